Context: an optimization exercise on an open-source flow, tuned for small area. The choices shown serve that exercise and are no tape-out recipe. RTL that was checked went through simulation tests only; none was proved equivalent to the original. Runs are listed by start time; runs that overlapped did not see each other's results, and the first one shown may already differ from the original design. Not every run is shown, and edits may drop behaviour that the tests do not exercise. The RTL of runs 3 and 16 to 19 was laid out without a check of its function. Power and IR drop assume default switching activity.

### config.mk
export PLATFORM = sky130hd
export DESIGN_NAME = diwall_top
export DESIGN_NICKNAME = diwall_top
export VERILOG_FILES = /design/flow/design.v
export SDC_FILE = /design/flow/constraint.sdc
export NUM_CORES = 4
export LEC_CHECK = 0
export CAP_MARGIN = 20
export CORE_MARGIN = 2
export CORE_UTILIZATION = 40
export SLEW_MARGIN = 20
### constraint.sdc
create_clock -name core_clock -period 5.0 [get_ports {clk}]
set_input_delay 1.0000 -clock core_clock [delete_from_list [all_inputs] [get_ports {clk}]]
set_output_delay 1.0000 -clock core_clock [all_outputs]
set_load 0.01 [all_outputs]
### design.v
module HPMtracer_synth(
    input logic                rst_h,
    input logic                clk_h,
    input logic [11:0]         csr_add,
    input logic [31:0]         csr_data,
    input logic [2:0][63:0]    HPM,
    output logic [2:0][63:0]   HPMout,
    input logic                EndDetect,
    output logic               EnableDetect,
    input logic          [1:0] target
    );
    bit         enableS1;
    bit         disableS1;
    assign enableS1  = (csr_add == 12'h320 )&&(csr_data ==32'h0000);
    assign disableS1 = (csr_add == 12'h320 )&&(csr_data ==32'hFFFFFFFF);
   typedef enum logic [1:0] {M=2'b11, R=2'b01, W=2'b10} state;
   state next_state;
always_ff @(posedge clk_h, negedge rst_h)
begin
  if(rst_h == 1'b0) begin
    EnableDetect <= 0;
    HPMout <= 0;
    next_state <= W;
  end
  else begin
            case(next_state)
             W: begin
                EnableDetect <= 0;
                HPMout <= 0;
                if(enableS1)
                   next_state <= M;
                else
                   next_state <= W;
                end
            M: begin
                if(disableS1) begin
                    next_state <= R;
                    EnableDetect <= 1;
                    HPMout <= HPM;
                end
                else begin
                 next_state <= M;
                 EnableDetect <= 0;
                 HPMout <= 0;
                end
                end
            R: begin
                if(EndDetect) begin
                     EnableDetect <= 0;
                     HPMout <= 0;
                     next_state <= W;
                end
                else begin
                        EnableDetect <= 0;
                        HPMout <= HPM;
                        next_state <= R;
                end
            end
            default: next_state <= W;
            endcase
  end
end
endmodule : HPMtracer_synth
module Detector(
    output logic [1:0]      alert,
    input logic             rst_h,
    input logic             clk_h,
    input  [1:0][63:0]      HPM,
    output logic            endD,
    input logic             enableD
    );
    localparam K1 = 55;
    localparam K2 = 595;
   typedef enum logic [1:0] {Analyze=2'b00, Monitor=2'b10} state;
   state next_state;
    logic  [1:0] alert_test;
    assign alert = alert_test;
  always_ff @(posedge clk_h, negedge rst_h) begin
        if(rst_h == 1'b0)  begin
                 endD <= 0;
                 alert_test <= 2'b00;
                 next_state <= Monitor;
        end
        else begin
          case(next_state)
            Analyze : begin
              endD <= 1;
              next_state <= Monitor;
              if(HPM[0] <= K1)
                alert_test <= 2'b00;       
              else if(HPM[1] <= K2)
                alert_test <= 2'b10;       
              else
                alert_test <= 2'b11;       
            end
            Monitor : begin
              endD <= 0;
              alert_test <= 2'b00;
              if(enableD)
                next_state <= Analyze;
              else
                next_state <= Monitor;
            end
            default : next_state <= Monitor;
          endcase
        end
  end
endmodule
module Ewma_rssi
    (
    input logic                rst_h,
    input logic                clk_h,
    input logic                EnableEwma,
    input logic   [31:0]       rssi,
    output  logic    [31:0]    ewma_rssi,
    output logic               endEwma,
    output logic               EnableDecision
    );
typedef enum logic [1:0] {Monitor =2'b00, Ewma = 2'b01, Init = 2'b10} state;
 state next_state;
  logic   [31:0] state_rssi, state_rssi25, real_rssi, ewmaRSSI, ewma_sum;
  assign ewma_rssi = ewmaRSSI;
  always_comb begin
    ewma_sum = real_rssi + state_rssi + state_rssi25;
    ewma_sum[31] = real_rssi[31];
  end
  always_ff @(posedge clk_h, negedge rst_h) begin
    if(rst_h == 1'b0)  begin
      endEwma <= 0;
      ewmaRSSI <= 0;
      state_rssi <= 0;
      real_rssi <= 0;
      state_rssi25 <= 0;
      EnableDecision <= 0;
      next_state <= Init;
    end
    else begin
      case(next_state)
        Init : begin
          if(EnableEwma) begin
            state_rssi <= {rssi[31], 1'b0, rssi[30:1]};
            state_rssi25 <= {rssi[31], 2'b00, rssi[30:2]};
            endEwma <= 1;
            next_state <= Monitor;
          end
        end
        Ewma: begin
          ewmaRSSI <= ewma_sum;
          state_rssi <= {ewma_sum[31], 1'b0, ewma_sum[30:1]};
          state_rssi25 <= {ewma_sum[31], 2'b00, ewma_sum[30:2]};
          endEwma <= 1;
          EnableDecision <= 1;
          next_state <= Monitor;
        end
        Monitor : begin
          endEwma <= 0;
          EnableDecision <= 0;
          if(EnableEwma) begin
            real_rssi <= {rssi[31], 2'b00, rssi[30:2]};
            next_state <= Ewma;
          end
          else next_state <= Monitor;
        end
        default : next_state <= Init;
      endcase
    end
  end
endmodule
module Ewma_Decision
    (
    input logic                rst_h,
    input logic                clk_h,
    input logic                EnableDecision,
    input logic [31:0]         ewma_rssi,
    output logic               Alert_Jamming
    );
    localparam logic [31:0] UCL = 32'd4294967231;  
    localparam logic [31:0] LCL = 32'd4294967190;  
    logic  [31:0]  ewma_sig;
    logic alert;
    assign Alert_Jamming = alert;
    assign ewma_sig  = ewma_rssi;
always_ff @(posedge clk_h, negedge rst_h) begin
    if(rst_h == 1'b0)  begin
        alert <= 0;
    end
    else begin
        if(EnableDecision) begin
            if(ewma_sig>UCL)
                alert <= 1'b1;
            else if(ewma_sig<LCL)
                alert <= 1'b1;
            else
                alert <= 1'b0;
        end
    end
end
endmodule
module diwall_top (
    input  logic        clk,
    input  logic        rst_n,
    input  logic [11:0] csr_addr,
    input  logic [31:0] csr_wdata,
    input  logic [63:0] hpm0,
    input  logic [63:0] hpm1,
    input  logic [63:0] hpm2,
    output logic [1:0]  alert,
    output logic        alert_jamming,
    output logic        detect_done,
    output logic        ewma_done,
    output logic        enable_detect,
    output logic [31:0] ewma_rssi
);
  logic [2:0][63:0] HPMsig;
  logic [2:0][63:0] HPMio;
  logic enabling;
  logic donee;
  logic donee1;
  logic doneall;
  logic [1:0] alerta;
  logic alert_jamm;
  logic [31:0] ewma_rssi_sig;
  logic EnableEwmaDecision;
  assign HPMsig[0] = hpm0;
  assign HPMsig[1] = hpm1;
  assign HPMsig[2] = hpm2;
  assign doneall = donee | donee1;
  HPMtracer_synth HPMtracer_i (
      .clk_h        (clk),
      .rst_h        (rst_n),
      .csr_add      (csr_addr),
      .csr_data     (csr_wdata),
      .HPM          (HPMsig),
      .HPMout       (HPMio),
      .EndDetect    (doneall),
      .EnableDetect (enabling),
      .target       (alerta + {1'b0, alert_jamm})
  );
  Detector Detector_i (
      .clk_h   (clk),
      .rst_h   (rst_n),
      .HPM     (HPMio[1:0]),
      .endD    (donee),
      .enableD (enabling),
      .alert   (alerta)
  );
  Ewma_rssi Ewma_i (
      .clk_h          (clk),
      .rst_h          (rst_n),
      .EnableEwma     (enabling),
      .rssi           (HPMio[2][31:0]),
      .ewma_rssi      (ewma_rssi_sig),
      .endEwma        (donee1),
      .EnableDecision (EnableEwmaDecision)
  );
  Ewma_Decision Ewma_i_Decision (
      .clk_h          (clk),
      .rst_h          (rst_n),
      .ewma_rssi      (ewma_rssi_sig),
      .EnableDecision (EnableEwmaDecision),
      .Alert_Jamming  (alert_jamm)
  );
  assign alert         = alerta;
  assign alert_jamming = alert_jamm;
  assign detect_done   = donee;
  assign ewma_done     = donee1;
  assign enable_detect = enabling;
  assign ewma_rssi     = ewma_rssi_sig;
endmodule
### run.sh
#!/bin/bash
# synth_recipe.tcl (not shown) runs the flow's synth.tcl, then flattens the netlist and writes it again
# the make line also repeats each setting of config.mk as NAME=value (left out here)
make -C /OpenROAD-flow-scripts/flow DESIGN_CONFIG=/design/flow/config.mk WORK_HOME=/design/flow/orfs CLKGATE_MAP_FILE= SYNTH_SCRIPT=/design/flow/synth_recipe.tcl finish
==> results.toml, run 1 <==
[timing]
worst_pin_slew_ns = 1.06
clock_skew_ns = 0.0334
drv_slew = 0
rsz0062_at_grt = "no"
fin_crit_ns = 3.29
setup-violations-final = 0
final_hold_viol_count = 0
fin_crit_sh = 0.657
slew_headroom = 0.291
max_freq_ghz = 0.304
tns_ns = 0
whs_ns = 0.452

[synthesis]
synthArstFlopShare = 1.00
syn_inst = 1105
yosys.area_share.simple = 0.120
synth_top_family_by_area = "compound AO/OA/AOI/OAI gates"
yosys-top-cells-area = "dfrtp_1 51%, a22o_1 11%, fa_1 4.8%"
synth_top_area_cell = "dfrtp_1"
synth_adder_area_share = 0.0820
synth_top_area_frac = 0.510
avgSynthCellArea_um2 = 11.3
synth_edf_count = 0
synth_nets = 1407
synthMuxAreaShare = 0.0354
ys_types = 63
synth_area_um2 = 12500
seq_area_frac_synth = 0.516
synth-seq-cells = 258
synth_compound_area_frac = 0.207
synth_xor_xnor_area_share = 0.0126
yosysWarningCount = 4
synth_ff_type = "dfrtp_1"

[run]
maxCapViolations = 0

[clock_network]
cts_tree = "done"
insertion_delay_ns = 0.57
cts_resized = 0
htree_num_levels = 1
clock_path_buffers = 3
numCtsBuffers = 28
clk_pin_slew_worst_paths_ns = 0.06
ctsHoldBuffers = 0
cts_setup_buffers = 0
clock-sinks = 258
clockRootBuffer = "clkbuf_16"

[floorplan]
die_w_um = 181
dieArea_um2 = 32700
core_area_um2 = 30700
io_pins = 276
die_h_um = 181
rows = 64
start_util = 0.408

[cells_and_area]
nets = 1624
areaGrowthSynthToFinish_pct = 30.1
final_layout_size_suffix_gt1_frac = 0.0856
fin_area_um2 = 16300

[setup_path]
cp.required_ns = 5.48
critPathKind = "reg -> reg"
cp-start-kind = "flop"
crit_path_max_fanout = 5
cp-end-kind = "flop"
arrival_ns = 3.77

[global_route]
grt_pass1_vias = 9924
grt_max_degree = 100
antenna_found_initial = 5
grt_usage = 0.198
grt_overflow = 0
grt_pass1_wl_um = 53000

[route]
avgViaCountPerCell = 5.56
drc = 0
final_antenna_net_count = 0
wire_per_inst_um = 18.8
drt-total-wl_um = 32800
routed-via-count = 9682
firstDrtPassIters = 5
drt-initial-drc-count = 547

[pwr]
p_leak_nw = 7.66
p_per_area_nw_per_um2 = 275
ir_worst_vdd_mv = 0.392

[placement]
port_buffers = 237
place.gp.congestion = 0.869
hpwl_um = 23600
place_area_um2 = 15300

[run_status]
status = "timing/DRC/antenna clean"

[min_path]
hold_class = "reg -> reg"
[per-stage QoR]
step	setup slack, ns	power (mW)	std cells	utilization
2_1_floorplan	2.17	2.13	1105	-
3_3_place_gp	1.46	2.34	1688	0.498
3_5_place_dp	1.44	2.34	1688	0.498
4_1_cts	1.74	4.52	1740	0.530
5_1_grt	1.52	4.62	1740	0.530
6_report	1.71	4.47	1741	0.531
[worst paths after layout]
kind                                          start                 endpoint  slack (ns)  cells past startpoint
setup / recovery             Ewma_i.state_rssi25[0]      Ewma_i.ewmaRSSI[21]        1.71                     11
hold / removal             Detector_i.next_state[1]          Detector_i.endD        0.45                      1
setup reg to reg             Ewma_i.state_rssi25[0]      Ewma_i.ewmaRSSI[21]        1.71                     11
hold reg to reg            Detector_i.next_state[1]          Detector_i.endD        0.45                      1
max in group asynchronous                     rst_n   HPMtracer_i.HPMout[33]        3.50                      2
min in group asynchronous                     rst_n  HPMtracer_i.HPMout[136]        0.48                      1
[cell families after synthesis]
kind of cell,count (synthesis)
mux,40
simple gates,301
flops,258
xor+xnor,18
fa+ha+maj,64
compound gates,342
buf+inv,82
[critical path: stages (launching register included)]
cell and delay (ns):
dfrtp_1 0.40, fa_1 0.52, ha_1 0.17, inv_1 0.06, fa_1 0.44, nor2b_4 0.15, o211ai_2 0.11, a31oi_2 0.36
nand3_1 0.19, nand3_1 0.19, xor2_1 0.39, mux2_2 0.23
[flip-flops by register name (all words and copies together) (netlist names)]
signal	cells
Ewma_i.real_rssi	30
Ewma_i_Decision.alert	1
Ewma_i.state_rssi	1
Detector_i.alert_test	2
Detector_i.next_state	1
Ewma_i.EnableDecision	1
HPMtracer_i.EnableDetect	1
Ewma_i.ewmaRSSI	32
Ewma_i.state_rssi25	29
HPMtracer_i.HPMout	154
HPMtracer_i.next_state	2
Ewma_i.next_state	2
Ewma_i.endEwma	1
Detector_i.endD	1
[placed cells by master, fill, tap and decap left out, drive strengths merged, types with 8 or more instances in the layout]
master and instances:
fa 30, a21oi 56, nand4 28, nor2 31
nor2b 19, nor4 39, ha 34, nand3 26
a31oi 9, xor2 9, clkbuf 42, inv 18
nand2 123, buf 15, mux2 34, a21o 17
o21ai 38, a22o 154, clkdlybuf4s50 236, xnor2 9
a211oi 8, dfrtp 255
[where the power goes]
part,total (mW),switching [mW],internal [mW]
sequential,2.09,0.00000000936,2.09
combinational,0.208,0.0679,0.140
clock,2.17,0.862,1.31
total,4.47,0.930,3.54
[Yosys cell counts, drive strengths merged (28+ instances only)]
cell,number
dfrtp,255
a22o,154
nand2,123
a21oi,56
clkbuf,39
nor4,39
o21ai,38
ha,34
mux2,34
nor2,31
fa,30
nand4,28
[per-layer routing]
layer / global-route usage / vias up / part of all wire
li1: - / 4594 / -
met1: 0.268 / 4778 / 0.45
met2: 0.310 / 249 / 0.45
met3: 0.0669 / 53 / 0.081
met4: 0.0426 / 8 / 0.020
met5: 0 / - / 0.0016
[cell type report]
cell class                 instances  area (um^2)
fill                            2747        14400
sequential                       258         6460
multi-input combinational        765         5750
timing repair buffer             251         2510
clock buffer                      42          833
tap                              396          495
clock inverter                    10          156
inverter                          18         67.6
antenna                            1         2.50
==> run 2, diff against run 1 <==
==> design.v (replaced) <==
module diwall_top (
    input  logic        clk,
    input  logic        rst_n,
    input  logic [11:0] csr_addr,
    input  logic [31:0] csr_wdata,
    input  logic [63:0] hpm0,
    input  logic [63:0] hpm1,
    input  logic [63:0] hpm2,
    output logic [1:0]  alert,
    output logic        alert_jamming,
    output logic        detect_done,
    output logic        ewma_done,
    output logic        enable_detect,
    output logic [31:0] ewma_rssi
);
  logic armed;    
  logic en;       
  logic an;       
  logic dd;       
  logic init;     
  logic valid;    
  logic jam;      
  logic        v0, v1;      
  logic [30:2] rx;          
  logic        rs;          
  logic [30:0] q;           
  logic        qs;          
  logic        cy;          
  localparam int CUT = 16;
  wire csr_hit  = (csr_addr == 12'h320);
  wire arm_wr   = csr_hit & ~|csr_wdata;
  wire disarm_wr= csr_hit & &csr_wdata;
  wire busy     = en | an | (dd & init);    
  wire start    = armed & disarm_wr;
  wire ld_init  = start & ~init;
  wire ld_sum   = an & init;
  wire gt0 = (|hpm0[63:6]) | (&hpm0[5:3]);
  wire gt1 = (|hpm1[63:10]) | (hpm1[9] & (hpm1[8] | hpm1[7] |
             (hpm1[6] & (hpm1[5] | (hpm1[4] & (hpm1[3] | hpm1[2]))))));
  logic [30:0] op_r, op_a, op_b, cs_s, cs_c, sum;
  logic [31:0] k;
  always_comb begin
    op_r = {2'b00, rx[30:2]};
    op_a = {1'b0, q[30:1]};
    op_b = {2'b00, q[30:2]};
    cs_s = op_r ^ op_a ^ op_b;
    cs_c = {(op_r[29:0] & op_a[29:0]) | (op_r[29:0] & op_b[29:0]) | (op_a[29:0] & op_b[29:0]), 1'b0};
    k = '0;
    for (int i = 0; i < 31; i++) begin
      logic ci;
      ci = (i == CUT) ? cy : k[i];
      sum[i]  = cs_s[i] ^ cs_c[i] ^ ci;
      k[i+1]  = (cs_s[i] & cs_c[i]) | (cs_s[i] & ci) | (cs_c[i] & ci);
    end
  end
  wire all_hi = &{qs, q[30:8]};
  wire above  = all_hi & q[7] & q[6];
  wire ge_lcl = all_hi & q[7] & (q[6] | q[5] | (q[4] & (q[3] | (q[2] & q[1]))));
  wire jam_nx = above | ~ge_lcl;
  always_ff @(posedge clk, negedge rst_n) begin
    if (!rst_n) begin
      armed <= 1'b0;
      en    <= 1'b0;
      an    <= 1'b0;
      dd    <= 1'b0;
      init  <= 1'b0;
      valid <= 1'b0;
      jam   <= 1'b0;
      qs    <= 1'b0;
      q[0]  <= 1'b0;
    end else begin
      armed <= ~busy & (armed ? ~disarm_wr : arm_wr);
      en    <= start;
      an    <= en;
      dd    <= an;
      init  <= init | dd;
      valid <= valid | ld_sum;
      if (dd & init) jam <= jam_nx;
      if (ld_sum) begin
        qs   <= rs;
        q[0] <= sum[0];
      end
    end
  end
  always_ff @(posedge clk) begin
    cy <= k[CUT];
    if (en) begin
      v0 <= gt0;
      v1 <= gt1;
    end
    if (start) begin
      rs <= hpm2[31];
      rx <= hpm2[30:2];
    end
    if (ld_sum) q[30:1] <= sum[30:1];
    else if (ld_init) q[30:1] <= hpm2[30:1];
  end
  assign enable_detect = en;
  assign detect_done   = dd;
  assign ewma_done     = init ? dd : an;
  assign alert         = {dd & v0, dd & v0 & v1};
  assign alert_jamming = jam;
  assign ewma_rssi     = {qs, q[30:1] & {30{valid}}, q[0]};
endmodule
==> run 2 against run 1 <==
Against the previous run: now fails the layout checks on negative setup slack; synthesized area decreased by 64%; critical path depth is 8 higher; count of clock-buffer cells in the layout fell by 33; flip-flop and latch count fell by 186; utilization up 16 points; hold slack worse by 0.013 ns; combinational power decreased by 8%; first-iteration DRC count decreased by 74%; sequential power decreased by 69%; final area shrank 53%; critical path type unchanged; largest cell class is now non-clock buffers; highest routed layer unchanged.
==> results.toml, run 2 <==
[cells_and_area]
layout_common_cells = "237 x clkdlybuf4s50_1, 62 x edfxtp_1, 34 x nor4_1"
num_antenna_cells = 0
nets = 885
final_common_cell = "clkdlybuf4s50_1"
fin_area_um2 = 7610
reg.largest.list = "q x31, rx x29"
regMostFlops = "q"
n_fill_cell = 805
areaGrowthSynthToFinish_pct = 67.4
largest_reg_flops = 31
final_layout_size_suffix_gt1_frac = 0.192
final_util = 0.693

[global_route]
grt_usage = 0.234
grt_max_degree = 37
grt-busiest-layer = "met2"
use_met1 = 0.295
grt_pass1_wl_um = 22000
grtUsageMet3 = 0.0785
antenna_found_initial = 2
grt_pass1_vias = 4081
use_met2 = 0.396
grt_overflow = 0

[pwr]
p_leak_nw = 2.72
p_per_area_nw_per_um2 = 187
ir_worst_vdd_mv = 0.214

[run_status]
check-failures = "negative setup slack"
status = "complete, but fails checks"

[synthesis]
ys_top_cells_by_count = "62 x edfxtp_1, 57 x fa_1, 34 x nor4_1"
synthArstFlopShare = 0.125
ys_types = 33
synth_nets = 618
avgSynthCellArea_um2 = 14.1
seq_area_frac_synth = 0.463
syn_inst = 322
yosys-top-cells-area = "edfxtp_1 41%, fa_1 25%, mux2_2 7.4%"
synth_adder_area_share = 0.254
synth_edf_count = 62
synthMuxAreaShare = 0.0743
synth_xor_xnor_area_share = 0
yosys.area_share.simple = 0.162
synth_area_um2 = 4550
yosysWarningCount = 1
synth_top_family_by_area = "adder cells"
synth_top_area_frac = 0.409
synth_top_area_cell = "edfxtp_1"
synth_compound_area_frac = 0.0171
synth-seq-cells = 72
synth.most_common_cell = "edfxtp_1"
synth_ff_type = "edfxtp_1"

[route]
drt-initial-drc-count = 143
avgViaCountPerCell = 5.05
final_antenna_net_count = 0
routed-via-count = 3710
wire_per_inst_um = 19.2
drt-total-wl_um = 14100
drc = 0
firstDrtPassIters = 4

[timing]
slew_headroom = 0.353
setup-violations-final = 11
fin_crit_sh = 1.32
fin_ws_ns = -1.58
worst_pin_slew_ns = 0.967
fin_crit_ns = 6.58
clock_skew_ns = 0.00527
max_freq_ghz = 0.152
drv_slew = 0
rsz0062_at_grt = "yes"
final_hold_viol_count = 0

[placement]
place_area_um2 = 7290
port_buffers = 237
place.gp.congestion = 0.927
hpwl_um = 11800

[setup_path]
crit_start = "q[2]"
arrival_ns = 6.65
cp-start-kind = "flop"
cp-end-kind = "flop"
path_cells = "inv_2 > fa_1 > inv_1 > ha_2 > fa_2 > fa_2 > fa_2 > fa_2 > fa_2 > fa_2 > fa_2 > fa_2 > fa_2 > fa_2 > fa_2 > fa_2 > fa_2 > fa_2 > mux2_4"
regToRegStartpoint = "q[2]"
cp.required_ns = 5.07
critPathBufInv = 2
path_depth = 19
crit_path_max_fanout = 2
cp_top_family = "adder cells"
crit_top_cell = "fa_2"
cp_slowest_cell = "fa_1"
critPathMaxStageDelay_ns = 0.50
r2r_cells = 19
critPathKind = "reg -> reg"

[floorplan]
core_area_um2 = 11000
dieArea_um2 = 12200
die_w_um = 111
die_h_um = 111
io_pins = 276
rows = 38
start_util = 0.414

[clock_network]
clockRootBuffer = "clkbuf_16"
clk_pin_slew_worst_paths_ns = 0.06
clock-sinks = 72
numCtsBuffers = 9
clock_path_buffers = 2
cts_tree = "done"
htree_num_levels = 3
insertion_delay_ns = 0.33

[min_path]
hold_class = "reg -> reg"
hp-start = "an"
hold_depth = 0

[run]
maxCapViolations = 0
==> run 2: cells by family (layout without fill, tap and decap cells) <==
family                   Yosys count  in the layout
AO/OA/AOI/OAI                     12             12
adder cells (fa/ha/maj)           58             58
buffers and inverters             34            306
flip-flops                        72             72
multiplexers                      30             30
AND/OR/NAND/NOR                  116            116
==> run 2: final cells by class <==
| class | count | area, um^2 | area share |
|---|---|---|---|
| inverter | 27 | 101 | 0.0133 |
| clock inverter | 7 | 48.8 | 0.00641 |
| timing repair buffer | 263 | 2570 | 0.337 |
| multi-input combinational | 216 | 2390 | 0.314 |
| tap | 140 | 175 | 0.0230 |
| sequential | 72 | 2110 | 0.277 |
| clock buffer | 9 | 225 | 0.0296 |
==> run 2: metrics by stage <==
stage | cells | total power [mW] | setup WS [ns] | setup TNS, ns | hold WS [ns]
after floorplan | 322 | 0.684 | -1.40 | -8.08 | 0.412
after global placement | 712 | 0.852 | -1.45 | -8.84 | 0.421
after detailed placement | 712 | 0.855 | -1.60 | -10.18 | 0.424
after CTS | 731 | 1.44 | -1.56 | -9.62 | 0.438
after global routing | 734 | 1.47 | -1.72 | -11.17 | 0.474
final | 734 | 1.42 | -1.58 | -9.55 | 0.439
==> run 2: final timing paths <==
check | to | slack (ns)
setup / recovery | q[15] | -1.58
hold / removal | dd | 0.44
setup reg to reg | q[15] | -1.58
hold reg to reg | dd | 0.44
max in group asynchronous | valid | 3.71
min in group asynchronous | jam | 0.98
==> run 2: worst register-to-register path, stage by stage (launching register included) <==
cell and delay, ns:
edfxtp_1 0.37, inv_2 0.06, fa_1 0.50, inv_1 0.04
ha_2 0.17, fa_2 0.34, fa_2 0.35, fa_2 0.35
fa_2 0.35, fa_2 0.35, fa_2 0.34, fa_2 0.35
fa_2 0.35, fa_2 0.35, fa_2 0.34, fa_2 0.35
fa_2 0.35, fa_2 0.34, fa_2 0.40, mux2_4 0.27
==> run 2: repair_timing <==
item                                    4_1_cts  5_1_grt
pin swaps                                     1        0
gates resized for setup                       4        2
setup buffers                                 3        3
hold buffers                                  0        0
endpoints found under the setup margin       11       12
==> run 2: metal layers <==
layer  routed length, um  up-vias
li1                    -     1726
met1                5790     1826
met2                7160      134
met3                 958       20
met4                 164        4
met5                  30        -
==> run 2: power by group <==
group,switching (mW),leakage (nW),internal [mW],total (mW)
clock network,0.243,0.123,0.334,0.577
registers,0,0.697,0.652,0.652
logic,0.0415,1.90,0.150,0.192
==> run 3, diff against run 2 <==
--- a/design.v
+++ b/design.v
@@ -37,21 +37,19 @@
   wire gt0 = (|hpm0[63:6]) | (&hpm0[5:3]);
   wire gt1 = (|hpm1[63:10]) | (hpm1[9] & (hpm1[8] | hpm1[7] |
              (hpm1[6] & (hpm1[5] | (hpm1[4] & (hpm1[3] | hpm1[2]))))));
-  logic [30:0] op_r, op_a, op_b, cs_s, cs_c, sum;
+  logic [30:0] op_r, op_a, op_b, s, c, sum;
   logic [31:0] k;
+  logic        k_cut;
   always_comb begin
     op_r = {2'b00, rx[30:2]};
     op_a = {1'b0, q[30:1]};
     op_b = {2'b00, q[30:2]};
-    cs_s = op_r ^ op_a ^ op_b;
-    cs_c = {(op_r[29:0] & op_a[29:0]) | (op_r[29:0] & op_b[29:0]) | (op_a[29:0] & op_b[29:0]), 1'b0};
+    s = op_r ^ op_a ^ op_b;
+    c = {(op_r[29:0] & op_a[29:0]) | (op_r[29:0] & op_b[29:0]) | (op_a[29:0] & op_b[29:0]), 1'b0};
+    {k_cut, sum[CUT-1:0]} = {1'b0, s[CUT-1:0]} + {1'b0, c[CUT-1:0]};
+    sum[30:CUT] = s[30:CUT] + c[30:CUT] + {{(30-CUT){1'b0}}, cy};
     k = '0;
-    for (int i = 0; i < 31; i++) begin
-      logic ci;
-      ci = (i == CUT) ? cy : k[i];
-      sum[i]  = cs_s[i] ^ cs_c[i] ^ ci;
-      k[i+1]  = (cs_s[i] & cs_c[i]) | (cs_s[i] & ci) | (cs_c[i] & ci);
-    end
+    k[CUT] = k_cut;
   end
   wire all_hi = &{qs, q[30:8]};
   wire above  = all_hi & q[7] & q[6];
==> run 3 against run 2 <==
Against the previous run: the run now finishes clean; critical path type is now in -> reg; largest cell class is now multi-input gates; via count grew 29%; critical endpoint is now rx[4]; first-iteration DRC count grew to 3.0 times the previous value; register-to-register slack gained 3.2 ns; non-clock buffer count shrank 23; combinational power is essentially flat; highest routed layer is now met4; hold slack gained 0.028 ns; clock skew grew 0.0047 ns.
==> results.toml, run 3 <==
[cells_and_area]
final_layout_size_suffix_gt1_frac = 0.0490
layout_common_cells = "237 x clkdlybuf4s50_1, 62 x edfxtp_1, 40 x nor4_1"
num_antenna_cells = 0
n_fill_cell = 1005
regMostFlops = "q"
fin_cells = 887
areaGrowthSynthToFinish_pct = 54.0
largest_reg_flops = 31
nets = 1008
reg.largest.list = "q x31, rx x29"
final_common_cell = "clkdlybuf4s50_1"

[pwr]
p_sw_mw = 0.290
power_frac_clock = 0.431
finalPower_mw = 1.49
p_leak_nw = 2.96
internal-power_mw = 1.20
seq_power_share = 0.439
ir_worst_vdd_mv = 0.152
p_per_area_nw_per_um2 = 184
power_frac_comb = 0.130
swShare = 0.195

[setup_path]
rrSetupSlack_ns = 1.58
cp-start-kind = "input pin"
critPathMaxStageDelay_ns = 0.60
crit_top_cell = "nand3_1"
cp.required_ns = 5.02
arrival_ns = 3.45
regToRegStartpoint = "q[3]"
critPathKind = "in -> reg"
crit_path_max_fanout = 16
crit_start = "csr_addr[1]"
cp-end-kind = "flop"
path_cells = "clkdlybuf4s50_1 > nor4b_1 > nand3_1 > nor4_1 > nand3_1 > inv_1 > buf_4"
cp_slowest_cell = "inv_1"

[synthesis]
syn_inst = 473
yosys-top-cells-area = "edfxtp_1 36%, fa_1 12%, ha_1 6.7%"
synth.most_common_cell = "edfxtp_1"
yosysWarningCount = 1
synth_area_um2 = 5230
synth_ff_type = "edfxtp_1"
synth-seq-cells = 72
seq_area_frac_synth = 0.403
synth_top_area_frac = 0.356
ys_types = 64
ys_top_cells_by_count = "62 x edfxtp_1, 40 x nor4_1, 35 x nand2_1"
avgSynthCellArea_um2 = 11.1
synthArstFlopShare = 0.125
synth_top_area_cell = "edfxtp_1"
synth_nets = 771
synth_edf_count = 62

[global_route]
grtUsageMet3 = 0.0454
grt-busiest-layer = "met2"
use_met2 = 0.461
use_met1 = 0.332
grt_overflow = 0
grt_max_degree = 67
grt_pass1_vias = 5133
grt_pass1_wl_um = 27700
grt_usage = 0.259
antenna_found_initial = 0

[clock_network]
clockRootBuffer = "clkbuf_16"
ctsHoldBuffers = 0
cts_tree = "done"
insertion_delay_ns = 0.34
clock_path_buffers = 2
clock-sinks = 72
numCtsBuffers = 9
htree_num_levels = 3
cts_resized = 0
cts_setup_buffers = 0
clk_pin_slew_worst_paths_ns = 0.05

[placement]
place.gp.congestion = 1.01
port_buffers = 237
hpwl_um = 14700
place_inst = 871

[timing]
max_freq_ghz = 0.291
clock_skew_ns = 0.0100
final_hold_viol_count = 0
setup-violations-final = 0
whs_ns = 0.468
worst_pin_slew_ns = 0.910
slew_headroom = 0.393
rsz0062_at_grt = "no"
fin_crit_sh = 0.687
tns_ns = 0
fin_crit_ns = 3.44
drv_slew = 0

[floorplan]
die_w_um = 118
start_util = 0.413
dieArea_um2 = 14000
io_pins = 276
core_area_um2 = 12700
die_h_um = 118
rows = 41

[run]
maxCapViolations = 0

[min_path]
hp-start = "an"
hold_class = "reg -> reg"

[route]
drt-total-wl_um = 17700
drc = 0
wire_per_inst_um = 20.0
routed-via-count = 4792
avgViaCountPerCell = 5.40
final_antenna_net_count = 0
firstDrtPassIters = 4
drt-initial-drc-count = 429

[run_status]
status = "timing/DRC/antenna clean"
-- run 3: cell count changes in the layout (fill, tap and decap cells not counted), sizes merged, moves of 11 or more --
cell,previous run,this run
mux2,30,4
ha,1,28
nand2,5,35
xnor2,0,11
o21ai,4,32
fa,57,32
buf,26,3
a21oi,2,18
a21o,0,11
-- run 3: cell type report --
class / instances / area (um^2) / area share
timing repair buffer: 240 / 2410 / 0.299
multi-input combinational: 369 / 2970 / 0.368
inverter: 18 / 67.6 / 0.00839
tap: 172 / 215 / 0.0267
clock buffer: 12 / 246 / 0.0306
clock inverter: 4 / 45.0 / 0.00559
sequential: 72 / 2110 / 0.262
-- run 3: kinds of logic after synthesis --
kind of cell,Yosys count,share of synthesized area
simple gates,182,0.197
compound gates,102,0.135
flops,72,0.403
fa+ha+maj,60,0.190
buf+inv,32,0.0311
xor+xnor,20,0.0335
mux,5,0.0105
-- run 3: power groups by stage --
| stage | registers (mW) | clock network, mW | logic, mW |
|---|---|---|---|
| global route | 0.652 | 0.670 | 0.206 |
| finish | 0.652 | 0.640 | 0.193 |
| floorplan | 0.665 | 0 | 0.0177 |
| global placement | 0.664 | 0 | 0.190 |
| CTS | 0.652 | 0.648 | 0.193 |
| detailed placement | 0.664 | 0 | 0.192 |
-- run 3: worst paths after layout --
| check | to | cells after the start |
|---|---|---|
| setup / recovery | rx[4] | 7 |
| hold / removal | dd | 0 |
| setup reg to reg | q[11] | 9 |
| hold reg to reg | dd | 0 |
| max in group asynchronous | dd | 1 |
| min in group asynchronous | en | 1 |
-- run 3: layer usage --
metal | part of all wire | vias up
li1 | - | 2297
met1 | 0.41 | 2338
met2 | 0.52 | 142
met3 | 0.053 | 15
met4 | 0.011 | 0
met5 | 0 | -
-- run 3: critical path: cells and delay by family --
kind,cells,cell delay [ns]
buf+inv,3,1.41
simple gates,4,1.03
-- run 3: metrics by stage --
stage	area, um^2	setup WS (ns)	util
finish	8050	1.56	0.636
global route	8050	1.39	0.636
CTS	8050	1.53	0.636
detailed placement	7760	1.17	0.613
global placement	7760	1.26	0.613
floorplan	5230	0.584	-
==> run 4, diff against run 3 <==
--- a/design.v
+++ b/design.v
@@ -26,7 +26,7 @@
   logic [30:0] q;           
   logic        qs;          
   logic        cy;          
-  localparam int CUT = 16;
+  localparam int CUT = 17;
   wire csr_hit  = (csr_addr == 12'h320);
   wire arm_wr   = csr_hit & ~|csr_wdata;
   wire disarm_wr= csr_hit & &csr_wdata;
@@ -37,19 +37,28 @@
   wire gt0 = (|hpm0[63:6]) | (&hpm0[5:3]);
   wire gt1 = (|hpm1[63:10]) | (hpm1[9] & (hpm1[8] | hpm1[7] |
              (hpm1[6] & (hpm1[5] | (hpm1[4] & (hpm1[3] | hpm1[2]))))));
-  logic [30:0] op_r, op_a, op_b, s, c, sum;
+  logic [30:0] op_r, op_a, op_b, s, c, h, g, sum;
   logic [31:0] k;
-  logic        k_cut;
   always_comb begin
     op_r = {2'b00, rx[30:2]};
     op_a = {1'b0, q[30:1]};
     op_b = {2'b00, q[30:2]};
     s = op_r ^ op_a ^ op_b;
     c = {(op_r[29:0] & op_a[29:0]) | (op_r[29:0] & op_b[29:0]) | (op_a[29:0] & op_b[29:0]), 1'b0};
-    {k_cut, sum[CUT-1:0]} = {1'b0, s[CUT-1:0]} + {1'b0, c[CUT-1:0]};
-    sum[30:CUT] = s[30:CUT] + c[30:CUT] + {{(30-CUT){1'b0}}, cy};
+    h = s ^ c;
+    g = s & c;
     k = '0;
-    k[CUT] = k_cut;
+    sum[0] = s[0];
+    for (int i = 1; i < 31; i += 2) begin
+      logic ci;
+      ci = (i == CUT) ? cy : k[i];
+      k[i+1] = g[i] | (h[i] & ci);
+      sum[i] = h[i] ^ ci;
+      if (i < 30) begin
+        k[i+2]   = g[i+1] | (h[i+1] & g[i]) | (h[i+1] & h[i] & ci);
+        sum[i+1] = h[i+1] ^ k[i+1];
+      end
+    end
   end
   wire all_hi = &{qs, q[30:8]};
   wire above  = all_hi & q[7] & q[6];
==> run 4 against run 3 <==
Against the previous run: power up 0.45%; hold slack lost 0.032 ns; setup slack worse by 0.38 ns; largest power group unchanged; synthesized cell count shrank 14%; critical path type is now reg -> reg; sequential power is essentially flat; register-to-register slack worse by 0.39 ns; synthesized area down 5.3%.
==> results.toml, run 4 <==
[run_status]
status = "timing/DRC/antenna clean"

[synthesis]
yosysWarningCount = 1
synthArstFlopShare = 0.125
ys_types = 43
synth_ff_type = "edfxtp_1"
syn_inst = 408
yosys-top-cells-area = "edfxtp_1 38%, fa_1 18%, ha_1 6.8%"
synth_edf_count = 62
synth-seq-cells = 72
ys_top_cells_by_count = "62 x edfxtp_1, 44 x fa_1, 38 x nor4_1"
synth.most_common_cell = "edfxtp_1"
synth_area_um2 = 4950
synth_top_area_frac = 0.376
avgSynthCellArea_um2 = 12.1
synth_top_area_cell = "edfxtp_1"
seq_area_frac_synth = 0.425
synth_nets = 717

[clock_network]
clk_pin_slew_worst_paths_ns = 0.06
ctsHoldBuffers = 0
htree_num_levels = 3
clock_path_buffers = 2
cts_tree = "done"
numCtsBuffers = 9
insertion_delay_ns = 0.33
cts_resized = 0
clockRootBuffer = "clkbuf_16"
cts_setup_buffers = 0
clock-sinks = 72

[route]
avgViaCountPerCell = 5.11
wire_per_inst_um = 18.7
drt-initial-drc-count = 226
drc = 0
routed-via-count = 4209
final_antenna_net_count = 0
drt-total-wl_um = 15400
firstDrtPassIters = 5

[floorplan]
dieArea_um2 = 13300
die_w_um = 115
die_h_um = 115
start_util = 0.411
core_area_um2 = 12100
io_pins = 276
rows = 40

[cells_and_area]
nets = 958
final_common_cell = "clkdlybuf4s50_1"
layout_common_cells = "237 x clkdlybuf4s50_1, 62 x edfxtp_1, 44 x fa_1"
regMostFlops = "q"
areaGrowthSynthToFinish_pct = 58.2
fin_area_um2 = 7840
reg.largest.list = "q x31, rx x29"
largest_reg_flops = 31
final_layout_size_suffix_gt1_frac = 0.0566

[placement]
hpwl_um = 13000
place.gp.congestion = 0.933
port_buffers = 237
place_area_um2 = 7530

[setup_path]
crit_path_max_fanout = 4
cp-start-kind = "flop"
critPathKind = "reg -> reg"
rrSetupSlack_ns = 1.19
arrival_ns = 3.89
cp-end-kind = "flop"
cp.required_ns = 5.08

[timing]
worst_pin_slew_ns = 0.814
final_hold_viol_count = 0
drv_slew = 0
fin_crit_sh = 0.763
clock_skew_ns = 0.00696
setup-violations-final = 0
rsz0062_at_grt = "no"
max_freq_ghz = 0.262
tns_ns = 0
fin_crit_ns = 3.81
slew_headroom = 0.457

[global_route]
antenna_found_initial = 1
grt_pass1_vias = 4778
grt_usage = 0.246
grt_max_degree = 52
grt_pass1_wl_um = 24400
grt_overflow = 0

[pwr]
p_per_area_nw_per_um2 = 190
p_leak_nw = 2.91
ir_worst_vdd_mv = 0.150

[run]
maxCapViolations = 0

[min_path]
hold_class = "reg -> reg"
## run 4: cell families (layout without fill, tap and decap cells)
logic type	count (synthesis)	after routing	synth area share
buffers and inverters	28	274	0.0222
other	0	1	0
XOR/XNOR	13	13	0.0230
AO/OA/AOI/OAI	58	58	0.0738
adder cells (fa/ha/maj)	71	71	0.246
AND/OR/NAND/NOR	150	150	0.173
flip-flops	72	72	0.425
multiplexers	16	16	0.0364
## run 4: critical path, cell delays in order, from the launching register on
cell	delay, ns
edfxtp_1	0.46
fa_1	0.49
ha_1	0.22
fa_1	0.46
a211oi_1	0.26
o21ai_1	0.20
o21a_1	0.26
o311ai_0	0.34
nand2_1	0.14
fa_1	0.47
mux2_2	0.27
## run 4: where the power goes
group	internal [mW]	switching (mW)	leakage [nW]	total, mW
Sequential	0.652	0	0.697	0.652
Clock	0.414	0.234	0.143	0.648
Combinational	0.147	0.0447	2.07	0.192
Total	1.21	0.278	2.91	1.49
## run 4: layout make-up
class	instances	area (um^2)
Antenna cell	1	2.50
Clock buffer	14	264
Clock inverter	2	37.5
Fill cell	977	4230
Inverter	18	67.6
Multi-Input combinational cell	308	2740
Sequential cell	72	2110
Tap cell	168	210
Timing Repair Buffer	240	2410
## run 4: through the flow
| step | cells | hold slack, ns | worst slack [ns] | util | power (mW) |
|---|---|---|---|---|---|
| 2_1_floorplan | 408 | 0.392 | 0.801 | - | 0.682 |
| 6_report | 823 | 0.436 | 1.19 | 0.650 | 1.49 |
| 3_5_place_dp | 806 | 0.418 | 1.16 | 0.624 | 0.856 |
| 3_3_place_gp | 806 | 0.406 | 1.21 | 0.624 | 0.853 |
| 5_1_grt | 823 | 0.460 | 0.874 | 0.650 | 1.54 |
| 4_1_cts | 822 | 0.432 | 1.14 | 0.649 | 1.50 |
## run 4: layer usage
| metal | vias to the layer above | routed length, um | track usage |
|---|---|---|---|
| li1 | 2021 | - | - |
| met1 | 2007 | 6410 | 0.306 |
| met2 | 155 | 7700 | 0.422 |
| met3 | 26 | 951 | 0.0517 |
| met4 | 0 | 352 | 0.0916 |
| met5 | - | 0 | 0 |
## run 4: path summary, 6_finish.rpt
path | from | end | cells after the start
hold reg to reg | an | dd | 0
min in group asynchronous | rst_n | qs | 1
setup / recovery | q[2] | q[15] | 10
setup reg to reg | q[2] | q[15] | 10
hold / removal | an | dd | 0
max in group asynchronous | rst_n | armed | 1
==> run 5, diff against run 4 <==
==> flow/run.sh (new file) <==
#!/bin/bash
# The standard layout, with the smallest buffer (buf_1) on every input and
# output port instead of the one buffer_ports picks by default.
set -euo pipefail
bash standard.sh BUFFER_PORTS_ARGS="-buffer_cell sky130_fd_sc_hd__buf_1" finish > orfs_make.log 2>&1
==> standard.sh (new file) <==
#!/bin/bash
# synth_recipe.tcl (not shown) runs the flow's synth.tcl, then flattens the netlist and writes it again
# the make line also repeats each setting of config.mk as NAME=value (left out here)
make -C /OpenROAD-flow-scripts/flow DESIGN_CONFIG=/design/flow/config.mk WORK_HOME=/design/flow/orfs CLKGATE_MAP_FILE= SYNTH_SCRIPT=/design/flow/synth_recipe.tcl "${@:-finish}"
removed: run.sh
==> run 5 against run 4 <==
Against the previous run: sequential power barely moved; still clean; power shrank 8.4%; highest routed layer unchanged; clock power fell by 4.0%; global-route usage decreased by 1.4 points; clock skew decreased by 0.00076 ns; synthesized cell count unchanged; critical path type unchanged; routed wire length is 4.1% lower; final area down 19%.
==> results.toml, run 5 <==
[min_path]
hp-start = "an"
whs_endpoint = "dd"
hold_depth = 0
hold_class = "reg -> reg"

[synthesis]
yosys.area_share.simple = 0.173
synth_edf_count = 62
synth.most_common_cell = "edfxtp_1"
synth_top_area_frac = 0.376
synth_adder_area_share = 0.246
ys_types = 43
yosysWarningCount = 1
ys_top_cells_by_count = "62 x edfxtp_1, 44 x fa_1, 38 x nor4_1"
synth_top_area_cell = "edfxtp_1"
seq_area_frac_synth = 0.425
synth_top_family_by_area = "adder cells"
synthArstFlopShare = 0.125
synth_area_um2 = 4950
syn_inst = 408
yosys-top-cells-area = "edfxtp_1 38%, fa_1 18%, ha_1 6.8%"
synth_compound_area_frac = 0.0738
synthMuxAreaShare = 0.0364
avgSynthCellArea_um2 = 12.1
synth_nets = 717
synth-seq-cells = 72
synth_ff_type = "edfxtp_1"
synth_xor_xnor_area_share = 0.0230

[clock_network]
clock_path_buffers = 2
htree_num_levels = 3
cts_tree = "done"
insertion_delay_ns = 0.33
ctsHoldBuffers = 0
clk_pin_slew_worst_paths_ns = 0.06
clock-sinks = 72
cts_resized = 0
clockRootBuffer = "clkbuf_16"
cts_setup_buffers = 0
numCtsBuffers = 9

[global_route]
grt_pass1_vias = 4426
grt_usage = 0.231
grt_max_degree = 32
antenna_found_initial = 1
grt_overflow = 0
grt_pass1_wl_um = 22700

[run]
maxCapViolations = 0

[setup_path]
critPathKind = "reg -> reg"
reg2reg_to = "q[15]"
rrSetupSlack_ns = 1.15
r2r_cells = 10
arrival_ns = 3.93
regToRegStartpoint = "q[2]"
crit_path_max_fanout = 4
cp.required_ns = 5.08
cp-end-kind = "flop"
cp-start-kind = "flop"

[pwr]
p_leak_nw = 2.28
p_per_area_nw_per_um2 = 216
ir_worst_vdd_mv = 0.159

[route]
drt-total-wl_um = 14800
firstDrtPassIters = 4
drc = 0
avgViaCountPerCell = 5.18
routed-via-count = 4263
final_antenna_net_count = 0
drt-initial-drc-count = 218
wire_per_inst_um = 18.0

[cells_and_area]
largest_reg_flops = 31
regMostFlops = "q"
final_layout_size_suffix_gt1_frac = 0.0566
layout_common_cells = "237 x buf_1, 62 x edfxtp_1, 44 x fa_1"
n_fill_cell = 1124
fin_cells = 823
final_util = 0.524
final_common_cell = "buf_1"
nets = 958
areaGrowthSynthToFinish_pct = 27.6
reg.largest.list = "q x31, rx x29"

[timing]
slew_headroom = 0.423
final_hold_viol_count = 0
fin_ws_ns = 1.15
max_freq_ghz = 0.259
fin_crit_ns = 3.85
worst_pin_slew_ns = 0.865
drv_slew = 0
tns_ns = 0
setup-violations-final = 0
whs_ns = 0.425
clock_skew_ns = 0.00621
rsz0062_at_grt = "no"
fin_crit_sh = 0.771

[placement]
place.gp.congestion = 0.889
place_ws_ns = 1.16
place_inst = 806
port_buffers = 237
hpwl_um = 11900

[floorplan]
core_area_um2 = 12100
dieArea_um2 = 13300
die_h_um = 115
rows = 40
io_pins = 276
start_util = 0.411
die_w_um = 115

[run_status]
status = "timing/DRC/antenna clean"
-- run 5: changes by cell type in the layout (fill, tap and decap cells not counted) --
| cell | delta |
|---|---|
| clkinv_1 | -1 |
| clkbuf_8 | -2 |
| buf_12 | -1 |
| clkdlybuf4s50_1 | -237 |
| buf_1 | +237 |
| inv_1 | +1 |
| buf_4 | +1 |
| clkinv_2 | +3 |
| clkinvlp_4 | -1 |
-- run 5: kinds of logic after synthesis --
group                      Yosys count
DFF                                 72
and+or+nand+nor                    150
AOI/OAI and AO/OA                   58
muxes                               16
adders and majority gates           71
buffers and inverters               28
xor gates and xnor gates            13
-- run 5: where the power goes --
| group | internal, mW | total [mW] | leakage [nW] | switching (mW) |
|---|---|---|---|---|
| Sequential | 0.652 | 0.652 | 0.697 | 0 |
| Combinational | 0.0465 | 0.0924 | 1.45 | 0.0460 |
| Clock | 0.384 | 0.622 | 0.140 | 0.238 |
-- run 5: final cells by class --
class                   count  area (um^2)  area share
flip-flops and latches     72         2110       0.333
inverters                  18         67.6      0.0107
well taps                 168          210      0.0333
diodes                      1         2.50    0.000396
clock buffers              12          236      0.0374
multi-input cells         308         2740       0.433
repair buffers            240          912       0.144
clock inverters             4         45.0     0.00713
-- run 5: layer usage --
metal	routed length (um)	up-vias	GRT usage
li1	-	2024	-
met1	6180	2058	0.299
met2	7240	164	0.388
met3	1040	17	0.0485
met4	314	0	0.0803
met5	0	-	0
-- run 5: worst max path at each step --
| stage | startpoint | end | slack (ns) | depth (start not counted) |
|---|---|---|---|---|
| finish | q[2] | q[15] | 1.15 | 10 |
| global route | q[2] | q[16] | 0.85 | 11 |
| CTS | q[2] | q[15] | 1.15 | 10 |
| detailed placement | q[2] | q[15] | 1.16 | 10 |
| global placement | q[2] | q[15] | 1.23 | 10 |
| floorplan | csr_addr[1] | q[10] | 0.80 | 4 |
-- run 5: critical path: stages, from the launching register on --
cell and delay [ns]:
edfxtp_1 0.45, fa_1 0.49, ha_1 0.22, fa_1 0.47, a211oi_1 0.29, o21ai_1 0.20, o21a_1 0.26, o311ai_0 0.34
nand2_1 0.14, fa_1 0.47, mux2_2 0.26
-- run 5: stage by stage --
stage               area, um^2  total power [mW]
CTS                       6320              1.38
floorplan                 4950             0.682
detailed placement        6040             0.756
global route              6320              1.42
finish                    6320              1.37
global placement          6040             0.753
==> run 6, diff against run 5 <==
--- a/config.mk
+++ b/config.mk
@@ -5,7 +5,9 @@
 export SDC_FILE = /design/flow/constraint.sdc
 export NUM_CORES = 4
 export LEC_CHECK = 0
+export ABC_AREA = 1
 export CAP_MARGIN = 20
 export CORE_MARGIN = 2
 export CORE_UTILIZATION = 40
+export CTS_BUF_LIST = sky130_fd_sc_hd__clkbuf_4
 export SLEW_MARGIN = 20
==> run 6 against run 5 <==
Against the previous run: global-route usage shrank 0.65 points; count of clock-buffer cells in the layout rose by 2; critical path depth rose by 7; combinational power rose by 1%; final cell count rose by 7.7%; via count is 2.4% higher; flip-flop and latch count unchanged; sequential power is essentially flat; fmax is 9.1% higher; clock power down 47%; highest routed layer unchanged.
==> results.toml, run 6 <==
[timing]
rsz0062_at_grt = "no"
fin_crit_sh = 0.706
clock_skew_ns = 0.00840
tns_ns = 0
max_freq_ghz = 0.283
setup-violations-final = 0
fin_crit_ns = 3.53
fin_ws_ns = 1.47
final_hold_viol_count = 0
slew_headroom = 0.495
drv_slew = 0
worst_pin_slew_ns = 0.751

[global_route]
grt_usage = 0.225
antenna_found_initial = 0
grt_pass1_vias = 4558
grt_max_degree = 52
grt_overflow = 0
grt_pass1_wl_um = 22400

[placement]
place_ws_ns = 1.43
port_buffers = 237
place.gp.congestion = 0.944
hpwl_um = 11300
place_area_um2 = 6100

[floorplan]
dieArea_um2 = 13500
core_area_um2 = 12100
start_util = 0.414
io_pins = 276
die_h_um = 116
die_w_um = 116
rows = 40

[cells_and_area]
largest_reg_flops = 31
regMostFlops = "q"
final_common_cell = "buf_1"
fin_area_um2 = 6240
areaGrowthSynthToFinish_pct = 24.4
final_layout_size_suffix_gt1_frac = 0.0711
layout_common_cells = "237 x buf_1, 79 x nand2_1, 70 x inv_1"
nets = 1021
reg.largest.list = "q x31, rx x29"

[setup_path]
arrival_ns = 3.72
reg2reg_to = "q[15]"
cp_top_family = "adder cells"
cp-start-kind = "flop"
rrSetupSlack_ns = 1.47
cp_slowest_cell = "edfxtp_1"
critPathKind = "reg -> reg"
crit_path_max_fanout = 4
crit_top_cell = "nand2_2"
r2r_cells = 17
path_cells = "fa_1 > ha_1 > fa_1 > nand3_1 > nand3_1 > nand2_1 > nand2_2 > nand2_2 > nand2_2 > nand2_1 > nand2_2 > nand2_1 > nand2_2 > nand2_2 > nand2_2 > fa_1 > mux2_2"
cp.required_ns = 5.19
critPathMaxStageDelay_ns = 0.50
critPathBufInv = 0
regToRegStartpoint = "q[3]"
cp-end-kind = "flop"

[run]
maxCapViolations = 0

[route]
firstDrtPassIters = 4
routed-wl-met3_um = 836
wire_per_inst_um = 15.9
avgViaCountPerCell = 4.93
dr_wl_met2_um = 7100
drc = 0
wl_met1_um = 5750
drt-total-wl_um = 14100
drt-initial-drc-count = 165
final_antenna_net_count = 0
routed.top_layer = "met4"
routed-via-count = 4367

[run_status]
status = "timing/DRC/antenna clean"

[clock_network]
insertion_delay_ns = 0.43
clk_pin_slew_worst_paths_ns = 0.11
cts_setup_buffers = 0
htree_num_levels = 3
clock-sinks = 72
ctsHoldBuffers = 0
numCtsBuffers = 9
cts_tree = "done"
clock_path_buffers = 2
cts_resized = 0
clockRootBuffer = "clkbuf_4"

[synthesis]
ys_types = 31
syn_inst = 470
avgSynthCellArea_um2 = 10.7
ys_top_cells_by_count = "80 x nand2_1, 70 x inv_1, 62 x edfxtp_1"
synthArstFlopShare = 0.125
synth.most_common_cell = "nand2_1"
seq_area_frac_synth = 0.420
synth_top_area_cell = "edfxtp_1"
synth_top_area_frac = 0.371
synth_ff_type = "edfxtp_1"
synth_area_um2 = 5020
synth_edf_count = 62
synth-seq-cells = 72
synth_nets = 779
yosysWarningCount = 1
yosys-top-cells-area = "edfxtp_1 37%, fa_1 18%, ha_1 6.7%"

[pwr]
p_per_area_nw_per_um2 = 172
p_leak_nw = 2.55
ir_worst_vdd_mv = 0.145
finalPower_mw = 1.07

[min_path]
hold_class = "reg -> reg"
hp-start = "an"
hold_depth = 0
whs_endpoint = "dd"
## run 6: changes by cell type in the layout (fill, tap and decap cells not counted), sizes merged, moves of 5 or more
cell,change
nand4,-5
nand3,+7
nand2,+65
inv,+52
a21o,-7
and2,-31
nor2,+9
## run 6: kinds of logic after synthesis
group | Yosys count | share of synthesized area
simple gates | 182 | 0.178
buf+inv | 79 | 0.0601
flops | 72 | 0.420
fa+ha+maj | 71 | 0.243
compound gates | 38 | 0.0429
mux | 15 | 0.0337
xor+xnor | 13 | 0.0227
## run 6: through the flow
stage | utilization | cells | hold WS (ns)
final | 0.515 | 886 | 0.437
after detailed placement | 0.504 | 868 | 0.424
after floorplan | - | 470 | 0.395
after global routing | 0.515 | 885 | 0.447
after CTS | 0.513 | 884 | 0.430
after global placement | 0.504 | 868 | 0.422
## run 6: worst max path at each step
stage                      from     to  slack [ns]  depth (start not counted)
floorplan           csr_addr[1]  q[10]        0.74                          5
global placement           q[3]  q[15]        1.51                         17
detailed placement         q[3]  q[15]        1.43                         17
CTS                        q[3]  q[15]        1.42                         17
global route               q[2]  q[15]        1.23                         17
finish                     q[3]  q[15]        1.47                         17
## run 6: power by group
part                switching, mW  internal [mW]  leakage [nW]
Sequential     0.0000000000000358          0.651         0.695
Clock                       0.199          0.128        0.0676
Combinational              0.0462         0.0471          1.78
## run 6: per-layer routing
metal | global-route usage | vias to the layer above
li1 | - | 2104
met1 | 0.269 | 2085
met2 | 0.395 | 158
met3 | 0.0601 | 20
met4 | 0.0746 | 0
met5 | 0 | -
## run 6: worst reg2reg max path: stages (launching register included)
cell	delay (ns)
edfxtp_1	0.50
fa_1	0.48
ha_1	0.22
fa_1	0.45
nand3_1	0.10
nand3_1	0.09
nand2_1	0.09
nand2_2	0.07
nand2_2	0.07
nand2_2	0.06
nand2_1	0.08
nand2_2	0.07
nand2_1	0.07
nand2_2	0.08
nand2_2	0.07
nand2_2	0.06
fa_1	0.48
mux2_2	0.27
## run 6: final cells by class
cell class	instances	area, um^2
antenna	1	2.50
clock buffer	14	105
clock inverter	2	7.51
fill	1185	5870
inverter	70	263
multi-input combinational	319	2620
sequential	72	2110
tap	168	210
timing repair buffer	240	932
==> run 7, diff against run 6 <==
==> flow/run.sh (replaced) <==
#!/bin/bash
# The standard layout, with the smallest buffer (buf_1) on every input and
# output port, and a clock tree of small buffers without dummy loads.
set -euo pipefail
bash standard.sh BUFFER_PORTS_ARGS="-buffer_cell sky130_fd_sc_hd__buf_1" \
  CTS_ARGS="-sink_clustering_enable -repair_clock_nets -dont_use_dummy_load -buf_list sky130_fd_sc_hd__clkbuf_8 -sink_clustering_size 24 -sink_clustering_max_diameter 60" \
  finish > orfs_make.log 2>&1
--- a/config.mk
+++ b/config.mk
@@ -5,9 +5,7 @@
 export SDC_FILE = /design/flow/constraint.sdc
 export NUM_CORES = 4
 export LEC_CHECK = 0
-export ABC_AREA = 1
 export CAP_MARGIN = 20
 export CORE_MARGIN = 2
 export CORE_UTILIZATION = 40
-export CTS_BUF_LIST = sky130_fd_sc_hd__clkbuf_4
 export SLEW_MARGIN = 20
==> run 7 against run 6 <==
Against the previous run: still clean; sequential share of layout area rose by 0.43 points; synthesized cell count is 13% lower; count of clock-buffer cells in the layout is 5 lower; routed wire length rose by 4.6%; flip-flop and latch count unchanged; utilization is 0.46 points lower; fmax shrank 8.1%; global-route usage increased by 0.59 points; synthesized area is 1.3% lower; via count down 2.3%; first-iteration DRC count rose by 30%; setup slack worse by 0.31 ns; critical endpoint unchanged.
==> results.toml, run 7 <==
[setup_path]
cp.required_ns = 5.11
rrSetupSlack_ns = 1.16
cp_slowest_cell = "fa_1"
cp-end-kind = "flop"
arrival_ns = 3.95
critPathMaxStageDelay_ns = 0.49
reg2reg_to = "q[15]"
critPathBufInv = 0
crit_top_cell = "fa_1"
cp_top_family = "adder cells"
regToRegStartpoint = "q[2]"
path_cells = "fa_1 > ha_1 > fa_1 > a211oi_1 > o21ai_1 > o21a_1 > o311ai_0 > nand2_1 > fa_1 > mux2_2"
crit_path_max_fanout = 4
r2r_cells = 10
cp-start-kind = "flop"
critPathKind = "reg -> reg"

[route]
drt-total-wl_um = 14700
avgViaCountPerCell = 5.23
drt-initial-drc-count = 215
final_antenna_net_count = 0
drc = 0
routed-via-count = 4267
wire_per_inst_um = 18.0
firstDrtPassIters = 4

[synthesis]
seq_area_frac_synth = 0.425
syn_inst = 408
yosys-top-cells-area = "edfxtp_1 38%, fa_1 18%, ha_1 6.8%"
synth_ff_type = "edfxtp_1"
synth_edf_count = 62
synth_area_um2 = 4950
synth_compound_area_frac = 0.0738
synth_top_area_cell = "edfxtp_1"
synth_top_area_frac = 0.376
ys_types = 43
yosysWarningCount = 1
ys_top_cells_by_count = "62 x edfxtp_1, 44 x fa_1, 38 x nor4_1"
synthArstFlopShare = 0.125
synth_nets = 717
synth-seq-cells = 72
avgSynthCellArea_um2 = 12.1
synth_adder_area_share = 0.246
synthMuxAreaShare = 0.0364
synth_xor_xnor_area_share = 0.0230
synth_top_family_by_area = "adder cells"
yosys.area_share.simple = 0.173
synth.most_common_cell = "edfxtp_1"

[timing]
worst_pin_slew_ns = 0.873
drv_slew = 0
setup-violations-final = 0
final_hold_viol_count = 0
slew_headroom = 0.418
fin_crit_sh = 0.768
tns_ns = 0
clock_skew_ns = 0.0160
rsz0062_at_grt = "no"
max_freq_ghz = 0.260
fin_crit_ns = 3.84

[placement]
place.gp.congestion = 0.889
port_buffers = 237
hpwl_um = 11900
place_inst = 806
place_area_um2 = 6040

[cells_and_area]
regMostFlops = "q"
nets = 958
reg.largest.list = "q x31, rx x29"
layout_common_cells = "237 x buf_1, 62 x edfxtp_1, 44 x fa_1"
final_common_cell = "buf_1"
fin_cells = 816
n_fill_cell = 1140
largest_reg_flops = 31
fin_area_um2 = 6160
areaGrowthSynthToFinish_pct = 24.4
final_layout_size_suffix_gt1_frac = 0.0510

[clock_network]
cts_tree = "done"
clock_path_buffers = 2
insertion_delay_ns = 0.36
clk_pin_slew_worst_paths_ns = 0.07
cts_resized = 0
numCtsBuffers = 9
clock-sinks = 72
ctsHoldBuffers = 0
cts_setup_buffers = 0
clockRootBuffer = "clkbuf_8"
htree_num_levels = 3

[min_path]
whs_endpoint = "dd"
hp-start = "an"
hold_depth = 0
hold_class = "reg -> reg"

[floorplan]
die_h_um = 115
die_w_um = 115
core_area_um2 = 12100
start_util = 0.411
io_pins = 276
rows = 40
dieArea_um2 = 13300

[pwr]
p_per_area_nw_per_um2 = 180
ir_worst_vdd_mv = 0.108
p_leak_nw = 2.21

[global_route]
grt_pass1_vias = 4396
antenna_found_initial = 1
grt_usage = 0.231
grt_max_degree = 32
grt_overflow = 0
grt_pass1_wl_um = 22600

[run]
maxCapViolations = 0

[run_status]
status = "timing/DRC/antenna clean"
==> run 7: cell count changes after synthesis, sizes merged, moves of 4 or more <==
cell   delta
a21o      +7
nor3      +4
inv      -52
nand4     +5
nand2    -65
nor2      -9
and2     +31
nand3     -7
==> run 7: per-stage QoR <==
stage / hold WS (ns) / utilization / power [mW] / setup WS, ns
6_report: 0.429 / 0.511 / 1.11 / 1.16
2_1_floorplan: 0.392 / - / 0.682 / 0.801
4_1_cts: 0.427 / 0.511 / 1.12 / 1.14
5_1_grt: 0.439 / 0.511 / 1.15 / 0.833
3_3_place_gp: 0.409 / 0.500 / 0.753 / 1.23
3_5_place_dp: 0.410 / 0.500 / 0.756 / 1.16
==> run 7: layout make-up <==
cell class	count	area, um^2	area share
Tap cell	168	210	0.0341
Antenna cell	1	2.50	0.000406
Timing Repair Buffer	240	912	0.148
Inverter	18	67.6	0.0110
Multi-Input combinational cell	308	2740	0.444
Clock buffer	9	124	0.0201
Sequential cell	72	2110	0.342
==> run 7: how the worst max path moves through the flow <==
stage                      startpoint  endpoint  slack (ns)  depth (start not counted)
after global routing             q[2]     q[16]        0.83                         11
after detailed placement         q[2]     q[15]        1.16                         10
after global placement           q[2]     q[15]        1.23                         10
after CTS                        q[2]     q[15]        1.14                         10
final                            q[2]     q[15]        1.16                         10
after floorplan           csr_addr[1]     q[10]        0.80                          4
==> run 7: cells by family after synthesis <==
group,count (synthesis)
compound gates,58
mux,16
fa+ha+maj,71
simple gates,150
xor+xnor,13
buf+inv,28
flops,72
==> run 7: routing by layer <==
| layer | share of wire | up-vias | global-route usage |
|---|---|---|---|
| met4 | 0.024 | 0 | 0.0900 |
| met5 | 0 | - | 0 |
| met3 | 0.062 | 21 | 0.0469 |
| li1 | - | 2014 | - |
| met1 | 0.43 | 2059 | 0.297 |
| met2 | 0.49 | 173 | 0.384 |
==> run 7: power by group <==
part	switching [mW]	leakage, nW	internal, mW	total, mW
registers	0	0.697	0.651	0.651
clock network	0.203	0.0647	0.161	0.363
logic	0.0460	1.45	0.0465	0.0925
total	0.249	2.21	0.859	1.11
==> run 8, diff against run 7 <==
==> flow/run.sh (replaced) <==
#!/bin/bash
# The standard layout, with the smallest buffer (buf_1) on every input and
# output port, and a clock tree of small buffers without dummy loads.
set -euo pipefail
bash standard.sh BUFFER_PORTS_ARGS="-buffer_cell sky130_fd_sc_hd__buf_1" \
  CTS_ARGS="-sink_clustering_enable -repair_clock_nets -dont_use_dummy_load -buf_list sky130_fd_sc_hd__clkbuf_4" \
  finish > orfs_make.log 2>&1
--- a/config.mk
+++ b/config.mk
@@ -7,5 +7,5 @@
 export LEC_CHECK = 0
 export CAP_MARGIN = 20
 export CORE_MARGIN = 2
-export CORE_UTILIZATION = 40
+export CORE_UTILIZATION = 65
 export SLEW_MARGIN = 20
==> run 8 against run 7 <==
Against the previous run: combinational power decreased by 4.6%; non-clock buffer count stayed put; flip-flop and latch count unchanged; critical path type unchanged.
==> results.toml, run 8 <==
[run_status]
status = "timing/DRC/antenna clean"

[timing]
drv_slew = 0
max_freq_ghz = 0.259
clock_skew_ns = 0.0315
worst_pin_slew_ns = 0.855
setup-violations-final = 0
fin_crit_ns = 3.86
tns_ns = 0
rsz0062_at_grt = "no"
final_hold_viol_count = 0
slew_headroom = 0.430
fin_crit_sh = 0.772

[synthesis]
yosys-top-cells-area = "edfxtp_1 38%, fa_1 18%, ha_1 6.8%"
synthArstFlopShare = 0.125
yosysWarningCount = 1
synthMuxAreaShare = 0.0364
synth_edf_count = 62
synth_adder_area_share = 0.246
ys_top_cells_by_count = "62 x edfxtp_1, 44 x fa_1, 38 x nor4_1"
ys_types = 43
synth_top_area_cell = "edfxtp_1"
synth_area_um2 = 4950
synth_compound_area_frac = 0.0738
avgSynthCellArea_um2 = 12.1
synth_nets = 717
synth.most_common_cell = "edfxtp_1"
synth_top_family_by_area = "adder cells"
yosys.area_share.simple = 0.173
synth-seq-cells = 72
synth_ff_type = "edfxtp_1"
syn_inst = 408
synth_xor_xnor_area_share = 0.0230
synth_top_area_frac = 0.376
seq_area_frac_synth = 0.425

[cells_and_area]
largest_reg_flops = 31
regMostFlops = "q"
multi_input_area_um2 = 2740
final_common_cell = "buf_1"
final_layout_size_suffix_gt1_frac = 0.0510
seq_area_um2 = 2110
areaGrowthSynthToFinish_pct = 21.5
n_fill_cell = 441
final_util = 0.821
nets = 958
layout_common_cells = "237 x buf_1, 62 x edfxtp_1, 44 x fa_1"
reg.largest.list = "q x31, rx x29"
fin_cells = 746
num_antenna_cells = 0
fin_area_um2 = 6020

[placement]
hpwl_um = 10800
place_area_um2 = 5950
place_inst = 737
port_buffers = 237
place.gp.congestion = 0.900

[route]
wire_per_inst_um = 17.9
drt-initial-drc-count = 307
firstDrtPassIters = 5
final_antenna_net_count = 0
avgViaCountPerCell = 5.83
routed-via-count = 4347
drt-total-wl_um = 13400
drc = 0

[setup_path]
rrSetupSlack_ns = 1.14
crit_path_max_fanout = 4
critPathKind = "reg -> reg"
regToRegStartpoint = "q[3]"
cp-end-kind = "flop"
arrival_ns = 4.02
cp.required_ns = 5.16
reg2reg_to = "q[16]"
cp-start-kind = "flop"
r2r_cells = 11

[min_path]
hold_class = "reg -> reg"
hold_depth = 0
whs_endpoint = "dd"
hp-start = "an"

[floorplan]
io_pins = 276
die_w_um = 91.3
start_util = 0.676
core_area_um2 = 7330
dieArea_um2 = 8330
rows = 31
die_h_um = 91.3

[clock_network]
cts_resized = 0
htree_num_levels = 3
cts_tree = "done"
clk_pin_slew_worst_paths_ns = 0.12
clock_path_buffers = 2
clock-sinks = 72
insertion_delay_ns = 0.42
ctsHoldBuffers = 0
cts_setup_buffers = 0
clockRootBuffer = "clkbuf_4"
numCtsBuffers = 9

[global_route]
grt-busiest-layer = "met2"
grt_pass1_vias = 4271
grt_overflow = 0
use_met1 = 0.461
grt_max_degree = 52
grt_pass1_wl_um = 20700
use_met2 = 0.523
grt_usage = 0.322
grtUsageMet3 = 0.0456
antenna_found_initial = 0

[pwr]
finalPower_mw = 1.00
p_leak_nw = 2.19
p_per_area_nw_per_um2 = 167
ir_worst_vdd_mv = 0.123

[run]
maxCapViolations = 0
run 8: final cells by class:
cell class / count / share of cell area
Clock buffer: 9 / 0.0112
Sequential cell: 72 / 0.350
Timing Repair Buffer: 240 / 0.152
Multi-Input combinational cell: 308 / 0.455
Tap cell: 99 / 0.0206
Inverter: 18 / 0.0112
run 8: worst max path at each step:
stage | start | end | slack [ns] | cells past startpoint
5_1_grt | q[3] | q[16] | 0.93 | 11
3_3_place_gp | q[2] | q[15] | 1.28 | 10
6_report | q[3] | q[16] | 1.14 | 11
2_1_floorplan | csr_addr[1] | q[10] | 0.80 | 4
3_5_place_dp | q[3] | q[15] | 1.12 | 10
4_1_cts | q[3] | q[16] | 1.12 | 11
run 8: logic make-up after synthesis:
kind of cell / after synthesis
fa+ha+maj: 71
flops: 72
buf+inv: 28
simple gates: 150
compound gates: 58
mux: 16
xor+xnor: 13
run 8: worst max-delay path: stages (launching register included):
cell      delay, ns
edfxtp_1       0.49
fa_1           0.48
ha_1           0.22
fa_1           0.47
a211oi_1       0.29
o21ai_1        0.21
o21a_1         0.25
o311ai_0       0.35
nand2_1        0.13
fa_1           0.45
xnor2_1        0.19
o21ai_0        0.09
run 8: per-layer routing:
layer,wire length [um],up-vias
met1,5430,2103
met3,1020,18
met2,6690,215
li1,-,2011
met5,0,-
met4,223,0
run 8: where the power goes:
part           switching (mW)  total [mW]  leakage [nW]  internal (mW)
clock                   0.182       0.265        0.0414         0.0838
combinational          0.0417      0.0882          1.45         0.0465
sequential                  0       0.651         0.697          0.651
total                   0.223        1.00          2.19          0.781
run 8: metrics by stage:
| step | hold slack (ns) | worst slack (ns) |
|---|---|---|
| after global routing | 0.474 | 0.934 |
| final | 0.437 | 1.14 |
| after global placement | 0.400 | 1.28 |
| after CTS | 0.437 | 1.12 |
| after detailed placement | 0.412 | 1.12 |
| after floorplan | 0.392 | 0.801 |
==> run 9, diff against run 8 <==
==> flow/run.sh (replaced) <==
#!/bin/bash
# The standard layout, with the smallest buffer (buf_1) on every input and
# output port, and a clock tree of small buffers without dummy loads.
set -euo pipefail
bash standard.sh RECOVER_POWER=100 BUFFER_PORTS_ARGS="-buffer_cell sky130_fd_sc_hd__buf_1" \
  CTS_ARGS="-sink_clustering_enable -repair_clock_nets -dont_use_dummy_load -buf_list sky130_fd_sc_hd__clkbuf_4" \
  finish > orfs_make.log 2>&1
--- a/config.mk
+++ b/config.mk
@@ -7,5 +7,5 @@
 export LEC_CHECK = 0
 export CAP_MARGIN = 20
 export CORE_MARGIN = 2
-export CORE_UTILIZATION = 65
+export CORE_UTILIZATION = 40
 export SLEW_MARGIN = 20
==> run 9 against run 8 <==
Against the previous run: now fails the layout checks on max-capacitance violations, max-slew violations; via count decreased by 1.8%; non-clock buffer count unchanged; clock skew fell by 0.0039 ns; largest power group unchanged; sequential power about the same.
==> results.toml, run 9 <==
[run_status]
status = "complete, but fails checks"
check-failures = "max-capacitance violations, max-slew violations"

[synthesis]
synth_top_area_frac = 0.376
synth.most_common_cell = "edfxtp_1"
ys_top_cells_by_count = "62 x edfxtp_1, 44 x fa_1, 38 x nor4_1"
yosys-top-cells-area = "edfxtp_1 38%, fa_1 18%, ha_1 6.8%"
synth_top_area_cell = "edfxtp_1"
synth_nets = 717
ys_types = 43
synth_ff_type = "edfxtp_1"
yosysWarningCount = 1
synthArstFlopShare = 0.125
synth_area_um2 = 4950
syn_inst = 408
seq_area_frac_synth = 0.425
synth_edf_count = 62
synth-seq-cells = 72
avgSynthCellArea_um2 = 12.1

[cells_and_area]
regMostFlops = "q"
largest_reg_flops = 31
nets = 958
final_layout_size_suffix_gt1_frac = 0.0417
reg.largest.list = "q x31, rx x29"
layout_common_cells = "236 x buf_1, 62 x edfxtp_1, 44 x fa_1"
final_common_cell = "buf_1"
n_fill_cell = 1155
final_util = 0.504
areaGrowthSynthToFinish_pct = 22.8

[pwr]
p_per_area_nw_per_um2 = 168
p_leak_nw = 2.16
ir_worst_vdd_mv = 0.0703

[timing]
setup-violations-final = 0
clock_skew_ns = 0.0276
final_hold_viol_count = 0
slew_headroom = -0.350
fin_crit_sh = 0.788
max_freq_ghz = 0.254
fin_crit_ns = 3.94
worst_pin_slew_ns = 2.02
rsz0062_at_grt = "no"
fin_ws_ns = 1.06
drv_slew = 62
tns_ns = 0

[setup_path]
arrival_ns = 4.06
critPathMaxStageDelay_ns = 0.49
critPathBufInv = 0
path_cells = "fa_1 > ha_1 > fa_1 > a211oi_1 > o21ai_0 > o21a_1 > o311ai_0 > nand2_1 > fa_1 > xnor2_1 > o21ai_0"
cp-start-kind = "flop"
crit_top_cell = "fa_1"
cp_slowest_cell = "fa_1"
cp_top_family = "adder cells"
critPathKind = "reg -> reg"
cp.required_ns = 5.12
cp-end-kind = "flop"
crit_path_max_fanout = 4

[global_route]
grt_usage = 0.231
grt_overflow = 0
grt_max_degree = 32
grt_pass1_wl_um = 22600
antenna_found_initial = 1
grt_pass1_vias = 4397

[run]
maxCapViolations = 2

[floorplan]
dieArea_um2 = 13300
core_area_um2 = 12100
die_w_um = 115
rows = 40
start_util = 0.411
die_h_um = 115
io_pins = 276

[clock_network]
clock_path_buffers = 2
ctsHoldBuffers = 0
clockRootBuffer = "clkbuf_4"
insertion_delay_ns = 0.44
cts_tree = "done"
clk_pin_slew_worst_paths_ns = 0.11
numCtsBuffers = 9
cts_setup_buffers = 0
cts_resized = 0
htree_num_levels = 3
clock-sinks = 72

[route]
wire_per_inst_um = 18.0
drc = 0
firstDrtPassIters = 4
drt-total-wl_um = 14700
final_antenna_net_count = 0
drt-initial-drc-count = 180
avgViaCountPerCell = 5.23
routed-via-count = 4267

[placement]
hpwl_um = 11900
port_buffers = 237
place.gp.congestion = 0.889
place_ws_ns = 1.16

[min_path]
hold_class = "reg -> reg"
## run 9: cell counts after synthesis
No cell type changed its count.
## run 9: kinds of logic after synthesis
logic type | count (synthesis) | share of synthesized area
fa+ha+maj | 71 | 0.246
xor+xnor | 13 | 0.0230
mux | 16 | 0.0364
flops | 72 | 0.425
compound gates | 58 | 0.0738
simple gates | 150 | 0.173
buf+inv | 28 | 0.0222
## run 9: worst paths after layout
check                      start  endpoint  slack (ns)  cells after the start
hold / removal                an        dd        0.44                      0
max in group asynchronous  rst_n        en        4.01                      1
hold reg to reg               an        dd        0.44                      0
setup / recovery            q[2]     q[16]        1.06                     11
min in group asynchronous  rst_n        dd        0.55                      1
setup reg to reg            q[2]     q[16]        1.06                     11
## run 9: cell type report
cell class                 count  area (um^2)  share of cell area
sequential                    72         2110               0.346
tap                          168          210              0.0346
antenna                        1         2.50            0.000411
multi-input combinational    308         2730               0.448
timing repair buffer         240          901               0.148
inverter                      18         67.6              0.0111
clock buffer                   9         67.6              0.0111
## run 9: worst register-to-register path, cell delays in order, from the launching register on
cell,delay (ns)
edfxtp_1,0.47
fa_1,0.49
ha_1,0.22
fa_1,0.47
a211oi_1,0.27
o21ai_0,0.27
o21a_1,0.29
o311ai_0,0.33
nand2_1,0.14
fa_1,0.44
xnor2_1,0.16
o21ai_0,0.09
## run 9: report_power, final
group	leakage [nW]	switching (mW)	internal [mW]
Sequential	0.697	0	0.651
Clock	0.0414	0.192	0.0837
Combinational	1.42	0.0460	0.0464
## run 9: through the flow
step	hold slack [ns]	cell area (um^2)	total power, mW	instances
6_report	0.436	6080	1.02	816
5_1_grt	0.450	6080	1.06	816
2_1_floorplan	0.392	4950	0.682	408
4_1_cts	0.436	6100	1.03	815
3_3_place_gp	0.409	6040	0.753	806
3_5_place_dp	0.410	6040	0.756	806
## run 9: layer usage
| metal | GRT usage | part of all wire | vias up | wire, um |
|---|---|---|---|---|
| li1 | - | - | 2018 | - |
| met1 | 0.297 | 0.43 | 2053 | 6270 |
| met2 | 0.384 | 0.49 | 174 | 7140 |
| met3 | 0.0469 | 0.062 | 22 | 904 |
| met4 | 0.0900 | 0.024 | 0 | 358 |
| met5 | 0 | 0 | - | 0 |
==> run 10, diff against run 9 <==
==> flow/run.sh (replaced) <==
#!/bin/bash
# The standard layout, with the smallest buffer (buf_1) on every input and
# output port, and a clock tree of small buffers without dummy loads.
set -euo pipefail
bash standard.sh BUFFER_PORTS_ARGS="-buffer_cell sky130_fd_sc_hd__buf_1" \
  CTS_ARGS="-sink_clustering_enable -repair_clock_nets -dont_use_dummy_load -buf_list sky130_fd_sc_hd__clkbuf_4" \
  finish > orfs_make.log 2>&1
==> run 10 against run 9 <==
Against the previous run: the run now finishes clean; fmax is 2.4% higher; synthesized cell count did not move; largest cell class unchanged; routed wire length decreased by 0.16%; hold slack better by 0.0017 ns; via count decreased by 0.19%.
==> results.toml, run 10 <==
[run_status]
status = "timing/DRC/antenna clean"

[floorplan]
start_util = 0.411
die_w_um = 115
die_h_um = 115
io_pins = 276
core_area_um2 = 12100
dieArea_um2 = 13300
rows = 40

[cells_and_area]
final_common_cell = "buf_1"
areaGrowthSynthToFinish_pct = 23.3
n_fill_cell = 1148
nets = 958
reg.largest.list = "q x31, rx x29"
largest_reg_flops = 31
regMostFlops = "q"
layout_common_cells = "237 x buf_1, 62 x edfxtp_1, 44 x fa_1"
final_layout_size_suffix_gt1_frac = 0.0510
final_util = 0.506

[timing]
final_hold_viol_count = 0
clock_skew_ns = 0.0239
tns_ns = 0
fin_crit_ns = 3.85
slew_headroom = 0.428
rsz0062_at_grt = "no"
max_freq_ghz = 0.260
drv_slew = 0
fin_crit_sh = 0.769
setup-violations-final = 0
worst_pin_slew_ns = 0.858

[synthesis]
syn_inst = 408
yosys-top-cells-area = "edfxtp_1 38%, fa_1 18%, ha_1 6.8%"
synthArstFlopShare = 0.125
synth_nets = 717
synth.most_common_cell = "edfxtp_1"
synth_edf_count = 62
synth-seq-cells = 72
synth_ff_type = "edfxtp_1"
ys_top_cells_by_count = "62 x edfxtp_1, 44 x fa_1, 38 x nor4_1"
synth_top_area_cell = "edfxtp_1"
synth_area_um2 = 4950
synth_top_area_frac = 0.376
ys_types = 43
seq_area_frac_synth = 0.425
avgSynthCellArea_um2 = 12.1
yosysWarningCount = 1

[setup_path]
rrSetupSlack_ns = 1.15
critPathKind = "reg -> reg"
path_cells = "fa_1 > ha_1 > fa_1 > a211oi_1 > o21ai_1 > o21a_1 > o311ai_0 > nand2_1 > fa_1 > mux2_2"
cp_slowest_cell = "fa_1"
regToRegStartpoint = "q[2]"
cp-start-kind = "flop"
crit_path_max_fanout = 4
arrival_ns = 4.02
critPathMaxStageDelay_ns = 0.49
crit_start = "q[2]"
cp.required_ns = 5.17
crit_top_cell = "fa_1"
cp_top_family = "adder cells"
cp-end-kind = "flop"
path_depth = 10
worstSetupEndpoint = "q[15]"
critPathBufInv = 0
r2r_cells = 10
reg2reg_to = "q[15]"

[clock_network]
ctsHoldBuffers = 0
cts_setup_buffers = 0
cts_resized = 0
clockRootBuffer = "clkbuf_4"
htree_num_levels = 3
numCtsBuffers = 9
insertion_delay_ns = 0.43
clock_path_buffers = 2
cts_tree = "done"
clk_pin_slew_worst_paths_ns = 0.11
clock-sinks = 72

[global_route]
grt_max_degree = 32
grt_overflow = 0
grt_pass1_wl_um = 22600
grt_usage = 0.231
grt_pass1_vias = 4397
antenna_found_initial = 1

[min_path]
hold_depth = 0
hold_class = "reg -> reg"
hp-start = "an"

[route]
drt-total-wl_um = 14600
drc = 0
routed-via-count = 4259
wire_per_inst_um = 18.0
drt-initial-drc-count = 216
final_antenna_net_count = 0
avgViaCountPerCell = 5.22
firstDrtPassIters = 4

[placement]
port_buffers = 237
place.gp.congestion = 0.889
hpwl_um = 11900

[run]
maxCapViolations = 0

[pwr]
p_leak_nw = 2.19
ir_worst_vdd_mv = 0.0701
p_per_area_nw_per_um2 = 166
[run 10: worst min path at each step]
stage / to / slack [ns]
final: dd / 0.44
after floorplan: dd / 0.39
after global routing: dd / 0.45
after CTS: dd / 0.44
after detailed placement: dd / 0.41
after global placement: dd / 0.41
[run 10: final cells by class]
class | instances | area (um^2) | share of cell area
clock buffer | 9 | 67.6 | 0.0111
multi-input combinational | 308 | 2740 | 0.449
antenna | 1 | 2.50 | 0.000410
inverter | 18 | 67.6 | 0.0111
tap | 168 | 210 | 0.0344
sequential | 72 | 2110 | 0.345
timing repair buffer | 240 | 912 | 0.149
[run 10: report_power, final]
group | switching, mW | internal (mW) | total [mW] | leakage, nW
clock | 0.189 | 0.0837 | 0.273 | 0.0414
combinational | 0.0460 | 0.0465 | 0.0925 | 1.45
sequential | 0 | 0.651 | 0.651 | 0.697
total | 0.235 | 0.781 | 1.02 | 2.19
[run 10: through the flow]
step	total power, mW	cells	worst slack [ns]	cell area [um^2]	hold slack (ns)
after CTS	1.03	815	1.13	6100	0.436
after floorplan	0.682	408	0.801	4950	0.392
after global routing	1.06	816	0.821	6110	0.450
after detailed placement	0.756	806	1.16	6040	0.410
final	1.02	816	1.15	6110	0.438
after global placement	0.753	806	1.23	6040	0.409
[run 10: routing by layer]
layer / GRT usage / share of wire / vias to the layer above
met2: 0.384 / 0.49 / 175
met4: 0.0900 / 0.024 / 0
li1: - / - / 2017
met5: 0 / 0 / -
met1: 0.297 / 0.42 / 2045
met3: 0.0469 / 0.065 / 22
[run 10: cell families (layout without fill, tap and decap cells)]
kind of cell | after synthesis | after routing | synth area share
AND/OR/NAND/NOR | 150 | 150 | 0.173
flip-flops | 72 | 72 | 0.425
adder cells (fa/ha/maj) | 71 | 71 | 0.246
AO/OA/AOI/OAI | 58 | 58 | 0.0738
buffers and inverters | 28 | 267 | 0.0222
multiplexers | 16 | 16 | 0.0364
XOR/XNOR | 13 | 13 | 0.0230
other | 0 | 1 | 0
[run 10: worst reg2reg max path, delay by kind of cell, from the launching register on]
family / cells / cell delay, ns
and+or+nand+nor: 1 / 0.14
muxes: 1 / 0.26
DFF: 1 / 0.47
adders and majority gates: 4 / 1.65
AOI/OAI and AO/OA: 4 / 1.07
==> run 11, diff against run 10 <==
==> flow/run.sh (replaced) <==
#!/bin/bash
# The standard layout, with the smallest buffer (buf_1) on every input and
# output port, and a clock tree of small buffers without dummy loads.
set -euo pipefail
bash standard.sh BUFFER_PORTS_ARGS="-buffer_cell sky130_fd_sc_hd__buf_1" \
  CTS_ARGS="-sink_clustering_enable -repair_clock_nets -dont_use_dummy_load -buf_list sky130_fd_sc_hd__clkbuf_4 -root_buf sky130_fd_sc_hd__clkbuf_8 -sink_clustering_size 20" \
  finish > orfs_make.log 2>&1
==> run 11 against run 10 <==
Against the previous run: first-iteration DRC count is 0.46% lower; register-to-register slack hardly changed; sequential power hardly changed; routed wire length is 0.45% higher; critical endpoint unchanged; highest routed layer unchanged.
==> results.toml, run 11 <==
[timing]
tns_ns = 0
rsz0062_at_grt = "no"
fin_ws_ns = 1.16
clock_skew_ns = 0.0160
fin_crit_ns = 3.84
fin_crit_sh = 0.768
drv_slew = 0
slew_headroom = 0.418
worst_pin_slew_ns = 0.873
max_freq_ghz = 0.260
setup-violations-final = 0
whs_ns = 0.429
final_hold_viol_count = 0

[global_route]
grt_usage = 0.231
grt_pass1_vias = 4396
grt_max_degree = 32
antenna_found_initial = 1
grt_overflow = 0
grt_pass1_wl_um = 22600

[synthesis]
synth_ff_type = "edfxtp_1"
avgSynthCellArea_um2 = 12.1
ys_types = 43
synth_top_area_frac = 0.376
ys_top_cells_by_count = "62 x edfxtp_1, 44 x fa_1, 38 x nor4_1"
syn_inst = 408
yosys-top-cells-area = "edfxtp_1 38%, fa_1 18%, ha_1 6.8%"
synth_top_area_cell = "edfxtp_1"
synth_edf_count = 62
synth_area_um2 = 4950
seq_area_frac_synth = 0.425
synth-seq-cells = 72
yosysWarningCount = 1
synthArstFlopShare = 0.125
synth.most_common_cell = "edfxtp_1"
synth_nets = 717

[pwr]
power_frac_clock = 0.328
power_frac_comb = 0.084
p_per_area_nw_per_um2 = 180
seq_power_share = 0.588
p_leak_nw = 2.21
ir_worst_vdd_mv = 0.108
internal-power_mw = 0.859
p_sw_mw = 0.249
swShare = 0.225
finalPower_mw = 1.11

[clock_network]
insertion_delay_ns = 0.36
ctsHoldBuffers = 0
cts_tree = "done"
cts_resized = 0
numCtsBuffers = 9
clockRootBuffer = "clkbuf_8"
clock-sinks = 72
cts_setup_buffers = 0
clock_path_buffers = 2
htree_num_levels = 3
clk_pin_slew_worst_paths_ns = 0.07

[setup_path]
path_cells = "fa_1 > ha_1 > fa_1 > a211oi_1 > o21ai_1 > o21a_1 > o311ai_0 > nand2_1 > fa_1 > mux2_2"
critPathBufInv = 0
reg2reg_to = "q[15]"
arrival_ns = 3.95
rrSetupSlack_ns = 1.16
critPathMaxStageDelay_ns = 0.49
cp.required_ns = 5.11
cp-start-kind = "flop"
crit_path_max_fanout = 4
cp-end-kind = "flop"
critPathKind = "reg -> reg"
regToRegStartpoint = "q[2]"
cp_slowest_cell = "fa_1"
cp_top_family = "adder cells"
r2r_cells = 10
crit_top_cell = "fa_1"
path_depth = 10

[route]
drt-total-wl_um = 14700
routed-via-count = 4267
drt-initial-drc-count = 215
avgViaCountPerCell = 5.23
firstDrtPassIters = 4
drc = 0
wire_per_inst_um = 18.0
final_antenna_net_count = 0

[placement]
place_inst = 806
hpwl_um = 11900
port_buffers = 237
place.gp.congestion = 0.889
place_ws_ns = 1.16

[floorplan]
rows = 40
io_pins = 276
die_h_um = 115
dieArea_um2 = 13300
core_area_um2 = 12100
start_util = 0.411
die_w_um = 115

[min_path]
hp-start = "an"
whs_endpoint = "dd"
hold_depth = 0
hold_class = "reg -> reg"

[cells_and_area]
largest_reg_flops = 31
reg.largest.list = "q x31, rx x29"
nets = 958
final_common_cell = "buf_1"
fin_cells = 816
areaGrowthSynthToFinish_pct = 24.4
regMostFlops = "q"
layout_common_cells = "237 x buf_1, 62 x edfxtp_1, 44 x fa_1"
final_layout_size_suffix_gt1_frac = 0.0510

[run_status]
status = "timing/DRC/antenna clean"

[run]
maxCapViolations = 0
## run 11: routing by layer
layer,wire (um),GRT usage,vias up
met3,912,0.0469,21
met2,7180,0.384,173
met4,360,0.0900,0
li1,-,-,2014
met5,0,0,-
met1,6260,0.297,2059
## run 11: kinds of logic (layout without fill, tap and decap cells)
group / count (synthesis) / count (layout) / share of synthesized area
simple gates: 150 / 150 / 0.173
flops: 72 / 72 / 0.425
fa+ha+maj: 71 / 71 / 0.246
compound gates: 58 / 58 / 0.0738
buf+inv: 28 / 267 / 0.0222
mux: 16 / 16 / 0.0364
xor+xnor: 13 / 13 / 0.0230
other cells: 0 / 1 / 0
## run 11: worst reg2reg max path, cell delays in order (launching register included)
cell and delay, ns:
edfxtp_1 0.46, fa_1 0.49, ha_1 0.22, fa_1 0.47, a211oi_1 0.29, o21ai_1 0.20
o21a_1 0.26, o311ai_0 0.33, nand2_1 0.14, fa_1 0.47, mux2_2 0.26
## run 11: power by group through the flow
stage / Sequential [mW] / Clock [mW] / Combinational [mW]
5_1_grt: 0.651 / 0.396 / 0.102
3_5_place_dp: 0.664 / 0 / 0.0910
6_report: 0.651 / 0.363 / 0.0925
3_3_place_gp: 0.664 / 0 / 0.0883
2_1_floorplan: 0.665 / 0 / 0.0178
4_1_cts: 0.651 / 0.375 / 0.0916
## run 11: layout make-up
type                    instances  area [um^2]
multi-input cells             308         2740
repair buffers                240          912
fillers                      1140         5900
inverters                      18         67.6
well taps                     168          210
diodes                          1         2.50
flip-flops and latches         72         2110
clock buffers                   9          124
## run 11: worst max-delay path by stage
stage,to,slack [ns],from
floorplan,q[10],0.80,csr_addr[1]
global placement,q[15],1.23,q[2]
detailed placement,q[15],1.16,q[2]
CTS,q[15],1.14,q[2]
global route,q[16],0.83,q[2]
finish,q[15],1.16,q[2]
## run 11: stage by stage
stage | util | cell area [um^2]
finish | 0.511 | 6160
global route | 0.511 | 6160
detailed placement | 0.500 | 6040
CTS | 0.511 | 6160
global placement | 0.500 | 6040
floorplan | - | 4950
==> run 12, diff against run 11 <==
==> flow/run.sh (replaced) <==
#!/bin/bash
# The standard layout, with the smallest buffer (buf_1) on every input and
# output port, and a clock tree of small buffers without dummy loads.
set -euo pipefail
bash standard.sh BUFFER_PORTS_ARGS="-buffer_cell sky130_fd_sc_hd__buf_1" \
  CTS_ARGS="-sink_clustering_enable -repair_clock_nets -dont_use_dummy_load -buf_list sky130_fd_sc_hd__clkbuf_2 -root_buf sky130_fd_sc_hd__clkbuf_8 -sink_clustering_size 10" \
  finish > orfs_make.log 2>&1
==> run 12 against run 11 <==
Against the previous run: register-to-register slack about the same; sequential power about the same; power unchanged; combinational power about the same; synthesized cell count unchanged; hold slack unchanged; final area unchanged; utilization unchanged; count of clock-buffer cells in the layout unchanged; clock skew unchanged; clock power about the same; setup slack unchanged.
==> results.toml, run 12 <==
[route]
wire_per_inst_um = 18.0
routed-via-count = 4267
drt-total-wl_um = 14700
avgViaCountPerCell = 5.23
drt-initial-drc-count = 215
final_antenna_net_count = 0
drc = 0
firstDrtPassIters = 4

[cells_and_area]
final_layout_size_suffix_gt1_frac = 0.0510
final_common_cell = "buf_1"
reg.largest.list = "q x31, rx x29"
n_fill_cell = 1140
regMostFlops = "q"
layout_common_cells = "237 x buf_1, 62 x edfxtp_1, 44 x fa_1"
fin_area_um2 = 6160
areaGrowthSynthToFinish_pct = 24.4
final_util = 0.511
nets = 958
largest_reg_flops = 31

[global_route]
grt_usage = 0.231
antenna_found_initial = 1
grt_pass1_vias = 4396
grt_pass1_wl_um = 22600
grt_overflow = 0
grt_max_degree = 32

[synthesis]
synth_area_um2 = 4950
avgSynthCellArea_um2 = 12.1
synth_edf_count = 62
ys_top_cells_by_count = "62 x edfxtp_1, 44 x fa_1, 38 x nor4_1"
yosys-top-cells-area = "edfxtp_1 38%, fa_1 18%, ha_1 6.8%"
yosysWarningCount = 1
synth_nets = 717
seq_area_frac_synth = 0.425
synth.most_common_cell = "edfxtp_1"
syn_inst = 408
synth_top_area_cell = "edfxtp_1"
synthArstFlopShare = 0.125
synth-seq-cells = 72
synth_ff_type = "edfxtp_1"
synth_top_area_frac = 0.376
ys_types = 43

[floorplan]
rows = 40
die_w_um = 115
io_pins = 276
core_area_um2 = 12100
start_util = 0.411
dieArea_um2 = 13300
die_h_um = 115

[setup_path]
regToRegStartpoint = "q[2]"
cp-start-kind = "flop"
cp_slowest_cell = "fa_1"
cp_top_family = "adder cells"
path_depth = 10
reg2reg_to = "q[15]"
critPathKind = "reg -> reg"
cp.required_ns = 5.11
cp-end-kind = "flop"
worstSetupEndpoint = "q[15]"
path_cells = "fa_1 > ha_1 > fa_1 > a211oi_1 > o21ai_1 > o21a_1 > o311ai_0 > nand2_1 > fa_1 > mux2_2"
rrSetupSlack_ns = 1.16
crit_start = "q[2]"
critPathMaxStageDelay_ns = 0.49
arrival_ns = 3.95
critPathBufInv = 0
crit_top_cell = "fa_1"
r2r_cells = 10
crit_path_max_fanout = 4

[timing]
max_freq_ghz = 0.260
fin_crit_sh = 0.768
tns_ns = 0
whs_ns = 0.429
setup-violations-final = 0
final_hold_viol_count = 0
clock_skew_ns = 0.0160
worst_pin_slew_ns = 0.873
drv_slew = 0
rsz0062_at_grt = "no"
fin_crit_ns = 3.84
slew_headroom = 0.418

[clock_network]
numCtsBuffers = 9
clockRootBuffer = "clkbuf_8"
clock-sinks = 72
clk_pin_slew_worst_paths_ns = 0.07
cts_setup_buffers = 0
cts_resized = 0
ctsHoldBuffers = 0
htree_num_levels = 3
insertion_delay_ns = 0.36
cts_tree = "done"
clock_path_buffers = 2

[run]
maxCapViolations = 0

[min_path]
hold_class = "reg -> reg"

[run_status]
status = "timing/DRC/antenna clean"

[placement]
hpwl_um = 11900
place.gp.congestion = 0.889
port_buffers = 237
place_area_um2 = 6040

[pwr]
p_per_area_nw_per_um2 = 180
ir_worst_vdd_mv = 0.108
p_leak_nw = 2.21
run 12: power by group:
part           total, mW  internal (mW)  switching, mW
Combinational     0.0925         0.0465         0.0460
Clock              0.363          0.161          0.203
Sequential         0.651          0.651              0
Total               1.11          0.859          0.249
run 12: kinds of logic after synthesis:
group	after synthesis	synth area share
xor+xnor	13	0.0230
compound gates	58	0.0738
fa+ha+maj	71	0.246
buf+inv	28	0.0222
simple gates	150	0.173
flops	72	0.425
mux	16	0.0364
run 12: final cells by class:
class	instances	area [um^2]	share of cell area
multi-input combinational	308	2740	0.444
clock buffer	9	124	0.0201
antenna	1	2.50	0.000406
sequential	72	2110	0.342
timing repair buffer	240	912	0.148
inverter	18	67.6	0.0110
tap	168	210	0.0341
run 12: metal layers:
metal / wire [um] / vias to the layer above / global-route usage
met3: 912 / 21 / 0.0469
met2: 7180 / 173 / 0.384
li1: - / 2014 / -
met4: 360 / 0 / 0.0900
met1: 6260 / 2059 / 0.297
met5: 0 / - / 0
run 12: metrics by stage:
| stage | instances | setup slack [ns] | power, mW |
|---|---|---|---|
| CTS | 815 | 1.14 | 1.12 |
| finish | 816 | 1.16 | 1.11 |
| detailed placement | 806 | 1.16 | 0.756 |
| floorplan | 408 | 0.801 | 0.682 |
| global placement | 806 | 1.23 | 0.753 |
| global route | 816 | 0.833 | 1.15 |
run 12: worst register-to-register path: cells and delay by family, from the launching register on:
kind,cells,cell delay (ns)
adder cells (fa/ha/maj),4,1.65
AO/OA/AOI/OAI,4,1.08
flip-flops,1,0.46
multiplexers,1,0.26
AND/OR/NAND/NOR,1,0.14
run 12: how the worst min path moves through the flow:
stage | start | end | slack (ns) | cells after the start
6_report | an | dd | 0.43 | 0
5_1_grt | an | dd | 0.44 | 0
4_1_cts | an | dd | 0.43 | 0
3_5_place_dp | an | dd | 0.41 | 0
3_3_place_gp | an | dd | 0.41 | 0
2_1_floorplan | an | dd | 0.39 | 0
==> run 13, diff against run 12 <==
==> flow/run.sh (replaced) <==
#!/bin/bash
# The standard layout, with the smallest buffer (buf_1) on every input and
# output port, and a clock tree of small buffers without dummy loads.
set -euo pipefail
bash standard.sh BUFFER_PORTS_ARGS="-buffer_cell sky130_fd_sc_hd__buf_1" \
  CTS_ARGS="-sink_clustering_enable -repair_clock_nets -dont_use_dummy_load -buf_list sky130_fd_sc_hd__clkbuf_4 -sink_clustering_size 30 -sink_clustering_max_diameter 200" \
  finish > orfs_make.log 2>&1
==> run 13 against run 12 <==
Against the previous run: final area is 0.91% lower; utilization down 0.47 points; sequential power about the same; hold slack improved by 0.0092 ns; flip-flop and latch count unchanged; critical path depth stayed put; count of clock-buffer cells in the layout unchanged; global-route usage is essentially flat; clock power decreased by 25%; critical path type unchanged; critical endpoint unchanged; highest routed layer unchanged.
==> results.toml, run 13 <==
[floorplan]
rows = 40
start_util = 0.411
die_h_um = 115
die_w_um = 115
dieArea_um2 = 13300
core_area_um2 = 12100
io_pins = 276

[run]
maxCapViolations = 0

[timing]
fin_crit_ns = 3.85
fin_ws_ns = 1.15
drv_slew = 0
clock_skew_ns = 0.0239
rsz0062_at_grt = "no"
worst_pin_slew_ns = 0.858
final_hold_viol_count = 0
setup-violations-final = 0
max_freq_ghz = 0.260
fin_crit_sh = 0.769
tns_ns = 0
slew_headroom = 0.428

[route]
avgViaCountPerCell = 5.22
drt-initial-drc-count = 216
routed-via-count = 4259
firstDrtPassIters = 4
final_antenna_net_count = 0
wire_per_inst_um = 18.0
drt-total-wl_um = 14600
drc = 0

[setup_path]
arrival_ns = 4.02
cp.required_ns = 5.17
cp-start-kind = "flop"
cp-end-kind = "flop"
critPathKind = "reg -> reg"
crit_path_max_fanout = 4

[clock_network]
cts_setup_buffers = 0
clock_path_buffers = 2
clockRootBuffer = "clkbuf_4"
clk_pin_slew_worst_paths_ns = 0.11
insertion_delay_ns = 0.43
ctsHoldBuffers = 0
cts_tree = "done"
numCtsBuffers = 9
clock-sinks = 72
cts_resized = 0
htree_num_levels = 3

[cells_and_area]
final_layout_size_suffix_gt1_frac = 0.0510
nets = 958
n_fill_cell = 1148
areaGrowthSynthToFinish_pct = 23.3
seq_area_um2 = 2110
reg.largest.list = "q x31, rx x29"
regMostFlops = "q"
largest_reg_flops = 31
final_common_cell = "buf_1"
layout_common_cells = "237 x buf_1, 62 x edfxtp_1, 44 x fa_1"
multi_input_area_um2 = 2740

[synthesis]
ys_types = 43
yosys-top-cells-area = "edfxtp_1 38%, fa_1 18%, ha_1 6.8%"
synthArstFlopShare = 0.125
synth_nets = 717
synth_edf_count = 62
synth_top_area_frac = 0.376
synth-seq-cells = 72
ys_top_cells_by_count = "62 x edfxtp_1, 44 x fa_1, 38 x nor4_1"
synth_area_um2 = 4950
seq_area_frac_synth = 0.425
yosysWarningCount = 1
synth_top_area_cell = "edfxtp_1"
syn_inst = 408
synth.most_common_cell = "edfxtp_1"
synth_ff_type = "edfxtp_1"
avgSynthCellArea_um2 = 12.1

[pwr]
finalPower_mw = 1.02
p_leak_nw = 2.19
ir_worst_vdd_mv = 0.0701
p_per_area_nw_per_um2 = 166

[placement]
hpwl_um = 11900
place.gp.congestion = 0.889
place_ws_ns = 1.16
port_buffers = 237

[min_path]
hold_class = "reg -> reg"

[global_route]
grt_overflow = 0
grt_usage = 0.231
grt_pass1_wl_um = 22600
antenna_found_initial = 1
grt_pass1_vias = 4397
grt_max_degree = 32

[run_status]
status = "timing/DRC/antenna clean"
-- run 13: cell types whose count changed in the layout (fill, tap and decap cells not counted) --
cell	before	now
clkbuf_4	0	9
clkbuf_8	9	0
-- run 13: where the power goes --
part	internal (mW)	switching (mW)
Combinational	0.0465	0.0460
Sequential	0.651	0
Clock	0.0837	0.189
-- run 13: per-layer routing --
layer	GRT usage	part of all wire
met1	0.297	0.42
met2	0.384	0.49
met3	0.0469	0.065
met4	0.0900	0.024
met5	0	0
-- run 13: final timing paths --
path | start | to | slack, ns | depth (start not counted)
min | an | dd | 0.44 | 0
min reg2reg | an | dd | 0.44 | 0
max in group asynchronous | rst_n | en | 4.00 | 1
max | q[2] | q[15] | 1.15 | 10
max reg2reg | q[2] | q[15] | 1.15 | 10
min in group asynchronous | rst_n | dd | 0.56 | 1
-- run 13: layout make-up --
cell class,count,share of cell area
multi-input cells,308,0.449
diodes,1,0.000410
well taps,168,0.0344
inverters,18,0.0111
repair buffers,240,0.149
flip-flops and latches,72,0.345
clock buffers,9,0.0111
-- run 13: cell families (layout without fill, tap and decap cells) --
kind of cell | count (synthesis) | after routing | synth area share
AND/OR/NAND/NOR | 150 | 150 | 0.173
flip-flops | 72 | 72 | 0.425
adder cells (fa/ha/maj) | 71 | 71 | 0.246
AO/OA/AOI/OAI | 58 | 58 | 0.0738
buffers and inverters | 28 | 267 | 0.0222
multiplexers | 16 | 16 | 0.0364
XOR/XNOR | 13 | 13 | 0.0230
other | 0 | 1 | 0
-- run 13: worst max-delay path, stage by stage, from the launching register on --
cell and delay, ns:
edfxtp_1 0.47, fa_1 0.49, ha_1 0.22, fa_1 0.47, a211oi_1 0.28, o21ai_1 0.20
o21a_1 0.26, o311ai_0 0.33, nand2_1 0.14, fa_1 0.47, mux2_2 0.26
-- run 13: per-stage QoR --
step | cells | hold slack, ns | utilization | cell area [um^2]
2_1_floorplan | 408 | 0.392 | - | 4950
3_3_place_gp | 806 | 0.409 | 0.500 | 6040
3_5_place_dp | 806 | 0.410 | 0.500 | 6040
4_1_cts | 815 | 0.436 | 0.506 | 6100
5_1_grt | 816 | 0.450 | 0.506 | 6110
6_report | 816 | 0.438 | 0.506 | 6110
==> run 14, diff against run 13 <==
==> flow/run.sh (replaced) <==
#!/bin/bash
# The standard layout, with the smallest buffer (buf_1) on every input and
# output port, and a clock tree of small buffers without dummy loads.
set -euo pipefail
bash standard.sh BUFFER_PORTS_ARGS="-buffer_cell sky130_fd_sc_hd__buf_1" \
  CTS_ARGS="-sink_clustering_enable -repair_clock_nets -dont_use_dummy_load -buf_list sky130_fd_sc_hd__clkbuf_8 -sink_clustering_size 40 -sink_clustering_max_diameter 300" \
  finish > orfs_make.log 2>&1
==> run 14 against run 13 <==
Against the previous run: critical path depth unchanged; combinational power is essentially flat; non-clock buffer count did not move; utilization rose by 0.47 points; highest routed layer unchanged; critical endpoint unchanged; count of clock-buffer cells in the layout stayed put.
==> results.toml, run 14 <==
[timing]
setup-violations-final = 0
fin_crit_ns = 3.84
slew_headroom = 0.418
max_freq_ghz = 0.260
whs_ns = 0.429
final_hold_viol_count = 0
fin_crit_sh = 0.768
drv_slew = 0
tns_ns = 0
rsz0062_at_grt = "no"
clock_skew_ns = 0.0160
worst_pin_slew_ns = 0.873

[synthesis]
yosys-top-cells-area = "edfxtp_1 38%, fa_1 18%, ha_1 6.8%"
synth_nets = 717
synth_adder_area_share = 0.246
ys_types = 43
ys_top_cells_by_count = "62 x edfxtp_1, 44 x fa_1, 38 x nor4_1"
seq_area_frac_synth = 0.425
synthArstFlopShare = 0.125
yosys.area_share.simple = 0.173
synth_ff_type = "edfxtp_1"
synth_xor_xnor_area_share = 0.0230
synth_top_area_cell = "edfxtp_1"
synthMuxAreaShare = 0.0364
synth_top_family_by_area = "adder cells"
syn_inst = 408
avgSynthCellArea_um2 = 12.1
synth-seq-cells = 72
synth_edf_count = 62
synth_area_um2 = 4950
synth_compound_area_frac = 0.0738
yosysWarningCount = 1
synth.most_common_cell = "edfxtp_1"
synth_top_area_frac = 0.376

[placement]
port_buffers = 237
place.gp.congestion = 0.889
hpwl_um = 11900

[floorplan]
core_area_um2 = 12100
dieArea_um2 = 13300
start_util = 0.411
die_h_um = 115
io_pins = 276
rows = 40
die_w_um = 115

[cells_and_area]
layout_common_cells = "237 x buf_1, 62 x edfxtp_1, 44 x fa_1"
reg.largest.list = "q x31, rx x29"
multi_input_area_um2 = 2740
regMostFlops = "q"
final_layout_size_suffix_gt1_frac = 0.0510
final_common_cell = "buf_1"
largest_reg_flops = 31
nets = 958
seq_area_um2 = 2110
areaGrowthSynthToFinish_pct = 24.4
n_fill_cell = 1140

[min_path]
hold_class = "reg -> reg"

[global_route]
grt_usage = 0.231
grt_pass1_wl_um = 22600
grt_overflow = 0
grt_pass1_vias = 4396
antenna_found_initial = 1
grt_max_degree = 32

[clock_network]
cts_resized = 0
ctsHoldBuffers = 0
clockRootBuffer = "clkbuf_8"
clock-sinks = 72
clk_pin_slew_worst_paths_ns = 0.07
numCtsBuffers = 9
insertion_delay_ns = 0.36
htree_num_levels = 3
cts_tree = "done"
clock_path_buffers = 2
cts_setup_buffers = 0

[setup_path]
cp_slowest_cell = "fa_1"
critPathBufInv = 0
cp_top_family = "adder cells"
path_cells = "fa_1 > ha_1 > fa_1 > a211oi_1 > o21ai_1 > o21a_1 > o311ai_0 > nand2_1 > fa_1 > mux2_2"
crit_top_cell = "fa_1"
cp-start-kind = "flop"
cp-end-kind = "flop"
critPathKind = "reg -> reg"
arrival_ns = 3.95
cp.required_ns = 5.11
critPathMaxStageDelay_ns = 0.49
crit_path_max_fanout = 4

[route]
routed-via-count = 4267
wire_per_inst_um = 18.0
firstDrtPassIters = 4
final_antenna_net_count = 0
drt-total-wl_um = 14700
drc = 0
drt-initial-drc-count = 215
avgViaCountPerCell = 5.23

[pwr]
p_leak_nw = 2.21
p_per_area_nw_per_um2 = 180
ir_worst_vdd_mv = 0.108

[run]
maxCapViolations = 0

[run_status]
status = "timing/DRC/antenna clean"
-- run 14: metrics by stage --
step / power, mW / worst slack, ns / instance area [um^2] / cells / utilization
detailed placement: 0.756 / 1.16 / 6040 / 806 / 0.500
CTS: 1.12 / 1.14 / 6160 / 815 / 0.511
floorplan: 0.682 / 0.801 / 4950 / 408 / -
finish: 1.11 / 1.16 / 6160 / 816 / 0.511
global placement: 0.753 / 1.23 / 6040 / 806 / 0.500
global route: 1.15 / 0.833 / 6160 / 816 / 0.511
-- run 14: logic make-up (layout without fill, tap and decap cells) --
kind of cell	count (synthesis)	after routing
compound gates	58	58
xor+xnor	13	13
fa+ha+maj	71	71
buf+inv	28	267
flops	72	72
mux	16	16
other cells	0	1
simple gates	150	150
-- run 14: cell type report --
| type | instances | share of cell area |
|---|---|---|
| Tap cell | 168 | 0.0341 |
| Sequential cell | 72 | 0.342 |
| Clock buffer | 9 | 0.0201 |
| Multi-Input combinational cell | 308 | 0.444 |
| Antenna cell | 1 | 0.000406 |
| Inverter | 18 | 0.0110 |
| Timing Repair Buffer | 240 | 0.148 |
-- run 14: worst reg2reg max path, stage by stage (launching register included) --
cell	delay, ns
edfxtp_1	0.46
fa_1	0.49
ha_1	0.22
fa_1	0.47
a211oi_1	0.29
o21ai_1	0.20
o21a_1	0.26
o311ai_0	0.33
nand2_1	0.14
fa_1	0.47
mux2_2	0.26
-- run 14: where the power goes --
group | switching (mW) | leakage [nW] | internal [mW]
logic | 0.0460 | 1.45 | 0.0465
clock network | 0.203 | 0.0647 | 0.161
registers | 0 | 0.697 | 0.651
total | 0.249 | 2.21 | 0.859
-- run 14: routing by layer --
metal | global-route usage | vias up | wire [um]
li1 | - | 2014 | -
met1 | 0.297 | 2059 | 6260
met2 | 0.384 | 173 | 7180
met3 | 0.0469 | 21 | 912
met4 | 0.0900 | 0 | 360
met5 | 0 | - | 0
-- run 14: worst paths after layout --
check / endpoint / slack, ns / depth (start not counted) / from
setup / recovery: q[15] / 1.16 / 10 / q[2]
hold / removal: dd / 0.43 / 0 / an
setup reg to reg: q[15] / 1.16 / 10 / q[2]
hold reg to reg: dd / 0.43 / 0 / an
max in group asynchronous: en / 3.92 / 1 / rst_n
min in group asynchronous: dd / 0.64 / 1 / rst_n
==> run 15, diff against run 14 <==
==> flow/run.sh (replaced) <==
#!/bin/bash
# The standard layout, with the smallest buffer (buf_1) on every input and
# output port, and a clock tree of small buffers without dummy loads.
set -euo pipefail
bash standard.sh RECOVER_POWER=30 BUFFER_PORTS_ARGS="-buffer_cell sky130_fd_sc_hd__buf_1" \
  CTS_ARGS="-sink_clustering_enable -repair_clock_nets -dont_use_dummy_load -buf_list sky130_fd_sc_hd__clkbuf_4" \
  finish > orfs_make.log 2>&1
==> run 15 against run 14 <==
Against the previous run: sequential share of layout area up 0.32 points; critical path type unchanged; setup slack worse by 0.0051 ns; final cell count unchanged; highest routed layer unchanged; utilization down 0.47 points; global-route usage about the same; routed wire length down 0.46%.
==> results.toml, run 15 <==
[clock_network]
cts_resized = 0
htree_num_levels = 3
clockRootBuffer = "clkbuf_4"
clock_path_buffers = 2
clock-sinks = 72
ctsHoldBuffers = 0
insertion_delay_ns = 0.43
numCtsBuffers = 9
cts_setup_buffers = 0
cts_tree = "done"
clk_pin_slew_worst_paths_ns = 0.11

[route]
wire_per_inst_um = 18.0
firstDrtPassIters = 4
avgViaCountPerCell = 5.22
drc = 0
drt-initial-drc-count = 216
routed-via-count = 4259
final_antenna_net_count = 0
drt-total-wl_um = 14600

[floorplan]
start_util = 0.411
core_area_um2 = 12100
io_pins = 276
rows = 40
die_w_um = 115
die_h_um = 115
dieArea_um2 = 13300

[setup_path]
crit_top_cell = "fa_1"
arrival_ns = 4.02
rrSetupSlack_ns = 1.15
cp-end-kind = "flop"
critPathMaxStageDelay_ns = 0.49
cp_slowest_cell = "fa_1"
cp.required_ns = 5.17
cp-start-kind = "flop"
critPathKind = "reg -> reg"
path_cells = "fa_1 > ha_1 > fa_1 > a211oi_1 > o21ai_1 > o21a_1 > o311ai_0 > nand2_1 > fa_1 > mux2_2"
crit_path_max_fanout = 4

[timing]
clock_skew_ns = 0.0239
worst_pin_slew_ns = 0.858
tns_ns = 0
rsz0062_at_grt = "no"
slew_headroom = 0.428
drv_slew = 0
fin_crit_ns = 3.85
fin_crit_sh = 0.769
max_freq_ghz = 0.260
final_hold_viol_count = 0
setup-violations-final = 0

[synthesis]
synth_area_um2 = 4950
avgSynthCellArea_um2 = 12.1
synth.most_common_cell = "edfxtp_1"
synthArstFlopShare = 0.125
seq_area_frac_synth = 0.425
synth_edf_count = 62
synth_top_area_frac = 0.376
yosysWarningCount = 1
synth-seq-cells = 72
syn_inst = 408
ys_top_cells_by_count = "62 x edfxtp_1, 44 x fa_1, 38 x nor4_1"
synth_top_area_cell = "edfxtp_1"
ys_types = 43
yosys-top-cells-area = "edfxtp_1 38%, fa_1 18%, ha_1 6.8%"
synth_ff_type = "edfxtp_1"
synth_nets = 717

[run]
maxCapViolations = 0

[cells_and_area]
final_layout_size_suffix_gt1_frac = 0.0510
layout_common_cells = "236 x buf_1, 62 x edfxtp_1, 44 x fa_1"
areaGrowthSynthToFinish_pct = 23.3
reg.largest.list = "q x31, rx x29"
nets = 958
largest_reg_flops = 31
n_fill_cell = 1148
final_util = 0.506
final_common_cell = "buf_1"
regMostFlops = "q"

[global_route]
grt_pass1_wl_um = 22600
grt_usage = 0.231
antenna_found_initial = 1
grt_max_degree = 32
grt_pass1_vias = 4397
grt_overflow = 0

[pwr]
ir_worst_vdd_mv = 0.0701
p_leak_nw = 2.19
p_per_area_nw_per_um2 = 166
finalPower_mw = 1.02

[min_path]
hold_class = "reg -> reg"

[placement]
hpwl_um = 11900
port_buffers = 237
place.gp.congestion = 0.889

[run_status]
status = "timing/DRC/antenna clean"
==> run 15: cell types whose count changed in the layout (fill, tap and decap cells not counted) <==
| cell | before | now |
|---|---|---|
| clkbuf_4 | 0 | 9 |
| clkbuf_8 | 9 | 0 |
| clkbuf_1 | 0 | 1 |
| buf_1 | 237 | 236 |
==> run 15: cell type report <==
class / instances / area (um^2) / area share
well taps: 168 / 210 / 0.0344
repair buffers: 240 / 912 / 0.149
inverters: 18 / 67.6 / 0.0111
multi-input cells: 308 / 2740 / 0.449
diodes: 1 / 2.50 / 0.000410
flip-flops and latches: 72 / 2110 / 0.345
clock buffers: 9 / 67.6 / 0.0111
==> run 15: path summary, 6_finish.rpt <==
| path | from | end | depth (start not counted) |
|---|---|---|---|
| worst max register to register | q[2] | q[15] | 10 |
| min in group asynchronous | rst_n | dd | 1 |
| worst min-delay path | an | dd | 0 |
| max in group asynchronous | rst_n | en | 1 |
| worst max-delay path | q[2] | q[15] | 10 |
| worst min register to register | an | dd | 0 |
==> run 15: stage by stage <==
stage                     setup slack (ns)  hold WS (ns)  cell area, um^2  std cells
after floorplan                      0.801         0.392             4950        408
after global placement                1.23         0.409             6040        806
after detailed placement              1.16         0.410             6040        806
after CTS                             1.13         0.436             6100        815
after global routing                 0.821         0.450             6110        816
final                                 1.15         0.438             6110        816
==> run 15: logic make-up after synthesis <==
logic type	after synthesis	synth area share
AOI/OAI and AO/OA	58	0.0738
adders and majority gates	71	0.246
DFF	72	0.425
buffers and inverters	28	0.0222
and+or+nand+nor	150	0.173
xor gates and xnor gates	13	0.0230
muxes	16	0.0364
==> run 15: worst max-delay path: cells and delay by family (launching register included) <==
kind,cells,cell delay [ns]
adders and majority gates,4,1.65
muxes,1,0.26
DFF,1,0.47
AOI/OAI and AO/OA,4,1.07
and+or+nand+nor,1,0.14
==> run 15: where the power goes <==
| group | total, mW | switching, mW | internal, mW |
|---|---|---|---|
| clock network | 0.273 | 0.189 | 0.0837 |
| registers | 0.651 | 0 | 0.651 |
| logic | 0.0925 | 0.0460 | 0.0465 |
==> run 15: routing by layer <==
layer / track usage / share of wire
met1: 0.297 / 0.42
met2: 0.384 / 0.49
met3: 0.0469 / 0.065
met4: 0.0900 / 0.024
met5: 0 / 0
==> run 16, diff against run 15 <==
--- a/design.v
+++ b/design.v
@@ -27,6 +27,7 @@
   logic        qs;          
   logic        cy;          
   localparam int CUT = 17;
+  localparam logic [30:0] LOOK = 31'h2aa8aaaa;
   wire csr_hit  = (csr_addr == 12'h320);
   wire arm_wr   = csr_hit & ~|csr_wdata;
   wire disarm_wr= csr_hit & &csr_wdata;
@@ -49,14 +50,16 @@
     g = s & c;
     k = '0;
     sum[0] = s[0];
-    for (int i = 1; i < 31; i += 2) begin
+    for (int i = 1; i < 31; i++) begin
       logic ci;
-      ci = (i == CUT) ? cy : k[i];
-      k[i+1] = g[i] | (h[i] & ci);
-      sum[i] = h[i] ^ ci;
-      if (i < 30) begin
-        k[i+2]   = g[i+1] | (h[i+1] & g[i]) | (h[i+1] & h[i] & ci);
-        sum[i+1] = h[i+1] ^ k[i+1];
+      if (!LOOK[i-1]) begin
+        ci = (i == CUT) ? cy : k[i];
+        k[i+1] = g[i] | (h[i] & ci);
+        sum[i] = h[i] ^ ci;
+        if (LOOK[i]) begin
+          k[i+2]   = g[i+1] | (h[i+1] & g[i]) | (h[i+1] & h[i] & ci);
+          sum[i+1] = h[i+1] ^ k[i+1];
+        end
       end
     end
   end
==> flow/run.sh (replaced) <==
#!/bin/bash
# The standard layout, with the smallest buffer (buf_1) on every input and
# output port, and a clock tree of small buffers without dummy loads.
set -euo pipefail
bash standard.sh BUFFER_PORTS_ARGS="-buffer_cell sky130_fd_sc_hd__buf_1" \
  CTS_ARGS="-sink_clustering_enable -repair_clock_nets -dont_use_dummy_load -buf_list sky130_fd_sc_hd__clkbuf_4" \
  finish > orfs_make.log 2>&1
==> run 16 against run 15 <==
Against the previous run: still clean on timing, DRC and antenna; clock skew rose by 0.0023 ns; register-to-register slack got worse by 0.17 ns; clock power fell by 4%; fmax fell by 4.3%; synthesized cell count fell by 2.0%; critical path type unchanged.
==> results.toml, run 16 <==
[run_status]
status = "timing/DRC/antenna clean"

[pwr]
finalPower_mw = 1.00
swShare = 0.218
p_leak_nw = 2.16
seq_power_share = 0.651
p_sw_mw = 0.218
internal-power_mw = 0.781
p_per_area_nw_per_um2 = 165
power_frac_clock = 0.261
power_frac_comb = 0.088
ir_worst_vdd_mv = 0.0968

[setup_path]
path_cells = "inv_1 > fa_1 > inv_1 > fa_1 > fa_1 > a211oi_2 > o21bai_1 > o311ai_2 > a21oi_1 > o41a_1 > fa_1 > mux2_2"
cp-start-kind = "flop"
regToRegStartpoint = "q[18]"
critPathKind = "reg -> reg"
cp.required_ns = 5.15
arrival_ns = 4.16
crit_path_max_fanout = 4
crit_top_cell = "fa_1"
cp-end-kind = "flop"
critPathMaxStageDelay_ns = 0.50
crit_start = "q[18]"
rrSetupSlack_ns = 0.98
cp_slowest_cell = "fa_1"

[route]
drt-initial-drc-count = 163
wire_per_inst_um = 16.9
final_antenna_net_count = 0
drt-total-wl_um = 13300
drc = 0
firstDrtPassIters = 4
routed-via-count = 4147
avgViaCountPerCell = 5.26

[cells_and_area]
final_layout_size_suffix_gt1_frac = 0.0594
layout_common_cells = "237 x buf_1, 62 x edfxtp_1, 45 x fa_1"
areaGrowthSynthToFinish_pct = 22.9
final_common_cell = "buf_1"
nets = 950
reg.largest.list = "q x31, rx x29"
regMostFlops = "q"
fin_cells = 788
fin_area_um2 = 6060
largest_reg_flops = 31

[clock_network]
clockRootBuffer = "clkbuf_4"
htree_num_levels = 3
numCtsBuffers = 9
cts_tree = "done"
cts_resized = 0
insertion_delay_ns = 0.40
clock_path_buffers = 2
ctsHoldBuffers = 0
clk_pin_slew_worst_paths_ns = 0.11
clock-sinks = 72
cts_setup_buffers = 0

[global_route]
grt_pass1_wl_um = 21300
grt_usage = 0.212
antenna_found_initial = 1
grt_max_degree = 51
grt_overflow = 0
grt_pass1_vias = 4455

[synthesis]
syn_inst = 400
synth_area_um2 = 4930
avgSynthCellArea_um2 = 12.3
synth-seq-cells = 72
synth.most_common_cell = "edfxtp_1"
synth_edf_count = 62
synth_nets = 708
seq_area_frac_synth = 0.427
ys_types = 45
synthArstFlopShare = 0.125
yosys-top-cells-area = "edfxtp_1 38%, fa_1 18%, ha_1 6.3%"
synth_top_area_cell = "edfxtp_1"
synth_ff_type = "edfxtp_1"
yosysWarningCount = 1
synth_top_area_frac = 0.378
ys_top_cells_by_count = "62 x edfxtp_1, 45 x fa_1, 39 x nor4_1"

[floorplan]
start_util = 0.410
dieArea_um2 = 13200
die_w_um = 115
core_area_um2 = 12000
io_pins = 276
rows = 40
die_h_um = 115

[timing]
final_hold_viol_count = 0
tns_ns = 0
rsz0062_at_grt = "no"
fin_crit_ns = 4.02
slew_headroom = 0.447
worst_pin_slew_ns = 0.830
drv_slew = 0
fin_crit_sh = 0.804
max_freq_ghz = 0.249
fin_ws_ns = 0.982
setup-violations-final = 0
clock_skew_ns = 0.0262

[placement]
port_buffers = 237
place_inst = 778
place_area_um2 = 5990
place_ws_ns = 0.998
hpwl_um = 10700
place.gp.congestion = 0.831

[min_path]
hp-start = "an"
hold_class = "reg -> reg"

[run]
maxCapViolations = 0
## run 16: cell types whose count changed in the layout (fill, tap and decap cells not counted), sizes merged, moves of 3 or more
| cell | delta |
|---|---|
| a21oi | -7 |
| nand2 | -5 |
| nor2 | +4 |
| o211ai | -3 |
| o21a | -3 |
| o21ai | +3 |
## run 16: final cells by class
| type | instances | area (um^2) |
|---|---|---|
| diodes | 1 | 2.50 |
| clock buffers | 9 | 67.6 |
| fillers | 1151 | 5950 |
| inverters | 20 | 75.1 |
| multi-input cells | 299 | 2710 |
| flip-flops and latches | 72 | 2110 |
| well taps | 147 | 184 |
| repair buffers | 240 | 912 |
## run 16: final timing paths
check                        end  cells after the start
min in group asynchronous    jam                      1
hold reg to reg               dd                      0
hold / removal                dd                      0
max in group asynchronous  armed                      1
setup reg to reg           q[29]                     12
setup / recovery           q[29]                     12
## run 16: logic make-up (layout without fill, tap and decap cells)
| logic type | count (synthesis) | count (layout) | share of synthesized area |
|---|---|---|---|
| adder cells (fa/ha/maj) | 70 | 70 | 0.246 |
| flip-flops | 72 | 72 | 0.427 |
| multiplexers | 16 | 16 | 0.0365 |
| other | 0 | 1 | 0 |
| buffers and inverters | 29 | 269 | 0.0234 |
| AND/OR/NAND/NOR | 147 | 147 | 0.170 |
| XOR/XNOR | 12 | 12 | 0.0213 |
| AO/OA/AOI/OAI | 54 | 54 | 0.0751 |
## run 16: metrics by stage
| step | utilization | hold WS (ns) |
|---|---|---|
| after floorplan | - | 0.395 |
| after global placement | 0.499 | 0.401 |
| after detailed placement | 0.499 | 0.411 |
| after CTS | 0.504 | 0.434 |
| after global routing | 0.504 | 0.451 |
| final | 0.504 | 0.431 |
## run 16: per-layer routing
layer | GRT usage | vias up | part of all wire
met5 | 0 | - | 0
met4 | 0.0618 | 0 | 0.018
met2 | 0.374 | 144 | 0.50
li1 | - | 1988 | -
met3 | 0.0374 | 19 | 0.058
met1 | 0.268 | 1996 | 0.42
## run 16: worst max-delay path: cells and delay by family, from the launching register on
| family | cells | cell delay, ns |
|---|---|---|
| AO/OA/AOI/OAI | 5 | 1.08 |
| adder cells (fa/ha/maj) | 4 | 1.84 |
| buffers and inverters | 2 | 0.13 |
| flip-flops | 1 | 0.45 |
| multiplexers | 1 | 0.27 |
## run 16: power by group through the flow
stage          combinational, mW  clock, mW  sequential [mW]
6_report                  0.0878      0.261            0.651
3_3_place_gp              0.0838          0            0.664
4_1_cts                   0.0880      0.277            0.651
5_1_grt                   0.0985      0.300            0.651
2_1_floorplan             0.0179          0            0.665
3_5_place_dp              0.0875          0            0.664
==> run 17, diff against run 16 <==
--- a/design.v
+++ b/design.v
@@ -27,7 +27,7 @@
   logic        qs;          
   logic        cy;          
   localparam int CUT = 17;
-  localparam logic [30:0] LOOK = 31'h2aa8aaaa;
+  localparam logic [30:0] LOOK = 31'h22aaa8a2;
   wire csr_hit  = (csr_addr == 12'h320);
   wire arm_wr   = csr_hit & ~|csr_wdata;
   wire disarm_wr= csr_hit & &csr_wdata;
==> flow/run.sh (replaced) <==
#!/bin/bash
# The standard layout, with the smallest buffer (buf_1) on every input and
# output port, and a clock tree of small buffers without dummy loads.
set -euo pipefail
bash standard.sh BUFFER_PORTS_ARGS="-buffer_cell sky130_fd_sc_hd__buf_1" \
  CTS_ARGS="-sink_clustering_enable -repair_clock_nets -dont_use_dummy_load -buf_list sky130_fd_sc_hd__clkbuf_4 -root_buf sky130_fd_sc_hd__clkbuf_8 -tree_buf sky130_fd_sc_hd__clkbuf_4" \
  finish > orfs_make.log 2>&1
==> run 17 against run 16 <==
Against the previous run: now fails the layout checks on negative setup slack; sequential share of layout area shrank 0.19 points; synthesized cell count decreased by 7.0%; via count down 3.4%; utilization is 0.91 points higher; critical path type unchanged; largest cell class unchanged.
==> results.toml, run 17 <==
[setup_path]
critPathKind = "reg -> reg"
cp-start-kind = "flop"
regToRegStartpoint = "q[2]"
path_cells = "fa_1 > ha_2 > fa_2 > fa_2 > fa_2 > a21o_1 > a21o_1 > a21o_1 > a21o_1 > fa_2 > fa_2 > a21o_1 > a21o_1 > a31oi_2 > nand2b_1 > fa_2 > mux2_2"
cp.required_ns = 5.07
cp_slowest_cell = "fa_1"
cp_top_family = "adder cells"
crit_path_max_fanout = 2
arrival_ns = 5.12
critPathMaxStageDelay_ns = 0.49
cp-end-kind = "flop"
rrSetupSlack_ns = -0.04
crit_start = "q[2]"
critPathBufInv = 0

[cells_and_area]
final_layout_size_suffix_gt1_frac = 0.0950
reg.largest.list = "q x31, rx x29"
num_antenna_cells = 0
n_fill_cell = 1092
final_common_cell = "buf_1"
fin_area_um2 = 6090
layout_common_cells = "237 x buf_1, 62 x edfxtp_1, 40 x fa_1"
regMostFlops = "q"
nets = 929
largest_reg_flops = 31
areaGrowthSynthToFinish_pct = 26.6
fin_cells = 768

[min_path]
hp-start = "an"
hold_class = "reg -> reg"

[placement]
hpwl_um = 9970
place.gp.congestion = 0.938
port_buffers = 237
place_area_um2 = 5920
place_inst = 755
place_ws_ns = -0.164

[timing]
worst_pin_slew_ns = 0.985
drv_slew = 0
fin_crit_ns = 5.04
final_hold_viol_count = 0
fin_ws_ns = -0.0430
rsz0062_at_grt = "yes"
setup-violations-final = 1
tns_ns = -0.0430
slew_headroom = 0.341
max_freq_ghz = 0.198
clock_skew_ns = 0.0310
fin_crit_sh = 1.01

[route]
final_antenna_net_count = 0
firstDrtPassIters = 4
wire_per_inst_um = 16.2
drt-total-wl_um = 12400
drt-initial-drc-count = 152
routed-via-count = 4007
avgViaCountPerCell = 5.22
drc = 0

[floorplan]
dieArea_um2 = 12900
die_h_um = 114
die_w_um = 114
rows = 40
io_pins = 276
start_util = 0.406
core_area_um2 = 11900

[run_status]
status = "complete, but fails checks"
check-failures = "negative setup slack"

[run]
maxCapViolations = 0

[global_route]
grt_pass1_wl_um = 20400
grt_usage = 0.200
antenna_found_initial = 0
grt_pass1_vias = 4182
grt_max_degree = 47
grt_overflow = 0

[synthesis]
ys_types = 40
yosysWarningCount = 1
synth-seq-cells = 72
synth_edf_count = 62
synth_nets = 678
synth.most_common_cell = "edfxtp_1"
synthArstFlopShare = 0.125
syn_inst = 372
yosys-top-cells-area = "edfxtp_1 39%, fa_1 20%, ha_1 5.5%"
avgSynthCellArea_um2 = 12.9
seq_area_frac_synth = 0.438
ys_top_cells_by_count = "62 x edfxtp_1, 47 x fa_1, 34 x nor4_1"
synth_area_um2 = 4810
synth_top_area_frac = 0.387
synth_top_area_cell = "edfxtp_1"
synth_ff_type = "edfxtp_1"

[clock_network]
clockRootBuffer = "clkbuf_8"
clock_path_buffers = 2
htree_num_levels = 3
clock-sinks = 72
cts_tree = "done"
insertion_delay_ns = 0.34
clk_pin_slew_worst_paths_ns = 0.08
numCtsBuffers = 9

[pwr]
ir_worst_vdd_mv = 0.133
p_per_area_nw_per_um2 = 180
p_leak_nw = 2.11
==> run 17: changes by cell type in the layout (fill, tap and decap cells not counted), moves of 5 or more <==
cell	delta
buf_4	+8
clkbuf_4	-9
clkbuf_8	+9
fa_1	-5
fa_2	+7
ha_1	-5
inv_1	-10
nand2_1	-5
nor4_1	-5
o21ai_0	-10
==> run 17: cell families (layout without fill, tap and decap cells) <==
| family | count (synthesis) | after routing | synth area share |
|---|---|---|---|
| AOI/OAI and AO/OA | 41 | 41 | 0.0525 |
| xor gates and xnor gates | 10 | 10 | 0.0182 |
| adders and majority gates | 68 | 68 | 0.250 |
| buffers and inverters | 19 | 268 | 0.0161 |
| DFF | 72 | 72 | 0.438 |
| muxes | 20 | 20 | 0.0468 |
| and+or+nand+nor | 142 | 142 | 0.178 |
==> run 17: report_power, final <==
part           switching (mW)  leakage, nW  internal [mW]
sequential                  0        0.697          0.651
clock                   0.195       0.0647          0.161
combinational          0.0417         1.35         0.0476
total                   0.237         2.11          0.860
==> run 17: timing repair <==
action	4_1_cts	5_1_grt
endpoints found under the setup margin	4	4
hold buffers	0	0
pin swaps	2	1
setup buffers	3	1
resized for setup	4	1
endpoints found under the hold margin	0	0
gates cloned	0	0
==> run 17: final timing paths <==
kind                         end  cells after the start
max                        q[15]                     17
min                           dd                      0
max reg2reg                q[15]                     17
min reg2reg                   dd                      0
max in group asynchronous   init                      1
min in group asynchronous     qs                      1
==> run 17: stage by stage <==
stage / hold WS [ns] / utilization / total power, mW
3_3_place_gp: 0.422 / 0.499 / 0.750
3_5_place_dp: 0.431 / 0.499 / 0.753
6_report: 0.441 / 0.514 / 1.10
5_1_grt: 0.458 / 0.514 / 1.14
4_1_cts: 0.447 / 0.513 / 1.11
2_1_floorplan: 0.412 / - / 0.683
==> run 17: cell type report <==
class | count | area (um^2) | area share
Timing Repair Buffer | 248 | 972 | 0.160
Clock buffer | 9 | 124 | 0.0203
Multi-Input combinational cell | 281 | 2660 | 0.437
Sequential cell | 72 | 2110 | 0.346
Tap cell | 147 | 184 | 0.0302
Inverter | 11 | 41.3 | 0.00678
==> run 17: per-layer routing <==
layer  global-route usage  routed length, um  vias to the layer above
li1                     -                  -                     1903
met1                0.285               5610                     1956
met2                0.330               5970                      142
met3               0.0308                779                        6
met4               0.0423                 69                        0
met5                    0                  0                        -
==> run 18, diff against run 17 <==
==> flow/run.sh (replaced) <==
#!/bin/bash
# The standard layout, with the smallest buffer (buf_1) on every input and
# output port, and a clock tree of small buffers without dummy loads.
set -euo pipefail
bash standard.sh BUFFER_PORTS_ARGS="-buffer_cell sky130_fd_sc_hd__buf_1" \
  CTS_ARGS="-sink_clustering_enable -repair_clock_nets -dont_use_dummy_load -buf_list \"sky130_fd_sc_hd__clkbuf_4 sky130_fd_sc_hd__clkbuf_8\"" \
  finish > orfs_make.log 2>&1
==> run 18 against run 17 <==
Against the previous run: the run now fails in clock tree synthesis; synthesized cell count unchanged; synthesized area stayed put.
==> results.toml, run 18 <==
[run_status]
status = "stopped before the end"
stop_stage = "clock tree synthesis"
stop_error = "[ERROR STA-0564] clock_tree_synthesis positional arguments not supported."

[synthesis]
ys_top_cells_by_count = "62 x edfxtp_1, 47 x fa_1, 34 x nor4_1"
synthArstFlopShare = 0.125
synth_edf_count = 62
synth_ff_type = "edfxtp_1"
ys_types = 40
synth.most_common_cell = "edfxtp_1"
yosysWarningCount = 1
avgSynthCellArea_um2 = 12.9
synth_nets = 678
syn_inst = 372
seq_area_frac_synth = 0.438
synth_top_area_frac = 0.387
synth_area_um2 = 4810
synth_top_area_cell = "edfxtp_1"
yosys-top-cells-area = "edfxtp_1 39%, fa_1 20%, ha_1 5.5%"
synth-seq-cells = 72

[floorplan]
start_util = 0.406
rows = 40
io_pins = 276
die_h_um = 114
die_w_um = 114

[placement]
port_buffers = 237
place.gp.congestion = 0.938
place_area_um2 = 5920
hpwl_um = 9970
## run 18: cell counts after synthesis
No cell type changed its count.
## run 18: cells by family after synthesis
logic type / after synthesis / synth area share
AO/OA/AOI/OAI: 41 / 0.0525
XOR/XNOR: 10 / 0.0182
adder cells (fa/ha/maj): 68 / 0.250
buffers and inverters: 19 / 0.0161
flip-flops: 72 / 0.438
multiplexers: 20 / 0.0468
AND/OR/NAND/NOR: 142 / 0.178
## run 18: how the worst max path moves through the flow
stage	startpoint	to	slack [ns]	cells past startpoint
detailed placement	q[2]	q[15]	-0.16	17
global placement	q[2]	q[15]	-0.12	17
floorplan	q[2]	q[15]	-0.02	17
## run 18: per-stage QoR
step / setup slack (ns) / instances
3_5_place_dp: -0.164 / 755
3_3_place_gp: -0.118 / 755
2_1_floorplan: -0.0216 / 372
## run 18: power groups by stage
stage / combinational (mW) / sequential [mW] / clock (mW)
2_1_floorplan: 0.0186 / 0.665 / 0
3_3_place_gp: 0.0855 / 0.664 / 0
3_5_place_dp: 0.0885 / 0.664 / 0
==> run 19, diff against run 18 <==
==> flow/run.sh (replaced) <==
#!/bin/bash
# The standard layout, with the smallest buffer (buf_1) on every input and
# output port, and a clock tree of small buffers without dummy loads.
set -euo pipefail
bash standard.sh BUFFER_PORTS_ARGS="-buffer_cell sky130_fd_sc_hd__buf_1" \
  CTS_ARGS="-sink_clustering_enable -repair_clock_nets -dont_use_dummy_load -buf_list {sky130_fd_sc_hd__clkbuf_4 sky130_fd_sc_hd__clkbuf_8}" \
  finish > orfs_make.log 2>&1
==> run 19 against run 18 <==
Against the previous run: synthesized cell count unchanged; now fails the layout checks on negative setup slack; synthesized area unchanged.
==> results.toml, run 19 <==
[run_status]
status = "complete, but fails checks"
check-failures = "negative setup slack"

[floorplan]
die_h_um = 114
die_w_um = 114
rows = 40
start_util = 0.406
core_area_um2 = 11900
dieArea_um2 = 12900
io_pins = 276

[pwr]
power_frac_comb = 0.081
ir_worst_vdd_mv = 0.133
p_sw_mw = 0.237
power_frac_clock = 0.325
swShare = 0.216
p_leak_nw = 2.11
seq_power_share = 0.594
p_per_area_nw_per_um2 = 180
internal-power_mw = 0.860
finalPower_mw = 1.10

[global_route]
grt_pass1_vias = 4182
grt_pass1_wl_um = 20400
grt_usage = 0.200
grt_max_degree = 47
antenna_found_initial = 0
grt_overflow = 0

[route]
drt-total-wl_um = 12400
wire_per_inst_um = 16.2
routed-via-count = 4007
firstDrtPassIters = 4
drt-initial-drc-count = 152
avgViaCountPerCell = 5.22
drc = 0
final_antenna_net_count = 0

[clock_network]
cts_tree = "done"
clock-sinks = 72
clockRootBuffer = "clkbuf_8"
ctsHoldBuffers = 0
insertion_delay_ns = 0.34
htree_num_levels = 3
numCtsBuffers = 9
clock_path_buffers = 2
clk_pin_slew_worst_paths_ns = 0.08

[cells_and_area]
regMostFlops = "q"
largest_reg_flops = 31
final_layout_size_suffix_gt1_frac = 0.0950
nets = 929
final_common_cell = "buf_1"
fin_cells = 768
areaGrowthSynthToFinish_pct = 26.6
reg.largest.list = "q x31, rx x29"
layout_common_cells = "237 x buf_1, 62 x edfxtp_1, 40 x fa_1"
num_antenna_cells = 0

[timing]
fin_crit_sh = 1.01
clock_skew_ns = 0.0310
final_hold_viol_count = 0
slew_headroom = 0.341
fin_ws_ns = -0.0430
max_freq_ghz = 0.198
drv_slew = 0
setup-violations-final = 1
worst_pin_slew_ns = 0.985
rsz0062_at_grt = "yes"
fin_crit_ns = 5.04

[synthesis]
seq_area_frac_synth = 0.438
synthArstFlopShare = 0.125
synth_ff_type = "edfxtp_1"
synth_top_area_frac = 0.387
synth-seq-cells = 72
ys_types = 40
synth_edf_count = 62
synth_top_area_cell = "edfxtp_1"
yosysWarningCount = 1
ys_top_cells_by_count = "62 x edfxtp_1, 47 x fa_1, 34 x nor4_1"
synth_area_um2 = 4810
synth.most_common_cell = "edfxtp_1"
synth_nets = 678
yosys-top-cells-area = "edfxtp_1 39%, fa_1 20%, ha_1 5.5%"
avgSynthCellArea_um2 = 12.9
syn_inst = 372

[placement]
place.gp.congestion = 0.938
port_buffers = 237
hpwl_um = 9970
place_inst = 755

[setup_path]
cp-start-kind = "flop"
cp-end-kind = "flop"
cp.required_ns = 5.07
crit_path_max_fanout = 2
critPathKind = "reg -> reg"
arrival_ns = 5.12

[run]
maxCapViolations = 0

[min_path]
hold_class = "reg -> reg"
[run 19: cell counts after synthesis]
Identical to the previous run, type by type.
[run 19: worst paths after layout]
path | start | to | slack, ns | cells past startpoint
worst max-delay path | q[2] | q[15] | -0.04 | 17
worst min-delay path | an | dd | 0.44 | 0
worst max register to register | q[2] | q[15] | -0.04 | 17
worst min register to register | an | dd | 0.44 | 0
max in group asynchronous | rst_n | init | 3.90 | 1
min in group asynchronous | rst_n | qs | 0.67 | 1
[run 19: power groups by stage]
stage	Clock [mW]	Combinational, mW	Sequential, mW
6_report	0.356	0.0893	0.651
3_5_place_dp	0	0.0885	0.664
3_3_place_gp	0	0.0855	0.664
4_1_cts	0.366	0.0891	0.651
5_1_grt	0.390	0.100	0.651
2_1_floorplan	0	0.0186	0.665
[run 19: logic make-up (layout without fill, tap and decap cells)]
logic type | after synthesis | after routing | synth area share
AO/OA/AOI/OAI | 41 | 41 | 0.0525
adder cells (fa/ha/maj) | 68 | 68 | 0.250
multiplexers | 20 | 20 | 0.0468
flip-flops | 72 | 72 | 0.438
XOR/XNOR | 10 | 10 | 0.0182
buffers and inverters | 19 | 268 | 0.0161
AND/OR/NAND/NOR | 142 | 142 | 0.178
[run 19: final cells by class]
class / instances / area, um^2
Sequential cell: 72 / 2110
Tap cell: 147 / 184
Multi-Input combinational cell: 281 / 2660
Inverter: 11 / 41.3
Clock buffer: 9 / 124
Timing Repair Buffer: 248 / 972
Fill cell: 1092 / 5770
[run 19: stage by stage]
| stage | TNS, ns | area, um^2 | setup WS (ns) | hold WS, ns | util |
|---|---|---|---|---|---|
| 6_report | -0.0430 | 6090 | -0.0430 | 0.441 | 0.514 |
| 5_1_grt | -0.447 | 6090 | -0.205 | 0.458 | 0.514 |
| 4_1_cts | -0.114 | 6080 | -0.0681 | 0.447 | 0.513 |
| 3_5_place_dp | -0.332 | 5920 | -0.164 | 0.431 | 0.499 |
| 3_3_place_gp | -0.206 | 5920 | -0.118 | 0.422 | 0.499 |
| 2_1_floorplan | -0.0216 | 4830 | -0.0216 | 0.412 | - |
[run 19: per-layer routing]
| layer | share of wire | track usage |
|---|---|---|
| met2 | 0.48 | 0.330 |
| met3 | 0.063 | 0.0308 |
| met4 | 0.0056 | 0.0423 |
| met5 | 0 | 0 |
| met1 | 0.45 | 0.285 |
[run 19: repair_timing]
action	CTS	global route
resized for setup	4	1
endpoints found under the setup margin	4	4
pin swaps	2	1
setup buffers	3	1
[run 19: worst max-delay path, stage by stage, from the launching register on]
cell      delay [ns]
edfxtp_1        0.43
fa_1            0.49
ha_2            0.20
fa_2            0.34
fa_2            0.35
fa_2            0.35
a21o_1          0.16
a21o_1          0.16
a21o_1          0.16
a21o_1          0.16
fa_2            0.34
fa_2            0.35
a21o_1          0.18
a21o_1          0.18
a31oi_2         0.19
nand2b_1        0.09
fa_2            0.40
mux2_2          0.26
==> run 20, diff against run 19 <==
--- a/design.v
+++ b/design.v
@@ -27,7 +27,7 @@
   logic        qs;          
   logic        cy;          
   localparam int CUT = 17;
-  localparam logic [30:0] LOOK = 31'h22aaa8a2;
+  localparam logic [30:0] LOOK = 31'h22a8aaa2;
   wire csr_hit  = (csr_addr == 12'h320);
   wire arm_wr   = csr_hit & ~|csr_wdata;
   wire disarm_wr= csr_hit & &csr_wdata;
==> flow/run.sh (replaced) <==
#!/bin/bash
# The standard layout, with the smallest buffer (buf_1) on every input and
# output port, and a clock tree of small buffers without dummy loads.
set -euo pipefail
bash standard.sh BUFFER_PORTS_ARGS="-buffer_cell sky130_fd_sc_hd__buf_1" \
  CTS_ARGS="-sink_clustering_enable -repair_clock_nets -dont_use_dummy_load -buf_list sky130_fd_sc_hd__clkbuf_4" \
  finish > orfs_make.log 2>&1
==> run 20 against run 19 <==
Against the previous run: the run now finishes clean; final area shrank 2.3%; flip-flop and latch count unchanged; largest power group unchanged; via count is 0.72% higher; global-route usage increased by 0.56 points; first-iteration DRC count increased by 21%; synthesized cell count up 0.81%; routed wire length grew 1.6%.
==> results.toml, run 20 <==
[run_status]
status = "timing/DRC/antenna clean"

[min_path]
hold_class = "reg -> reg"
hp-start = "an"

[clock_network]
clock-sinks = 72
clockRootBuffer = "clkbuf_4"
htree_num_levels = 3
clk_pin_slew_worst_paths_ns = 0.11
ctsHoldBuffers = 0
clock_path_buffers = 2
cts_setup_buffers = 0
numCtsBuffers = 9
cts_tree = "done"
insertion_delay_ns = 0.41
cts_resized = 0

[route]
wire_per_inst_um = 16.5
avgViaCountPerCell = 5.28
firstDrtPassIters = 5
final_antenna_net_count = 0
drc = 0
drt-initial-drc-count = 184
drt-total-wl_um = 12600
routed-via-count = 4036

[pwr]
ir_worst_vdd_mv = 0.105
p_leak_nw = 2.10
p_per_area_nw_per_um2 = 169

[global_route]
grt_pass1_vias = 4130
grt_usage = 0.206
antenna_found_initial = 1
grt_pass1_wl_um = 20600
grt_max_degree = 47
grt_overflow = 0

[synthesis]
ys_top_cells_by_count = "62 x edfxtp_1, 47 x fa_1, 39 x nor4_1"
synth-seq-cells = 72
synth_ff_type = "edfxtp_1"
avgSynthCellArea_um2 = 12.9
synth_top_area_cell = "edfxtp_1"
ys_types = 43
yosysWarningCount = 1
synth_edf_count = 62
synth_top_area_frac = 0.386
synthArstFlopShare = 0.125
synth_nets = 681
synth.most_common_cell = "edfxtp_1"
yosys-top-cells-area = "edfxtp_1 39%, fa_1 20%, ha_1 5.5%"
syn_inst = 375
synth_area_um2 = 4820
seq_area_frac_synth = 0.437

[timing]
rsz0062_at_grt = "no"
final_hold_viol_count = 0
max_freq_ghz = 0.215
fin_crit_sh = 0.932
drv_slew = 0
worst_pin_slew_ns = 0.817
clock_skew_ns = 0.0382
fin_ws_ns = 0.340
setup-violations-final = 0
slew_headroom = 0.456
fin_crit_ns = 4.66
tns_ns = 0

[setup_path]
critPathKind = "reg -> reg"
cp-start-kind = "flop"
cp.required_ns = 5.16
regToRegStartpoint = "q[18]"
crit_start = "q[18]"
cp-end-kind = "flop"
arrival_ns = 4.82
crit_path_max_fanout = 4
rrSetupSlack_ns = 0.34

[cells_and_area]
fin_cells = 764
areaGrowthSynthToFinish_pct = 23.5
largest_reg_flops = 31
final_layout_size_suffix_gt1_frac = 0.0633
reg.largest.list = "q x31, rx x29"
regMostFlops = "q"
n_fill_cell = 1119
nets = 924
fin_area_um2 = 5950
final_common_cell = "buf_1"
layout_common_cells = "237 x buf_1, 62 x edfxtp_1, 47 x fa_1"

[placement]
place_inst = 754
place_area_um2 = 5880
place_ws_ns = 0.355
hpwl_um = 10200
place.gp.congestion = 0.899
port_buffers = 237

[floorplan]
die_h_um = 114
io_pins = 276
die_w_um = 114
core_area_um2 = 11900
start_util = 0.406
rows = 40
dieArea_um2 = 12900

[run]
maxCapViolations = 0
run 20: changes by cell type after synthesis, moves of 2 or more:
| cell | change |
|---|---|
| inv_1 | +4 |
| or2_2 | -2 |
| a21oi_1 | -5 |
| a211oi_1 | +2 |
| nor4_1 | +5 |
| o21ai_0 | +2 |
| nand3_1 | -2 |
| nand2b_1 | -2 |
| nor4_2 | -4 |
| a21o_2 | +2 |
run 20: where the power goes:
group	internal (mW)	leakage (nW)	switching, mW
Combinational	0.0472	1.36	0.0417
Sequential	0.651	0.697	0
Clock	0.0839	0.0414	0.181
run 20: worst paths after layout:
| path | to | depth (start not counted) |
|---|---|---|
| setup / recovery | q[29] | 14 |
| hold / removal | dd | 0 |
| setup reg to reg | q[29] | 14 |
| hold reg to reg | dd | 0 |
| max in group asynchronous | en | 1 |
| min in group asynchronous | q[0] | 1 |
run 20: cells by family after synthesis:
group | after synthesis | share of synthesized area
adders and majority gates | 68 | 0.250
AOI/OAI and AO/OA | 46 | 0.0646
muxes | 20 | 0.0467
DFF | 72 | 0.437
xor gates and xnor gates | 10 | 0.0182
buffers and inverters | 23 | 0.0189
and+or+nand+nor | 136 | 0.165
run 20: metrics by stage:
stage                      util  hold WS (ns)  total power, mW
final                     0.502         0.397             1.00
after global routing      0.502         0.403             1.05
after CTS                 0.502         0.398             1.02
after detailed placement  0.496         0.408            0.753
after global placement    0.496         0.406            0.749
after floorplan               -         0.395            0.683
run 20: critical path, cell delays in order, from the launching register on:
cell and delay, ns:
edfxtp_1 0.43, inv_1 0.08, fa_1 0.51, inv_1 0.05
fa_1 0.40, fa_1 0.46, a21o_1 0.22, a211oi_1 0.29
o21ai_0 0.16, nand4_1 0.11, nand2_1 0.08, fa_1 0.45
fa_1 0.46, fa_1 0.45, mux2_2 0.27
run 20: area by class of cell:
| cell class | instances | area, um^2 | area share |
|---|---|---|---|
| Sequential cell | 72 | 2110 | 0.354 |
| Multi-Input combinational cell | 280 | 2630 | 0.441 |
| Inverter | 15 | 56.3 | 0.00946 |
| Clock buffer | 9 | 67.6 | 0.0113 |
| Timing Repair Buffer | 240 | 912 | 0.153 |
| Tap cell | 147 | 184 | 0.0309 |
| Antenna cell | 1 | 2.50 | 0.000420 |
run 20: per-layer routing:
metal,track usage,wire length [um],vias to the layer above
li1,-,-,1906
met1,0.285,5550,1932
met2,0.343,6060,186
met3,0.0377,936,12
met4,0.0455,88,0
met5,0,0,-
==> run 21, diff against run 20 <==
==> flow/run.sh (replaced) <==
#!/bin/bash
# The standard layout, with the smallest buffer (buf_1) on every input and
# output port, and a clock tree of small buffers without dummy loads.
set -euo pipefail
bash standard.sh BUFFER_PORTS_ARGS="-buffer_cell sky130_fd_sc_hd__buf_1" \
  CTS_ARGS="-sink_clustering_enable -repair_clock_nets -dont_use_dummy_load -buf_list {sky130_fd_sc_hd__clkbuf_4 sky130_fd_sc_hd__clkbuf_8}" \
  finish > orfs_make.log 2>&1
==> run 21 against run 20 <==
Against the previous run: clock power increased by 35%; sequential power about the same; die area unchanged; power increased by 9.2%; final cell count unchanged; flip-flop and latch count unchanged; non-clock buffer count unchanged; highest routed layer unchanged.
==> results.toml, run 21 <==
[run_status]
status = "timing/DRC/antenna clean"

[route]
wl_met1_um = 5630
final_antenna_net_count = 0
dr_wl_met2_um = 6080
drt-total-wl_um = 12700
routed.top_layer = "met4"
wire_per_inst_um = 16.6
routed-wl-met3_um = 877
firstDrtPassIters = 5
routed-via-count = 4037
drc = 0
avgViaCountPerCell = 5.28
drt-initial-drc-count = 177

[setup_path]
crit_top_cell = "fa_1"
path_cells = "inv_1 > fa_1 > inv_1 > fa_1 > fa_1 > a21o_1 > a211oi_1 > o21ai_0 > nand4_1 > nand2_1 > fa_1 > fa_1 > fa_1 > mux2_2"
critPathKind = "reg -> reg"
critPathMaxStageDelay_ns = 0.51
r2r_cells = 14
cp-start-kind = "flop"
arrival_ns = 4.76
crit_path_max_fanout = 4
cp_slowest_cell = "fa_1"
reg2reg_to = "q[29]"
regToRegStartpoint = "q[18]"
cp-end-kind = "flop"
rrSetupSlack_ns = 0.34
cp.required_ns = 5.10

[pwr]
p_per_area_nw_per_um2 = 183
p_leak_nw = 2.12
ir_worst_vdd_mv = 0.0948

[global_route]
grt_pass1_wl_um = 20700
grt_usage = 0.208
grt_max_degree = 47
grt_overflow = 0
antenna_found_initial = 1
grt_pass1_vias = 4129

[cells_and_area]
fin_area_um2 = 6010
areaGrowthSynthToFinish_pct = 24.7
nets = 924
layout_common_cells = "237 x buf_1, 62 x edfxtp_1, 47 x fa_1"
final_util = 0.507
regMostFlops = "q"
final_layout_size_suffix_gt1_frac = 0.0633
seq_area_um2 = 2110
final_common_cell = "buf_1"
multi_input_area_um2 = 2630
fin_cells = 764
n_fill_cell = 1115
largest_reg_flops = 31
reg.largest.list = "q x31, rx x29"

[synthesis]
synth_nets = 681
avgSynthCellArea_um2 = 12.9
ys_top_cells_by_count = "62 x edfxtp_1, 47 x fa_1, 39 x nor4_1"
seq_area_frac_synth = 0.437
yosysWarningCount = 1
synth_top_area_cell = "edfxtp_1"
ys_types = 43
synth_area_um2 = 4820
synth.most_common_cell = "edfxtp_1"
syn_inst = 375
synth_top_area_frac = 0.386
synthArstFlopShare = 0.125
synth_edf_count = 62
synth-seq-cells = 72
yosys-top-cells-area = "edfxtp_1 39%, fa_1 20%, ha_1 5.5%"
synth_ff_type = "edfxtp_1"

[clock_network]
cts_tree = "done"
clockRootBuffer = "clkbuf_8"
clk_pin_slew_worst_paths_ns = 0.08
htree_num_levels = 3
clock-sinks = 72
cts_resized = 0
cts_setup_buffers = 0
ctsHoldBuffers = 0
insertion_delay_ns = 0.35
clock_path_buffers = 2
numCtsBuffers = 9

[timing]
final_hold_viol_count = 0
slew_headroom = 0.437
setup-violations-final = 0
fin_crit_sh = 0.932
clock_skew_ns = 0.0241
tns_ns = 0
worst_pin_slew_ns = 0.845
drv_slew = 0
fin_crit_ns = 4.66
max_freq_ghz = 0.215
rsz0062_at_grt = "no"

[min_path]
hp-start = "an"
whs_endpoint = "dd"
hold_depth = 0
hold_class = "reg -> reg"

[floorplan]
core_area_um2 = 11900
die_h_um = 114
start_util = 0.406
dieArea_um2 = 12900
rows = 40
die_w_um = 114
io_pins = 276

[placement]
place_inst = 754
port_buffers = 237
place.gp.congestion = 0.899
hpwl_um = 10200
place_area_um2 = 5880

[run]
maxCapViolations = 0
==> run 21: cell counts after synthesis <==
Identical to the previous run, type by type.
==> run 21: power breakdown <==
group,leakage (nW),internal [mW],switching (mW)
clock network,0.0647,0.161,0.196
logic,1.36,0.0472,0.0417
registers,0.697,0.652,0
==> run 21: worst max-delay path by stage <==
stage / endpoint / start / slack [ns]
final: q[29] / q[18] / 0.34
after global routing: q[29] / q[19] / 0.09
after CTS: q[29] / q[18] / 0.31
after detailed placement: q[29] / q[18] / 0.36
after global placement: q[29] / q[18] / 0.39
after floorplan: q[10] / csr_addr[1] / 0.58
==> run 21: cells by family (layout without fill, tap and decap cells) <==
logic type      Yosys count  in the layout  share of synthesized area
fa+ha+maj                68             68                      0.250
compound gates           46             46                     0.0646
buf+inv                  23            264                     0.0189
simple gates            136            136                      0.165
xor+xnor                 10             10                     0.0182
mux                      20             20                     0.0467
other cells               0              1                          0
flops                    72             72                      0.437
==> run 21: metrics by stage <==
step | hold WS, ns | total power, mW | worst slack [ns]
4_1_cts | 0.404 | 1.11 | 0.306
3_3_place_gp | 0.406 | 0.749 | 0.386
2_1_floorplan | 0.395 | 0.683 | 0.584
5_1_grt | 0.411 | 1.14 | 0.0865
3_5_place_dp | 0.408 | 0.753 | 0.355
6_report | 0.404 | 1.10 | 0.342
==> run 21: final cells by class <==
class                      instances  area share
antenna                            1    0.000416
clock buffer                       9      0.0206
inverter                          15     0.00937
multi-input combinational        280       0.437
sequential                        72       0.351
tap                              147      0.0306
timing repair buffer             240       0.152
==> run 21: worst max-delay path: cells and delay by family (launching register included) <==
kind | cells | cell delay [ns]
buffers and inverters | 2 | 0.13
muxes | 1 | 0.27
DFF | 1 | 0.41
adders and majority gates | 6 | 2.73
and+or+nand+nor | 2 | 0.19
AOI/OAI and AO/OA | 3 | 0.67
==> run 21: metal layers <==
layer / global-route usage / vias to the layer above
li1: - / 1898
met1: 0.285 / 1944
met2: 0.344 / 180
met3: 0.0425 / 15
met5: 0 / -
met4: 0.0455 / 0

re-timing with driven ports:
The flow's constraints put no driver on any port. The routed layouts listed below were extracted and timed again, unchanged, in two steps.
Step 1, drivers: a clkbuf_16 drives clk and a buf_2 each remaining input, both assumed.
Step 2 adds t to the input delays and takes it off the output delays; t is the mean of the earliest and latest rising clock arrival at the registers after step 1. Input paths then give back, and output paths get back, about the clock's delay inside the block.
Three values: no drivers, after step 1, after step 2; two values: the first two.
run	t, ns	setup WS [ns]	worst data-port slew with drivers (ns)
run 1	0.598	1.713 / 1.713 / 1.432	0.08
run 2	0.358	-1.577 / -1.577 / -1.577	0.10
run 3	0.373	1.564 / 1.578 / 1.205	0.07
run 4	0.363	1.186 / 1.186 / 1.186	0.06
run 5	0.364	1.146 / 1.146 / 1.146	0.08
run 6	0.453	1.468 / 1.468 / 1.468	0.08
run 7	0.386	1.158 / 1.158 / 1.158	0.08
run 8	0.424	1.139 / 1.139 / 1.139	0.08
run 9	0.452	1.060 / 1.060 / 0.910	0.08
run 10	0.449	1.153 / 1.153 / 1.153	0.08
run 11	0.386	1.158 / 1.158 / 1.158	0.08
run 12	0.386	1.158 / 1.158 / 1.158	0.08
run 13	0.449	1.153 / 1.153 / 1.153	0.08
run 14	0.386	1.158 / 1.158 / 1.158	0.08
run 15	0.449	1.153 / 1.153 / 1.153	0.08
run 16	0.421	0.982 / 0.982 / 0.982	0.08
run 17	0.361	-0.043 / -0.043 / -0.043	0.05
run 19	0.361	-0.043 / -0.043 / -0.043	0.05
run 20	0.419	0.340 / 0.340 / 0.340	0.07
run 21	0.369	0.342 / 0.342 / 0.342	0.06
For run 3, which loses most, drivers alone change the setup slack by +0.014 ns; drivers and shift together by -0.359 ns.
